This is an optimization exercise on Yosys and OpenROAD, whose aim is small area and a short achievable clock period, not a production implementation.
At most, simulation tests tie the RTL to the original design; equivalence was not proved.
The runs stand in the order in which they began. Some may have run side by side, so a run need not build on the results above it, and the first need not be the original design.
Some runs may be left out. An edit can pass the tests and still lose a function that they never use.
Only the layout flow was run in runs 2 to 4, 7 to 12 and 20; the RTL was not checked for function there.
No activity file was given, so power comes from the tool's default toggle rates.

File: run.sh
#!/bin/bash
# synth_recipe.tcl (not shown) runs the flow's synth.tcl, then flattens the netlist and writes it again
# the make line also repeats each setting of config.mk as NAME=value (left out here)
make -C /OpenROAD-flow-scripts/flow DESIGN_CONFIG=/design/flow/config.mk WORK_HOME=/design/flow/orfs CLKGATE_MAP_FILE= SYNTH_SCRIPT=/design/flow/synth_recipe.tcl finish
File: config.mk
export PLATFORM = sky130hd
export DESIGN_NAME = free_list
export DESIGN_NICKNAME = free_list
export VERILOG_FILES = /design/flow/design.v
export SDC_FILE = /design/flow/constraint.sdc
export NUM_CORES = 4
export LEC_CHECK = 0
export CAP_MARGIN = 20
export CORE_MARGIN = 2
export CORE_UTILIZATION = 40
export SETUP_SLACK_MARGIN = 0.2
export SLEW_MARGIN = 20
File: constraint.sdc
create_clock -name core_clock -period 7.0 [get_ports {i_clk}]
set_input_delay 1.4000 -clock core_clock [delete_from_list [all_inputs] [get_ports {i_clk}]]
set_output_delay 1.4000 -clock core_clock [all_outputs]
set_load 0.01 [all_outputs]
File: design.v
`default_nettype none
module free_list #(
    parameter LEN = 32 + 16,
    parameter LBITS = $clog2(LEN)
) (
    input wire i_clk,
    input wire i_rst_n,
    input wire [LBITS - 1:0] i_ret_p0,
    input wire [LBITS - 1:0] i_ret_p1,
    input wire [LBITS - 1:0] i_ret_p2,
    input wire [LBITS - 1:0] i_ret_p3,
    input wire [2:0] i_ret_count,
    input wire [2:0] i_req_count,
    output reg [LBITS - 1:0] o_req0,
    output reg [LBITS - 1:0] o_req1,
    output reg [LBITS - 1:0] o_req2,
    output reg [LBITS - 1:0] o_req3,
    output reg [2:0] o_req_count,  
    output reg [LBITS - 1:0] o_avail_count
);
    reg [0:LEN - 1] free;
    wire [0:3] ret_mask = {i_ret_count != 0, i_ret_count > 1, i_ret_count > 2, i_ret_count == 4};
    wire [0:LEN - 1] released0 = ret_mask[0] << i_ret_p0;
    wire [0:LEN - 1] released1 = ret_mask[1] << i_ret_p1;
    wire [0:LEN - 1] released2 = ret_mask[2] << i_ret_p2;
    wire [0:LEN - 1] released3 = ret_mask[3] << i_ret_p3;
    wire [0:LEN - 1] released = free | released0 | released1 | released2 | released3;
    wire [0:LEN - 1] clb0 = released & (released - 1);
    wire [0:LEN - 1] clb1 = clb0 & (clb0 - 1);
    wire [0:LEN - 1] clb2 = clb1 & (clb1 - 1);
    wire [0:LEN - 1] clb3 = clb2 & (clb2 - 1);
    wire [0:LEN - 1] mask0 = released ^ clb0;
    wire [0:LEN - 1] mask1 = clb0 ^ clb1;
    wire [0:LEN - 1] mask2 = clb1 ^ clb2;
    wire [0:LEN - 1] mask3 = clb2 ^ clb3;
    wire [LBITS - 1:0] req0, req1, req2, req3;
    encoder_6bit enc0 (.i_vec(mask0), .o_code(req0));
    encoder_6bit enc1 (.i_vec(mask1), .o_code(req1));
    encoder_6bit enc2 (.i_vec(mask2), .o_code(req2));
    encoder_6bit enc3 (.i_vec(mask3), .o_code(req3));
    always @(posedge i_clk, negedge i_rst_n) begin
        if (!i_rst_n) begin
            free <= {LEN{1'b1}};
            o_avail_count <= LEN;
            o_req0 <= {LBITS{1'b0}};
            o_req1 <= {LBITS{1'b0}};
            o_req2 <= {LBITS{1'b0}};
            o_req3 <= {LBITS{1'b0}};
            o_req_count <= 3'd0;
        end else begin
            o_avail_count <= o_avail_count + i_ret_count - i_req_count;
            case (i_req_count)
                3'd0: free <= released;
                3'd1: free <= clb0;
                3'd2: free <= clb1;
                3'd3: free <= clb2;
                3'd4: free <= clb3;
            endcase
            o_req0 <= req0;
            o_req1 <= req1;
            o_req2 <= req2;
            o_req3 <= req3;
            o_req_count <= i_req_count;
        end
    end
endmodule
module encoder_6bit (
    input wire [63:0] i_vec,
    output reg [5:0] o_code
);
    always @(*) begin
        o_code = 6'h0;
        case (1'b1)
            i_vec[6'h0]: o_code = 6'h0;
            i_vec[6'h1]: o_code = 6'h1;
            i_vec[6'h2]: o_code = 6'h2;
            i_vec[6'h3]: o_code = 6'h3;
            i_vec[6'h4]: o_code = 6'h4;
            i_vec[6'h5]: o_code = 6'h5;
            i_vec[6'h6]: o_code = 6'h6;
            i_vec[6'h7]: o_code = 6'h7;
            i_vec[6'h8]: o_code = 6'h8;
            i_vec[6'h9]: o_code = 6'h9;
            i_vec[6'ha]: o_code = 6'ha;
            i_vec[6'hb]: o_code = 6'hb;
            i_vec[6'hc]: o_code = 6'hc;
            i_vec[6'hd]: o_code = 6'hd;
            i_vec[6'he]: o_code = 6'he;
            i_vec[6'hf]: o_code = 6'hf;
            i_vec[6'h10]: o_code = 6'h10;
            i_vec[6'h11]: o_code = 6'h11;
            i_vec[6'h12]: o_code = 6'h12;
            i_vec[6'h13]: o_code = 6'h13;
            i_vec[6'h14]: o_code = 6'h14;
            i_vec[6'h15]: o_code = 6'h15;
            i_vec[6'h16]: o_code = 6'h16;
            i_vec[6'h17]: o_code = 6'h17;
            i_vec[6'h18]: o_code = 6'h18;
            i_vec[6'h19]: o_code = 6'h19;
            i_vec[6'h1a]: o_code = 6'h1a;
            i_vec[6'h1b]: o_code = 6'h1b;
            i_vec[6'h1c]: o_code = 6'h1c;
            i_vec[6'h1d]: o_code = 6'h1d;
            i_vec[6'h1e]: o_code = 6'h1e;
            i_vec[6'h1f]: o_code = 6'h1f;
            i_vec[6'h20]: o_code = 6'h20;
            i_vec[6'h21]: o_code = 6'h21;
            i_vec[6'h22]: o_code = 6'h22;
            i_vec[6'h23]: o_code = 6'h23;
            i_vec[6'h24]: o_code = 6'h24;
            i_vec[6'h25]: o_code = 6'h25;
            i_vec[6'h26]: o_code = 6'h26;
            i_vec[6'h27]: o_code = 6'h27;
            i_vec[6'h28]: o_code = 6'h28;
            i_vec[6'h29]: o_code = 6'h29;
            i_vec[6'h2a]: o_code = 6'h2a;
            i_vec[6'h2b]: o_code = 6'h2b;
            i_vec[6'h2c]: o_code = 6'h2c;
            i_vec[6'h2d]: o_code = 6'h2d;
            i_vec[6'h2e]: o_code = 6'h2e;
            i_vec[6'h2f]: o_code = 6'h2f;
            i_vec[6'h30]: o_code = 6'h30;
            i_vec[6'h31]: o_code = 6'h31;
            i_vec[6'h32]: o_code = 6'h32;
            i_vec[6'h33]: o_code = 6'h33;
            i_vec[6'h34]: o_code = 6'h34;
            i_vec[6'h35]: o_code = 6'h35;
            i_vec[6'h36]: o_code = 6'h36;
            i_vec[6'h37]: o_code = 6'h37;
            i_vec[6'h38]: o_code = 6'h38;
            i_vec[6'h39]: o_code = 6'h39;
            i_vec[6'h3a]: o_code = 6'h3a;
            i_vec[6'h3b]: o_code = 6'h3b;
            i_vec[6'h3c]: o_code = 6'h3c;
            i_vec[6'h3d]: o_code = 6'h3d;
            i_vec[6'h3e]: o_code = 6'h3e;
            i_vec[6'h3f]: o_code = 6'h3f;
        endcase
    end
endmodule
==> summary.md, run 1 <==
| Metric | Value |
|---|---|
| Post-route setup slack | `0.248 ns` |
| Fin util | `between 60 and 70%` |
| Starting Density | `between 40% and 50%` |
| RePlAce Congestion | `1.11` |
| Peak VDD IR | `0.000293 V` |
| Filler cells | `2751` |
| Critical-path maximum fanout | `13` |
| Chip width | `178 um` |
| CTS root buf | `clkbuf_16` |
| RR Startpoint | `free[43]` |
| CP startpoint | `i_ret_p0[2]` |
| Share of cells above drive strength 1 | `between 30% and 40%` |
| Post-route ant nets | `0` |
| Area delta synth->final | `52.3%` |
| Via density | `6.81` |
| Fmax | `roughly 150 MHz` |
| CTS tree | `yes` |
| Cells after synthesis | `between 1500 and 2000` |
| Sequential area share after synthesis | `17.3%` |
| CP required | `7.32 ns` |
| Die footprint | `31700 um2` |
| FF-to-FF path depth | `19` |
| EDFF count, synth | `0` |
| Max cap viols | `0` |
| Vias post-DR | `18512` |
| WL final | `74900 um` |
| Mean Syn Cell Area | `approximately 6.9 um2` |
| IO Count | `between 60 and 70` |
| Design Area, Final | `18500 um2` |
| Vias in the first global route | `roughly 17000` |
| Synth warn | `6` |
| 1st-pass router iterations | `8` |
| Port Buffers | `64` |
| R2r setup slk | `1.68 ns` |
| Crit Path Class | `in2reg` |
| Relative slew slack | `33.2%` |
| Antenna violations before repair | `5` |
| Worst hold-check path type | `reg2reg` |
| Post-Layout Cell Count | `around 2700` |
| Min-delay src | `free[2]` |
| Post-Place Cells | `2660` |
| Synth unique cells | `105` |
| First-pass GRT wire length | `109000 um` |
| Status | `timing/DRC/antenna clean` |
| Top_reg_cell synth | `dfstp_2` |
| Largest buffer count on any clock path | `2` |
| R2R Path End | `o_req3[0]` |
| RSZ-0062 raised after global routing | `yes` |
| Leakage Power | `7.76 nW` |
| DP Worst Slack | `-0.716 ns` |
| Worst-margin pin slew | `1.00 ns` |
| PwrDens | `224 nW/um2` |
| Grt total ovfl | `0` |
| WHS Endpoint | `free[2]` |
| Core Rows | `63` |
| Arr. time, crit path | `about 7.1 ns` |
| Largest net degree at the start of global routing | `63` |
| DPL Wire Length | `58300 um` |
| H-Tree Depth | `3` |
| Final Max Slew Viols | `0` |
| Final hold vios | `0` |
| Min Tclk post-route | `6.75 ns` |
| Synthesized area | `12100 um2` |
| Hold Crit Depth | `2` |
| Crit end category | `flip-flop` |
| WL per Instance | `27.6 um` |
| Worst Setup Start Kind | `input port` |
| Async set-reset flop share out of synthesis | `100%` |
| Final Setup Violations | `0` |
| Synthesized flop and latch total | `81` |
| Clock transition at path regs | `0.07 ns` |
| Skew final | `0.0145 ns` |
| DRC errors left | `0` |
| Gr usage total | `46.5%` |
| CTS Sinks | `81` |
| 1st-iter DRT viols | `2803` |
| Nets@finish | `2363` |
| Die height | `178 um` |
| Core Box Area | `29700 um2` |
| Hold buffers post-CTS | `0` |
| Mapped Nets | `1797` |
| Clock Latency Late Sink | `between 0.3 and 0.4 ns` |
| Crit share post-route | `96.5%` |
| Dpl cell area | `roughly 17000 um2` |
| Clock buffers created by TritonCTS | `9` |
[logic make-up (layout without fill, tap and decap cells)]
family	Yosys count	count (layout)	synth area share, %
DFF	81	81	17.3
adders and majority gates	18	18	1.86
buffers and inverters	164	734	5.37
AOI/OAI and AO/OA	646	646	36.8
and+or+nand+nor	833	834	37.7
other	0	1	0
xor gates and xnor gates	10	10	0.723
muxes	4	4	0.341
[layout by cell type (no fill, tap or decap), drive strengths merged, types with 20 or more instances in the layout]
| cell type | count |
|---|---|
| dfstp | 50 |
| dfrtp | 31 |
| and3 | 27 |
| a21oi | 140 |
| nor4bb | 20 |
| inv | 35 |
| o21ai | 139 |
| buf | 621 |
| nor2 | 155 |
| o211ai | 20 |
| nand2 | 197 |
| nor4 | 29 |
| clkdlybuf4s50 | 46 |
| nor3 | 44 |
| a31oi | 68 |
| and4 | 33 |
| nand4 | 51 |
| a221oi | 36 |
| nand3 | 151 |
| and2 | 27 |
| a211oi | 20 |
[critical path, cell delays in order]
cell and delay (ns):
clkdlybuf4s50_1 0.45, buf_4 0.21, nor4b_1 0.18, buf_4 0.17, buf_4 0.14, a221o_1 0.34
buf_4 0.18, nor4_4 0.21, buf_4 0.18, buf_4 0.11, nand4_4 0.11, buf_4 0.19
o21ai_0 0.18, buf_4 0.15, and4_4 0.22, nand4_1 0.10, buf_4 0.20, o31ai_4 0.28
nand4_1 0.22, buf_4 0.21, nor3_4 0.14, buf_6 0.16, o2111ai_2 0.11, a311oi_2 0.38
nand3_2 0.21, a2111oi_4 0.45, o32a_1 0.20
[stage by stage]
| step | hold WS (ns) | TNS, ns | power [mW] |
|---|---|---|---|
| CTS | 0.506 | 0 | 3.90 |
| finish | 0.503 | 0 | 4.13 |
| global route | 0.526 | 0 | 4.28 |
| detailed placement | 0.485 | -9.51 | 3.31 |
| floorplan | 0.463 | 0 | 1.91 |
| global placement | 0.479 | -6.13 | 3.28 |
[per-layer routing]
metal  vias to the layer above  GRT usage, %  wire length, um
li1                       8061             -                -
met1                      8805          58.0            29000
met2                      1309          68.4            31300
met3                       331          15.7             9370
met4                         6          29.2             5180
met5                         -             0               40
[synth_stat cells, types with 10 or more instances]
cell,n,area (um2)
clkbuf_1,104,390
inv_1,35,131
nand4_1,49,307
a31o_2,10,87.6
a221o_1,19,190
nor4bb_1,20,200
a41oi_1,15,131
a211oi_1,19,143
o22ai_1,18,113
a221oi_1,31,272
nor2b_1,16,100
o211ai_1,18,135
a31oi_1,68,425
nor4b_1,16,140
or3_1,13,81.3
buf_2,13,65.1
nand2_1,196,736
nor4_1,21,131
a22oi_1,12,90.1
a21oi_1,139,696
o21ai_0,127,636
and2_1,21,131
a21o_1,15,113
nand3_1,148,741
o31ai_1,18,135
a311oi_1,10,87.6
and3_1,27,169
and4_1,33,289
dfrtp_1,31,776
nand2b_1,11,68.8
dfstp_2,50,1310
nor3_1,39,195
nor2_1,154,578
[worst max path at each step]
stage / endpoint / cells past startpoint / slack (ns)
after floorplan: o_req3[0] / 20 / 0.20
after global placement: o_req3[0] / 26 / -0.46
after detailed placement: o_req3[0] / 24 / -0.72
after CTS: o_req3[0] / 21 / 0.13
after global routing: o_req3[0] / 27 / 0.11
final: o_req3[0] / 27 / 0.25
[what timing repair did]
item,CTS,global route
setup buffers,10,28
cloned,1,2
pin swaps,16,43
gates resized for setup,42,118
setup endpoints to repair,22,36
[flip-flops by register name (all words and copies together), names as in the netlist]
name / cells
free: 48
o_req3: 6
o_req0: 6
o_req2: 6
o_req_count: 3
o_req1: 6
o_avail_count: 6
[power breakdown]
part / internal [mW] / total [mW] / switching (mW)
combinational: 1.26 / 2.85 / 1.59
sequential: 0.625 / 0.729 / 0.105
clock: 0.288 / 0.544 / 0.256
total: 2.17 / 4.13 / 1.96
[area by class of cell]
type,count,area (um2),area share (%)
timing repair buffer,683,5440,29.5
clock buffer,12,246,1.34
multi-input combinational,1512,10000,54.2
sequential,81,2090,11.3
antenna,1,2.50,0.0136
tap,390,488,2.64
inverter,35,131,0.712
clock inverter,4,52.6,0.285
==> run 2, diff against run 1 <==
==> design.v (replaced) <==
`default_nettype none
module free_list #(
    parameter LEN = 32 + 16,
    parameter LBITS = $clog2(LEN)
) (
    input wire i_clk,
    input wire i_rst_n,
    input wire [LBITS - 1:0] i_ret_p0,
    input wire [LBITS - 1:0] i_ret_p1,
    input wire [LBITS - 1:0] i_ret_p2,
    input wire [LBITS - 1:0] i_ret_p3,
    input wire [2:0] i_ret_count,
    input wire [2:0] i_req_count,
    output reg [LBITS - 1:0] o_req0,
    output reg [LBITS - 1:0] o_req1,
    output reg [LBITS - 1:0] o_req2,
    output reg [LBITS - 1:0] o_req3,
    output reg [2:0] o_req_count,
    output reg [LBITS - 1:0] o_avail_count
);
    reg [LEN - 1:0] free;
    reg [4:0] rank [0:LEN];
    reg [LEN - 1:0] m0, m1, m2, m3;
    integer i;
    always @(*) begin
        rank[0] = 5'b00001;
        for (i = 0; i < LEN; i = i + 1) begin
            rank[i + 1] = free[i] ? {rank[i][4] | rank[i][3], rank[i][2:0], 1'b0} : rank[i];
            m0[i] = free[i] & rank[i][0];
            m1[i] = free[i] & rank[i][1];
            m2[i] = free[i] & rank[i][2];
            m3[i] = free[i] & rank[i][3];
        end
    end
    reg [LBITS - 1:0] e0, e1, e2, e3;
    always @(*) begin
        e0 = 0; e1 = 0; e2 = 0; e3 = 0;
        for (i = 0; i < LEN; i = i + 1) begin
            e0 = e0 | ({LBITS{m0[i]}} & i[LBITS - 1:0]);
            e1 = e1 | ({LBITS{m1[i]}} & i[LBITS - 1:0]);
            e2 = e2 | ({LBITS{m2[i]}} & i[LBITS - 1:0]);
            e3 = e3 | ({LBITS{m3[i]}} & i[LBITS - 1:0]);
        end
    end
    wire q1 = i_req_count != 3'd0;
    wire q2 = i_req_count[2] | i_req_count[1];
    wire q3 = i_req_count[2] | (i_req_count[1] & i_req_count[0]);
    wire q4 = i_req_count[2];
    wire [LEN - 1:0] taken = (m0 & {LEN{q1}}) | (m1 & {LEN{q2}}) | (m2 & {LEN{q3}}) | (m3 & {LEN{q4}});
    wire r1 = i_ret_count != 3'd0;
    wire r2 = i_ret_count[2] | i_ret_count[1];
    wire r3 = i_ret_count[2] | (i_ret_count[1] & i_ret_count[0]);
    wire r4 = i_ret_count[2];
    reg [LEN - 1:0] ret;
    always @(*) begin
        for (i = 0; i < LEN; i = i + 1)
            ret[i] = (r1 & (i_ret_p0 == i)) | (r2 & (i_ret_p1 == i)) |
                     (r3 & (i_ret_p2 == i)) | (r4 & (i_ret_p3 == i));
    end
    always @(posedge i_clk, negedge i_rst_n) begin
        if (!i_rst_n) begin
            free <= {LEN{1'b1}};
            o_avail_count <= LEN;
            o_req_count <= 3'd0;
        end else begin
            free <= (free & ~taken) | ret;
            o_avail_count <= o_avail_count + i_ret_count - i_req_count;
            o_req_count <= i_req_count;
        end
    end
    always @(posedge i_clk) begin
        o_req0 <= e0;
        o_req1 <= e1;
        o_req2 <= e2;
        o_req3 <= e3;
    end
endmodule
==> run 2 against run 1 <==
Against the previous run:
- critical path depth is 8 lower
- die area is 13% higher
- non-clock buffer count is 565 lower
- sequential power is 77% higher
- clock power is 7.9% lower
- maximum frequency is 3.3% higher
- hold slack better by 0.12 ns
- area after synthesis is 13% higher
- largest power group unchanged
- first-iteration DRC count is 11% higher
- global-route usage is 5.9 points lower
==> summary.md, run 2 <==
| Metric | Value |
|---|---|
| Async set-reset flop share out of synthesis | `a little over two thirds` |
| Leading cell type in the layout, fill and taps excluded | `nand2_1` |
| Synth unique cells | `104` |
| Synthesized area | `13700 um2` |
| Largest net degree at the start of global routing | `58` |
| Commonest cells after routing, fill and taps aside | `nand2_1 (297), nor2_1 (224), a21oi_1 (162), o21ai_0 (162), nand3_1 (79)` |
| Setup tns final | `0 ns` |
| Fmax | `153 MHz` |
| Starting Density | `40.7%` |
| Gr usage total | `just over 40%` |
| CP startpoint | `free[0]` |
| Vias in the first global route | `16659` |
| Design Area, Final | `between 10000 and 15000 um2` |
| Relative slew slack | `27.3%` |
| Vias post-DR | `around 18000` |
| CTS root buf | `clkbuf_16` |
| Sequential area share after synthesis | `14.4%` |
| Top-area cell type share of the netlist area | `9.61%` |
| Port Buffers | `64` |
| Mean Syn Cell Area | `6.43 um2` |
| Final Setup Violations | `0` |
| Hold buffers post-CTS | `0` |
| Peak VDD IR | `0.000326 V` |
| WL per Instance | `29.3 um` |
| Final hold slack | `0.628 ns` |
| Core Box Area | `around 34000 um2` |
| Clock transition at path regs | `0.07 ns` |
| CTS tree | `yes` |
| Post-CTS Resized | `0` |
| Core Rows | `67` |
| 1st-pass router iterations | `8` |
| Top_reg_cell synth | `dfstp_2` |
| Largest buffer count on any clock path | `2` |
| Min Tclk post-route | `6.54 ns` |
| Synth warn | `2` |
| 1st-iter DRT viols | `3115` |
| Post-CTS setup buffer count | `0` |
| Via density | `a little over 7` |
| Chip width | `189 um` |
| RR Startpoint | `free[0]` |
| Most numerous cell in the Yosys netlist | `nand2_1` |
| Antenna violations before repair | `0` |
| Min-delay src | `o_avail_count[4]` |
| Share of cells above drive strength 1 | `9.86%` |
| Largest register FFs | `48` |
| WL final | `~74000 um` |
| Filler cells | `roughly 3600` |
| PnR Total Power | `9.19 mW` |
| Dpl cell area | `14600 um2` |
| Antenna diodes | `0` |
| Worst-margin pin slew | `between 1 and 1.5 ns` |
| Clock Latency Late Sink | `about 0.39 ns` |
| Skew final | `0.0235 ns` |
| Grt total ovfl | `0` |
| PwrDens | `615 nW/um2` |
| DRC errors left | `0` |
| Post-synth top cells | `nand2_1 (297), nor2_1 (227), o21ai_0 (165)` |
| Fin util | `44.5%` |
| Synthesized flop and latch total | `81` |
| DPL Wire Length | `57700 um` |
| Leakage Power | `5.49 nW` |
| Cells after synthesis | `~2100` |
| Post-route ant nets | `0` |
| Status | `timing/DRC/antenna clean` |
| Worst hold-check path type | `reg2reg` |
| Crit Path Class | `reg2reg` |
| Mapped Nets | `approximately 2200` |
| CP required | `7.25 ns` |
| RSZ-0062 raised after global routing | `yes` |
| Synth area leaders | `dfstp_2 (9.6%), nand2_1 (8.2%), nor2_1 (6.2%), o21ai_0 (6.0%), a21oi_1 (6.0%)` |
| Nets@finish | `roughly 2100` |
| Max cap viols | `0` |
| IO Count | `65` |
| Arr. time, crit path | `around 6.8 ns` |
| Die height | `189 um` |
| Clock buffers created by TritonCTS | `9` |
| H-Tree Depth | `3` |
| Die footprint | `roughly 36000 um2` |
| Final Max Slew Viols | `0` |
| Final hold vios | `0` |
| Worst Setup Start Kind | `flip-flop` |
| Crit end category | `flip-flop` |
| Crit share post-route | `93.4%` |
| Post-synth top area cell | `dfstp_2` |
| Critical-path maximum fanout | `13` |
| CTS Sinks | `81` |
| EDFF count, synth | `0` |
| Top reg by flops | `free` |
| First-pass GRT wire length | `between 100000 and 150000 um` |
| R2r setup slk | `0.46 ns` |
| RePlAce Congestion | `just over 1` |
| Area delta synth->final | `9.37%` |
## run 2: changes by cell type after synthesis, moves of 24 or more
| cell | before | now |
|---|---|---|
| dfxtp_1 | 0 | 24 |
| o211ai_1 | 18 | 49 |
| clkbuf_1 | 104 | 136 |
| dfrtp_1 | 31 | 7 |
| nor2_1 | 154 | 227 |
| o22ai_1 | 18 | 46 |
| a21oi_1 | 139 | 163 |
| a31oi_1 | 68 | 34 |
| o21ai_0 | 127 | 165 |
| nand3_1 | 148 | 80 |
| nor3_1 | 39 | 64 |
| o221ai_1 | 8 | 32 |
| and4_1 | 33 | 5 |
| nand2_1 | 196 | 297 |
## run 2: cells by family after synthesis
| family | share of synthesized area (%) |
|---|---|
| compound gates | 40.4 |
| xor+xnor | 1.73 |
| fa+ha+maj | 1.48 |
| buf+inv | 6.75 |
| flops | 14.4 |
| mux | 1.68 |
| simple gates | 33.5 |
## run 2: routing by layer
layer	GRT usage, %	vias to the layer above	wire length (um)
met1	57.4	8763	30700
met2	56.8	1469	30200
met3	9.33	242	9030
met4	20.7	0	4270
met5	0	-	0
li1	-	7995	-
## run 2: layout make-up
cell class | count | area (um2) | area share (%)
multi-input cells | 1812 | 10900 | 72.6
inverters | 63 | 236 | 1.58
clock buffers | 13 | 260 | 1.74
clock inverters | 3 | 23.8 | 0.159
well taps | 448 | 561 | 3.75
repair buffers | 118 | 1040 | 6.97
flip-flops and latches | 81 | 1970 | 13.2
## run 2: final timing paths
| path | to | depth (start not counted) |
|---|---|---|
| max | o_req3[1] | 19 |
| min | o_avail_count[5] | 2 |
| max reg2reg | o_req3[1] | 19 |
| min reg2reg | o_avail_count[5] | 2 |
| max in group asynchronous | o_avail_count[1] | 2 |
| min in group asynchronous | o_req_count[1] | 2 |
## run 2: worst max-delay path, cell delays in order, from the launching register on
cell	delay, ns
dfstp_2	0.55
inv_1	0.06
ha_1	0.40
mux2_4	0.40
nand4_1	0.29
a211oi_1	0.21
or2_1	0.33
nor2_2	0.31
o2111a_1	0.31
nand4_1	0.28
a211oi_1	0.57
or4b_4	0.57
nand3_1	0.14
a31oi_1	0.16
a211oi_2	0.36
o31ai_1	0.22
a21o_1	0.22
a221oi_1	0.44
nand2_1	0.10
or4_1	0.47
## run 2: through the flow
step,setup WS [ns],std cells
after CTS,0.308,2538
final,0.464,2538
after global placement,0.473,2522
after detailed placement,0.305,2522
after floorplan,1.56,2125
after global routing,0.148,2538
## run 2: power by group
part	switching, mW	total, mW	internal [mW]
clock	0.239	0.501	0.262
combinational	4.94	7.40	2.46
sequential	0.544	1.29	0.746
==> run 3, diff against run 2 <==
==> design.v (replaced) <==
`default_nettype none
module free_list #(
    parameter LEN = 32 + 16,
    parameter LBITS = $clog2(LEN)
) (
    input wire i_clk,
    input wire i_rst_n,
    input wire [LBITS - 1:0] i_ret_p0,
    input wire [LBITS - 1:0] i_ret_p1,
    input wire [LBITS - 1:0] i_ret_p2,
    input wire [LBITS - 1:0] i_ret_p3,
    input wire [2:0] i_ret_count,
    input wire [2:0] i_req_count,
    output reg [LBITS - 1:0] o_req0,
    output reg [LBITS - 1:0] o_req1,
    output reg [LBITS - 1:0] o_req2,
    output reg [LBITS - 1:0] o_req3,
    output reg [2:0] o_req_count,
    output reg [LBITS - 1:0] o_avail_count
);
    localparam NN = LEN / 4;
    reg [LEN - 1:0] free;
    function automatic [3:0] tadd(input [3:0] x, input [3:0] y);
        begin
            tadd[0] = x[0] | y[0];
            tadd[1] = x[1] | y[1] | (x[0] & y[0]);
            tadd[2] = x[2] | y[2] | (x[0] & y[1]) | (x[1] & y[0]);
            tadd[3] = x[3] | y[3] | (x[0] & y[2]) | (x[1] & y[1]) | (x[2] & y[0]);
        end
    endfunction
    reg [3:0] ncnt [0:NN - 1];
    reg [3:0] pre [0:NN];
    reg [1:0] lpos [0:NN - 1][0:3];
    integer j, r, u, k;
    reg a, b, c, d;
    always @(*) begin
        for (j = 0; j < NN; j = j + 1) begin
            a = free[4 * j]; b = free[4 * j + 1]; c = free[4 * j + 2]; d = free[4 * j + 3];
            ncnt[j] = tadd(tadd({3'b0, a}, {3'b0, b}), tadd({3'b0, c}, {3'b0, d}));
            lpos[j][0] = a ? 2'd0 : b ? 2'd1 : c ? 2'd2 : 2'd3;
            lpos[j][1] = (a & b) ? 2'd1 : ((a | b) & c) ? 2'd2 : 2'd3;
            lpos[j][2] = (a & b & c) ? 2'd2 : 2'd3;
            lpos[j][3] = 2'd3;
        end
        pre[0] = 4'b0;
        for (j = 0; j < NN; j = j + 1) begin
            if (j % 3 == 0)
                pre[j + 1] = ncnt[j];
            else
                pre[j + 1] = tadd(pre[j], ncnt[j]);
        end
    end
    reg [3:0] gs [0:3];     
    reg [3:0] tb [0:NN];    
    always @(*) begin
        gs[0] = 4'b0;
        gs[1] = pre[3];
        gs[2] = tadd(pre[3], pre[6]);
        gs[3] = tadd(gs[2], pre[9]);
        for (j = 0; j < NN; j = j + 1)
            tb[j] = (j % 3 == 0) ? gs[j / 3] : tadd(gs[j / 3], pre[j]);
        tb[NN] = tadd(gs[3], pre[NN]);
    end
    reg [NN - 1:0] sel [0:3];
    reg [LBITS - 1:0] cand [0:3];
    reg [1:0] lp;
    reg [3:0] eq;   
    always @(*) begin
        for (k = 0; k < 4; k = k + 1) begin
            cand[k] = 0;
            for (j = 0; j < NN; j = j + 1) begin
                sel[k][j] = tb[j + 1][k] & ~tb[j][k];
                eq = {tb[j][2] & ~tb[j][3], tb[j][1] & ~tb[j][2], tb[j][0] & ~tb[j][1], ~tb[j][0]};
                lp = 2'd0;
                for (u = 0; u <= k; u = u + 1)
                    lp = lp | ({2{eq[u]}} & lpos[j][k - u]);
                cand[k] = cand[k] | ({LBITS{sel[k][j]}} & {j[3:0], lp});
            end
        end
    end
    wire [4:0] q = {i_req_count[2], i_req_count[2] | (i_req_count[1] & i_req_count[0]),
                    i_req_count[2] | i_req_count[1], i_req_count != 3'd0, 1'b1};
    reg [3:0] want;
    reg [LEN - 1:0] taken;
    always @(*) begin
        for (j = 0; j < NN; j = j + 1) begin
            eq = {tb[j][2] & ~tb[j][3], tb[j][1] & ~tb[j][2], tb[j][0] & ~tb[j][1], ~tb[j][0]};
            for (r = 0; r < 4; r = r + 1) begin
                want[r] = 1'b0;
                for (u = 0; u < 4; u = u + 1)
                    if (u + r + 1 <= 4)
                        want[r] = want[r] | (eq[u] & q[u + r + 1]);
            end
            a = free[4 * j]; b = free[4 * j + 1]; c = free[4 * j + 2]; d = free[4 * j + 3];
            taken[4 * j]     = a & want[0];
            taken[4 * j + 1] = b & (a ? want[1] : want[0]);
            taken[4 * j + 2] = c & ((a & b) ? want[2] : (a | b) ? want[1] : want[0]);
            taken[4 * j + 3] = d & ((a & b & c) ? want[3] : ((a & b) | (a & c) | (b & c)) ? want[2] :
                                    (a | b | c) ? want[1] : want[0]);
        end
    end
    wire r1 = i_ret_count != 3'd0;
    wire r2 = i_ret_count[2] | i_ret_count[1];
    wire r3 = i_ret_count[2] | (i_ret_count[1] & i_ret_count[0]);
    wire r4 = i_ret_count[2];
    reg [LEN - 1:0] ret;
    integer i;
    always @(*) begin
        for (i = 0; i < LEN; i = i + 1)
            ret[i] = (r1 & (i_ret_p0 == i)) | (r2 & (i_ret_p1 == i)) |
                     (r3 & (i_ret_p2 == i)) | (r4 & (i_ret_p3 == i));
    end
    always @(posedge i_clk, negedge i_rst_n) begin
        if (!i_rst_n) begin
            free <= {LEN{1'b1}};
            o_avail_count <= LEN;
            o_req_count <= 3'd0;
        end else begin
            free <= (free & ~taken) | ret;
            o_avail_count <= o_avail_count + i_ret_count - i_req_count;
            o_req_count <= i_req_count;
        end
    end
    always @(posedge i_clk) begin
        o_req0 <= cand[0];
        o_req1 <= cand[1];
        o_req2 <= cand[2];
        o_req3 <= cand[3];
    end
endmodule
--- a/config.mk
+++ b/config.mk
@@ -6,4 +6,5 @@
 export NUM_CORES = 4
 export LEC_CHECK = 0
+export ABC_AREA = 1
 export CAP_MARGIN = 20
 export CORE_MARGIN = 2
==> run 3 against run 2 <==
Against the previous run:
- synthesized cell count shrank 18%
- wire length shrank 40%
- critical path depth shrank 5
- die area shrank 25%
- sequential power shrank 39%
- clock power shrank 2%
- hold slack lost 0.12 ns
- sequential cell count is the same
- cell count shrank 15%
- non-clock buffer count shrank 44
- power shrank 33%
- global-route usage shrank 7.0 points
- critical path type is now in2reg
==> summary.md, run 3 <==
| Metric | Value |
|---|---|
| DPL Wire Length | `35900 um` |
| Synth unique cells | `57` |
| Crit Path Class | `in2reg` |
| Grt total ovfl | `0` |
| Clock transition at path regs | `around 0.07 ns` |
| EDFF count, synth | `0` |
| Vias post-DR | `12676` |
| Register area | `between 1500 and 2000 um2` |
| Most numerous cell in the Yosys netlist | `nand2_1` |
| Worst Setup Start Kind | `input port` |
| Sequential area share after synthesis | `19.4%` |
| Leakage Power | `around 5.4 nW` |
| PnR Total Power | `6.13 mW` |
| Starting Density | `between 40% and 50%` |
| Core Box Area | `roughly 25000 um2` |
| H-Tree Depth | `3` |
| Vias in the first global route | `11525` |
| Arr. time, crit path | `around 5 ns` |
| Clock buffers created by TritonCTS | `9` |
| Skew final | `0.0161 ns` |
| First-pass GRT wire length | `68000 um` |
| Leading cell type in the layout, fill and taps excluded | `nand2_1` |
| Port Buffers | `between 60 and 70` |
| RePlAce Congestion | `approximately 1.0` |
| Relative slew slack | `22.6%` |
| Multi-input gate area | `6920 um2` |
| Post-route ant nets | `0` |
| Max cap viols | `0` |
| CTS Sinks | `between 80 and 90` |
| Via density | `5.90` |
| Worst-margin pin slew | `1.16 ns` |
| Die height | `163 um` |
| Async set-reset flop share out of synthesis | `70.4%` |
| CP required | `7.29 ns` |
| Mean Syn Cell Area | `roughly 5.8 um2` |
| Post-CTS setup buffer count | `0` |
| Critical-path maximum fanout | `31` |
| Gr usage total | `33.5%` |
| Largest buffer count on any clock path | `2` |
| DRC errors left | `0` |
| CTS tree | `yes` |
| Min Tclk post-route | `4.86 ns` |
| 1st-iter DRT viols | `between 1500 and 2000` |
| Chip width | `163 um` |
| Area delta synth->final | `12.5%` |
| Commonest cells after routing, fill and taps aside | `nand2_1 (420), inv_1 (277), nor2_1 (262)` |
| Post-synth top area cell | `nand2_1` |
| Synthesized area | `10100 um2` |
| IO Count | `65` |
| Dpl cell area | `between 10000 and 15000 um2` |
| Fmax | `just over 200 MHz` |
| Antenna violations before repair | `2` |
| Filler cells | `2788` |
| WL per Instance | `20.7 um` |
| Crit share post-route | `69.4%` |
| Final Max Slew Viols | `0` |
| Design Area, Final | `11400 um2` |
| Synthesized flop and latch total | `between 80 and 90` |
| 1st-pass router iterations | `7` |
| CTS root buf | `clkbuf_16` |
| Antenna diodes | `0` |
| Crit end category | `flip-flop` |
| Post-route setup slack | `between 2 and 2.5 ns` |
| DP Worst Slack | `1.85 ns` |
| Post-CTS Resized | `0` |
| Hold buffers post-CTS | `0` |
| Largest register FFs | `48` |
| Synth warn | `12` |
| Synth area leaders | `nand2_1 (16%), dfstp_2 (13%), inv_1 (10%), nor2_1 (9.7%), nand3_1 (5.2%)` |
| Final Setup Violations | `0` |
| Clock Latency Late Sink | `around 0.37 ns` |
| Post-synth top cells | `nand2_1 (420), inv_1 (277), nor2_1 (262)` |
| Worst hold-check path type | `reg2reg` |
| WL final | `44500 um` |
| Setup tns final | `0 ns` |
| Top reg by flops | `free` |
| Core Rows | `58` |
| Status | `timing/DRC/antenna clean` |
| Top-area cell type share of the netlist area | `15.5%` |
| Cells after synthesis | `1750` |
| Largest net degree at the start of global routing | `58` |
| PwrDens | `537 nW/um2` |
| RSZ-0062 raised after global routing | `no` |
| Top_reg_cell synth | `dfstp_2` |
| Die footprint | `26600 um2` |
| Nets@finish | `between 1500 and 2000` |
| Share of cells above drive strength 1 | `9.89%` |
| Final hold vios | `0` |
| Mapped Nets | `1791` |
| Peak VDD IR | `0.000340 V` |
## run 3: cell count changes after synthesis, sizes merged, moves of 33 or more
| cell | previous run | this run |
|---|---|---|
| inv | 56 | 293 |
| o211ai | 49 | 16 |
| a21oi | 166 | 99 |
| nor2 | 227 | 309 |
| o21ai | 175 | 105 |
| clkbuf | 137 | 7 |
| nand2 | 297 | 447 |
## run 3: worst paths after layout
check | startpoint | endpoint | slack (ns) | cells past startpoint
worst max-delay path | i_req_count[2] | free[15] | 2.14 | 14
worst min-delay path | free[15] | free[15] | 0.51 | 2
worst max register to register | free[2] | o_req3[1] | 2.97 | 19
worst min register to register | free[15] | free[15] | 0.51 | 2
max in group asynchronous | i_rst_n | o_avail_count[0] | 5.31 | 2
min in group asynchronous | i_rst_n | o_avail_count[2] | 1.19 | 2
## run 3: power by group
group | leakage [nW] | switching (mW) | internal, mW
combinational | 4.45 | 3.41 | 1.44
clock | 0.135 | 0.244 | 0.247
sequential | 0.801 | 0.107 | 0.686
## run 3: cell families (layout without fill, tap and decap cells)
kind of cell             after synthesis  count (layout)  synth area share (%)
AO/OA/AOI/OAI                        400             400                  24.7
adder cells (fa/ha/maj)                9               9                  1.33
buffers and inverters                319             389                  12.4
flip-flops                            81              81                  19.4
XOR/XNOR                               5               5                 0.432
AND/OR/NAND/NOR                      936             936                  41.7
## run 3: routing by layer
layer | global-route usage [%] | share of wire, %
met5 | 0 | 0.027
met4 | 11.2 | 3.6
met3 | 8.18 | 11
met2 | 49.6 | 42
met1 | 47.3 | 43
## run 3: worst max-delay path, cell delays in order
cell,delay (ns)
clkdlybuf4s50_1,0.45
buf_4,0.40
clkinv_1,0.12
buf_4,0.24
nand2_1,0.34
nand2_1,0.66
inv_1,0.78
a21oi_1,0.15
nand2_1,0.15
nand2_1,0.08
o21ai_0,0.15
o21bai_1,0.08
nand3_1,0.07
nand2_1,0.05
## run 3: stage by stage
step / util [%] / std cells / hold slack, ns
2_1_floorplan: - / 1750 / 0.474
3_3_place_gp: 44.4 / 2133 / 0.493
3_5_place_dp: 44.4 / 2133 / 0.495
4_1_cts: 45.6 / 2149 / 0.506
5_1_grt: 45.6 / 2150 / 0.529
6_report: 45.6 / 2150 / 0.505
## run 3: layout make-up
cell class,instances,share of cell area (%)
multi-input combinational,1350,60.6
sequential,81,17.3
inverter,299,9.85
timing repair buffer,74,6.23
tap,330,3.62
clock buffer,9,1.97
clock inverter,7,0.504
==> run 4, diff against run 3 <==
--- a/config.mk
+++ b/config.mk
@@ -10,4 +10,4 @@
 export CORE_MARGIN = 2
 export CORE_UTILIZATION = 40
-export SETUP_SLACK_MARGIN = 0.2
+export SETUP_SLACK_MARGIN = 4.2
 export SLEW_MARGIN = 20
==> run 4 against run 3 <==
Against the previous run:
- clock power grew 8.1%
- wire length grew 11%
- critical endpoint is now o_req3[1]
- critical path type is now reg2reg
- via count up 9.6%
- combinational power rose by 37%
==> summary.md, run 4 <==
| Metric | Value |
|---|---|
| Status | `timing/DRC/antenna clean` |
| Final Max Slew Viols | `0` |
| Chip width | `163 um` |
| PnR Total Power | `approximately 8.0 mW` |
| Vias in the first global route | `roughly 12000` |
| CTS root buf | `clkbuf_16` |
| Synth area leaders | `nand2_1 (16%), dfstp_2 (13%), inv_1 (10%), nor2_1 (9.7%), nand3_1 (5.2%)` |
| Crit end category | `flip-flop` |
| 1st-iter DRT viols | `1768` |
| Gr usage total | `35.6%` |
| Area delta synth->final | `44.3%` |
| Dpl cell area | `11100 um2` |
| Largest net degree at the start of global routing | `58` |
| Via density | `5.99` |
| Core Box Area | `25000 um2` |
| Max cap viols | `0` |
| Worst-margin pin slew | `0.846 ns` |
| Post-synth top area cell | `nand2_1` |
| Worst hold-check path type | `reg2reg` |
| R2R Path End | `o_req3[1]` |
| Die footprint | `26600 um2` |
| Commonest cells after routing, fill and taps aside | `nand2_1 (353), inv_1 (233), nor2_1 (217)` |
| WL final | `49300 um` |
| Worst Setup Start Kind | `flip-flop` |
| Clock transition at path regs | `0.08 ns` |
| EDFF count, synth | `0` |
| Antenna violations before repair | `1` |
| Final hold vios | `0` |
| WL per Instance | `about 21 um` |
| CP startpoint | `free[24]` |
| Core Rows | `58` |
| Async set-reset flop share out of synthesis | `between 70 and 80%` |
| Nets@finish | `approximately 2000` |
| Most numerous cell in the Yosys netlist | `nand2_1` |
| Grt total ovfl | `0` |
| Post-synth top cells | `nand2_1 (420), inv_1 (277), nor2_1 (262)` |
| RSZ-0062 raised after global routing | `yes` |
| FF-to-FF path depth | `20` |
| DP Worst Slack | `between 1 and 1.5 ns` |
| Top_reg_cell synth | `dfstp_2` |
| Crit Path Class | `reg2reg` |
| Final Setup Violations | `0` |
| Mean Syn Cell Area | `between 5 and 6 um2` |
| Post-route ant nets | `0` |
| Min Tclk post-route | `roughly 3 ns` |
| Vias post-DR | `13887` |
| First-pass GRT wire length | `72300 um` |
| Largest register FFs | `48` |
| Die height | `163 um` |
| PwrDens | `546 nW/um2` |
| Post-route setup slack | `4.06 ns` |
| CTS Sinks | `81` |
| Share of cells above drive strength 1 | `31.7%` |
| Sequential area share after synthesis | `between 10% and 20%` |
| Synthesized area | `around 10000 um2` |
| Top reg by flops | `free` |
| Design Area, Final | `~15000 um2` |
| Mapped Nets | `1791` |
| Peak VDD IR | `~0.00047 V` |
| Synth warn | `12` |
| H-Tree Depth | `3` |
| DRC errors left | `0` |
| Synthesized flop and latch total | `81` |
| Critical path capture point | `o_req3[1]` |
| Clock Latency Late Sink | `0.36 ns` |
| Crit share post-route | `about two fifths` |
| Top-area cell type share of the netlist area | `15.5%` |
| R2r setup slk | `4.06 ns` |
| Leading cell type in the layout, fill and taps excluded | `nand2_1` |
| Skew final | `0.0177 ns` |
| DPL Wire Length | `approximately 36000 um` |
| Synth unique cells | `57` |
| Fmax | `340 MHz` |
| Clock buffers created by TritonCTS | `9` |
| RePlAce Congestion | `1.00` |
| CP required | `7.31 ns` |
| Relative slew slack | `a little over two fifths` |
| Cells after synthesis | `1750` |
| IO Count | `65` |
| Largest buffer count on any clock path | `2` |
| 1st-pass router iterations | `6` |
| CTS tree | `yes` |
| Critical-path maximum fanout | `10` |
| Setup tns final | `0 ns` |
| RR Startpoint | `free[24]` |
| Arr. time, crit path | `~3.3 ns` |
| Leakage Power | `6.77 nW` |
| Port Buffers | `64` |
| Starting Density | `40.5%` |
## run 4: cell counts after synthesis
No cell type changed its count.
## run 4: timing repair
action | in CTS | in global routing
gates cloned | 2 | 0
hold endpoints to repair | 0 | 0
pin swaps | 54 | 139
hold buffers | 0 | 0
buffers inserted | 79 | 90
resized for setup | 206 | 285
endpoints found under the setup margin | 75 | 59
## run 4: stage by stage
stage / hold slack (ns) / std cells / util, %
4_1_cts: 0.524 / 2228 / 51.6
3_5_place_dp: 0.513 / 2131 / 44.5
6_report: 0.515 / 2319 / 58.5
2_1_floorplan: 0.474 / 1750 / -
5_1_grt: 0.550 / 2318 / 58.5
3_3_place_gp: 0.496 / 2131 / 44.5
## run 4: metal layers
metal  GRT usage [%]  part of all wire, %
met5               0                0.024
met4            15.3                  5.0
met3            7.39                   11
met2            51.9                   42
met1            50.6                   42
## run 4: worst max-delay path, stage by stage (launching register included)
cell and delay [ns]:
dfstp_2 0.40, nor2_4 0.24, nand2_8 0.15, nor2_8 0.15, inv_2 0.11, nor2_4 0.17
buf_4 0.14, nor2_4 0.04, nor2_4 0.19, nand2_8 0.14, buf_6 0.16, clkinv_8 0.04
o21ai_4 0.05, nor2_4 0.21, buf_4 0.16, nand2_4 0.04, nor2_4 0.20, nand2_2 0.09
nand2_4 0.09, inv_2 0.03, nand2_1 0.05
## run 4: worst min path at each step
stage / start / to / cells after the start
6_report: free[11] / free[11] / 2
5_1_grt: free[11] / free[11] / 2
4_1_cts: free[15] / free[15] / 2
3_5_place_dp: free[15] / free[15] / 2
3_3_place_gp: free[15] / free[15] / 2
2_1_floorplan: free[15] / free[15] / 2
## run 4: area by class of cell
cell class	count	area, um2
timing repair buffer	241	2230
clock buffer	9	225
antenna	1	2.50
multi-input combinational	1351	8490
fill	2455	10400
inverter	299	1230
tap	330	413
clock inverter	7	81.3
sequential	81	1970
## run 4: cell families after synthesis
family	Yosys count	share of synthesized area (%)
AND/OR/NAND/NOR	936	41.7
AO/OA/AOI/OAI	400	24.7
buffers and inverters	319	12.4
flip-flops	81	19.4
adder cells (fa/ha/maj)	9	1.33
XOR/XNOR	5	0.432
## run 4: power breakdown
| part | internal (mW) | switching, mW |
|---|---|---|
| Sequential | 0.686 | 0.117 |
| Combinational | 2.44 | 4.22 |
| Clock | 0.284 | 0.246 |
| Total | 3.41 | 4.58 |
==> run 5, diff against run 4 <==
==> design.v (replaced) <==
`default_nettype none
module free_list #(
    parameter LEN = 32 + 16,
    parameter LBITS = $clog2(LEN)
) (
    input wire i_clk,
    input wire i_rst_n,
    input wire [LBITS - 1:0] i_ret_p0,
    input wire [LBITS - 1:0] i_ret_p1,
    input wire [LBITS - 1:0] i_ret_p2,
    input wire [LBITS - 1:0] i_ret_p3,
    input wire [2:0] i_ret_count,
    input wire [2:0] i_req_count,
    output reg [LBITS - 1:0] o_req0,
    output reg [LBITS - 1:0] o_req1,
    output reg [LBITS - 1:0] o_req2,
    output reg [LBITS - 1:0] o_req3,
    output reg [2:0] o_req_count,
    output reg [LBITS - 1:0] o_avail_count
);
    localparam NN = 12;    
    reg [47:0] free;
    function automatic [1:0] sadd(input [1:0] x, input [1:0] y);
        sadd = {x[1] | y[1] | (x[0] & y[0]), x[0] | y[0]};
    endfunction
    wire [1:0] ncnt [0:NN - 1];
    wire [1:0] lo0 [0:NN - 1];
    wire [1:0] lo1 [0:NN - 1];
    wire [1:0] hi0 [0:NN - 1];
    wire [1:0] hi1 [0:NN - 1];
    genvar j;
    generate
        for (j = 0; j < NN; j = j + 1) begin : g_nib
            wire a = free[4 * j], b = free[4 * j + 1], c = free[4 * j + 2], d = free[4 * j + 3];
            assign ncnt[j] = {(a & b) | (a & c) | (a & d) | (b & c) | (b & d) | (c & d), a | b | c | d};
            assign lo0[j] = a ? 2'd0 : b ? 2'd1 : c ? 2'd2 : 2'd3;
            assign lo1[j] = (a & b) ? 2'd1 : ((a | b) & c) ? 2'd2 : 2'd3;
            assign hi0[j] = d ? 2'd3 : c ? 2'd2 : b ? 2'd1 : 2'd0;
            assign hi1[j] = (d & c) ? 2'd2 : ((d | c) & b) ? 2'd1 : 2'd0;
        end
    endgenerate
    wire [1:0] sl [0:4][0:NN - 1];    
    wire [1:0] sh [0:4][0:NN - 1];    
    genvar lv;
    generate
        for (j = 0; j < NN; j = j + 1) begin : g_p0
            assign sl[0][j] = ncnt[j];
            assign sh[0][j] = ncnt[j];
        end
        for (lv = 0; lv < 4; lv = lv + 1) begin : g_lv
            for (j = 0; j < NN; j = j + 1) begin : g_j
                if (j >= (1 << lv)) begin : g_l
                    assign sl[lv + 1][j] = sadd(sl[lv][j - (1 << lv)], sl[lv][j]);
                end else begin : g_lc
                    assign sl[lv + 1][j] = sl[lv][j];
                end
                if (j + (1 << lv) < NN) begin : g_h
                    assign sh[lv + 1][j] = sadd(sh[lv][j], sh[lv][j + (1 << lv)]);
                end else begin : g_hc
                    assign sh[lv + 1][j] = sh[lv][j];
                end
            end
        end
    endgenerate
    wire [4:0] q = {i_req_count[2], i_req_count[2] | (i_req_count[1] & i_req_count[0]),
                    i_req_count[2] | i_req_count[1], i_req_count != 3'd0, 1'b1};
    wire nl1 = q[1], nl2 = q[3], nh1 = q[2], nh2 = q[4];
    wire [LBITS - 1:0] tl0 [0:NN - 1];
    wire [LBITS - 1:0] tl1 [0:NN - 1];
    wire [LBITS - 1:0] th0 [0:NN - 1];
    wire [LBITS - 1:0] th1 [0:NN - 1];
    wire [47:0] taken;
    generate
        for (j = 0; j < NN; j = j + 1) begin : g_sel
            wire [1:0] pl = (j == 0) ? 2'b00 : sl[4][j - 1];
            wire [1:0] ph = (j == NN - 1) ? 2'b00 : sh[4][j + 1];
            wire l0 = ~pl[0], l1 = pl[0] & ~pl[1];    
            wire h0 = ~ph[0], h1 = ph[0] & ~ph[1];
            wire [3:0] nib = j;
            wire sl0 = l0 & ncnt[j][0];
            wire sl1 = (l0 & ncnt[j][1]) | (l1 & ncnt[j][0]);
            wire sh0 = h0 & ncnt[j][0];
            wire sh1 = (h0 & ncnt[j][1]) | (h1 & ncnt[j][0]);
            assign tl0[j] = {LBITS{sl0}} & {nib, lo0[j]};
            assign tl1[j] = {LBITS{sl1}} & {nib, l0 ? lo1[j] : lo0[j]};
            assign th0[j] = {LBITS{sh0}} & {nib, hi0[j]};
            assign th1[j] = {LBITS{sh1}} & {nib, h0 ? hi1[j] : hi0[j]};
            wire wl1 = (l0 & nl1) | (l1 & nl2), wl2 = l0 & nl2;
            wire wh1 = (h0 & nh1) | (h1 & nh2), wh2 = h0 & nh2;
            wire a = free[4 * j], b = free[4 * j + 1], c = free[4 * j + 2], d = free[4 * j + 3];
            wire [1:0] bl1 = {1'b0, a}, bl2 = {a & b, a | b}, bl3 = {(a & b) | (a & c) | (b & c), a | b | c};
            wire [1:0] bh2 = {1'b0, d}, bh1 = {d & c, d | c}, bh0 = {(d & c) | (d & b) | (c & b), d | c | b};
            assign taken[4 * j]     = a & (wl1 | (bh0[0] ? (~bh0[1] & wh2) : wh1));
            assign taken[4 * j + 1] = b & ((bl1[0] ? wl2 : wl1) | (bh1[0] ? (~bh1[1] & wh2) : wh1));
            assign taken[4 * j + 2] = c & ((bl2[0] ? (~bl2[1] & wl2) : wl1) | (bh2[0] ? wh2 : wh1));
            assign taken[4 * j + 3] = d & ((bl3[0] ? (~bl3[1] & wl2) : wl1) | wh1);
        end
    endgenerate
    reg [LBITS - 1:0] cl0, cl1, ch0, ch1;
    integer jj;
    always @(*) begin
        cl0 = 0; cl1 = 0; ch0 = 0; ch1 = 0;
        for (jj = 0; jj < NN; jj = jj + 1) begin
            cl0 = cl0 | tl0[jj];
            cl1 = cl1 | tl1[jj];
            ch0 = ch0 | th0[jj];
            ch1 = ch1 | th1[jj];
        end
    end
    wire [3:0] rv = {i_ret_count[2], i_ret_count[2] | (i_ret_count[1] & i_ret_count[0]),
                     i_ret_count[2] | i_ret_count[1], i_ret_count != 3'd0};
    wire [LBITS - 1:0] rp [0:3];
    assign rp[0] = i_ret_p0;
    assign rp[1] = i_ret_p1;
    assign rp[2] = i_ret_p2;
    assign rp[3] = i_ret_p3;
    wire [5:0] rh [0:3];
    wire [7:0] rl [0:3];
    genvar k, i;
    generate
        for (k = 0; k < 4; k = k + 1) begin : g_pre
            for (i = 0; i < 6; i = i + 1) begin : g_h
                assign rh[k][i] = rv[k] & (rp[k][5:3] == i);
            end
            for (i = 0; i < 8; i = i + 1) begin : g_l
                assign rl[k][i] = rp[k][2:0] == i;
            end
        end
    endgenerate
    wire [47:0] ret;
    generate
        for (i = 0; i < 48; i = i + 1) begin : g_ret
            assign ret[i] = (rh[0][i / 8] & rl[0][i % 8]) | (rh[1][i / 8] & rl[1][i % 8]) |
                            (rh[2][i / 8] & rl[2][i % 8]) | (rh[3][i / 8] & rl[3][i % 8]);
        end
    endgenerate
    wire [4:0] rc1h = {i_ret_count == 3'd4, i_ret_count == 3'd3, i_ret_count == 3'd2,
                       i_ret_count == 3'd1, i_ret_count == 3'd0};
    wire [4:0] qc1h = {i_req_count == 3'd4, i_req_count == 3'd3, i_req_count == 3'd2,
                       i_req_count == 3'd1, i_req_count == 3'd0};
    reg [8:0] dsel;    
    reg [LBITS - 1:0] avail_n;
    integer ri, qi, m;
    always @(*) begin
        dsel = 9'b0;
        for (ri = 0; ri < 5; ri = ri + 1)
            for (qi = 0; qi < 5; qi = qi + 1)
                dsel[ri - qi + 4] = dsel[ri - qi + 4] | (rc1h[ri] & qc1h[qi]);
        avail_n = {LBITS{1'b0}};
        for (m = 0; m < 9; m = m + 1)
            avail_n = avail_n | ({LBITS{dsel[m]}} & (o_avail_count + m - 4));
    end
    always @(posedge i_clk, negedge i_rst_n) begin
        if (!i_rst_n) begin
            free <= {48{1'b1}};
            o_avail_count <= LEN;
            o_req_count <= 3'd0;
        end else begin
            free <= (free & ~taken) | ret;
            o_avail_count <= avail_n;
            o_req_count <= i_req_count;
        end
    end
    always @(posedge i_clk) begin
        o_req0 <= cl0;
        o_req1 <= ch0;
        o_req2 <= cl1;
        o_req3 <= ch1;
    end
endmodule
--- a/config.mk
+++ b/config.mk
@@ -10,4 +10,4 @@
 export CORE_MARGIN = 2
 export CORE_UTILIZATION = 40
-export SETUP_SLACK_MARGIN = 4.2
+export SETUP_SLACK_MARGIN = 0.2
 export SLEW_MARGIN = 20
==> run 5 against run 4 <==
Against the previous run:
- design area decreased by 25%
- maximum frequency decreased by 31%
- sequential power decreased by 8.0%
- critical path depth decreased by 6
==> summary.md, run 5 <==
| Metric | Value |
|---|---|
| Status | `timing/DRC/antenna clean` |
| Vias post-DR | `11961` |
| Synthesized flop and latch total | `just over 80` |
| Worst hold-check path type | `reg2reg` |
| CTS tree | `yes` |
| WL final | `between 40000 and 50000 um` |
| RR Startpoint | `free[0]` |
| Met2 wire length | `19200 um` |
| Min-delay src | `o_avail_count[5]` |
| Met1 Wirelength | `17800 um` |
| PwrDens | `between 300 and 400 nW/um2` |
| Post-synth top area cell | `nand2_1` |
| Post-CTS Resized | `0` |
| Peak VDD IR | `0.000168 V` |
| Clock Power Share | `11.6%` |
| Clock buffers created by TritonCTS | `9` |
| Skew final | `roughly 0.0090 ns` |
| DR top layer | `met5` |
| CTS root buf | `clkbuf_16` |
| Top delay family on crit path | `simple AND/OR/NAND/NOR gates` |
| Final hold slack | `0.534 ns` |
| Grt total ovfl | `0` |
| WL per Instance | `20.9 um` |
| Chip width | `about 160 um` |
| H-Tree Depth | `3` |
| Most numerous cell in the Yosys netlist | `nand2_1` |
| WL met3 | `3670 um` |
| Core Rows | `56` |
| Share of cells above drive strength 1 | `9.96%` |
| Relative slew slack | `between 30 and 40%` |
| Largest buffer count on any clock path | `2` |
| FF-to-FF path depth | `10` |
| Vias in the first global route | `10933` |
| CP required | `7.30 ns` |
| Buf+Inv Stages, Crit Path | `5` |
| Nets@finish | `around 1800` |
| EDFF count, synth | `0` |
| WHS Endpoint | `o_avail_count[5]` |
| DP Worst Slack | `2.53 ns` |
| R2r setup slk | `slightly above 4 ns` |
| Crit share post-route | `approximately 61%` |
| Largest net degree at the start of global routing | `58` |
| Final Max Slew Viols | `0` |
| Core Box Area | `23500 um2` |
| Top-area cell type share of the netlist area | `between 10% and 20%` |
| Synth unique cells | `52` |
| Starting Density | `40.9%` |
| Sw power | `2.51 mW` |
| Internal Dissipation | `about 1.8 mW` |
| Post-route setup slack | `2.76 ns` |
| Worst Setup Start Kind | `input port` |
| Slowest stage delay, CP | `just over 0.6 ns` |
| Clock Latency Late Sink | `about 0.36 ns` |
| Leakage Power | `5.01 nW` |
| Sequential share of power | `17.2%` |
| Crit end category | `flip-flop` |
| Post-Layout Cell Count | `roughly 2000` |
| DRC errors left | `0` |
| Top_reg_cell synth | `dfstp_2` |
| Final hold vios | `0` |
| Post-CTS setup buffer count | `0` |
| Hold Crit Depth | `2` |
| Arr. time, crit path | `4.55 ns` |
| Logic gate share of total power | `a little under three quarters` |
| Fmax | `236 MHz` |
| Critical-path maximum fanout | `23` |
| First-pass GRT wire length | `65000 um` |
| Critical-path cell list | `clkdlybuf4s50_1 -> buf_4 -> nor2_2 -> nand2_1 -> inv_1 -> nor2_1 -> inv_1 -> o21ai_0 -> inv_1 -> nand3_1 -> o21ai_0 -> o21ai_0 -> a21o_1 -> nand2_1` |
| IO Count | `65` |
| R2R Path End | `free[21]` |
| Hold buffers post-CTS | `0` |
| PnR Total Power | `4.29 mW` |
| Crit Path Class | `in2reg` |
| Cells after synthesis | `between 1500 and 2000` |
| 1st-pass router iterations | `6` |
| Slowest stage cell on the critical path | `nor2_2` |
| Largest register FFs | `48` |
| Gr usage total | `33.1%` |
| CTS Sinks | `81` |
| Max cap viols | `0` |
| Worst-margin pin slew | `1.02 ns` |
| Sw Ratio | `between 50% and 60%` |
| Mean Syn Cell Area | `5.83 um2` |
| Die footprint | `25300 um2` |
| Leading cell type in the layout, fill and taps excluded | `nand2_1` |
| Port Buffers | `64` |
| 1st-iter DRT viols | `around 1400` |
| Top reg by flops | `free` |
| Sequential area share after synthesis | `20.5%` |
| Setup tns final | `0 ns` |
| Clock transition at path regs | `0.07 ns` |
| RePlAce Congestion | `1.02` |
| Antenna violations before repair | `2` |
| Via density | `5.84` |
| Mapped Nets | `1694` |
| Post-route ant nets | `0` |
| Die height | `159 um` |
| DPL Wire Length | `35000 um` |
| Post-synth top cells | `nand2_1 (424), nor2_1 (250), inv_1 (213)` |
| Post-Place Cells | `2030` |
| Min Tclk post-route | `4.24 ns` |
| Area delta synth->final | `13.6%` |
| Final Setup Violations | `0` |
| Synthesized area | `9630 um2` |
| Synth warn | `1` |
| Async set-reset flop share out of synthesis | `a little over two thirds` |
| Commonest cells after routing, fill and taps aside | `nand2_1 (424), nor2_1 (250), inv_1 (213)` |
| RSZ-0062 raised after global routing | `no` |
| Synth area leaders | `nand2_1 (17%), dfstp_2 (14%), nor2_1 (9.7%), inv_1 (8.3%), nand3_1 (7.4%)` |
-- run 5: cell types whose count changed after synthesis, moves of 10 or more --
cell | before | now
o221ai_1 | 21 | 7
a21oi_1 | 93 | 63
o21ai_0 | 89 | 76
nor2_1 | 262 | 250
nor3_1 | 40 | 70
nand3_1 | 106 | 142
o22ai_1 | 75 | 61
a221oi_1 | 30 | 15
inv_1 | 277 | 213
nand2_2 | 19 | 9
-- run 5: power by group through the flow --
stage | logic (mW) | registers [mW] | clock network, mW
6_report | 3.05 | 0.739 | 0.496
5_1_grt | 3.30 | 0.755 | 0.512
4_1_cts | 2.96 | 0.737 | 0.498
3_5_place_dp | 2.95 | 0.745 | 0
3_3_place_gp | 2.98 | 0.744 | 0
2_1_floorplan | 1.95 | 0.752 | 0
-- run 5: kinds of logic (layout without fill, tap and decap cells) --
group	count (synthesis)	after routing	synth area share, %
flip-flops	81	81	20.5
XOR/XNOR	12	12	1.09
other	0	1	0
adder cells (fa/ha/maj)	9	9	1.17
buffers and inverters	240	314	9.45
AO/OA/AOI/OAI	313	313	20.1
AND/OR/NAND/NOR	998	998	47.8
-- run 5: how the worst max path moves through the flow --
stage,start,endpoint,cells past startpoint
floorplan,i_ret_count[2],o_avail_count[5],10
global placement,i_req_count[2],free[5],14
detailed placement,i_req_count[2],free[5],14
CTS,i_req_count[2],free[5],14
global route,i_req_count[2],free[5],14
finish,i_req_count[2],free[5],14
-- run 5: through the flow --
step	util, %	instance area, um2
2_1_floorplan	-	9630
3_3_place_gp	45.2	10600
3_5_place_dp	45.2	10600
4_1_cts	46.5	10900
5_1_grt	46.5	10900
6_report	46.5	10900
-- run 5: final cells by class --
type | instances | area, um2
tap | 319 | 399
antenna | 1 | 2.50
timing repair buffer | 67 | 658
sequential | 81 | 1970
multi-input combinational | 1332 | 6750
inverter | 231 | 867
clock inverter | 3 | 22.5
clock buffer | 13 | 270
fill | 2583 | 12600
-- run 5: routing by layer --
metal | global-route usage (%) | vias up
met2 | 53.5 | 665
li1 | - | 5686
met4 | 15.2 | 2
met3 | 5.08 | 133
met5 | 0 | -
met1 | 43.5 | 5475
-- run 5: worst reg2reg max path, stage by stage, from the launching register on --
cell and delay [ns]:
dfstp_2 0.39, nor2_2 0.22, nand2_2 0.28, nor2_8 0.30, nand2_4 0.14, inv_2 0.18
nand2_1 0.25, nor3_1 0.68, a311oi_1 0.13, o211ai_1 0.15, nand2_1 0.07
==> run 6, diff against run 5 <==
--- a/config.mk
+++ b/config.mk
@@ -10,4 +10,4 @@
 export CORE_MARGIN = 2
 export CORE_UTILIZATION = 40
-export SETUP_SLACK_MARGIN = 0.2
+export SETUP_SLACK_MARGIN = 4.5
 export SLEW_MARGIN = 20
==> run 6 against run 5 <==
Against the previous run:
- power grew 9.9%
- critical path type unchanged
- register-to-register slack gained 0.27 ns
- still clean on timing, DRC and antenna
- critical endpoint is now free[18]
- maximum frequency grew 63%
- count of clock-buffer cells in the layout shrank 1
- via count grew 9.0%
- first-iteration DRC count grew 6.6%
- cell count grew 5.5%
- worst setup slack gained 1.6 ns
- largest power group unchanged
- area after synthesis is the same
- non-clock buffer count grew 113
- global-route usage grew 4.0 points
==> summary.md, run 6 <==
| Metric | Value |
|---|---|
| Clock Power Share | `10.1%` |
| Synthesized flop and latch total | `81` |
| WL final | `49100 um` |
| Vias post-DR | `13036` |
| Antenna diodes | `0` |
| Largest family of logic cells by synthesized area | `simple AND/OR/NAND/NOR gates` |
| Final hold vios | `0` |
| Top-area cell type share of the netlist area | `16.5%` |
| Mapped Nets | `about 1700` |
| Mux contribution to synthesized area | `0%` |
| Slowest stage cell on the critical path | `nor2_4` |
| Final Setup Violations | `0` |
| Commonest cells after routing, fill and taps aside | `nand2_1 (396), nor2_1 (220), inv_1 (168)` |
| Status | `timing/DRC/antenna clean` |
| RR Startpoint | `free[29]` |
| Min Tclk post-route | `roughly 2.6 ns` |
| Worst-margin pin slew | `0.867 ns` |
| Worst hold-check path type | `reg2reg` |
| Mean Syn Cell Area | `5.83 um2` |
| Largest buffer count on any clock path | `2` |
| Die footprint | `25300 um2` |
| Critical-path maximum fanout | `4` |
| Top delay family on crit path | `simple AND/OR/NAND/NOR gates` |
| Synthesized area | `9630 um2` |
| Port Buffers | `64` |
| Crit end category | `flip-flop` |
| CP required | `7.28 ns` |
| Sequential share of power | `15.3%` |
| Fmax | `~380 MHz` |
| Skew final | `0.0100 ns` |
| Post-route ant nets | `0` |
| Core Rows | `56` |
| Chip width | `159 um` |
| Post-synth top cells | `nand2_1 (424), nor2_1 (250), inv_1 (213)` |
| IO Count | `65` |
| Nets@finish | `~1900` |
| Area delta synth->final | `40.9%` |
| Slowest stage delay, CP | `about 0.25 ns` |
| Starting Density | `40.9%` |
| Share of cells above drive strength 1 | `a little under a third` |
| Synth Area in Compound Gates | `between 20% and 30%` |
| Crit path top cell by count | `nor2_4` |
| Most numerous cell in the Yosys netlist | `nand2_1` |
| Top reg by flops | `free` |
| CP startpoint | `i_req_count[2]` |
| Internal Dissipation | `1.93 mW` |
| PwrDens | `347 nW/um2` |
| Core Box Area | `between 20000 and 25000 um2` |
| Antenna violations before repair | `2` |
| Vias in the first global route | `around 12000` |
| Design Area, Final | `roughly 14000 um2` |
| Synth warn | `1` |
| Leakage Power | `6.08 nW` |
| Clock buffers created by TritonCTS | `9` |
| DRC errors left | `0` |
| Synth area leaders | `nand2_1 (17%), dfstp_2 (14%), nor2_1 (9.7%), inv_1 (8.3%), nand3_1 (7.4%)` |
| Min-delay src | `free[15]` |
| Sequential area share after synthesis | `~20%` |
| Hold buffers post-CTS | `0` |
| Setup tns final | `0 ns` |
| DPL Wire Length | `37100 um` |
| Sw power | `~2.8 mW` |
| Leading cell type in the layout, fill and taps excluded | `nand2_1` |
| Final Max Slew Viols | `0` |
| 1st-iter DRT viols | `about 1500` |
| Adder-cell share of the synthesized area | `approximately 1.2%` |
| Post-Synth XOR/XNOR Area | `1.09%` |
| Via density | `between 6 and 7` |
| EDFF count, synth | `0` |
| Buf+Inv Stages, Crit Path | `4` |
| Top_reg_cell synth | `dfstp_2` |
| Die height | `159 um` |
| R2r setup slk | `about 4.4 ns` |
| Simple-gate share of the synthesized area | `47.8%` |
| Async set-reset flop share out of synthesis | `70.4%` |
| RePlAce Congestion | `about 1` |
| 1st-pass router iterations | `6` |
| Sw Ratio | `58.9%` |
| Relative slew slack | `42.2%` |
| Post-synth top area cell | `nand2_1` |
| CTS root buf | `clkbuf_16` |
| H-Tree Depth | `3` |
| Arr. time, crit path | `roughly 2.9 ns` |
| Crit Path Class | `in2reg` |
| Largest register FFs | `48` |
| Logic gate share of total power | `74.6%` |
| Grt total ovfl | `0` |
| Synth unique cells | `52` |
| Gr usage total | `a little under two fifths` |
| Crit share post-route | `37.3%` |
| Fin util | `57.6%` |
| CTS Sinks | `81` |
| Critical-path cell list | `buf_8 -> buf_12 -> nor2_4 -> buf_12 -> nor2_4 -> inv_2 -> nor2_4 -> nand2_4 -> nor2_4 -> nand2_2 -> o211ai_1 -> a21oi_1 -> nand2_1 -> o211ai_1` |
| RSZ-0062 raised after global routing | `yes` |
| Clock transition at path regs | `0.07 ns` |
| Worst Setup Start Kind | `input port` |
| Peak VDD IR | `0.000158 V` |
| Clock Latency Late Sink | `roughly 0.37 ns` |
| CTS tree | `yes` |
| Largest net degree at the start of global routing | `58` |
| Cells after synthesis | `1653` |
| Dpl cell area | `between 10000 and 15000 um2` |
| Max cap viols | `0` |
| First-pass GRT wire length | `72200 um` |
| WL per Instance | `22.7 um` |
run 6: cell types whose count changed in the layout (fill, tap and decap cells not counted), moves of 28 or more:
cell             change
nor3_4              +28
inv_1               -45
buf_4               +95
nand3_1             -34
nand2_1             -28
nor3_1              -40
dlygate4sd2_1       +39
inv_2               +30
clkdlybuf4s50_1     -63
nor2_1              -30
run 6: power by group through the flow:
stage / sequential [mW] / combinational, mW / clock, mW
floorplan: 0.752 / 1.96 / 0
global placement: 0.744 / 3.04 / 0
detailed placement: 0.744 / 3.02 / 0
CTS: 0.714 / 3.17 / 0.481
global route: 0.736 / 3.75 / 0.497
finish: 0.720 / 3.52 / 0.474
run 6: worst paths after layout:
path | end | cells after the start
min in group asynchronous | o_req_count[2] | 2
max reg2reg | o_req3[1] | 15
max | free[18] | 14
min reg2reg | free[15] | 2
min | free[15] | 2
max in group asynchronous | o_avail_count[1] | 2
run 6: cell type report:
type | instances | area (um2)
flip-flops and latches | 81 | 1970
inverters | 231 | 920
repair buffers | 180 | 1600
well taps | 319 | 399
multi-input cells | 1333 | 8390
fillers | 2361 | 9980
clock buffers | 12 | 246
clock inverters | 4 | 28.8
run 6: metrics by stage:
stage / worst slack [ns] / total power, mW / cells / hold WS (ns)
floorplan: 4.46 / 2.72 / 1653 / 0.486
global placement: 2.80 / 3.78 / 2030 / 0.532
detailed placement: 2.73 / 3.76 / 2030 / 0.542
CTS: 4.43 / 4.36 / 2115 / 0.562
global route: 4.27 / 4.99 / 2160 / 0.578
finish: 4.39 / 4.71 / 2160 / 0.563
run 6: per-layer routing:
| layer | vias to the layer above | GRT usage (%) | wire length [um] |
|---|---|---|---|
| li1 | 5960 | - | - |
| met4 | 2 | 23.8 | 3440 |
| met5 | - | 0 | 13 |
| met2 | 790 | 60.0 | 22100 |
| met3 | 226 | 6.93 | 4440 |
| met1 | 6058 | 45.6 | 19000 |
run 6: worst min-delay path, cell delays in order, from the launching register on:
cell and delay (ns):
dfstp_2 0.41, o311ai_2 0.09, o21ai_1 0.06
run 6: what timing repair did:
item	4_1_cts	5_1_grt
endpoints found under the hold margin	0	0
pin swaps	54	75
setup buffers	67	44
endpoints found under the setup margin	96	67
cloned	2	1
gates resized for setup	350	170
run 6: logic make-up (layout without fill, tap and decap cells):
logic type,after synthesis,count (layout)
compound gates,313,313
flops,81,81
fa+ha+maj,9,9
xor+xnor,12,12
buf+inv,240,427
simple gates,998,999
==> run 7, diff against run 6 <==
--- a/design.v
+++ b/design.v
@@ -70,5 +70,5 @@
     wire [LBITS - 1:0] th0 [0:NN - 1];
     wire [LBITS - 1:0] th1 [0:NN - 1];
-    wire [47:0] taken;
+    wire [47:0] keep;
     generate
         for (j = 0; j < NN; j = j + 1) begin : g_sel
@@ -86,13 +86,21 @@
             assign th0[j] = {LBITS{sh0}} & {nib, hi0[j]};
             assign th1[j] = {LBITS{sh1}} & {nib, h0 ? hi1[j] : hi0[j]};
-            wire wl1 = (l0 & nl1) | (l1 & nl2), wl2 = l0 & nl2;
-            wire wh1 = (h0 & nh1) | (h1 & nh2), wh2 = h0 & nh2;
             wire a = free[4 * j], b = free[4 * j + 1], c = free[4 * j + 2], d = free[4 * j + 3];
-            wire [1:0] bl1 = {1'b0, a}, bl2 = {a & b, a | b}, bl3 = {(a & b) | (a & c) | (b & c), a | b | c};
-            wire [1:0] bh2 = {1'b0, d}, bh1 = {d & c, d | c}, bh0 = {(d & c) | (d & b) | (c & b), d | c | b};
-            assign taken[4 * j]     = a & (wl1 | (bh0[0] ? (~bh0[1] & wh2) : wh1));
-            assign taken[4 * j + 1] = b & ((bl1[0] ? wl2 : wl1) | (bh1[0] ? (~bh1[1] & wh2) : wh1));
-            assign taken[4 * j + 2] = c & ((bl2[0] ? (~bl2[1] & wl2) : wl1) | (bh2[0] ? wh2 : wh1));
-            assign taken[4 * j + 3] = d & ((bl3[0] ? (~bl3[1] & wl2) : wl1) | wh1);
+            wire [1:0] rl [0:3];
+            wire [1:0] rh [0:3];
+            assign rl[0] = pl;
+            assign rl[1] = sadd(pl, {1'b0, a});
+            assign rl[2] = sadd(pl, {a & b, a | b});
+            assign rl[3] = sadd(pl, {(a & b) | (a & c) | (b & c), a | b | c});
+            assign rh[3] = ph;
+            assign rh[2] = sadd(ph, {1'b0, d});
+            assign rh[1] = sadd(ph, {d & c, d | c});
+            assign rh[0] = sadd(ph, {(d & c) | (d & b) | (c & b), d | c | b});
+            genvar l;
+            for (l = 0; l < 4; l = l + 1) begin : g_b
+                assign keep[4 * j + l] = free[4 * j + l] &
+                                         (~nl1 | rl[l][1] | (rl[l][0] & ~nl2)) &
+                                         (~nh1 | rh[l][1] | (rh[l][0] & ~nh2));
+            end
         end
     endgenerate
@@ -157,5 +165,5 @@
             o_req_count <= 3'd0;
         end else begin
-            free <= (free & ~taken) | ret;
+            free <= keep | ret;
             o_avail_count <= avail_n;
             o_req_count <= i_req_count;
==> run 7 against run 6 <==
Against the previous run:
- worst setup slack got worse by 0.0091 ns
- clock power is 4.4% higher
- register-to-register slack better by 0.14 ns
- core utilization decreased by 3.0 points
- wire length grew 0.89%
- count of clock-buffer cells in the layout unchanged
- cell count down 3.8%
- critical endpoint is now free[25]
==> summary.md, run 7 <==
| Metric | Value |
|---|---|
| Synth area leaders | `nand2_1 (14%), dfstp_2 (14%), nor2_1 (9.0%), inv_1 (7.7%), nand3_1 (6.2%)` |
| CTS root buf | `clkbuf_16` |
| Area delta synth->final | `34.0%` |
| Synthesized area | `9570 um2` |
| Via density | `6.09` |
| Chip width | `159 um` |
| Port Buffers | `64` |
| Vias post-DR | `around 13000` |
| Most numerous cell in the Yosys netlist | `nand2_1` |
| WL final | `49500 um` |
| Starting Density | `approximately two fifths` |
| Skew final | `just over 0.01 ns` |
| Commonest cells after routing, fill and taps aside | `nand2_1 (333), nor2_1 (201), inv_1 (156)` |
| Peak VDD IR | `0.000211 V` |
| Worst hold-check path type | `reg2reg` |
| Largest register FFs | `48` |
| Leakage Power | `just under 6 nW` |
| Worst Setup Start Kind | `input port` |
| Largest net degree at the start of global routing | `58` |
| Die height | `159 um` |
| Synthesized flop and latch total | `81` |
| Hold buffers post-CTS | `0` |
| Post-synth top cells | `nand2_1 (358), nor2_1 (229), inv_1 (197)` |
| IO Count | `65` |
| Largest buffer count on any clock path | `2` |
| Mean Syn Cell Area | `6.00 um2` |
| Status | `timing/DRC/antenna clean` |
| Antenna violations before repair | `2` |
| Crit end category | `flip-flop` |
| Crit share post-route | `between 30 and 40%` |
| Relative slew slack | `42.8%` |
| Post-route ant nets | `0` |
| EDFF count, synth | `0` |
| Critical-path maximum fanout | `14` |
| Max cap viols | `0` |
| R2R Path End | `o_req2[0]` |
| Sequential area share after synthesis | `20.6%` |
| Clock buffers created by TritonCTS | `9` |
| Top-area cell type share of the netlist area | `between 10 and 15%` |
| CTS tree | `yes` |
| Final Max Slew Viols | `0` |
| Mapped Nets | `1635` |
| Min Tclk post-route | `2.62 ns` |
| Final Setup Violations | `0` |
| Post-Place Cells | `1966` |
| Crit Path Class | `in2reg` |
| H-Tree Depth | `3` |
| Fmax | `about 380 MHz` |
| Nets@finish | `1794` |
| R2r setup slk | `4.55 ns` |
| Post-Layout Cell Count | `2078` |
| Post-synth top area cell | `nand2_1` |
| RePlAce Congestion | `approximately 1.1` |
| Design Area, Final | `between 10000 and 15000 um2` |
| DPL Wire Length | `between 30000 and 40000 um` |
| RR Startpoint | `free[2]` |
| Synth unique cells | `51` |
| Dpl cell area | `10600 um2` |
| Setup tns final | `0 ns` |
| Clock Latency Late Sink | `0.37 ns` |
| Core Box Area | `23500 um2` |
| WL per Instance | `about 24 um` |
| FF-to-FF path depth | `14` |
| Die footprint | `25200 um2` |
| 1st-pass router iterations | `5` |
| Grt total ovfl | `0` |
| Clock transition at path regs | `0.07 ns` |
| Gr usage total | `39.7%` |
| Async set-reset flop share out of synthesis | `slightly above 70%` |
| DRC errors left | `0` |
| CP required | `7.27 ns` |
| Worst-margin pin slew | `0.850 ns` |
| Arr. time, crit path | `2.89 ns` |
| CTS Sinks | `81` |
| Leading cell type in the layout, fill and taps excluded | `nand2_1` |
| Synth warn | `1` |
| First-pass GRT wire length | `72800 um` |
| Critical path capture point | `free[25]` |
| Final hold vios | `0` |
| Top_reg_cell synth | `dfstp_2` |
| 1st-iter DRT viols | `around 1400` |
| CP startpoint | `i_req_count[2]` |
| PwrDens | `361 nW/um2` |
| Cells after synthesis | `1594` |
| Core Rows | `56` |
| Vias in the first global route | `~12000` |
| Top reg by flops | `free` |
| Share of cells above drive strength 1 | `29.2%` |
| RSZ-0062 raised after global routing | `yes` |
==> run 7: cell count changes after synthesis, moves of 10 or more <==
cell / delta
o211ai_1: +10
nand2_1: -66
nand3_1: -23
o21ai_0: +19
inv_1: -16
o22ai_1: +13
nor2_1: -21
nor3_1: -18
nand4_1: +10
nand2_2: +10
==> run 7: what timing repair did <==
| action | in CTS | in global routing |
|---|---|---|
| pin swaps | 44 | 52 |
| setup endpoints to repair | 97 | 63 |
| buffers inserted | 56 | 39 |
| gates resized for setup | 304 | 122 |
==> run 7: logic make-up after synthesis <==
| kind of cell | share of synthesized area (%) |
|---|---|
| buffers and inverters | 9.53 |
| adder cells (fa/ha/maj) | 1.28 |
| AO/OA/AOI/OAI | 22.4 |
| AND/OR/NAND/NOR | 45.1 |
| flip-flops | 20.6 |
| XOR/XNOR | 1.10 |
==> run 7: layout make-up <==
class / instances / area (um2)
diodes: 1 / 2.50
fillers: 2379 / 10700
flip-flops and latches: 81 / 1970
inverters: 223 / 910
well taps: 319 / 399
clock inverters: 4 / 47.5
multi-input cells: 1277 / 7870
clock buffers: 12 / 236
repair buffers: 161 / 1380
==> run 7: worst min path at each step <==
| stage | start | endpoint | slack [ns] | depth (start not counted) |
|---|---|---|---|---|
| after floorplan | free[1] | free[1] | 0.47 | 2 |
| final | free[1] | free[1] | 0.51 | 2 |
| after global placement | free[1] | free[1] | 0.49 | 2 |
| after detailed placement | free[1] | free[1] | 0.50 | 2 |
| after CTS | free[1] | free[1] | 0.51 | 2 |
| after global routing | free[1] | free[1] | 0.54 | 2 |
==> run 7: report_power, final <==
group          total, mW  internal (mW)  switching [mW]
logic               3.38           1.03            2.35
clock network      0.495          0.276           0.219
registers          0.753          0.640           0.113
==> run 7: critical path, cell delays in order <==
cell and delay [ns]:
buf_16 0.11, inv_16 0.07, nor2_4 0.13, inv_4 0.07, nor2_4 0.12, nand2_2 0.09
nor2_4 0.27, nand2_2 0.12, o21ai_0 0.10, nand3_1 0.10, o211ai_1 0.14, o211ai_1 0.15
==> run 7: metal layers <==
layer	wire length, um	GRT usage, %	up-vias
met5	0	0	-
met4	3980	26.6	0
met3	4790	7.73	208
met2	21500	61.3	865
met1	19200	50.2	5860
li1	-	-	5730
==> run 7: metrics by stage <==
stage	utilization [%]	worst slack (ns)	hold slack, ns	power [mW]
floorplan	-	4.46	0.474	2.69
global placement	45.1	2.53	0.495	3.73
detailed placement	45.1	2.33	0.501	3.70
CTS	51.8	4.46	0.510	4.26
global route	54.6	4.37	0.537	4.87
finish	54.6	4.38	0.507	4.63
==> run 8, diff against run 7 <==
--- a/config.mk
+++ b/config.mk
@@ -10,4 +10,4 @@
 export CORE_MARGIN = 2
 export CORE_UTILIZATION = 40
-export SETUP_SLACK_MARGIN = 4.5
+export SETUP_SLACK_MARGIN = 4.8
 export SLEW_MARGIN = 20
==> run 8 against run 7 <==
Against the previous run:
- design area increased by 26%
- core utilization increased by 14 points
- cell count increased by 8.5%
- maximum frequency increased by 1.9%
- sequential power increased by 3%
- via count increased by 11%
- count of clock-buffer cells in the layout decreased by 1
- critical path depth decreased by 1
- area after synthesis unchanged
- first-iteration DRC count increased by 18%
- critical endpoint is now free[36]
==> summary.md, run 8 <==
| Metric | Value |
|---|---|
| Core Rows | `56` |
| Top-area cell type share of the netlist area | `14.0%` |
| Crit share post-route | `~37%` |
| Core Box Area | `~23000 um2` |
| Commonest cells after routing, fill and taps aside | `nand2_1 (258), buf_4 (204), nor2_1 (156)` |
| Final Setup Violations | `0` |
| IO Count | `65` |
| Fin util | `68.7%` |
| 1st-iter DRT viols | `roughly 1600` |
| Gr usage total | `about 40%` |
| Vias post-DR | `14000` |
| Skew final | `0.0161 ns` |
| Synthesized area | `9570 um2` |
| CP required | `7.30 ns` |
| Leading cell type in the layout, fill and taps excluded | `nand2_1` |
| Antenna violations before repair | `2` |
| WL final | `55700 um` |
| Post-synth top cells | `nand2_1 (358), nor2_1 (229), inv_1 (197)` |
| RSZ-0062 raised after global routing | `yes` |
| Worst hold-check path type | `reg2reg` |
| Post-route setup slack | `4.43 ns` |
| PnR Total Power | `~6 mW` |
| Slowest stage cell on the critical path | `nor2_4` |
| Largest buffer count on any clock path | `2` |
| Crit Path Class | `in2reg` |
| CTS tree | `yes` |
| Sequential area share after synthesis | `20.6%` |
| Mapped Nets | `1635` |
| Design Area, Final | `around 16000 um2` |
| DP Worst Slack | `2.94 ns` |
| Mean Syn Cell Area | `6.00 um2` |
| Worst Setup Start Kind | `input port` |
| PwrDens | `around 380 nW/um2` |
| Arr. time, crit path | `2.87 ns` |
| Vias in the first global route | `12220` |
| Buf+Inv Stages, Crit Path | `5` |
| Share of cells above drive strength 1 | `51.0%` |
| Dpl cell area | `10700 um2` |
| Synth warn | `1` |
| CTS Sinks | `81` |
| Most numerous cell in the Yosys netlist | `nand2_1` |
| Nets@finish | `between 1500 and 2000` |
| Largest register FFs | `48` |
| Clock buffers created by TritonCTS | `9` |
| Logic gate share of total power | `78.3%` |
| Area delta synth->final | `68.6%` |
| Worst-margin pin slew | `just over 0.9 ns` |
| Final hold vios | `0` |
| Top reg by flops | `free` |
| CTS root buf | `clkbuf_16` |
| Post-route ant nets | `0` |
| Sequential share of power | `12.6%` |
| Sw Ratio | `a little over half` |
| Status | `timing/DRC/antenna clean` |
| Die footprint | `between 20000 and 30000 um2` |
| Sw power | `3.33 mW` |
| Critical-path maximum fanout | `6` |
| Top delay family on crit path | `buffers and inverters` |
| H-Tree Depth | `3` |
| Clock Latency Late Sink | `0.37 ns` |
| Clock Power Share | `9.1%` |
| Async set-reset flop share out of synthesis | `70.4%` |
| First-pass GRT wire length | `~76000 um` |
| EDFF count, synth | `0` |
| Final Max Slew Viols | `0` |
| Final hold slack | `0.510 ns` |
| Synth unique cells | `51` |
| Crit end category | `flip-flop` |
| Via density | `a little over 6` |
| Largest net degree at the start of global routing | `58` |
| Die height | `159 um` |
| 1st-pass router iterations | `6` |
| Starting Density | `40.8%` |
| DRC errors left | `0` |
| Slowest stage delay, CP | `0.20 ns` |
| Relative slew slack | `around 39%` |
| RePlAce Congestion | `1.05` |
| Chip width | `approximately 160 um` |
| Post-Place Cells | `roughly 2000` |
| Setup tns final | `0 ns` |
| Leakage Power | `~7 nW` |
| Max cap viols | `0` |
| Synth area leaders | `nand2_1 (14%), dfstp_2 (14%), nor2_1 (9.0%), inv_1 (7.7%), nand3_1 (6.2%)` |
| Port Buffers | `64` |
| Top_reg_cell synth | `dfstp_2` |
| DPL Wire Length | `around 38000 um` |
| Post-synth top area cell | `nand2_1` |
| Min Tclk post-route | `2.57 ns` |
| Internal Dissipation | `2.81 mW` |
| Synthesized flop and latch total | `81` |
| Peak VDD IR | `0.000328 V` |
| Grt total ovfl | `0` |
| Cells after synthesis | `1594` |
| Post-Layout Cell Count | `approximately 2300` |
| Critical-path cell list | `buf_6 -> buf_12 -> nor2_4 -> buf_6 -> clkinvlp_4 -> buf_12 -> o211ai_1 -> a211oi_2 -> nand2_1 -> nand3_2 -> nand2_1` |
| WL per Instance | `24.7 um` |
| Fmax | `389 MHz` |
| Clock transition at path regs | `0.07 ns` |
[run 8: cell counts after synthesis]
No cell type changed its count.
[run 8: layer usage]
metal	vias to the layer above	share of wire (%)	GRT usage (%)
met5	-	0.059	0
met4	4	10	29.5
met3	352	11	7.87
met2	1046	43	64.4
met1	6509	36	50.5
li1	6089	-	-
[run 8: power groups by stage]
stage	clock (mW)	sequential (mW)	combinational (mW)
4_1_cts	0.563	0.757	3.62
3_5_place_dp	0	0.788	2.91
3_3_place_gp	0	0.789	2.94
5_1_grt	0.578	0.781	5.01
2_1_floorplan	0	0.778	1.92
6_report	0.561	0.772	4.81
[run 8: final timing paths]
kind | depth (start not counted) | to | slack [ns] | start
max | 11 | free[36] | 4.43 | i_req_count[2]
min in group asynchronous | 2 | o_req_count[1] | 1.23 | i_rst_n
min reg2reg | 2 | free[43] | 0.51 | free[43]
max reg2reg | 13 | free[14] | 4.59 | free[20]
min | 2 | free[43] | 0.51 | free[43]
max in group asynchronous | 2 | o_avail_count[2] | 5.20 | i_rst_n
[run 8: layout make-up]
class | count | area (um2)
multi-input cells | 1277 | 9380
well taps | 319 | 399
fillers | 1947 | 7340
clock buffers | 11 | 243
flip-flops and latches | 81 | 1990
repair buffers | 337 | 3040
inverters | 223 | 988
clock inverters | 5 | 87.6
diodes | 1 | 2.50
[run 8: timing repair]
item | in CTS | in global routing
resized for setup | 651 | 357
setup endpoints to repair | 108 | 95
pin swaps | 133 | 177
buffers inserted | 144 | 126
hold buffers | 0 | 0
[run 8: logic make-up (layout without fill, tap and decap cells)]
| kind of cell | after synthesis | after routing | synth area share, % |
|---|---|---|---|
| DFF | 81 | 81 | 20.6 |
| buffers and inverters | 236 | 576 | 9.53 |
| adders and majority gates | 10 | 10 | 1.28 |
| AOI/OAI and AO/OA | 355 | 355 | 22.4 |
| and+or+nand+nor | 900 | 900 | 45.1 |
| xor gates and xnor gates | 12 | 12 | 1.10 |
| other | 0 | 1 | 0 |
[run 8: worst register-to-register path, stage by stage, from the launching register on]
cell and delay [ns]:
dfstp_2 0.42, nor2_4 0.16, nand2_4 0.10, buf_6 0.14
nor2_4 0.17, inv_2 0.10, nand2_1 0.10, nand3_2 0.14
nor2_1 0.16, nand2_1 0.14, nor2_2 0.25, nand2_1 0.08
o211ai_1 0.22, nand2_1 0.13
==> run 9, diff against run 8 <==
--- a/config.mk
+++ b/config.mk
@@ -9,5 +9,5 @@
 export CAP_MARGIN = 20
 export CORE_MARGIN = 2
-export CORE_UTILIZATION = 40
-export SETUP_SLACK_MARGIN = 4.8
+export CORE_UTILIZATION = 65
+export SETUP_SLACK_MARGIN = 4.5
 export SLEW_MARGIN = 20
==> run 9 against run 8 <==
Against the previous run:
- the run now fails in global routing (5_1_grt)
- synthesized cell count stayed put
- area after synthesis did not move
==> summary.md, run 9 <==
| Metric | Value |
|---|---|
| Synthesized flop and latch total | `81` |
| DP Worst Slack | `2.70 ns` |
| Status | `did not finish` |
| Synth Area in Compound Gates | `between 20% and 30%` |
| DPL Wire Length | `31100 um` |
| Mapped Nets | `between 1500 and 2000` |
| Port Buffers | `64` |
| CTS Sinks | `81` |
| Die height | `125 um` |
| Top-area cell type share of the netlist area | `14.0%` |
| Grt total ovfl | `8` |
| Post-Place Cells | `between 1500 and 2000` |
| Dpl cell area | `~10000 um2` |
| RePlAce Congestion | `about 1.3` |
| Worst-path end type | `register input` |
| Adder-cell share of the synthesized area | `1.28%` |
| CTS root buf | `clkbuf_16` |
| Post-synth top area cell | `nand2_1` |
| Largest family of logic cells by synthesized area | `simple AND/OR/NAND/NOR gates` |
| Gr usage total | `72.7%` |
| Largest buffer count on any clock path | `2` |
| Chip width | `125 um` |
| Core Rows | `44` |
| Synth area leaders | `nand2_1 (14%), dfstp_2 (14%), nor2_1 (9.0%), inv_1 (7.7%), nand3_1 (6.2%)` |
| Post-Synth XOR/XNOR Area | `1.10%` |
| Mux contribution to synthesized area | `0%` |
| Top_reg_cell synth | `dfstp_2` |
| Sequential area share after synthesis | `20.6%` |
| Synth unique cells | `51` |
| Error | `[ERROR GRT-0232] Routing congestion too high. Check the congestion heatmap in the GUI.` |
| Synthesized area | `~9600 um2` |
| Synth warn | `1` |
| Async set-reset flop share out of synthesis | `70.4%` |
| Post-synth top cells | `nand2_1 (358), nor2_1 (229), inv_1 (197)` |
| Starting Density | `66.1%` |
| Simple-gate share of the synthesized area | `45.1%` |
| H-Tree Depth | `3` |
| Mean Syn Cell Area | `6.00 um2` |
| Most numerous cell in the Yosys netlist | `nand2_1` |
| Clock buffers created by TritonCTS | `9` |
| GR repair worst EP | `free[24]$_DFF_PN1_/D` |
| Largest net degree at the start of global routing | `58` |
| Hold buffers post-CTS | `0` |
| Last step reached | `global routing (5_1_grt)` |
| IO Count | `between 60 and 70` |
| Cells after synthesis | `roughly 1600` |
| EDFF count, synth | `0` |
-- run 9: cell counts after synthesis --
Identical to the previous run, type by type.
-- run 9: how the worst min path moves through the flow --
stage                     endpoint  slack, ns  cells after the start
after floorplan            free[1]       0.47                      2
after global placement    free[43]       0.49                      2
after detailed placement  free[43]       0.50                      2
after CTS                 free[43]       0.50                      2
-- run 9: kinds of logic after synthesis --
logic type                 after synthesis
and+or+nand+nor                        900
AOI/OAI and AO/OA                      355
buffers and inverters                  236
DFF                                     81
xor gates and xnor gates                12
adders and majority gates               10
-- run 9: through the flow --
step	hold WS (ns)	util [%]
4_1_cts	0.504	78.9
3_5_place_dp	0.495	71.9
3_3_place_gp	0.493	71.9
2_1_floorplan	0.474	-
-- run 9: routing by layer --
metal  GRT overflow  global-route usage [%]
met5              0                    17.3
met4              4                    70.1
met3              0                    56.7
met2              4                    89.5
met1              0                    74.4
-- run 9: timing repair --
| action | 4_1_cts |
|---|---|
| cloned | 0 |
| setup endpoints to repair | 92 |
| gates resized for setup | 215 |
| setup buffers | 31 |
| pin swaps | 20 |
-- run 9: power groups by stage --
stage	registers, mW	logic, mW	clock network [mW]
2_1_floorplan	0.778	1.91	0
3_3_place_gp	0.772	2.71	0
3_5_place_dp	0.778	2.77	0
4_1_cts	0.747	2.83	0.460
==> run 10, diff against run 9 <==
--- a/config.mk
+++ b/config.mk
@@ -9,5 +9,6 @@
 export CAP_MARGIN = 20
 export CORE_MARGIN = 2
-export CORE_UTILIZATION = 65
+export CORE_UTILIZATION = 40
 export SETUP_SLACK_MARGIN = 4.5
 export SLEW_MARGIN = 20
+export TNS_END_PERCENT = 5
==> run 10 against run 9 <==
Against the previous run:
- now clean on timing, DRC and antenna
- synthesized cell count unchanged
- area after synthesis stayed put
==> summary.md, run 10 <==
| Metric | Value |
|---|---|
| Worst Setup Start Kind | `flip-flop` |
| Mapped Nets | `1635` |
| First-pass GRT wire length | `71200 um` |
| WL per Instance | `23.9 um` |
| DPL Wire Length | `just under 40000 um` |
| CTS root buf | `clkbuf_16` |
| Chip width | `159 um` |
| Most numerous cell in the Yosys netlist | `nand2_1` |
| Nets@finish | `between 1500 and 2000` |
| Final Max Slew Viols | `0` |
| EDFF count, synth | `0` |
| Core Box Area | `23500 um2` |
| Grt total ovfl | `0` |
| Hold buffers post-CTS | `0` |
| Largest buffer count on any clock path | `2` |
| Synthesized flop and latch total | `approximately 80` |
| Antenna violations before repair | `3` |
| Top reg by flops | `free` |
| PnR Total Power | `4.51 mW` |
| DP Worst Slack | `2.11 ns` |
| WL final | `between 40000 and 50000 um` |
| Async set-reset flop share out of synthesis | `70.4%` |
| Min Tclk post-route | `approximately 2.7 ns` |
| Clock Latency Late Sink | `0.37 ns` |
| Largest register FFs | `48` |
| CTS Sinks | `81` |
| IO Count | `65` |
| Mean Syn Cell Area | `6.00 um2` |
| Top_reg_cell synth | `dfstp_2` |
| Final hold slack | `0.511 ns` |
| CP required | `7.17 ns` |
| Relative slew slack | `37.7%` |
| DRC errors left | `0` |
| Post-route ant nets | `0` |
| PwrDens | `~370 nW/um2` |
| Critical-path maximum fanout | `9` |
| 1st-iter DRT viols | `1407` |
| Fmax | `368 MHz` |
| Sequential area share after synthesis | `20.6%` |
| Clock buffers created by TritonCTS | `9` |
| Die footprint | `25200 um2` |
| Vias post-DR | `12369` |
| Synth area leaders | `nand2_1 (14%), dfstp_2 (14%), nor2_1 (9.0%), inv_1 (7.7%), nand3_1 (6.2%)` |
| Worst hold-check path type | `reg2reg` |
| H-Tree Depth | `3` |
| Setup tns final | `0 ns` |
| Cells after synthesis | `roughly 1600` |
| Peak VDD IR | `about 0.00020 V` |
| Final hold vios | `0` |
| CTS tree | `yes` |
| Die height | `159 um` |
| Vias in the first global route | `11330` |
| Leading cell type in the layout, fill and taps excluded | `nand2_1` |
| RSZ-0062 raised after global routing | `yes` |
| Core Rows | `56` |
| Top-area cell type share of the netlist area | `14.0%` |
| Leakage Power | `5.62 nW` |
| Arr. time, crit path | `2.88 ns` |
| Gr usage total | `approximately two fifths` |
| Commonest cells after routing, fill and taps aside | `nand2_1 (337), nor2_1 (212), inv_1 (166)` |
| Final Setup Violations | `0` |
| Post-synth top cells | `nand2_1 (358), nor2_1 (229), inv_1 (197)` |
| Post-route setup slack | `4.29 ns` |
| Skew final | `0.0180 ns` |
| Port Buffers | `64` |
| Area delta synth->final | `29.0%` |
| Clock transition at path regs | `0.07 ns` |
| Synth warn | `1` |
| RePlAce Congestion | `1.09` |
| 1st-pass router iterations | `6` |
| Synth unique cells | `51` |
| Starting Density | `40.8%` |
| Crit Path Class | `reg2reg` |
| Synthesized area | `between 9000 and 10000 um2` |
| Share of cells above drive strength 1 | `around 25%` |
| Status | `timing/DRC/antenna clean` |
| Worst-margin pin slew | `0.934 ns` |
| Crit share post-route | `38.8%` |
| Via density | `6.04` |
| Largest net degree at the start of global routing | `between 50 and 60` |
| Max cap viols | `0` |
| Post-synth top area cell | `nand2_1` |
| Crit end category | `flip-flop` |
## run 10: cells by family (layout without fill, tap and decap cells)
group           after synthesis  in the layout  synth area share, %
simple gates                900            900                 45.1
other cells                   0              1                    0
compound gates              355            355                 22.4
buf+inv                     236            369                 9.53
flops                        81             81                 20.6
xor+xnor                     12             12                 1.10
fa+ha+maj                    10             10                 1.28
## run 10: stage by stage
step | std cells | utilization, % | area, um2
after global routing | 2046 | 52.6 | 12300
after detailed placement | 1968 | 45.1 | 10600
after CTS | 2027 | 50.5 | 11900
final | 2047 | 52.6 | 12300
after global placement | 1968 | 45.1 | 10600
after floorplan | 1594 | - | 9590
## run 10: path summary, 6_finish.rpt
path,from,to,depth (start not counted),slack (ns)
worst max-delay path,free[40],o_req1[1],10,4.29
worst min-delay path,free[1],free[1],2,0.51
worst max register to register,free[40],o_req1[1],10,4.29
worst min register to register,free[1],free[1],2,0.51
max in group asynchronous,i_rst_n,o_avail_count[3],2,5.22
min in group asynchronous,i_rst_n,o_req_count[1],2,1.21
## run 10: layout make-up
type / instances / area, um2
fill: 2436 / 11100
multi-input combinational: 1277 / 7530
sequential: 81 / 1970
timing repair buffer: 130 / 1220
inverter: 223 / 883
tap: 319 / 399
clock buffer: 11 / 233
clock inverter: 5 / 104
antenna: 1 / 2.50
## run 10: timing repair
action,CTS,global route
buffers inserted,43,19
hold endpoints to repair,0,0
gates resized for setup,174,100
setup endpoints to repair,100,101
pin swaps,26,17
## run 10: worst max-delay path: stages (launching register included)
cell      delay [ns]
dfstp_2         0.63
nor2_4          0.10
nand2_4         0.18
nor2_4          0.06
buf_4           0.19
nand2_8         0.13
nor2_8          0.06
nand2_4         0.11
nor2_2          0.05
a221oi_1        0.74
nand4_1         0.24
## run 10: metal layers
layer	global-route usage (%)	routed length, um
met5	0	25
met4	26.4	3960
met3	7.46	4410
met2	60.9	21400
met1	48.9	19200
## run 10: where the power goes
group          internal (mW)  switching, mW  leakage [nW]
sequential             0.641          0.118         0.800
combinational          0.947           2.23          4.66
clock                  0.350          0.225         0.164
==> run 11, diff against run 10 <==
--- a/config.mk
+++ b/config.mk
@@ -9,5 +9,5 @@
 export CAP_MARGIN = 20
 export CORE_MARGIN = 2
-export CORE_UTILIZATION = 40
+export CORE_UTILIZATION = 52
 export SETUP_SLACK_MARGIN = 4.5
 export SLEW_MARGIN = 20
==> run 11 against run 10 <==
Against the previous run:
- largest cell class unchanged
- core utilization up 14 points
- count of clock-buffer cells in the layout unchanged
- first-iteration DRC count up 45%
- maximum frequency decreased by 4.8%
- cell count shrank 4.9%
- via count is 4.1% higher
- worst setup slack worse by 0.14 ns
- wire length down 4.6%
- clock power down 8.5%
- critical endpoint is now free[0]
- global-route usage increased by 6.3 points
- die area fell by 23%
- power is 1.2% higher
==> summary.md, run 11 <==
| Metric | Value |
|---|---|
| Status | `timing/DRC/antenna clean` |
| Synthesized area | `9570 um2` |
| Arr. time, crit path | `3.10 ns` |
| Worst-margin pin slew | `approximately 0.86 ns` |
| Chip width | `140 um` |
| Crit end category | `flip-flop` |
| Post-route setup slack | `4.15 ns` |
| Async set-reset flop share out of synthesis | `70.4%` |
| Cells after synthesis | `approximately 1600` |
| Commonest cells after routing, fill and taps aside | `nand2_1 (338), nor2_1 (212), inv_1 (175)` |
| Leakage Power | `5.54 nW` |
| Sw Ratio | `between 50 and 60%` |
| WHS Endpoint | `free[1]` |
| Grt total ovfl | `0` |
| CP required | `7.25 ns` |
| Crit share post-route | `between 40% and 50%` |
| Slowest stage cell on the critical path | `a21oi_1` |
| Nets@finish | `1754` |
| Largest buffer count on any clock path | `2` |
| Max cap viols | `0` |
| RR Startpoint | `free[3]` |
| Logic gate share of total power | `71.9%` |
| WL per Instance | `24.0 um` |
| Antenna violations before repair | `1` |
| First-pass GRT wire length | `67800 um` |
| Critical-path maximum fanout | `6` |
| WL final | `46800 um` |
| IO Count | `65` |
| Die footprint | `19500 um2` |
| Synth area leaders | `nand2_1 (14%), dfstp_2 (14%), nor2_1 (9.0%), inv_1 (7.7%), nand3_1 (6.2%)` |
| 1st-pass router iterations | `9` |
| Gr usage total | `45.4%` |
| Sw power | `2.62 mW` |
| RSZ-0062 raised after global routing | `yes` |
| Post-synth top area cell | `nand2_1` |
| Post-Layout Cell Count | `1947` |
| Critical-path cell list | `clkdlybuf4s15_2 -> inv_2 -> o21ai_4 -> buf_4 -> nand3_2 -> inv_1 -> a21oi_1 -> o221ai_2` |
| Mean Syn Cell Area | `6.00 um2` |
| Leading cell type in the layout, fill and taps excluded | `nand2_1` |
| Sequential area share after synthesis | `20.6%` |
| Top_reg_cell synth | `dfstp_2` |
| CTS tree | `yes` |
| Core Rows | `49` |
| EDFF count, synth | `0` |
| H-Tree Depth | `3` |
| Most numerous cell in the Yosys netlist | `nand2_1` |
| RePlAce Congestion | `1.18` |
| Top-area cell type share of the netlist area | `14.0%` |
| Port Buffers | `64` |
| Largest register FFs | `48` |
| Largest net degree at the start of global routing | `58` |
| Clock Latency Late Sink | `0.36 ns` |
| Post-synth top cells | `nand2_1 (358), nor2_1 (229), inv_1 (197)` |
| Min Tclk post-route | `2.85 ns` |
| Clock Power Share | `11.5%` |
| Skew final | `0.00904 ns` |
| Relative slew slack | `42.6%` |
| Final hold vios | `0` |
| Synth warn | `1` |
| R2R Path End | `o_req2[0]` |
| Hold Crit Depth | `2` |
| R2r setup slk | `4.34 ns` |
| Internal Dissipation | `approximately 1.9 mW` |
| Vias in the first global route | `11424` |
| 1st-iter DRT viols | `about 2000` |
| Post-Place Cells | `between 1500 and 2000` |
| Mapped Nets | `1635` |
| Antenna diodes | `0` |
| Area delta synth->final | `26.0%` |
| Vias post-DR | `12880` |
| Share of cells above drive strength 1 | `24.1%` |
| Final Max Slew Viols | `0` |
| PnR Total Power | `4.56 mW` |
| Crit Path Class | `in2reg` |
| Top reg by flops | `free` |
| FF-to-FF path depth | `13` |
| CTS Sinks | `81` |
| Fin util | `66.9%` |
| Setup tns final | `0 ns` |
| DP Worst Slack | `2.34 ns` |
| Post-route ant nets | `0` |
| Min-delay src | `free[1]` |
| Sequential share of power | `~17%` |
| Slowest stage delay, CP | `0.42 ns` |
| Fmax | `351 MHz` |
| DPL Wire Length | `35100 um` |
| Synthesized flop and latch total | `81` |
| Die height | `140 um` |
| Clock buffers created by TritonCTS | `9` |
| Synth unique cells | `51` |
| Worst Setup Start Kind | `input port` |
| CTS root buf | `clkbuf_16` |
| Worst hold-check path type | `reg2reg` |
| Core Box Area | `18000 um2` |
| PwrDens | `379 nW/um2` |
| Final Setup Violations | `0` |
| Via density | `6.62` |
| Clock transition at path regs | `0.06 ns` |
| Filler cells | `roughly 1700` |
| Starting Density | `between 50% and 60%` |
| Peak VDD IR | `0.000281 V` |
| DRC errors left | `0` |
run 11: power groups by stage:
stage          combinational, mW  clock (mW)  sequential, mW
2_1_floorplan               1.91           0           0.778
3_3_place_gp                2.86           0           0.777
3_5_place_dp                2.86           0           0.781
4_1_cts                     2.96       0.523           0.750
5_1_grt                     3.46       0.542           0.769
6_report                    3.28       0.526           0.758
run 11: kinds of logic after synthesis:
group           after synthesis  share of synthesized area, %
xor+xnor                     12                          1.10
buf+inv                     236                          9.53
flops                        81                          20.6
compound gates              355                          22.4
fa+ha+maj                    10                          1.28
simple gates                900                          45.1
run 11: timing repair:
| item | 4_1_cts | 5_1_grt |
|---|---|---|
| cloned | 0 | 1 |
| gates resized for setup | 126 | 118 |
| hold buffers | 0 | 0 |
| pin swaps | 18 | 28 |
| setup buffers | 26 | 29 |
| setup endpoints to repair | 97 | 99 |
run 11: area by class of cell:
| cell class | count | area, um2 | area share, % |
|---|---|---|---|
| clock buffer | 11 | 233 | 1.93 |
| clock inverter | 5 | 80.1 | 0.664 |
| inverter | 223 | 862 | 7.15 |
| multi-input combinational | 1278 | 7530 | 62.5 |
| sequential | 81 | 1970 | 16.4 |
| tap | 229 | 287 | 2.38 |
| timing repair buffer | 120 | 1080 | 9.00 |
run 11: worst max path at each step:
stage                         from          endpoint  slack (ns)  depth (start not counted)
global route        i_ret_count[2]           free[0]        4.11                          8
global placement    i_req_count[2]           free[9]        2.67                         10
floorplan           i_ret_count[0]  o_avail_count[3]        4.44                         11
finish              i_ret_count[2]           free[0]        4.15                          8
CTS                    i_ret_p3[0]          free[19]        4.31                          7
detailed placement  i_req_count[2]           free[9]        2.34                         10
run 11: layer usage:
layer | wire, um | track usage [%] | vias to the layer above
met5 | 0 | 0 | -
met4 | 4260 | 31.3 | 0
met3 | 6580 | 13.4 | 328
met2 | 19300 | 67.5 | 1148
met1 | 16600 | 56.6 | 5751
li1 | - | - | 5653
run 11: through the flow:
stage / instance area [um2] / hold WS (ns)
after floorplan: 9590 / 0.474
after global placement: 10400 / 0.499
after detailed placement: 10400 / 0.502
after CTS: 11400 / 0.510
after global routing: 12100 / 0.553
final: 12100 / 0.509
run 11: critical path: cells and delay by family:
family	cells	cell delay [ns]
AO/OA/AOI/OAI	3	0.77
AND/OR/NAND/NOR	1	0.12
buffers and inverters	4	0.80
==> run 12, diff against run 11 <==
--- a/config.mk
+++ b/config.mk
@@ -9,6 +9,6 @@
 export CAP_MARGIN = 20
 export CORE_MARGIN = 2
-export CORE_UTILIZATION = 52
-export SETUP_SLACK_MARGIN = 4.5
+export CORE_UTILIZATION = 40
+export SETUP_SLACK_MARGIN = 4.3
 export SLEW_MARGIN = 20
 export TNS_END_PERCENT = 5
==> run 12 against run 11 <==
Against the previous run:
- still clean on timing, DRC and antenna
- sequential share of layout area rose by 0.81 points
- global-route usage fell by 6.9 points
- clock skew rose by 0.0030 ns
- maximum frequency rose by 0.46%
- design area fell by 4.7%
- critical endpoint is now free[34]
- wire length rose by 2.7%
- largest cell class unchanged
- power fell by 2.5%
- via count fell by 5.6%
==> summary.md, run 12 <==
| Metric | Value |
|---|---|
| Status | `timing/DRC/antenna clean` |
| Crit end category | `flip-flop` |
| Setup tns final | `0 ns` |
| Crit Path Class | `reg2reg` |
| Post-route setup slack | `4.16 ns` |
| Port Buffers | `64` |
| Share of cells above drive strength 1 | `18.1%` |
| Synth area leaders | `nand2_1 (14%), dfstp_2 (14%), nor2_1 (9.0%), inv_1 (7.7%), nand3_1 (6.2%)` |
| Crit share post-route | `40.6%` |
| Peak VDD IR | `0.000196 V` |
| Sequential area share after synthesis | `20.6%` |
| DPL Wire Length | `around 39000 um` |
| Cells after synthesis | `1594` |
| Async set-reset flop share out of synthesis | `70.4%` |
| R2r setup slk | `4.16 ns` |
| Commonest cells after routing, fill and taps aside | `nand2_1 (350), nor2_1 (216), inv_1 (189)` |
| Final hold slack | `0.524 ns` |
| WL final | `approximately 48000 um` |
| Min Tclk post-route | `about 2.8 ns` |
| Mean Syn Cell Area | `6.00 um2` |
| CP required | `7.26 ns` |
| Antenna diodes | `0` |
| Post-Layout Cell Count | `between 2000 and 2500` |
| Post-synth top cells | `nand2_1 (358), nor2_1 (229), inv_1 (197)` |
| 1st-iter DRT viols | `1543` |
| Largest net degree at the start of global routing | `58` |
| Vias in the first global route | `10853` |
| Synthesized area | `around 9600 um2` |
| Vias post-DR | `12157` |
| Max cap viols | `0` |
| Slowest stage cell on the critical path | `dfstp_2` |
| Via density | `6.06` |
| EDFF count, synth | `0` |
| CTS tree | `yes` |
| Post-synth top area cell | `nand2_1` |
| Slowest stage delay, CP | `0.40 ns` |
| IO Count | `65` |
| WHS Endpoint | `free[1]` |
| Largest register FFs | `48` |
| Final hold vios | `0` |
| Multi-input gate area | `7120 um2` |
| PwrDens | `387 nW/um2` |
| Relative slew slack | `a little under half` |
| Final Setup Violations | `0` |
| RePlAce Congestion | `1.08` |
| Synth unique cells | `51` |
| RR Startpoint | `free[10]` |
| WL per Instance | `roughly 24 um` |
| Register area | `1970 um2` |
| Hold Crit Depth | `2` |
| Leading cell type in the layout, fill and taps excluded | `nand2_1` |
| Skew final | `0.0121 ns` |
| Clock Latency Late Sink | `approximately 0.36 ns` |
| Critical-path maximum fanout | `9` |
| Worst-margin pin slew | `~0.82 ns` |
| Worst Setup Start Kind | `flip-flop` |
| Critical-path cell list | `nor2_4 -> nand2_4 -> nor2_8 -> nor2_1 -> nor2_1 -> nand2_1 -> nor3b_1 -> nand2_1 -> o21ai_1 -> o211ai_1` |
| 1st-pass router iterations | `5` |
| Starting Density | `approximately 40%` |
| Post-route ant nets | `0` |
| Grt total ovfl | `0` |
| Dpl cell area | `10500 um2` |
| Chip width | `~160 um` |
| Filler cells | `around 2500` |
| Clock transition at path regs | `around 0.07 ns` |
| Synth warn | `1` |
| Core Box Area | `23500 um2` |
| Die footprint | `25200 um2` |
| Critical Path Stages | `10` |
| Nets@finish | `1723` |
| Top_reg_cell synth | `dfstp_2` |
| First-pass GRT wire length | `69900 um` |
| Worst hold-check path type | `reg2reg` |
| CTS Sinks | `between 80 and 90` |
| Arr. time, crit path | `3.10 ns` |
| RSZ-0062 raised after global routing | `yes` |
| Hold buffers post-CTS | `0` |
| DP Worst Slack | `around 2.0 ns` |
| Top-area cell type share of the netlist area | `14.0%` |
| Design Area, Final | `11500 um2` |
| CTS root buf | `clkbuf_16` |
| Largest buffer count on any clock path | `2` |
| Buf+Inv Stages, Crit Path | `0` |
| Top reg by flops | `free` |
| Final Max Slew Viols | `0` |
| Leakage Power | `5.19 nW` |
| H-Tree Depth | `3` |
| FF-to-FF path depth | `10` |
| Synthesized flop and latch total | `81` |
| Antenna violations before repair | `0` |
| Gr usage total | `38.5%` |
| DRC errors left | `0` |
| Fmax | `around 350 MHz` |
| Area delta synth->final | `20.0%` |
| Clock buffers created by TritonCTS | `9` |
| Most numerous cell in the Yosys netlist | `nand2_1` |
| Mapped Nets | `approximately 1600` |
| Top delay family on crit path | `simple AND/OR/NAND/NOR gates` |
| R2R Path End | `free[34]` |
| Min-delay src | `free[1]` |
| Core Rows | `56` |
| Post-Place Cells | `1966` |
| Die height | `159 um` |
[run 12: cell counts after synthesis]
Identical to the previous run, type by type.
[run 12: logic make-up (layout without fill, tap and decap cells)]
logic type | Yosys count | after routing | synth area share (%)
flip-flops | 81 | 81 | 20.6
AND/OR/NAND/NOR | 900 | 900 | 45.1
adder cells (fa/ha/maj) | 10 | 10 | 1.28
XOR/XNOR | 12 | 12 | 1.10
AO/OA/AOI/OAI | 355 | 355 | 22.4
buffers and inverters | 236 | 329 | 9.53
[run 12: metal layers]
layer	up-vias	part of all wire, %	track usage, %
li1	5594	-	-
met1	5568	40	49.7
met2	798	42	57.7
met3	197	9.8	7.95
met4	0	8.2	26.0
met5	-	0	0
[run 12: timing repair]
action                     CTS  global route
pin swaps                   12             7
setup endpoints to repair   64            70
setup buffers               12            12
gates resized for setup     91            38
[run 12: worst max path at each step]
stage / from / end
after CTS: i_req_count[0] / free[35]
after floorplan: i_req_count[2] / o_avail_count[4]
final: free[10] / free[34]
after global routing: i_ret_p0[2] / free[27]
after detailed placement: i_req_count[2] / free[9]
after global placement: i_req_count[2] / o_avail_count[3]
[run 12: area by class of cell]
cell class | count | share of cell area, %
Multi-Input combinational cell | 1277 | 62.0
Sequential cell | 81 | 17.2
Inverter | 223 | 7.41
Timing Repair Buffer | 90 | 7.35
Tap cell | 319 | 3.48
Clock buffer | 10 | 1.99
Clock inverter | 6 | 0.599
[run 12: where the power goes]
| part | switching [mW] | leakage, nW | internal, mW |
|---|---|---|---|
| registers | 0.129 | 0.800 | 0.640 |
| logic | 2.25 | 4.25 | 0.920 |
| clock network | 0.236 | 0.143 | 0.279 |
[run 12: through the flow]
step / utilization (%) / total power [mW]
6_report: 48.9 / 4.45
5_1_grt: 48.9 / 4.68
4_1_cts: 47.9 / 4.26
3_5_place_dp: 44.9 / 3.71
3_3_place_gp: 44.9 / 3.75
2_1_floorplan: - / 2.68
[run 12: tightest hold or removal path: cells and delay by family (launching register included)]
family | cells | cell delay [ns]
DFF | 1 | 0.39
and+or+nand+nor | 2 | 0.14
==> run 13, diff against run 12 <==
--- a/design.v
+++ b/design.v
@@ -148,6 +148,9 @@
                        i_req_count == 3'd1, i_req_count == 3'd0};
     reg [8:0] dsel;    
-    reg [LBITS - 1:0] avail_n;
-    integer ri, qi, m;
+    reg [1:0] lo_n;
+    reg cup, cdn;
+    wire [1:0] alo = o_avail_count[1:0];
+    wire [3:0] ahi = o_avail_count[5:2];
+    integer ri, qi, m, t;
     always @(*) begin
         dsel = 9'b0;
@@ -155,8 +158,18 @@
             for (qi = 0; qi < 5; qi = qi + 1)
                 dsel[ri - qi + 4] = dsel[ri - qi + 4] | (rc1h[ri] & qc1h[qi]);
-        avail_n = {LBITS{1'b0}};
-        for (m = 0; m < 9; m = m + 1)
-            avail_n = avail_n | ({LBITS{dsel[m]}} & (o_avail_count + m - 4));
+        lo_n = 2'b0;
+        cup = 1'b0;
+        cdn = 1'b0;
+        for (m = -4; m <= 4; m = m + 1) begin
+            lo_n = lo_n | ({2{dsel[m + 4]}} & (alo + m[1:0]));
+            t = alo + m;
+            cup = cup | (dsel[m + 4] & (t >= 4));
+            cdn = cdn | (dsel[m + 4] & (t < 0));
+        end
     end
+    wire [3:0] ahi_p = ahi + 4'd1;
+    wire [3:0] ahi_m = ahi - 4'd1;
+    wire [3:0] hi_n = ({4{cup}} & ahi_p) | ({4{cdn}} & ahi_m) | ({4{~cup & ~cdn}} & ahi);
+    wire [LBITS - 1:0] avail_n = {hi_n, lo_n};
     always @(posedge i_clk, negedge i_rst_n) begin
         if (!i_rst_n) begin
--- a/config.mk
+++ b/config.mk
@@ -10,5 +10,5 @@
 export CORE_MARGIN = 2
 export CORE_UTILIZATION = 40
-export SETUP_SLACK_MARGIN = 4.3
+export SETUP_SLACK_MARGIN = 4.4
 export SLEW_MARGIN = 20
 export TNS_END_PERCENT = 5
==> run 13 against run 12 <==
Against the previous run:
- hold slack worse by 0.0078 ns
- sequential cell count is the same
- synthesized cell count shrank 2.1%
- largest cell class unchanged
- highest routed layer is now met5
- largest power group unchanged
- critical endpoint is now free[14]
==> summary.md, run 13 <==
| Metric | Value |
|---|---|
| Status | `timing/DRC/antenna clean` |
| Logic gate share of total power | `69.9%` |
| Commonest cells after routing, fill and taps aside | `nand2_1 (386), nor2_1 (240), inv_1 (170)` |
| Slowest stage cell on the critical path | `clkdlybuf4s50_1` |
| Critical-path maximum fanout | `6` |
| Port Buffers | `64` |
| Nets@finish | `1702` |
| Cells after synthesis | `about 1600` |
| Worst Setup Start Kind | `input port` |
| RR Startpoint | `free[16]` |
| Arr. time, crit path | `3.05 ns` |
| CP required | `7.27 ns` |
| Sequential share of power | `between 10% and 20%` |
| 1st-pass router iterations | `5` |
| WL per Instance | `22.4 um` |
| Most numerous cell in the Yosys netlist | `nand2_1` |
| RSZ-0062 raised after global routing | `yes` |
| Clock buffers created by TritonCTS | `9` |
| Max cap viols | `0` |
| Top delay family on crit path | `buffers and inverters` |
| Top_reg_cell synth | `dfstp_2` |
| First-pass GRT wire length | `65500 um` |
| Crit Path Class | `in2reg` |
| Peak VDD IR | `0.000157 V` |
| Critical-path cell list | `clkdlybuf4s50_1 -> inv_1 -> nand3_1 -> o22ai_1 -> nor3_4 -> nand2_1` |
| Synthesized area | `9150 um2` |
| PwrDens | `370 nW/um2` |
| Area delta synth->final | `23.5%` |
| H-Tree Depth | `3` |
| Async set-reset flop share out of synthesis | `70.4%` |
| Internal Dissipation | `around 1.8 mW` |
| Skew final | `0.0167 ns` |
| Sequential area share after synthesis | `21.5%` |
| Gr usage total | `36.4%` |
| Crit end category | `flip-flop` |
| Grt total ovfl | `0` |
| Min Tclk post-route | `2.78 ns` |
| Starting Density | `about two fifths` |
| Slowest stage delay, CP | `0.58 ns` |
| Buf+Inv Stages, Crit Path | `2` |
| Vias in the first global route | `10614` |
| FF-to-FF path depth | `14` |
| IO Count | `65` |
| Fmax | `~360 MHz` |
| Vias post-DR | `~12000` |
| Critical path capture point | `free[14]` |
| Die height | `155 um` |
| Post-route ant nets | `0` |
| Clock Latency Late Sink | `0.36 ns` |
| Share of cells above drive strength 1 | `19.1%` |
| Largest net degree at the start of global routing | `58` |
| Leakage Power | `5.24 nW` |
| Largest buffer count on any clock path | `2` |
| CTS Sinks | `~80` |
| Sw Ratio | `57.2%` |
| Chip width | `155 um` |
| Setup tns final | `0 ns` |
| Core Box Area | `22600 um2` |
| Worst-margin pin slew | `0.795 ns` |
| Via density | `5.96` |
| Crit share post-route | `between 30% and 40%` |
| Relative slew slack | `47.0%` |
| Filler cells | `2351` |
| Register area | `between 1500 and 2000 um2` |
| Largest register FFs | `48` |
| Final hold vios | `0` |
| Die footprint | `between 20000 and 25000 um2` |
| Mapped Nets | `between 1500 and 2000` |
| R2R Path End | `o_req3[1]` |
| Final Max Slew Viols | `0` |
| Clock Power Share | `around an eighth` |
| Synthesized flop and latch total | `81` |
| Worst hold-check path type | `reg2reg` |
| Synth area leaders | `nand2_1 (16%), dfstp_2 (14%), nor2_1 (11%), inv_1 (7.6%), nand3_1 (6.8%)` |
| DRC errors left | `0` |
| Top reg by flops | `free` |
| CP startpoint | `i_ret_p3[0]` |
| Clock transition at path regs | `approximately 0.08 ns` |
| DPL Wire Length | `~35000 um` |
| Leading cell type in the layout, fill and taps excluded | `nand2_1` |
| Synth warn | `1` |
| Top-area cell type share of the netlist area | `16.3%` |
| Post-synth top area cell | `nand2_1` |
| Post-synth top cells | `nand2_1 (398), nor2_1 (257), inv_1 (185)` |
| EDFF count, synth | `0` |
| Core Rows | `55` |
| 1st-iter DRT viols | `1225` |
| Antenna violations before repair | `2` |
| CTS root buf | `clkbuf_16` |
| Synth unique cells | `50` |
| Final Setup Violations | `0` |
| Critical Path Stages | `6` |
| WL final | `43900 um` |
| R2r setup slk | `4.37 ns` |
| Multi-input gate area | `approximately 6900 um2` |
| Sw power | `approximately 2.4 mW` |
| Final hold slack | `0.517 ns` |
| Mean Syn Cell Area | `5.86 um2` |
| CTS tree | `yes` |
| RePlAce Congestion | `1.05` |
## run 13: kinds of logic (layout without fill, tap and decap cells)
kind of cell	count (synthesis)	in the layout	share of synthesized area, %
other cells	0	2	0
flops	81	81	21.5
compound gates	296	296	19.2
simple gates	964	964	49.3
fa+ha+maj	7	7	0.930
xor+xnor	4	4	0.383
buf+inv	208	317	8.70
## run 13: power by group through the flow
stage | clock network, mW | registers (mW) | logic (mW)
finish | 0.507 | 0.751 | 2.92
global route | 0.531 | 0.771 | 3.13
CTS | 0.513 | 0.748 | 2.78
detailed placement | 0 | 0.761 | 2.72
global placement | 0 | 0.760 | 2.77
floorplan | 0 | 0.772 | 1.75
## run 13: area by class of cell
class / instances / area share, %
Multi-Input combinational cell: 1271 / 61.3
Inverter: 198 / 6.81
Clock buffer: 9 / 1.99
Timing Repair Buffer: 103 / 8.52
Clock inverter: 7 / 0.676
Tap cell: 285 / 3.16
Sequential cell: 81 / 17.5
Antenna cell: 2 / 0.0443
## run 13: worst register-to-register path, cell delays in order (launching register included)
cell and delay (ns):
dfstp_2 0.40, nor2_2 0.30, nand2_4 0.19, nor2_4 0.31
nand2_4 0.17, nor2_4 0.18, nand2_2 0.17, clkinv_2 0.12
nor2_1 0.05, nand3_1 0.09, nand2_1 0.14, nand2_1 0.12
nand2_1 0.06, nor2_1 0.17, nand2_1 0.07
## run 13: routing by layer
metal | vias to the layer above | GRT usage (%) | wire (um)
li1 | 5461 | - | -
met1 | 5287 | 47.8 | 17700
met2 | 750 | 57.2 | 19100
met3 | 158 | 7.35 | 4480
met4 | 2 | 17.6 | 2600
met5 | - | 0 | 13
## run 13: how the worst min path moves through the flow
stage | start | to | slack, ns | cells past startpoint
after detailed placement | free[21] | free[21] | 0.50 | 2
after CTS | free[21] | free[21] | 0.52 | 2
after floorplan | free[9] | free[9] | 0.48 | 2
final | free[21] | free[21] | 0.52 | 2
after global routing | free[21] | free[21] | 0.53 | 2
after global placement | free[21] | free[21] | 0.50 | 2
## run 13: through the flow
| stage | utilization (%) | instance area, um2 | std cells | power [mW] | setup slack [ns] |
|---|---|---|---|---|---|
| global placement | 44.8 | 10100 | 1900 | 3.53 | 2.35 |
| CTS | 48.5 | 10900 | 1944 | 4.04 | 4.17 |
| detailed placement | 44.8 | 10100 | 1900 | 3.48 | 2.18 |
| floorplan | - | 9170 | 1560 | 2.52 | 4.38 |
| global route | 50.0 | 11300 | 1954 | 4.43 | 4.19 |
| finish | 50.0 | 11300 | 1956 | 4.18 | 4.22 |
## run 13: repair_timing
item / 4_1_cts / 5_1_grt
setup endpoints to repair: 84 / 91
hold buffers: 0 / 0
cloned: 0 / 0
pin swaps: 11 / 12
hold endpoints to repair: 0 / 0
setup buffers: 28 / 10
gates resized for setup: 93 / 73
==> run 14, diff against run 13 <==
--- a/config.mk
+++ b/config.mk
@@ -10,4 +10,6 @@
 export CORE_MARGIN = 2
 export CORE_UTILIZATION = 40
+export CTS_BUF_LIST = sky130_fd_sc_hd__clkbuf_8
+export CTS_CLUSTER_SIZE = 40
 export SETUP_SLACK_MARGIN = 4.4
 export SLEW_MARGIN = 20
==> run 14 against run 13 <==
Against the previous run:
- clock power shrank 25%
- die area is the same
- critical path depth is the same
- sequential power shrank 1%
- wire length grew 0.18%
- maximum frequency is essentially flat
- critical endpoint is now free[3]
==> summary.md, run 14 <==
| Metric | Value |
|---|---|
| Filler cells | `2370` |
| DP Worst Slack | `2.18 ns` |
| Crit Path Class | `in2reg` |
| Synth unique cells | `50` |
| DPL Wire Length | `35300 um` |
| H-Tree Depth | `3` |
| Antenna violations before repair | `0` |
| WL met3 | `4020 um` |
| Final Max Slew Viols | `0` |
| Skew final | `0.0284 ns` |
| Via density | `5.94` |
| Min Tclk post-route | `2.78 ns` |
| Top reg by flops | `free` |
| Die footprint | `between 20000 and 25000 um2` |
| Hold buffers post-CTS | `0` |
| Clock Latency Late Sink | `0.40 ns` |
| Arr. time, crit path | `slightly above 3 ns` |
| Cells after synthesis | `between 1500 and 2000` |
| Post-route setup slack | `~4.2 ns` |
| Final hold vios | `0` |
| Post-synth top cells | `nand2_1 (398), nor2_1 (257), inv_1 (185)` |
| Most numerous cell in the Yosys netlist | `nand2_1` |
| Vias in the first global route | `10589` |
| EDFF count, synth | `0` |
| WHS Endpoint | `o_avail_count[5]` |
| Crit end category | `flip-flop` |
| Synth area leaders | `nand2_1 (16%), dfstp_2 (14%), nor2_1 (11%), inv_1 (7.6%), nand3_1 (6.8%)` |
| Share of cells above drive strength 1 | `between 10% and 20%` |
| Internal Dissipation | `1.70 mW` |
| Area delta synth->final | `22.3%` |
| Mapped Nets | `1598` |
| RR Startpoint | `free[6]` |
| Clock Power Share | `about a tenth` |
| RSZ-0062 raised after global routing | `yes` |
| Top-area cell type share of the netlist area | `16.3%` |
| Fmax | `359 MHz` |
| R2r setup slk | `4.41 ns` |
| Sw Ratio | `58.4%` |
| Top_reg_cell synth | `dfstp_2` |
| Max cap viols | `0` |
| 1st-pass router iterations | `6` |
| R2R Path End | `free[33]` |
| Setup tns final | `0 ns` |
| Gr usage total | `36.4%` |
| FF-to-FF path depth | `12` |
| Clock transition at path regs | `approximately 0.1 ns` |
| Logic gate share of total power | `approximately 73%` |
| Final Setup Violations | `0` |
| First-pass GRT wire length | `about 66000 um` |
| Synthesized flop and latch total | `81` |
| Clock buffers created by TritonCTS | `9` |
| PwrDens | `365 nW/um2` |
| Port Buffers | `64` |
| Slowest stage delay, CP | `0.63 ns` |
| 1st-iter DRT viols | `~1400` |
| Die height | `~160 um` |
| Commonest cells after routing, fill and taps aside | `nand2_1 (386), nor2_1 (237), inv_1 (172)` |
| Leading cell type in the layout, fill and taps excluded | `nand2_1` |
| Worst-margin pin slew | `0.789 ns` |
| Relative slew slack | `46.9%` |
| WL per Instance | `approximately 22 um` |
| Starting Density | `40.5%` |
| Synthesized area | `9150 um2` |
| Sequential share of power | `18.1%` |
| CP required | `approximately 7.3 ns` |
| Core Box Area | `about 23000 um2` |
| CTS Sinks | `81` |
| Vias post-DR | `~12000` |
| Peak VDD IR | `between 0.0001 and 0.00015 V` |
| Post-route ant nets | `0` |
| Worst hold-check path type | `reg2reg` |
| Largest buffer count on any clock path | `2` |
| Mean Syn Cell Area | `5.86 um2` |
| Sequential area share after synthesis | `between 20% and 30%` |
| Crit share post-route | `39.8%` |
| CTS root buf | `clkbuf_8` |
| DRC errors left | `0` |
| Grt total ovfl | `0` |
| Min-delay src | `o_avail_count[5]` |
| Chip width | `155 um` |
| DR top layer | `met4` |
| Synth warn | `1` |
| Async set-reset flop share out of synthesis | `70.4%` |
| Critical-path maximum fanout | `6` |
| Core Rows | `55` |
| Slowest stage cell on the critical path | `clkdlybuf4s50_1` |
| Status | `timing/DRC/antenna clean` |
| Post-synth top area cell | `nand2_1` |
| Met2 wire length | `19400 um` |
| Final hold slack | `0.522 ns` |
| Antenna diodes | `0` |
| Largest net degree at the start of global routing | `between 50 and 60` |
| CTS tree | `yes` |
| Worst Setup Start Kind | `input port` |
| Met1 Wirelength | `18200 um` |
| Largest register FFs | `48` |
| Hold Crit Depth | `2` |
| Sw power | `2.39 mW` |
| PnR Total Power | `~4.1 mW` |
| Critical-path cell list | `clkdlybuf4s50_1 -> inv_1 -> nand3_1 -> o22ai_1 -> nor2_1 -> o21ai_0` |
| RePlAce Congestion | `1.05` |
| WL final | `roughly 44000 um` |
| IO Count | `65` |
| Leakage Power | `5.20 nW` |
| Nets@finish | `1708` |
## run 14: cell count changes in the layout (fill, tap and decap cells not counted), moves of 3 or more
cell / delta
buf_4: +7
clkbuf_16: -9
nor2_1: -3
nand3_2: -3
nor2_2: +4
clkbuf_8: +9
## run 14: metrics by stage
step / instance area (um2) / util, % / cells
floorplan: 9170 / - / 1560
global placement: 10100 / 44.8 / 1900
detailed placement: 10100 / 44.8 / 1900
CTS: 10900 / 48.2 / 1947
global route: 11200 / 49.5 / 1960
finish: 11200 / 49.5 / 1960
## run 14: worst max path at each step
stage,end,depth (start not counted),slack (ns),from
4_1_cts,free[29],7,4.26,i_ret_p0[0]
6_report,free[3],6,4.22,i_ret_p2[2]
5_1_grt,free[3],6,4.23,i_ret_p2[2]
3_5_place_dp,o_avail_count[2],8,2.18,i_req_count[2]
3_3_place_gp,o_avail_count[2],8,2.35,i_req_count[2]
2_1_floorplan,o_avail_count[2],10,4.38,i_req_count[2]
## run 14: critical path, delay by kind of cell
family	cells	cell delay, ns
AOI/OAI and AO/OA	2	0.30
and+or+nand+nor	2	0.58
buffers and inverters	2	0.81
## run 14: kinds of logic after synthesis
group           count (synthesis)  share of synthesized area [%]
flops                          81                           21.5
compound gates                296                           19.2
simple gates                  964                           49.3
fa+ha+maj                       7                          0.930
xor+xnor                        4                          0.383
buf+inv                       208                           8.70
## run 14: cell type report
type | instances | area (um2) | share of cell area, %
inverters | 198 | 769 | 6.88
multi-input cells | 1271 | 6890 | 61.6
clock inverters | 7 | 76.3 | 0.683
repair buffers | 109 | 993 | 8.88
well taps | 285 | 357 | 3.19
flip-flops and latches | 81 | 1970 | 17.6
clock buffers | 9 | 124 | 1.11
## run 14: power by group through the flow
stage               clock [mW]  sequential [mW]  combinational (mW)
finish                   0.382            0.741                2.96
global placement             0            0.760                2.77
detailed placement           0            0.761                2.72
floorplan                    0            0.772                1.75
global route             0.402            0.758                3.17
CTS                      0.387            0.738                2.81
## run 14: what timing repair did
| action | CTS | global route |
|---|---|---|
| setup buffers | 31 | 13 |
| pin swaps | 11 | 14 |
| gates cloned | 0 | 0 |
| resized for setup | 97 | 55 |
| endpoints found under the setup margin | 96 | 93 |
## run 14: layer usage
metal | up-vias | global-route usage, %
li1 | 5455 | -
met1 | 5351 | 48.7
met2 | 689 | 57.6
met3 | 146 | 6.21
met4 | 0 | 16.7
met5 | - | 0
==> run 15, diff against run 14 <==
==> flow/run.sh (new file) <==
#!/bin/bash
# The standard layout, with the port buffers made of plain buffers
# (sky130_fd_sc_hd__buf_1) instead of the default delay buffers; the resizer
# may still resize them. Each tool's log is kept under orfs/logs; the make
# output goes to standard.log.
set -euo pipefail
export BUFFER_PORTS_ARGS="-buffer_cell sky130_fd_sc_hd__buf_1"
bash standard.sh finish > standard.log 2>&1
==> standard.sh (new file) <==
#!/bin/bash
# synth_recipe.tcl (not shown) runs the flow's synth.tcl, then flattens the netlist and writes it again
# the make line also repeats each setting of config.mk as NAME=value (left out here)
make -C /OpenROAD-flow-scripts/flow DESIGN_CONFIG=/design/flow/config.mk WORK_HOME=/design/flow/orfs CLKGATE_MAP_FILE= SYNTH_SCRIPT=/design/flow/synth_recipe.tcl "${@:-finish}"
--- a/config.mk
+++ b/config.mk
@@ -10,6 +10,4 @@
 export CORE_MARGIN = 2
 export CORE_UTILIZATION = 40
-export CTS_BUF_LIST = sky130_fd_sc_hd__clkbuf_8
-export CTS_CLUSTER_SIZE = 40
 export SETUP_SLACK_MARGIN = 4.4
 export SLEW_MARGIN = 20
removed: run.sh
==> run 15 against run 14 <==
Against the previous run:
- still clean on timing, DRC and antenna
- synthesized cell count stayed put
- via count is 0.55% higher
- clock skew is 0.014 ns lower
- sequential cell count stayed put
- hold slack better by 0.00066 ns
- worst setup slack better by 0.11 ns
- register-to-register slack worse by 0.08 ns
- die area stayed put
==> summary.md, run 15 <==
| Metric | Value |
|---|---|
| Worst hold-check path type | `reg2reg` |
| Post-route ant nets | `0` |
| Critical-path maximum fanout | `8` |
| RSZ-0062 raised after global routing | `yes` |
| Synthesized area | `approximately 9100 um2` |
| Status | `timing/DRC/antenna clean` |
| Top-area cell type share of the netlist area | `between 15 and 20%` |
| Filler cells | `2503` |
| Sequential share of power | `18.4%` |
| Vias post-DR | `11705` |
| Post-Layout Cell Count | `1960` |
| Die height | `155 um` |
| Synth Area in Compound Gates | `between 10% and 20%` |
| Largest register FFs | `48` |
| Adder-cell share of the synthesized area | `less than 1%` |
| WL per Instance | `roughly 23 um` |
| 1st-pass router iterations | `6` |
| Crit Path Class | `reg2reg` |
| RePlAce Congestion | `1.03` |
| Clock transition at path regs | `0.08 ns` |
| Worst Setup Start Kind | `flip-flop` |
| Share of cells above drive strength 1 | `17.6%` |
| Starting Density | `roughly two fifths` |
| Area delta synth->final | `18.0%` |
| Largest net degree at the start of global routing | `58` |
| First-pass GRT wire length | `between 60000 and 70000 um` |
| Most numerous cell in the Yosys netlist | `nand2_1` |
| Crit end category | `flip-flop` |
| DRC errors left | `0` |
| Clock Latency Late Sink | `0.36 ns` |
| Largest family of logic cells by synthesized area | `simple AND/OR/NAND/NOR gates` |
| DPL Wire Length | `35200 um` |
| PwrDens | `383 nW/um2` |
| Antenna diodes | `0` |
| CTS root buf | `clkbuf_16` |
| WL final | `44500 um` |
| Vias in the first global route | `10637` |
| Top reg by flops | `free` |
| Synth area leaders | `nand2_1 (16%), dfstp_2 (14%), nor2_1 (11%), inv_1 (7.6%), nand3_1 (6.8%)` |
| Sequential area share after synthesis | `21.5%` |
| Post-synth top cells | `nand2_1 (398), nor2_1 (257), inv_1 (185)` |
| Setup tns final | `0 ns` |
| Gr usage total | `around 37%` |
| Min Tclk post-route | `2.67 ns` |
| Chip width | `155 um` |
| Synth unique cells | `50` |
| EDFF count, synth | `0` |
| Crit share post-route | `a little under two fifths` |
| Sw power | `2.46 mW` |
| 1st-iter DRT viols | `roughly 1400` |
| Simple-gate share of the synthesized area | `49.3%` |
| Leading cell type in the layout, fill and taps excluded | `nand2_1` |
| Commonest cells after routing, fill and taps aside | `nand2_1 (385), nor2_1 (239), inv_1 (177)` |
| Worst-margin pin slew | `0.876 ns` |
| Via density | `5.97` |
| Fin util | `around 48%` |
| Mapped Nets | `1598` |
| Antenna violations before repair | `0` |
| Final hold vios | `0` |
| Relative slew slack | `41.0%` |
| Nets@finish | `~1700` |
| Logic gate share of total power | `69.9%` |
| Die footprint | `24100 um2` |
| Final Setup Violations | `0` |
| Port Buffers | `64` |
| Multi-input gate area | `6790 um2` |
| Grt total ovfl | `0` |
| Clock Power Share | `11.7%` |
| Final Max Slew Viols | `0` |
| Internal Dissipation | `around 1.7 mW` |
| H-Tree Depth | `3` |
| Max cap viols | `0` |
| Core Rows | `between 50 and 60` |
| CTS tree | `yes` |
| Register area | `1970 um2` |
| Post-Synth XOR/XNOR Area | `0.383%` |
| Post-Place Cells | `between 1500 and 2000` |
| Cells after synthesis | `around 1600` |
| Synthesized flop and latch total | `81` |
| Synth warn | `1` |
| Core Box Area | `22600 um2` |
| Largest buffer count on any clock path | `2` |
| Clock buffers created by TritonCTS | `9` |
| Async set-reset flop share out of synthesis | `70.4%` |
| Fmax | `374 MHz` |
| CTS Sinks | `81` |
| Leakage Power | `5.01 nW` |
| Sw Ratio | `59.5%` |
| Mean Syn Cell Area | `5.86 um2` |
| Arr. time, crit path | `2.87 ns` |
| Hold buffers post-CTS | `0` |
| IO Count | `65` |
| CP required | `7.20 ns` |
| Top_reg_cell synth | `dfstp_2` |
| Mux contribution to synthesized area | `0%` |
| Skew final | `0.0144 ns` |
| Post-synth top area cell | `nand2_1` |
| Peak VDD IR | `0.000187 V` |
## run 15: cell types whose count changed in the layout (fill, tap and decap cells not counted), moves of 4 or more
cell / change
buf_1: +60
clkdlybuf4s50_1: -53
clkbuf_16: +9
clkbuf_8: -9
nand3_1: +9
nand3_2: -8
inv_2: -7
nor3_4: -6
inv_1: +5
nor2_2: -5
dlygate4sd2_1: -4
## run 15: logic make-up after synthesis
| kind of cell | Yosys count |
|---|---|
| AND/OR/NAND/NOR | 964 |
| AO/OA/AOI/OAI | 296 |
| XOR/XNOR | 4 |
| buffers and inverters | 208 |
| flip-flops | 81 |
| adder cells (fa/ha/maj) | 7 |
## run 15: layout make-up
class / count / share of cell area, %
multi-input cells: 1271 / 62.9
flip-flops and latches: 81 / 18.2
inverters: 198 / 7.30
repair buffers: 109 / 5.67
well taps: 285 / 3.30
clock buffers: 10 / 2.12
clock inverters: 6 / 0.452
## run 15: stage by stage
step                hold slack, ns  power (mW)  setup WS, ns  instance area [um2]
floorplan                    0.481        2.52          4.38                 9170
global placement             0.505        3.41          3.14                 9730
detailed placement           0.509        3.39          3.05                 9730
CTS                          0.519        3.91          4.27                10400
global route                 0.547        4.38          4.29                10800
finish                       0.523        4.14          4.33                10800
## run 15: path summary, 6_finish.rpt
path,cells after the start,slack (ns),start,endpoint
min in group asynchronous,2,1.22,i_rst_n,o_avail_count[1]
worst min register to register,2,0.52,free[43],free[43]
max in group asynchronous,2,5.29,i_rst_n,o_req_count[0]
worst max-delay path,11,4.33,free[30],o_req1[1]
worst min-delay path,2,0.52,free[43],free[43]
worst max register to register,11,4.33,free[30],o_req1[1]
## run 15: repair_timing
| action | 4_1_cts | 5_1_grt |
|---|---|---|
| endpoints found under the setup margin | 63 | 69 |
| setup buffers | 26 | 17 |
| pin swaps | 7 | 13 |
| hold endpoints to repair | 0 | 0 |
| resized for setup | 42 | 69 |
## run 15: routing by layer
| metal | wire length, um | global-route usage, % |
|---|---|---|
| met5 | 0 | 0 |
| met4 | 3020 | 21.1 |
| met3 | 4690 | 6.96 |
| met2 | 18600 | 55.0 |
| met1 | 18200 | 49.2 |
## run 15: power by group through the flow
stage | clock network [mW] | logic (mW) | registers (mW)
2_1_floorplan | 0 | 1.75 | 0.772
3_3_place_gp | 0 | 2.65 | 0.763
3_5_place_dp | 0 | 2.62 | 0.764
4_1_cts | 0.488 | 2.67 | 0.756
5_1_grt | 0.502 | 3.10 | 0.779
6_report | 0.485 | 2.89 | 0.762
## run 15: worst max-delay path: stages, from the launching register on
cell and delay, ns:
dfstp_2 0.67, nor2_4 0.12, nand2_4 0.17, nor2_4 0.08
nand2_2 0.20, nor2_4 0.10, nand2_2 0.17, clkinv_2 0.13
nand2_1 0.16, o211ai_1 0.18, nor3_1 0.34, nand4_1 0.20
==> run 16, diff against run 15 <==
--- a/design.v
+++ b/design.v
@@ -40,24 +40,35 @@
         end
     endgenerate
-    wire [1:0] sl [0:4][0:NN - 1];    
-    wire [1:0] sh [0:4][0:NN - 1];    
-    genvar lv;
-    generate
-        for (j = 0; j < NN; j = j + 1) begin : g_p0
-            assign sl[0][j] = ncnt[j];
-            assign sh[0][j] = ncnt[j];
-        end
-        for (lv = 0; lv < 4; lv = lv + 1) begin : g_lv
-            for (j = 0; j < NN; j = j + 1) begin : g_j
-                if (j >= (1 << lv)) begin : g_l
-                    assign sl[lv + 1][j] = sadd(sl[lv][j - (1 << lv)], sl[lv][j]);
-                end else begin : g_lc
-                    assign sl[lv + 1][j] = sl[lv][j];
-                end
-                if (j + (1 << lv) < NN) begin : g_h
-                    assign sh[lv + 1][j] = sadd(sh[lv][j], sh[lv][j + (1 << lv)]);
-                end else begin : g_hc
-                    assign sh[lv + 1][j] = sh[lv][j];
-                end
+    wire [1:0] sl [0:NN - 1];
+    wire [1:0] sh [0:NN - 1];
+    wire [1:0] xl [0:NN - 1];    
+    wire [1:0] xh [0:NN - 1];    
+    generate
+        for (j = 0; j < NN; j = j + 1) begin : g_x
+            if (j % 4 == 0) begin : g_f
+                assign xl[j] = ncnt[j];
+            end else begin : g_n
+                assign xl[j] = sadd(xl[j - 1], ncnt[j]);
+            end
+            if (j % 4 == 3) begin : g_hf
+                assign xh[j] = ncnt[j];
+            end else begin : g_hn
+                assign xh[j] = sadd(xh[j + 1], ncnt[j]);
+            end
+        end
+    endgenerate
+    wire [1:0] gl1 = xl[3], gl2 = sadd(xl[3], xl[7]);       
+    wire [1:0] gh1 = xh[8], gh0 = sadd(xh[8], xh[4]);       
+    generate
+        for (j = 0; j < NN; j = j + 1) begin : g_s
+            if (j < 4) begin : g_0
+                assign sl[j] = xl[j];
+                assign sh[j] = sadd(gh0, xh[j]);
+            end else if (j < 8) begin : g_1
+                assign sl[j] = sadd(gl1, xl[j]);
+                assign sh[j] = sadd(gh1, xh[j]);
+            end else begin : g_2
+                assign sl[j] = sadd(gl2, xl[j]);
+                assign sh[j] = xh[j];
             end
         end
@@ -73,6 +84,6 @@
     generate
         for (j = 0; j < NN; j = j + 1) begin : g_sel
-            wire [1:0] pl = (j == 0) ? 2'b00 : sl[4][j - 1];
-            wire [1:0] ph = (j == NN - 1) ? 2'b00 : sh[4][j + 1];
+            wire [1:0] pl = (j == 0) ? 2'b00 : sl[j - 1];
+            wire [1:0] ph = (j == NN - 1) ? 2'b00 : sh[j + 1];
             wire l0 = ~pl[0], l1 = pl[0] & ~pl[1];    
             wire h0 = ~ph[0], h1 = ph[0] & ~ph[1];
==> run 16 against run 15 <==
Against the previous run:
- still clean on timing, DRC and antenna
- cell count shrank 7.3%
- hold slack gained 0.0034 ns
- clock power grew 3%
- power shrank 7.1%
- maximum frequency shrank 0.91%
- combinational power shrank 11%
- wire length shrank 14%
- via count shrank 6.3%
- critical path type unchanged
- largest cell class unchanged
- highest routed layer is now met5
==> summary.md, run 16 <==
| Metric | Value |
|---|---|
| Status | `timing/DRC/antenna clean` |
| Internal Dissipation | `around 1.7 mW` |
| Mean Syn Cell Area | `slightly above 6 um2` |
| Vias in the first global route | `10094` |
| CTS root buf | `clkbuf_16` |
| Sequential area share after synthesis | `22.5%` |
| 1st-iter DRT viols | `1376` |
| Arr. time, crit path | `2.95 ns` |
| Share of cells above drive strength 1 | `17.5%` |
| Sequential share of power | `between 15 and 20%` |
| Largest buffer count on any clock path | `2` |
| Crit share post-route | `38.5%` |
| Largest register FFs | `48` |
| Sw Ratio | `~57%` |
| Clock Power Share | `a little over an eighth` |
| Setup tns final | `0 ns` |
| Vias post-DR | `10969` |
| Gr usage total | `32.3%` |
| Synthesized area | `roughly 9000 um2` |
| Leakage Power | `approximately 4.6 nW` |
| Post-Place Cells | `1767` |
| Crit Path Class | `reg2reg` |
| Logic gate share of total power | `67.3%` |
| EDFF count, synth | `0` |
| Largest net degree at the start of global routing | `between 50 and 60` |
| GR Util met3 | `6.30%` |
| Worst-margin pin slew | `0.876 ns` |
| Mapped Nets | `1470` |
| Post-route setup slack | `4.30 ns` |
| Min Tclk post-route | `2.70 ns` |
| Top_reg_cell synth | `dfstp_2` |
| Sw power | `between 2 and 2.5 mW` |
| Die height | `approximately 150 um` |
| Dpl cell area | `9320 um2` |
| Die footprint | `~23000 um2` |
| Most used routing layer | `met2` |
| Synth warn | `1` |
| Core Rows | `54` |
| CP required | `7.26 ns` |
| RePlAce Congestion | `between 1 and 1.5` |
| Post-Layout Cell Count | `approximately 1800` |
| Starting Density | `40.5%` |
| Chip width | `around 150 um` |
| R2R Path End | `free[9]` |
| Antenna diodes | `0` |
| Grt met2 use | `49.0%` |
| IO Count | `65` |
| Peak VDD IR | `0.000163 V` |
| Nets@finish | `1569` |
| Antenna violations before repair | `1` |
| RR Startpoint | `free[46]` |
| Top-area cell type share of the netlist area | `15.0%` |
| Final hold vios | `0` |
| Cells after synthesis | `around 1400` |
| Filler cells | `between 2000 and 2500` |
| Critical-path maximum fanout | `14` |
| Top reg by flops | `free` |
| Relative slew slack | `41.6%` |
| Synth area leaders | `dfstp_2 (15%), nand2_1 (12%), nor2_1 (9.5%), inv_1 (7.9%), nand3_1 (6.4%)` |
| Worst hold-check path type | `reg2reg` |
| DPL Wire Length | `~29000 um` |
| CTS tree | `yes` |
| R2r setup slk | `around 4.3 ns` |
| Fin util | `47.6%` |
| CTS Sinks | `81` |
| Leading cell type in the layout, fill and taps excluded | `nand2_1` |
| WL final | `between 30000 and 40000 um` |
| Grt total ovfl | `0` |
| Commonest cells after routing, fill and taps aside | `nand2_1 (277), nor2_1 (211), inv_1 (178)` |
| Fmax | `371 MHz` |
| Via density | `between 6 and 7` |
| Clock transition at path regs | `0.08 ns` |
| Worst Setup Start Kind | `flip-flop` |
| Crit end category | `flip-flop` |
| Area delta synth->final | `17.6%` |
| PwrDens | `373 nW/um2` |
| Skew final | `0.00965 ns` |
| RSZ-0062 raised after global routing | `yes` |
| 1st-pass router iterations | `7` |
| Post-synth top cells | `nand2_1 (286), nor2_1 (222), inv_1 (185)` |
| Async set-reset flop share out of synthesis | `70.4%` |
| Post-synth top area cell | `dfstp_2` |
| Hold Crit Depth | `2` |
| Synthesized flop and latch total | `81` |
| Max cap viols | `0` |
| Post-route ant nets | `0` |
| Clock buffers created by TritonCTS | `9` |
| Final Max Slew Viols | `0` |
| First-pass GRT wire length | `around 58000 um` |
| H-Tree Depth | `3` |
| Final Setup Violations | `0` |
| Min-delay src | `free[4]` |
| WL per Instance | `21.1 um` |
| Design Area, Final | `10300 um2` |
| DP Worst Slack | `1.67 ns` |
| Hold buffers post-CTS | `0` |
| WHS Endpoint | `free[4]` |
| Core Box Area | `21600 um2` |
| Met1 Use GR | `between 40% and 50%` |
| Most numerous cell in the Yosys netlist | `nand2_1` |
| DRC errors left | `0` |
| FF-to-FF path depth | `12` |
| Port Buffers | `64` |
| Synth unique cells | `56` |
| Clock Latency Late Sink | `around 0.37 ns` |
[run 16: cell count changes after synthesis, sizes merged, moves of 2 or more]
cell / before / now
xor2: 4 / 2
inv: 195 / 199
nor3b: 2 / 0
xnor2: 0 / 3
a21oi: 61 / 67
nor4: 3 / 9
a211oi: 7 / 10
nand3: 125 / 114
o211ai: 19 / 21
a32oi: 0 / 2
nand2: 431 / 309
o22ai: 62 / 80
a31oi: 7 / 9
nor2: 309 / 268
[run 16: what timing repair did]
action / 4_1_cts / 5_1_grt
pin swaps: 6 / 12
gates resized for setup: 49 / 64
setup endpoints to repair: 60 / 66
gates cloned: 1 / 0
setup buffers: 13 / 19
[run 16: metrics by stage]
stage / hold slack, ns / total power [mW]
floorplan: 0.491 / 2.38
global placement: 0.516 / 3.11
detailed placement: 0.512 / 3.09
CTS: 0.527 / 3.64
global route: 0.535 / 4.09
finish: 0.526 / 3.84
[run 16: how the worst max path moves through the flow]
stage | startpoint | endpoint | slack [ns] | depth (start not counted)
after floorplan | i_req_count[2] | o_avail_count[4] | 4.39 | 12
after global placement | i_req_count[2] | free[42] | 1.96 | 15
after detailed placement | i_req_count[2] | free[42] | 1.67 | 15
after CTS | i_ret_count[2] | free[7] | 4.22 | 9
after global routing | i_req_count[1] | o_avail_count[4] | 4.21 | 14
final | free[46] | free[9] | 4.30 | 12
[run 16: logic make-up (layout without fill, tap and decap cells)]
group	after synthesis	after routing	share of synthesized area, %
adder cells (fa/ha/maj)	6	6	0.858
flip-flops	81	81	22.5
AND/OR/NAND/NOR	797	797	43.7
AO/OA/AOI/OAI	331	331	23.0
XOR/XNOR	5	5	0.501
buffers and inverters	212	316	9.40
[run 16: power groups by stage]
stage	clock [mW]	sequential, mW	combinational [mW]
after detailed placement	0	0.762	2.33
after CTS	0.499	0.754	2.39
after global routing	0.520	0.779	2.79
final	0.499	0.757	2.58
after floorplan	0	0.778	1.60
after global placement	0	0.760	2.35
[run 16: worst max-delay path: stages, from the launching register on]
cell      delay [ns]
dfstp_2         0.42
nor2_4          0.21
nand2_4         0.13
nor2_8          0.24
nand2_4         0.22
nor2_8          0.21
nand2_1         0.17
inv_1           0.22
nor2_1          0.12
inv_1           0.08
a31oi_1         0.08
o21ai_2         0.25
o211ai_1        0.21
[run 16: final cells by class]
type                            instances  area, um2  share of cell area (%)
Tap cell                              280        350                    3.41
Multi-Input combinational cell       1139       6320                    61.5
Sequential cell                        81       1970                    19.1
Timing Repair Buffer                   98        566                    5.50
Clock buffer                            9        225                    2.19
Timing Repair inverter                  1       7.51                  0.0730
Inverter                              201        787                    7.65
Clock inverter                          7       60.1                   0.584
[run 16: routing by layer]
layer / up-vias / share of wire (%) / wire length [um]
met5: - / 0.034 / 13
li1: 5119 / - / -
met4: 2 / 6.8 / 2610
met2: 651 / 43 / 16400
met3: 132 / 9.7 / 3710
met1: 5065 / 41 / 15600
==> run 17, diff against run 16 <==
--- a/config.mk
+++ b/config.mk
@@ -10,5 +10,5 @@
 export CORE_MARGIN = 2
 export CORE_UTILIZATION = 40
-export SETUP_SLACK_MARGIN = 4.4
+export SETUP_SLACK_MARGIN = 4.6
 export SLEW_MARGIN = 20
 export TNS_END_PERCENT = 5
==> run 17 against run 16 <==
Against the previous run:
- wire length grew 2.1%
- clock power is essentially flat
- largest power group unchanged
- worst setup slack gained 0.015 ns
- still clean
- sequential share of layout area shrank 0.96 points
- cell count grew 1.9%
- critical path type is now in2reg
- design area grew 5.3%
- combinational power grew 7.8%
==> summary.md, run 17 <==
| Metric | Value |
|---|---|
| Final Setup Violations | `0` |
| Synthesized flop and latch total | `a little over 80` |
| Top-area cell type share of the netlist area | `15.0%` |
| Gr usage total | `32.6%` |
| RePlAce Congestion | `1.02` |
| Worst-margin pin slew | `0.872 ns` |
| CTS root buf | `clkbuf_16` |
| Clock Latency Late Sink | `0.37 ns` |
| Mean Syn Cell Area | `6.11 um2` |
| Post-Synth XOR/XNOR Area | `less than 1%` |
| Antenna diodes | `0` |
| Logic gate share of total power | `68.8%` |
| Starting Density | `roughly two fifths` |
| DP Worst Slack | `between 1.5 and 2 ns` |
| Synth area leaders | `dfstp_2 (15%), nand2_1 (12%), nor2_1 (9.5%), inv_1 (7.9%), nand3_1 (6.4%)` |
| DRC errors left | `0` |
| Synth unique cells | `56` |
| Largest family of logic cells by synthesized area | `simple AND/OR/NAND/NOR gates` |
| Top_reg_cell synth | `dfstp_2` |
| Vias post-DR | `11244` |
| Mux contribution to synthesized area | `0%` |
| Status | `timing/DRC/antenna clean` |
| Via density | `around 6` |
| 1st-pass router iterations | `6` |
| Crit share post-route | `38.3%` |
| Post-synth top cells | `nand2_1 (286), nor2_1 (222), inv_1 (185)` |
| Grt total ovfl | `0` |
| Largest buffer count on any clock path | `2` |
| Leading cell type in the layout, fill and taps excluded | `nand2_1` |
| Slowest stage cell on the critical path | `a2111oi_0` |
| Final hold slack | `0.533 ns` |
| Sw power | `2.27 mW` |
| CTS tree | `yes` |
| Sw Ratio | `56.2%` |
| Crit end category | `flip-flop` |
| Port Buffers | `64` |
| Share of cells above drive strength 1 | `21.8%` |
| CTS Sinks | `81` |
| Sequential share of power | `between 10% and 20%` |
| Clock buffers created by TritonCTS | `9` |
| Area delta synth->final | `23.8%` |
| Internal Dissipation | `between 1.5 and 2 mW` |
| Hold buffers post-CTS | `0` |
| Clock Power Share | `approximately 12%` |
| Final hold vios | `0` |
| Simple-gate share of the synthesized area | `about 44%` |
| Nets@finish | `1604` |
| RSZ-0062 raised after global routing | `yes` |
| Synth Area in Compound Gates | `between 20% and 30%` |
| Min Tclk post-route | `roughly 2.7 ns` |
| PwrDens | `between 300 and 400 nW/um2` |
| 1st-iter DRT viols | `1400` |
| Antenna violations before repair | `1` |
| Most numerous cell in the Yosys netlist | `nand2_1` |
| Post-route setup slack | `4.32 ns` |
| Fmax | `~370 MHz` |
| Largest net degree at the start of global routing | `just under 60` |
| Die height | `152 um` |
| Worst Setup Start Kind | `input port` |
| Top reg by flops | `free` |
| Die footprint | `23100 um2` |
| Worst hold-check path type | `reg2reg` |
| DPL Wire Length | `29400 um` |
| IO Count | `65` |
| Fin util | `between 50% and 60%` |
| Post-Layout Cell Count | `1851` |
| Async set-reset flop share out of synthesis | `70.4%` |
| Adder-cell share of the synthesized area | `0.858%` |
| Leakage Power | `slightly below 5 nW` |
| First-pass GRT wire length | `59000 um` |
| Mapped Nets | `between 1000 and 1500` |
| Core Rows | `54` |
| Largest register FFs | `48` |
| Skew final | `0.0118 ns` |
| Post-synth top area cell | `dfstp_2` |
| Clock transition at path regs | `0.08 ns` |
| Arr. time, crit path | `2.96 ns` |
| Commonest cells after routing, fill and taps aside | `nand2_1 (263), nor2_1 (205), inv_1 (176)` |
| Max cap viols | `0` |
| Relative slew slack | `41.9%` |
| WL final | `39100 um` |
| Cells after synthesis | `1432` |
| Critical-path maximum fanout | `10` |
| Synth warn | `1` |
| EDFF count, synth | `0` |
| Final Max Slew Viols | `0` |
| Synthesized area | `8750 um2` |
| CP required | `7.28 ns` |
| Setup tns final | `0 ns` |
| Critical-path cell list | `buf_8 -> nor2_4 -> buf_4 -> nand2_4 -> inv_6 -> nor2_1 -> nand2_1 -> a2111oi_0 -> o31ai_1` |
| Chip width | `152 um` |
| Slowest stage delay, CP | `0.54 ns` |
| H-Tree Depth | `3` |
| WL per Instance | `21.1 um` |
| Core Box Area | `21600 um2` |
| Crit Path Class | `in2reg` |
| Sequential area share after synthesis | `a little under a quarter` |
| Peak VDD IR | `0.000166 V` |
| Post-route ant nets | `0` |
| Post-Place Cells | `about 1800` |
| Vias in the first global route | `10327` |
## run 17: cell counts after synthesis
Identical to the previous run, type by type.
## run 17: critical path, delay by kind of cell
kind | cells | cell delay, ns
buffers and inverters | 3 | 0.36
AOI/OAI and AO/OA | 2 | 0.67
and+or+nand+nor | 4 | 0.51
## run 17: power groups by stage
stage | clock (mW) | sequential, mW | combinational, mW
final | 0.499 | 0.761 | 2.78
after global routing | 0.520 | 0.781 | 2.98
after CTS | 0.499 | 0.756 | 2.47
after detailed placement | 0 | 0.762 | 2.33
after global placement | 0 | 0.760 | 2.35
after floorplan | 0 | 0.778 | 1.60
## run 17: kinds of logic after synthesis
logic type,after synthesis
buffers and inverters,212
adders and majority gates,6
and+or+nand+nor,797
DFF,81
xor gates and xnor gates,5
AOI/OAI and AO/OA,331
## run 17: path summary, 6_finish.rpt
path	cells after the start	endpoint	slack, ns	from
max	9	free[15]	4.32	i_req_count[1]
min	2	free[33]	0.53	free[33]
max reg2reg	14	free[1]	4.43	free[46]
min reg2reg	2	free[33]	0.53	free[33]
max in group asynchronous	2	o_avail_count[1]	5.20	i_rst_n
min in group asynchronous	2	o_avail_count[2]	1.26	i_rst_n
## run 17: area by class of cell
type / instances / area (um2)
timing repair inverter: 1 / 7.51
inverter: 201 / 802
clock buffer: 9 / 225
clock inverter: 7 / 60.1
tap: 280 / 350
timing repair buffer: 133 / 837
sequential: 81 / 1970
multi-input combinational: 1139 / 6580
fill: 2244 / 10800
## run 17: what timing repair did
action | CTS | global route
pin swaps | 16 | 41
endpoints found under the setup margin | 69 | 77
buffers inserted | 27 | 40
cloned | 1 | 0
resized for setup | 92 | 85
## run 17: metrics by stage
step / power [mW] / area [um2]
after floorplan: 2.38 / 8780
after global placement: 3.11 / 9320
after detailed placement: 3.09 / 9320
after CTS: 3.72 / 10200
after global routing: 4.28 / 10800
final: 4.04 / 10800
## run 17: per-layer routing
layer | vias up | part of all wire [%] | global-route usage [%]
li1 | 5188 | - | -
met1 | 5235 | 40 | 42.4
met2 | 692 | 44 | 50.0
met3 | 129 | 10 | 6.25
met4 | 0 | 6.4 | 20.5
met5 | - | 0 | 0
==> run 18, diff against run 17 <==
--- a/config.mk
+++ b/config.mk
@@ -10,5 +10,6 @@
 export CORE_MARGIN = 2
 export CORE_UTILIZATION = 40
-export SETUP_SLACK_MARGIN = 4.6
+export CTS_BUF_LIST = sky130_fd_sc_hd__clkbuf_8
+export SETUP_SLACK_MARGIN = 4.4
 export SLEW_MARGIN = 20
 export TNS_END_PERCENT = 5
==> run 18 against run 17 <==
Against the previous run:
- first-iteration DRC count decreased by 2.7%
- area after synthesis unchanged
- still clean
- sequential power barely moved
- highest routed layer unchanged
- die area unchanged
==> summary.md, run 18 <==
| Metric | Value |
|---|---|
| Largest buffer count on any clock path | `2` |
| Async set-reset flop share out of synthesis | `70.4%` |
| Leading cell type in the layout, fill and taps excluded | `nand2_1` |
| CTS Sinks | `between 80 and 90` |
| Hold Crit Depth | `2` |
| Final Setup Violations | `0` |
| Crit Path Class | `reg2reg` |
| Vias post-DR | `11020` |
| Critical-path maximum fanout | `9` |
| H-Tree Depth | `3` |
| Relative slew slack | `42.1%` |
| Synthesized area | `8750 um2` |
| Post-synth top area cell | `dfstp_2` |
| Clock buffers created by TritonCTS | `9` |
| Grt total ovfl | `0` |
| Largest register FFs | `48` |
| Commonest cells after routing, fill and taps aside | `nand2_1 (277), nor2_1 (210), inv_1 (176)` |
| Post-route ant nets | `0` |
| Top_reg_cell synth | `dfstp_2` |
| Worst-margin pin slew | `a little under 0.9 ns` |
| Synthesized flop and latch total | `81` |
| Starting Density | `40.5%` |
| Share of cells above drive strength 1 | `17.9%` |
| Post-route setup slack | `roughly 4.4 ns` |
| Final Max Slew Viols | `0` |
| Fmax | `380 MHz` |
| WL final | `38500 um` |
| DPL Wire Length | `roughly 29000 um` |
| First-pass GRT wire length | `58300 um` |
| Gr usage total | `approximately a third` |
| Sequential area share after synthesis | `a little under a quarter` |
| Min Tclk post-route | `2.63 ns` |
| Core Box Area | `21600 um2` |
| Crit share post-route | `a little under two fifths` |
| Area delta synth->final | `17.4%` |
| DP Worst Slack | `1.67 ns` |
| Top reg by flops | `free` |
| RePlAce Congestion | `1.02` |
| 1st-pass router iterations | `6` |
| EDFF count, synth | `0` |
| CP required | `7.30 ns` |
| Max cap viols | `0` |
| Min-delay src | `free[4]` |
| Top-area cell type share of the netlist area | `15.0%` |
| Via density | `6.05` |
| PwrDens | `365 nW/um2` |
| Hold buffers post-CTS | `0` |
| Antenna violations before repair | `2` |
| Core Rows | `54` |
| Port Buffers | `64` |
| Crit end category | `flip-flop` |
| Post-synth top cells | `nand2_1 (286), nor2_1 (222), inv_1 (185)` |
| Skew final | `0.0165 ns` |
| Vias in the first global route | `10075` |
| Mapped Nets | `1470` |
| Arr. time, crit path | `2.94 ns` |
| Synth area leaders | `dfstp_2 (15%), nand2_1 (12%), nor2_1 (9.5%), inv_1 (7.9%), nand3_1 (6.4%)` |
| Clock Latency Late Sink | `0.40 ns` |
| Setup tns final | `0 ns` |
| Final hold vios | `0` |
| Synth unique cells | `56` |
| R2R Path End | `free[9]` |
| Cells after synthesis | `1432` |
| Die height | `152 um` |
| Status | `timing/DRC/antenna clean` |
| WL per Instance | `21.1 um` |
| Synth warn | `1` |
| 1st-iter DRT viols | `about 1400` |
| Die footprint | `23100 um2` |
| DRC errors left | `0` |
| Chip width | `152 um` |
| Mean Syn Cell Area | `6.11 um2` |
| Peak VDD IR | `0.000168 V` |
| RSZ-0062 raised after global routing | `yes` |
| Leakage Power | `~4.6 nW` |
| Largest net degree at the start of global routing | `58` |
| IO Count | `65` |
| CTS tree | `yes` |
| RR Startpoint | `free[46]` |
| R2r setup slk | `approximately 4.4 ns` |
| Worst Setup Start Kind | `flip-flop` |
| CTS root buf | `clkbuf_8` |
| Filler cells | `2316` |
| WHS Endpoint | `free[4]` |
| Most numerous cell in the Yosys netlist | `nand2_1` |
| Worst hold-check path type | `reg2reg` |
| Clock transition at path regs | `0.11 ns` |
| FF-to-FF path depth | `12` |
| Nets@finish | `about 1600` |
==> run 18: final cells by class <==
type | instances | area, um2 | area share (%)
Timing Repair Buffer | 100 | 581 | 5.66
Tap cell | 280 | 350 | 3.41
Clock buffer | 9 | 124 | 1.21
Multi-Input combinational cell | 1140 | 6380 | 62.2
Inverter | 201 | 792 | 7.72
Clock inverter | 7 | 60.1 | 0.585
Antenna cell | 1 | 2.50 | 0.0244
Timing Repair inverter | 1 | 5.00 | 0.0488
Sequential cell | 81 | 1970 | 19.2
==> run 18: worst max path at each step <==
stage                    from                to  slack, ns
2_1_floorplan  i_req_count[2]  o_avail_count[4]       4.39
3_5_place_dp   i_req_count[2]          free[42]       1.67
4_1_cts              free[45]         o_req3[1]       4.22
6_report             free[46]           free[9]       4.37
3_3_place_gp   i_req_count[2]          free[42]       1.96
5_1_grt        i_ret_count[2]  o_avail_count[4]       4.26
==> run 18: through the flow <==
step	cell area [um2]	cells	hold slack (ns)	utilization [%]	power, mW
finish	10300	1820	0.528	47.5	3.75
detailed placement	9320	1767	0.512	43.1	3.09
global placement	9320	1767	0.516	43.1	3.11
floorplan	8780	1432	0.491	-	2.38
CTS	9750	1795	0.532	45.1	3.51
global route	10300	1819	0.541	47.5	3.98
==> run 18: power by group <==
| group | total, mW | internal, mW | switching [mW] |
|---|---|---|---|
| registers | 0.758 | 0.636 | 0.122 |
| clock network | 0.372 | 0.136 | 0.236 |
| logic | 2.62 | 0.782 | 1.83 |
| total | 3.75 | 1.56 | 2.19 |
==> run 18: repair_timing <==
item | 4_1_cts | 5_1_grt
gates cloned | 1 | 1
pin swaps | 5 | 17
hold endpoints to repair | 0 | 0
endpoints found under the setup margin | 61 | 64
buffers inserted | 11 | 23
resized for setup | 44 | 77
==> run 18: cells by family after synthesis <==
| group | share of synthesized area (%) |
|---|---|
| AND/OR/NAND/NOR | 43.7 |
| XOR/XNOR | 0.501 |
| flip-flops | 22.5 |
| AO/OA/AOI/OAI | 23.0 |
| adder cells (fa/ha/maj) | 0.858 |
| buffers and inverters | 9.40 |
==> run 18: critical path: stages (launching register included) <==
cell,delay [ns]
dfstp_2,0.43
nor2_4,0.18
nand2_4,0.15
nor2_8,0.24
inv_2,0.06
nand2_1,0.11
nand3_2,0.13
nor2_4,0.29
nand3_4,0.19
nor3_2,0.20
nand2_1,0.16
o21ai_4,0.21
o211ai_1,0.18
==> run 18: per-layer routing <==
| metal | routed length (um) | GRT usage [%] | vias up |
|---|---|---|---|
| li1 | - | - | 5131 |
| met1 | 15800 | 42.4 | 5112 |
| met2 | 16600 | 49.2 | 649 |
| met3 | 3570 | 6.59 | 128 |
| met4 | 2540 | 18.8 | 0 |
| met5 | 0 | 0 | - |
==> run 19, diff against run 18 <==
--- a/config.mk
+++ b/config.mk
@@ -10,6 +10,5 @@
 export CORE_MARGIN = 2
 export CORE_UTILIZATION = 40
-export CTS_BUF_LIST = sky130_fd_sc_hd__clkbuf_8
-export SETUP_SLACK_MARGIN = 4.4
+export SETUP_SLACK_MARGIN = 4.2
 export SLEW_MARGIN = 20
 export TNS_END_PERCENT = 5
==> run 19 against run 18 <==
Against the previous run:
- sequential power is essentially flat
- die area stayed put
- sequential cell count stayed put
- clock power grew 32%
- global-route usage shrank 0.61 points
- critical path type is now in2reg
- largest power group unchanged
==> summary.md, run 19 <==
| Metric | Value |
|---|---|
| Final hold slack | `0.530 ns` |
| Hold Crit Depth | `2` |
| Top-area cell type share of the netlist area | `between 10% and 20%` |
| Crit end category | `flip-flop` |
| WL per Instance | `approximately 21 um` |
| Largest register FFs | `48` |
| WL met3 | `between 3000 and 4000 um` |
| Leakage Power | `4.50 nW` |
| Die height | `approximately 150 um` |
| Critical-path maximum fanout | `9` |
| Top reg by flops | `free` |
| Relative slew slack | `45.2%` |
| Min Tclk post-route | `~2.9 ns` |
| EDFF count, synth | `0` |
| Synth warn | `1` |
| Port Buffers | `64` |
| Filler cells | `around 2400` |
| CTS tree | `yes` |
| Leading cell type in the layout, fill and taps excluded | `nand2_1` |
| Vias in the first global route | `a little under 10000` |
| DP Worst Slack | `2.48 ns` |
| Clock buffers created by TritonCTS | `9` |
| Via density | `around 6` |
| Status | `timing/DRC/antenna clean` |
| Die footprint | `23100 um2` |
| Worst-margin pin slew | `0.812 ns` |
| Final hold vios | `0` |
| Share of cells above drive strength 1 | `14.8%` |
| Core Box Area | `21600 um2` |
| FF-to-FF path depth | `13` |
| Post-synth top cells | `nand2_1 (286), nor2_1 (222), inv_1 (185)` |
| Starting Density | `40.5%` |
| Final Max Slew Viols | `0` |
| 1st-pass router iterations | `8` |
| Crit share post-route | `about two fifths` |
| Synthesized area | `8750 um2` |
| Max cap viols | `0` |
| R2R Path End | `o_req3[1]` |
| Met2 wire length | `16500 um` |
| Area delta synth->final | `14.0%` |
| Worst Setup Start Kind | `input port` |
| Synth area leaders | `dfstp_2 (15%), nand2_1 (12%), nor2_1 (9.5%), inv_1 (7.9%), nand3_1 (6.4%)` |
| Mean Syn Cell Area | `slightly above 6 um2` |
| PnR Total Power | `between 3 and 4 mW` |
| Post-route setup slack | `4.07 ns` |
| R2r setup slk | `4.17 ns` |
| Crit Path Class | `in2reg` |
| DPL Wire Length | `slightly below 30000 um` |
| Synthesized flop and latch total | `81` |
| Sequential area share after synthesis | `a little under a quarter` |
| CTS Sinks | `81` |
| Grt total ovfl | `0` |
| RePlAce Congestion | `roughly 1` |
| WL final | `37900 um` |
| Async set-reset flop share out of synthesis | `70.4%` |
| IO Count | `between 60 and 70` |
| Met1 Wirelength | `roughly 16000 um` |
| Vias post-DR | `between 10000 and 15000` |
| Setup tns final | `0 ns` |
| First-pass GRT wire length | `57200 um` |
| Chip width | `152 um` |
| Post-route ant nets | `0` |
| Final Setup Violations | `0` |
| CP required | `approximately 7.3 ns` |
| 1st-iter DRT viols | `roughly 1700` |
| Commonest cells after routing, fill and taps aside | `nand2_1 (281), nor2_1 (214), inv_1 (182)` |
| Fmax | `341 MHz` |
| Clock transition at path regs | `approximately 0.07 ns` |
| Gr usage total | `31.7%` |
| Arr. time, crit path | `3.20 ns` |
| Mapped Nets | `1470` |
| RSZ-0062 raised after global routing | `yes` |
| Critical-path cell list | `buf_1 -> buf_6 -> clkinvlp_4 -> buf_6 -> buf_4 -> nor2_2 -> inv_2 -> nor2_2 -> a22oi_1 -> nor3_2 -> o221ai_1` |
| Min-delay src | `free[4]` |
| WHS Endpoint | `free[4]` |
| Post-synth top area cell | `dfstp_2` |
| Largest buffer count on any clock path | `2` |
| RR Startpoint | `free[42]` |
| Skew final | `0.0104 ns` |
| CTS root buf | `clkbuf_16` |
| Cells after synthesis | `about 1400` |
| Slowest stage delay, CP | `around 0.24 ns` |
| PwrDens | `373 nW/um2` |
| Clock Latency Late Sink | `between 0.3 and 0.4 ns` |
| Most numerous cell in the Yosys netlist | `nand2_1` |
| Largest net degree at the start of global routing | `a little under 60` |
| Antenna violations before repair | `1` |
| Peak VDD IR | `about 0.00018 V` |
| H-Tree Depth | `3` |
| DR top layer | `met4` |
| Synth unique cells | `56` |
| Nets@finish | `1559` |
| DRC errors left | `0` |
| Top_reg_cell synth | `dfstp_2` |
| Slowest stage cell on the critical path | `nor3_2` |
| Core Rows | `54` |
| Worst hold-check path type | `reg2reg` |
-- run 19: cell counts after synthesis --
No cell type changed its count.
-- run 19: cells by family (layout without fill, tap and decap cells) --
group / Yosys count / count (layout) / synth area share [%]
other: 0 / 1 / 0
buffers and inverters: 212 / 305 / 9.40
adders and majority gates: 6 / 6 / 0.858
DFF: 81 / 81 / 22.5
and+or+nand+nor: 797 / 798 / 43.7
AOI/OAI and AO/OA: 331 / 331 / 23.0
xor gates and xnor gates: 5 / 5 / 0.501
-- run 19: through the flow --
| step | cells | area [um2] | utilization (%) |
|---|---|---|---|
| global route | 1806 | 9970 | 46.1 |
| floorplan | 1432 | 8750 | - |
| global placement | 1767 | 9290 | 43.0 |
| CTS | 1794 | 9780 | 45.2 |
| detailed placement | 1767 | 9290 | 43.0 |
| finish | 1807 | 9970 | 46.1 |
-- run 19: final cells by class --
| type | count | area [um2] | area share (%) |
|---|---|---|---|
| multi-input cells | 1140 | 6160 | 61.8 |
| flip-flops and latches | 81 | 1970 | 19.7 |
| inverters | 201 | 774 | 7.77 |
| repair buffers | 87 | 424 | 4.25 |
| well taps | 280 | 350 | 3.51 |
| clock buffers | 13 | 260 | 2.61 |
| clock inverters | 3 | 25.0 | 0.251 |
| repair inverters | 1 | 5.00 | 0.0502 |
| diodes | 1 | 2.50 | 0.0251 |
-- run 19: repair_timing --
item	in CTS	in global routing
pin swaps	4	5
setup endpoints to repair	56	49
gates resized for setup	30	27
cloned	1	1
hold buffers	0	0
buffers inserted	10	11
-- run 19: power by group --
part           switching, mW  internal (mW)  total, mW
clock                  0.227          0.262      0.490
sequential             0.124          0.637      0.761
combinational           1.77          0.702       2.47
-- run 19: worst max-delay path by stage --
stage	start	end	slack, ns
4_1_cts	i_req_count[2]	free[46]	4.15
3_5_place_dp	i_req_count[2]	free[46]	2.48
6_report	i_req_count[2]	free[20]	4.07
5_1_grt	i_req_count[2]	free[42]	4.06
3_3_place_gp	i_req_count[2]	free[46]	2.62
2_1_floorplan	i_req_count[1]	o_avail_count[4]	4.24
-- run 19: critical path: cells and delay by family --
family,cells,cell delay [ns]
buffers and inverters,6,0.95
and+or+nand+nor,3,0.57
AOI/OAI and AO/OA,2,0.28
-- run 19: metal layers --
metal / track usage [%] / up-vias
met5: 0 / -
li1: - / 5111
met3: 6.76 / 122
met1: 42.9 / 5124
met4: 13.3 / 0
met2: 48.9 / 707
==> run 20, diff against run 19 <==
--- a/design.v
+++ b/design.v
@@ -25,8 +25,4 @@
     endfunction
     wire [1:0] ncnt [0:NN - 1];
-    wire [1:0] lo0 [0:NN - 1];
-    wire [1:0] lo1 [0:NN - 1];
-    wire [1:0] hi0 [0:NN - 1];
-    wire [1:0] hi1 [0:NN - 1];
     genvar j;
     generate
@@ -34,8 +30,4 @@
             wire a = free[4 * j], b = free[4 * j + 1], c = free[4 * j + 2], d = free[4 * j + 3];
             assign ncnt[j] = {(a & b) | (a & c) | (a & d) | (b & c) | (b & d) | (c & d), a | b | c | d};
-            assign lo0[j] = a ? 2'd0 : b ? 2'd1 : c ? 2'd2 : 2'd3;
-            assign lo1[j] = (a & b) ? 2'd1 : ((a | b) & c) ? 2'd2 : 2'd3;
-            assign hi0[j] = d ? 2'd3 : c ? 2'd2 : b ? 2'd1 : 2'd0;
-            assign hi1[j] = (d & c) ? 2'd2 : ((d | c) & b) ? 2'd1 : 2'd0;
         end
     endgenerate
@@ -77,8 +69,13 @@
                     i_req_count[2] | i_req_count[1], i_req_count != 3'd0, 1'b1};
     wire nl1 = q[1], nl2 = q[3], nh1 = q[2], nh2 = q[4];
-    wire [LBITS - 1:0] tl0 [0:NN - 1];
-    wire [LBITS - 1:0] tl1 [0:NN - 1];
-    wire [LBITS - 1:0] th0 [0:NN - 1];
-    wire [LBITS - 1:0] th1 [0:NN - 1];
+    wire [3:0] tl0 [0:NN - 1];
+    wire [3:0] tl1 [0:NN - 1];
+    wire [3:0] th0 [0:NN - 1];
+    wire [3:0] th1 [0:NN - 1];
+    wire [3:0] nl0 [0:NN - 1];
+    wire [3:0] nl1s [0:NN - 1];
+    wire [3:0] nh0 [0:NN - 1];
+    wire [3:0] nh1s [0:NN - 1];
+    wire [NN - 1:0] zl, zh;
     wire [47:0] keep;
     generate
@@ -93,8 +90,15 @@
             wire sh0 = h0 & ncnt[j][0];
             wire sh1 = (h0 & ncnt[j][1]) | (h1 & ncnt[j][0]);
-            assign tl0[j] = {LBITS{sl0}} & {nib, lo0[j]};
-            assign tl1[j] = {LBITS{sl1}} & {nib, l0 ? lo1[j] : lo0[j]};
-            assign th0[j] = {LBITS{sh0}} & {nib, hi0[j]};
-            assign th1[j] = {LBITS{sh1}} & {nib, h0 ? hi1[j] : hi0[j]};
+            wire [3:0] fn = free[4 * j +: 4];
+            assign tl0[j] = {4{sl0}} & nib;
+            assign tl1[j] = {4{sl1}} & nib;
+            assign th0[j] = {4{sh0}} & nib;
+            assign th1[j] = {4{sh1}} & nib;
+            assign nl0[j] = {4{sl0}} & fn;
+            assign nl1s[j] = {4{sl1}} & fn;
+            assign nh0[j] = {4{sh0}} & fn;
+            assign nh1s[j] = {4{sh1}} & fn;
+            assign zl[j] = sl1 & l0;
+            assign zh[j] = sh1 & h0;
             wire a = free[4 * j], b = free[4 * j + 1], c = free[4 * j + 2], d = free[4 * j + 3];
             wire [1:0] rl [0:3];
@@ -116,15 +120,37 @@
         end
     endgenerate
-    reg [LBITS - 1:0] cl0, cl1, ch0, ch1;
+    reg [3:0] il0, il1, ih0, ih1;    
+    reg [3:0] ql0, ql1, qh0, qh1;    
     integer jj;
     always @(*) begin
-        cl0 = 0; cl1 = 0; ch0 = 0; ch1 = 0;
+        il0 = 0; il1 = 0; ih0 = 0; ih1 = 0;
+        ql0 = 0; ql1 = 0; qh0 = 0; qh1 = 0;
         for (jj = 0; jj < NN; jj = jj + 1) begin
-            cl0 = cl0 | tl0[jj];
-            cl1 = cl1 | tl1[jj];
-            ch0 = ch0 | th0[jj];
-            ch1 = ch1 | th1[jj];
-        end
-    end
+            il0 = il0 | tl0[jj];
+            il1 = il1 | tl1[jj];
+            ih0 = ih0 | th0[jj];
+            ih1 = ih1 | th1[jj];
+            ql0 = ql0 | nl0[jj];
+            ql1 = ql1 | nl1s[jj];
+            qh0 = qh0 | nh0[jj];
+            qh1 = qh1 | nh1s[jj];
+        end
+    end
+    function automatic [1:0] first(input [3:0] n);
+        first = n[0] ? 2'd0 : n[1] ? 2'd1 : n[2] ? 2'd2 : 2'd3;
+    endfunction
+    function automatic [1:0] second(input [3:0] n);
+        second = (n[0] & n[1]) ? 2'd1 : ((n[0] | n[1]) & n[2]) ? 2'd2 : 2'd3;
+    endfunction
+    function automatic [1:0] last(input [3:0] n);
+        last = n[3] ? 2'd3 : n[2] ? 2'd2 : n[1] ? 2'd1 : 2'd0;
+    endfunction
+    function automatic [1:0] slast(input [3:0] n);
+        slast = (n[3] & n[2]) ? 2'd2 : ((n[3] | n[2]) & n[1]) ? 2'd1 : 2'd0;
+    endfunction
+    wire [LBITS - 1:0] cl0 = {il0, first(ql0)};
+    wire [LBITS - 1:0] cl1 = {il1, (|zl) ? second(ql1) : first(ql1)};
+    wire [LBITS - 1:0] ch0 = {ih0, last(qh0)};
+    wire [LBITS - 1:0] ch1 = {ih1, (|zh) ? slast(qh1) : last(qh1)};
     wire [3:0] rv = {i_ret_count[2], i_ret_count[2] | (i_ret_count[1] & i_ret_count[0]),
                      i_ret_count[2] | i_ret_count[1], i_ret_count != 3'd0};
--- a/config.mk
+++ b/config.mk
@@ -10,5 +10,6 @@
 export CORE_MARGIN = 2
 export CORE_UTILIZATION = 40
-export SETUP_SLACK_MARGIN = 4.2
+export CTS_BUF_LIST = sky130_fd_sc_hd__clkbuf_8
+export SETUP_SLACK_MARGIN = 4.4
 export SLEW_MARGIN = 20
 export TNS_END_PERCENT = 5
==> run 20 against run 19 <==
Against the previous run:
- sequential power increased by 2.9%
- still clean on timing, DRC and antenna
- non-clock buffer count increased by 103
- critical endpoint is now free[18]
- clock power decreased by about 20%
- combinational power increased by 9.7%
- worst setup slack improved by 0.27 ns
- critical path type unchanged
- maximum frequency increased by 10%
- highest routed layer unchanged
- wire length increased by 8.5%
- cell count increased by 1.9%
- synthesized cell count decreased by 3.6%
==> summary.md, run 20 <==
| Metric | Value |
|---|---|
| Status | `timing/DRC/antenna clean` |
| Vias in the first global route | `around 9600` |
| 1st-iter DRT viols | `1221` |
| FF-to-FF path depth | `14` |
| Starting Density | `40.9%` |
| Skew final | `roughly 0.022 ns` |
| Worst hold-check path type | `reg2reg` |
| Grt total ovfl | `0` |
| Relative slew slack | `48.5%` |
| DRC errors left | `0` |
| Final hold slack | `0.565 ns` |
| CTS Sinks | `81` |
| Clock transition at path regs | `0.10 ns` |
| Worst Setup Start Kind | `input port` |
| R2R Path End | `free[3]` |
| Die height | `about 150 um` |
| RePlAce Congestion | `1.01` |
| Post-route ant nets | `0` |
| EDFF count, synth | `0` |
| Mapped Nets | `1418` |
| Post-Synth XOR/XNOR Area | `0.506%` |
| Peak VDD IR | `~0.00016 V` |
| RSZ-0062 raised after global routing | `yes` |
| Most numerous cell in the Yosys netlist | `nand2_1` |
| Simple-gate share of the synthesized area | `40.9%` |
| Gr usage total | `a little over a third` |
| Antenna diodes | `0` |
| Adder-cell share of the synthesized area | `0.983%` |
| IO Count | `65` |
| PwrDens | `351 nW/um2` |
| Design Area, Final | `11100 um2` |
| Top_reg_cell synth | `dfstp_2` |
| CTS tree | `yes` |
| Hold buffers post-CTS | `0` |
| Via density | `5.90` |
| Clock Latency Late Sink | `0.39 ns` |
| Fmax | `between 300 and 400 MHz` |
| Port Buffers | `64` |
| Final hold vios | `0` |
| Synth unique cells | `60` |
| WHS Endpoint | `o_avail_count[5]` |
| Synth warn | `1` |
| Min-delay src | `o_avail_count[5]` |
| WL final | `roughly 41000 um` |
| Share of cells above drive strength 1 | `a little over a quarter` |
| Crit share post-route | `about two fifths` |
| Critical-path maximum fanout | `13` |
| First-pass GRT wire length | `a little under 60000 um` |
| Vias post-DR | `10865` |
| Largest net degree at the start of global routing | `between 50 and 60` |
| Filler cells | `2205` |
| Mean Syn Cell Area | `6.28 um2` |
| Mux contribution to synthesized area | `0%` |
| Synth Area in Compound Gates | `23.9%` |
| CTS root buf | `clkbuf_8` |
| Antenna violations before repair | `0` |
| Final Max Slew Viols | `0` |
| Clock buffers created by TritonCTS | `9` |
| WL per Instance | `about 22 um` |
| Dpl cell area | `9140 um2` |
| Chip width | `151 um` |
| Min Tclk post-route | `2.66 ns` |
| DPL Wire Length | `31800 um` |
| Crit end category | `flip-flop` |
| Post-synth top cells | `nand2_1 (282), nor2_1 (207), inv_1 (183)` |
| Post-synth top area cell | `dfstp_2` |
| Area delta synth->final | `27.7%` |
| Synthesized area | `approximately 8700 um2` |
| Die footprint | `approximately 23000 um2` |
| Top reg by flops | `free` |
| Async set-reset flop share out of synthesis | `70.4%` |
| Largest family of logic cells by synthesized area | `simple AND/OR/NAND/NOR gates` |
| Leading cell type in the layout, fill and taps excluded | `nand2_1` |
| Sequential area share after synthesis | `22.7%` |
| Worst-margin pin slew | `0.773 ns` |
| Arr. time, crit path | `2.96 ns` |
| Cells after synthesis | `1380` |
| Synth area leaders | `dfstp_2 (15%), nand2_1 (12%), nor2_1 (9.0%), inv_1 (7.9%), dfxtp_1 (5.5%)` |
| Largest register FFs | `48` |
| H-Tree Depth | `3` |
| Core Rows | `53` |
| Leakage Power | `4.97 nW` |
| Final Setup Violations | `0` |
| Hold Crit Depth | `2` |
| Synthesized flop and latch total | `between 80 and 90` |
| Largest buffer count on any clock path | `2` |
| R2r setup slk | `4.35 ns` |
| CP required | `7.30 ns` |
| 1st-pass router iterations | `8` |
| Core Box Area | `21200 um2` |
| Nets@finish | `1600` |
| RR Startpoint | `free[24]` |
| Crit Path Class | `in2reg` |
| Top-area cell type share of the netlist area | `15.2%` |
| Setup tns final | `0 ns` |
| Commonest cells after routing, fill and taps aside | `nand2_1 (254), nor2_1 (184), inv_1 (175)` |
| Max cap viols | `0` |
-- run 20: timing repair --
item,CTS,global route
pin swaps,13,62
endpoints found under the setup margin,63,62
resized for setup,56,142
endpoints found under the hold margin,0,0
buffers inserted,37,87
gates cloned,0,2
-- run 20: cell families after synthesis --
| group | count (synthesis) |
|---|---|
| AOI/OAI and AO/OA | 309 |
| buffers and inverters | 238 |
| adders and majority gates | 7 |
| and+or+nand+nor | 740 |
| xor gates and xnor gates | 5 |
| DFF | 81 |
-- run 20: power breakdown --
group	internal, mW	total, mW	switching [mW]
clock	0.169	0.390	0.222
sequential	0.636	0.783	0.147
combinational	0.943	2.71	1.77
total	1.75	3.89	2.14
-- run 20: area by class of cell --
type                    instances  area (um2)  share of cell area, %
clock buffers                   9         124                   1.12
clock inverters                 7        76.3                  0.690
inverters                     217         873                   7.90
multi-input cells            1063        6370                   57.6
flip-flops and latches         81        1970                   17.8
well taps                     275         344                   3.11
repair buffers                190        1310                   11.8
-- run 20: critical path, stage by stage --
cell and delay [ns]:
buf_16 0.12, nor2_4 0.06, buf_4 0.15, nand2_8 0.13
clkinvlp_4 0.13, buf_4 0.19, nor3_1 0.40, a21oi_1 0.12
o221ai_1 0.12, o211ai_1 0.13
-- run 20: per-layer routing --
metal	up-vias	GRT usage (%)	wire length, um
li1	5118	-	-
met1	4984	50.0	17400
met2	660	52.3	17400
met3	103	7.02	4470
met4	0	13.7	1830
met5	-	0	0
-- run 20: worst max path at each step --
| stage | from | to | slack [ns] | cells past startpoint |
|---|---|---|---|---|
| final | i_req_count[2] | free[18] | 4.34 | 10 |
| after global routing | i_req_count[2] | o_avail_count[4] | 4.23 | 13 |
| after CTS | i_req_count[1] | free[43] | 4.26 | 16 |
| after detailed placement | i_req_count[2] | o_avail_count[5] | 2.57 | 12 |
| after global placement | i_req_count[2] | o_avail_count[4] | 2.70 | 12 |
| after floorplan | i_req_count[0] | free[43] | 4.09 | 14 |
-- run 20: metrics by stage --
stage               cells  util [%]  power, mW  setup WS [ns]
CTS                  1753      46.4       3.36           4.26
finish               1842      52.3       3.89           4.34
global placement     1700      43.2       2.89           2.70
detailed placement   1700      43.2       2.87           2.57
floorplan            1380         -       2.27           4.09
global route         1842      52.3       4.12           4.23
==> run 21, diff against run 20 <==
==> design.v: back to that of run 16 <==
--- a/config.mk
+++ b/config.mk
@@ -11,4 +11,5 @@
 export CORE_UTILIZATION = 40
 export CTS_BUF_LIST = sky130_fd_sc_hd__clkbuf_8
+export CTS_CLUSTER_SIZE = 40
 export SETUP_SLACK_MARGIN = 4.4
 export SLEW_MARGIN = 20
==> run 21 against run 20 <==
Against the previous run:
- power is 3.5% lower
- still clean
- die area is 0.98% higher
- core utilization is 4.8 points lower
- non-clock buffer count is 90 lower
==> summary.md, run 21 <==
| Metric | Value |
|---|---|
| Post-Place Cells | `~1800` |
| Post-route ant nets | `0` |
| Synthesized flop and latch total | `81` |
| Top delay family on crit path | `simple AND/OR/NAND/NOR gates` |
| Skew final | `around 0.017 ns` |
| Peak VDD IR | `0.000168 V` |
| Mapped Nets | `1470` |
| Core Rows | `54` |
| Worst hold-check path type | `reg2reg` |
| Critical Path Stages | `12` |
| Status | `timing/DRC/antenna clean` |
| Post-synth top cells | `nand2_1 (286), nor2_1 (222), inv_1 (185)` |
| Clock Latency Late Sink | `0.40 ns` |
| Slowest stage delay, CP | `0.43 ns` |
| DRC errors left | `0` |
| 1st-pass router iterations | `6` |
| Cells after synthesis | `approximately 1400` |
| Buf+Inv Stages, Crit Path | `1` |
| CTS Sinks | `81` |
| Top reg by flops | `free` |
| Most numerous cell in the Yosys netlist | `nand2_1` |
| Top_reg_cell synth | `dfstp_2` |
| Crit share post-route | `37.6%` |
| Gr usage total | `between 30% and 40%` |
| H-Tree Depth | `3` |
| Relative slew slack | `between 40% and 50%` |
| Grt total ovfl | `0` |
| Max cap viols | `0` |
| Largest net degree at the start of global routing | `58` |
| RSZ-0062 raised after global routing | `yes` |
| Clock Power Share | `9.9%` |
| CTS tree | `yes` |
| Area delta synth->final | `17.4%` |
| CTS root buf | `clkbuf_8` |
| Leakage Power | `4.57 nW` |
| Arr. time, crit path | `2.94 ns` |
| DPL Wire Length | `between 20000 and 30000 um` |
| WL final | `38500 um` |
| PwrDens | `approximately 370 nW/um2` |
| Antenna violations before repair | `2` |
| Internal Dissipation | `around 1.6 mW` |
| Share of cells above drive strength 1 | `17.9%` |
| Post-synth top area cell | `dfstp_2` |
| Chip width | `152 um` |
| Final Setup Violations | `0` |
| Hold buffers post-CTS | `0` |
| RePlAce Congestion | `1.02` |
| Fmax | `380 MHz` |
| Final Max Slew Viols | `0` |
| Synth unique cells | `56` |
| Nets@finish | `1572` |
| Filler cells | `2316` |
| Sw power | `between 2 and 2.5 mW` |
| Logic gate share of total power | `between 60% and 70%` |
| Via density | `around 6.1` |
| Vias in the first global route | `10075` |
| Port Buffers | `64` |
| Synthesized area | `8750 um2` |
| Synth warn | `1` |
| Leading cell type in the layout, fill and taps excluded | `nand2_1` |
| Crit Path Class | `reg2reg` |
| Sequential share of power | `20.2%` |
| Post-Layout Cell Count | `1820` |
| Worst Setup Start Kind | `flip-flop` |
| Core Box Area | `21600 um2` |
| Sequential area share after synthesis | `22.5%` |
| Worst-margin pin slew | `just under 0.9 ns` |
| Crit end category | `flip-flop` |
| 1st-iter DRT viols | `~1400` |
| Critical-path cell list | `nor2_4 -> nand2_4 -> nor2_8 -> inv_2 -> nand2_1 -> nand3_2 -> nor2_4 -> nand3_4 -> nor3_2 -> nand2_1 -> o21ai_4 -> o211ai_1` |
| Min Tclk post-route | `between 2 and 3 ns` |
| Setup tns final | `0 ns` |
| Largest register FFs | `48` |
| Critical-path maximum fanout | `9` |
| IO Count | `65` |
| Die footprint | `between 20000 and 25000 um2` |
| Clock buffers created by TritonCTS | `9` |
| Die height | `152 um` |
| First-pass GRT wire length | `58300 um` |
| Starting Density | `40.5%` |
| Sw Ratio | `58.5%` |
| Slowest stage cell on the critical path | `dfstp_2` |
| FF-to-FF path depth | `12` |
| Mean Syn Cell Area | `6.11 um2` |
| Vias post-DR | `11020` |
| EDFF count, synth | `0` |
| Final hold vios | `0` |
| Largest buffer count on any clock path | `2` |
| Clock transition at path regs | `between 0.1 and 0.15 ns` |
| Hold Crit Depth | `2` |
| WL per Instance | `21.1 um` |
| Synth area leaders | `dfstp_2 (15%), nand2_1 (12%), nor2_1 (9.5%), inv_1 (7.9%), nand3_1 (6.4%)` |
| Top-area cell type share of the netlist area | `between 10% and 20%` |
| Async set-reset flop share out of synthesis | `between 70% and 80%` |
| Commonest cells after routing, fill and taps aside | `nand2_1 (277), nor2_1 (210), inv_1 (176)` |
| CP required | `7.30 ns` |
[run 21: cell types whose count changed in the layout (fill, tap and decap cells not counted), sizes merged, moves of 18 or more]
cell    before  now
o21ai       58  103
buf        187   97
o211ai      41   21
inv        219  199
o22ai       62   80
nand3       90  114
[run 21: power groups by stage]
| stage | Clock, mW | Combinational (mW) | Sequential (mW) |
|---|---|---|---|
| floorplan | 0 | 1.60 | 0.778 |
| finish | 0.372 | 2.62 | 0.758 |
| global route | 0.392 | 2.81 | 0.778 |
| detailed placement | 0 | 2.33 | 0.762 |
| CTS | 0.372 | 2.38 | 0.754 |
| global placement | 0 | 2.35 | 0.760 |
[run 21: cell families after synthesis]
kind of cell,count (synthesis),share of synthesized area [%]
XOR/XNOR,5,0.501
adder cells (fa/ha/maj),6,0.858
flip-flops,81,22.5
AO/OA/AOI/OAI,331,23.0
buffers and inverters,212,9.40
AND/OR/NAND/NOR,797,43.7
[run 21: path summary, 6_finish.rpt]
check	from	to	slack, ns
max	free[46]	free[9]	4.37
min	free[4]	free[4]	0.53
max reg2reg	free[46]	free[9]	4.37
min reg2reg	free[4]	free[4]	0.53
max in group asynchronous	i_rst_n	o_req_count[0]	5.25
min in group asynchronous	i_rst_n	o_avail_count[2]	1.19
[run 21: cell type report]
cell class	instances	area (um2)	area share, %
Multi-Input combinational cell	1140	6380	62.2
Sequential cell	81	1970	19.2
Clock buffer	9	124	1.21
Inverter	201	792	7.72
Clock inverter	7	60.1	0.585
Antenna cell	1	2.50	0.0244
Timing Repair inverter	1	5.00	0.0488
Timing Repair Buffer	100	581	5.66
Tap cell	280	350	3.41
[run 21: routing by layer]
layer / up-vias / wire, um / GRT usage, %
met5: - / 0 / 0
met4: 0 / 2540 / 18.8
met3: 128 / 3570 / 6.59
met2: 649 / 16600 / 49.2
met1: 5112 / 15800 / 42.4
li1: 5131 / - / -
[run 21: metrics by stage]
stage | worst slack, ns | util, % | power, mW | area (um2) | hold slack (ns)
global route | 4.26 | 47.5 | 3.98 | 10300 | 0.541
detailed placement | 1.67 | 43.1 | 3.09 | 9320 | 0.512
global placement | 1.96 | 43.1 | 3.11 | 9320 | 0.516
floorplan | 4.39 | - | 2.38 | 8780 | 0.491
finish | 4.37 | 47.5 | 3.75 | 10300 | 0.528
CTS | 4.22 | 45.1 | 3.51 | 9750 | 0.532
[run 21: what timing repair did]
action / CTS / global route
setup buffers: 11 / 23
setup endpoints to repair: 61 / 64
resized for setup: 44 / 77
pin swaps: 5 / 17
gates cloned: 1 / 1
[run 21: worst min-delay path, stage by stage, from the launching register on]
cell and delay [ns]:
dfstp_2 0.41, nand2_1 0.07, o21ai_1 0.06
==> run 22, diff against run 21 <==
==> flow/run.sh (replaced) <==
#!/bin/bash
# The standard layout, with the port buffers made of plain buffers
# (sky130_fd_sc_hd__buf_2) instead of the default delay buffers; the resizer
# may still resize them. Each tool's log is kept under orfs/logs; the make
# output goes to standard.log.
set -euo pipefail
export BUFFER_PORTS_ARGS="-buffer_cell sky130_fd_sc_hd__buf_2"
bash standard.sh finish > standard.log 2>&1
--- a/config.mk
+++ b/config.mk
@@ -11,5 +11,4 @@
 export CORE_UTILIZATION = 40
 export CTS_BUF_LIST = sky130_fd_sc_hd__clkbuf_8
-export CTS_CLUSTER_SIZE = 40
 export SETUP_SLACK_MARGIN = 4.4
 export SLEW_MARGIN = 20
==> run 22 against run 21 <==
Against the previous run:
- clock power is 2% lower
- critical path depth stayed put
- hold slack better by 0.0092 ns
- largest power group unchanged
- highest routed layer is now met5
- worst setup slack worse by 0.070 ns
==> summary.md, run 22 <==
| Metric | Value |
|---|---|
| Status | `timing/DRC/antenna clean` |
| Critical-path maximum fanout | `9` |
| Fmax | `370 MHz` |
| Hold buffers post-CTS | `0` |
| Leakage Power | `4.83 nW` |
| Largest net degree at the start of global routing | `58` |
| CP required | `~7.3 ns` |
| Largest register FFs | `48` |
| 1st-pass router iterations | `8` |
| WL final | `just under 40000 um` |
| Chip width | `152 um` |
| Area delta synth->final | `20.7%` |
| Cells after synthesis | `between 1000 and 1500` |
| Final hold vios | `0` |
| WL per Instance | `21.1 um` |
| Synth unique cells | `56` |
| Clock transition at path regs | `0.10 ns` |
| Hold Crit Depth | `2` |
| Die footprint | `about 23000 um2` |
| Worst-margin pin slew | `~0.84 ns` |
| Synthesized flop and latch total | `81` |
| Via density | `6.07` |
| Die height | `152 um` |
| RSZ-0062 raised after global routing | `yes` |
| Worst Setup Start Kind | `flip-flop` |
| Core Rows | `54` |
| Min Tclk post-route | `2.70 ns` |
| Post-route ant nets | `0` |
| Async set-reset flop share out of synthesis | `70.4%` |
| Final Max Slew Viols | `0` |
| Relative slew slack | `43.7%` |
| PwrDens | `366 nW/um2` |
| EDFF count, synth | `0` |
| Synth warn | `1` |
| H-Tree Depth | `3` |
| CTS Sinks | `about 80` |
| Most numerous cell in the Yosys netlist | `nand2_1` |
| Crit Path Class | `reg2reg` |
| RePlAce Congestion | `0.997` |
| Commonest cells after routing, fill and taps aside | `nand2_1 (271), nor2_1 (206), inv_1 (177)` |
| Post-synth top area cell | `dfstp_2` |
| Vias post-DR | `11129` |
| Share of cells above drive strength 1 | `23.5%` |
| Clock buffers created by TritonCTS | `9` |
| Grt total ovfl | `0` |
| First-pass GRT wire length | `roughly 57000 um` |
| Peak VDD IR | `between 0.00015 and 0.0002 V` |
| 1st-iter DRT viols | `1316` |
| Filler cells | `about 2300` |
| Arr. time, crit path | `approximately 3 ns` |
| Mean Syn Cell Area | `6.11 um2` |
| Port Buffers | `64` |
| Leading cell type in the layout, fill and taps excluded | `nand2_1` |
| Gr usage total | `a little under a third` |
| Largest buffer count on any clock path | `2` |
| FF-to-FF path depth | `12` |
| Nets@finish | `around 1600` |
| Antenna diodes | `0` |
| Top_reg_cell synth | `dfstp_2` |
| Clock Latency Late Sink | `0.41 ns` |
| CTS tree | `yes` |
| Core Box Area | `21600 um2` |
| Synth area leaders | `dfstp_2 (15%), nand2_1 (12%), nor2_1 (9.5%), inv_1 (7.9%), nand3_1 (6.4%)` |
| Setup tns final | `0 ns` |
| Max cap viols | `0` |
| Skew final | `around 0.015 ns` |
| Crit share post-route | `38.6%` |
| Post-route setup slack | `about 4.3 ns` |
| Worst hold-check path type | `reg2reg` |
| Top-area cell type share of the netlist area | `about 15%` |
| Post-synth top cells | `nand2_1 (286), nor2_1 (222), inv_1 (185)` |
| Top reg by flops | `free` |
| Antenna violations before repair | `2` |
| DRC errors left | `0` |
| DPL Wire Length | `29600 um` |
| Mapped Nets | `1470` |
| CTS root buf | `clkbuf_8` |
| Vias in the first global route | `about 10000` |
| IO Count | `65` |
| Final Setup Violations | `0` |
| Crit end category | `flip-flop` |
| DP Worst Slack | `2.86 ns` |
| Fin util | `48.8%` |
| Starting Density | `40.5%` |
| Sequential area share after synthesis | `a little under a quarter` |
| Synthesized area | `8750 um2` |
-- run 22: changes by cell type in the layout (fill, tap and decap cells not counted), moves of 3 or more --
cell / before / now
nand2_4: 16 / 13
buf_4: 34 / 45
nor2_1: 210 / 206
a21oi_2: 1 / 4
nor3_2: 13 / 16
buf_1: 58 / 0
nand2_1: 277 / 271
a21oi_1: 64 / 61
clkbuf_2: 3 / 0
nor3_1: 46 / 43
buf_2: 0 / 61
clkinv_4: 0 / 3
nand2_2: 13 / 20
-- run 22: what timing repair did --
action,4_1_cts,5_1_grt
pin swaps,5,32
setup buffers,6,40
gates cloned,0,2
setup endpoints to repair,57,65
gates resized for setup,35,99
-- run 22: worst paths after layout --
check / startpoint / end / slack, ns
worst max-delay path: free[41] / free[5] / 4.30
worst min-delay path: free[4] / free[4] / 0.54
worst max register to register: free[41] / free[5] / 4.30
worst min register to register: free[4] / free[4] / 0.54
max in group asynchronous: i_rst_n / o_req_count[0] / 5.28
min in group asynchronous: i_rst_n / o_avail_count[2] / 1.19
-- run 22: through the flow --
stage	hold slack [ns]	cells	cell area (um2)	power, mW
finish	0.538	1832	10600	3.86
global route	0.560	1832	10600	4.11
CTS	0.535	1790	9780	3.53
detailed placement	0.520	1768	9410	3.13
global placement	0.518	1768	9410	3.14
floorplan	0.491	1432	8780	2.38
-- run 22: area by class of cell --
cell class | instances | area (um2) | area share, %
clock buffer | 9 | 124 | 1.17
clock inverter | 7 | 66.3 | 0.628
inverter | 201 | 791 | 7.49
multi-input combinational | 1140 | 6460 | 61.2
sequential | 81 | 1970 | 18.7
tap | 280 | 350 | 3.32
timing repair buffer | 114 | 793 | 7.52
-- run 22: cells by family after synthesis --
logic type / count (synthesis) / share of synthesized area [%]
XOR/XNOR: 5 / 0.501
AO/OA/AOI/OAI: 331 / 23.0
buffers and inverters: 212 / 9.40
adder cells (fa/ha/maj): 6 / 0.858
AND/OR/NAND/NOR: 797 / 43.7
flip-flops: 81 / 22.5
-- run 22: where the power goes --
part | internal, mW | switching, mW | leakage, nW
registers | 0.636 | 0.120 | 0.803
logic | 0.872 | 1.87 | 3.94
clock network | 0.135 | 0.230 | 0.0888
-- run 22: per-layer routing --
| layer | part of all wire (%) | GRT usage, % |
|---|---|---|
| met4 | 4.8 | 13.9 |
| met5 | 0.021 | 0 |
| met1 | 40 | 42.1 |
| met3 | 10 | 5.11 |
| met2 | 45 | 51.2 |
-- run 22: worst max-delay path: stages, from the launching register on --
cell and delay (ns):
dfstp_2 0.43, nor2_4 0.22, nand2_8 0.13, nor2_8 0.19, inv_2 0.05, nand2_1 0.10, nand3_2 0.13, nor2_4 0.31
nand3_4 0.15, inv_4 0.11, nand2_4 0.08, o31ai_4 0.35, o211ai_1 0.28
==> run 23, diff against run 22 <==
==> flow/run.sh (replaced) <==
#!/bin/bash
# The standard layout, with the port buffers made of plain buffers
# (sky130_fd_sc_hd__buf_1) instead of the default delay buffers; the resizer
# may still resize them. Each tool's log is kept under orfs/logs; the make
# output goes to standard.log.
set -euo pipefail
export BUFFER_PORTS_ARGS="-buffer_cell sky130_fd_sc_hd__buf_1"
bash standard.sh finish > standard.log 2>&1
--- a/config.mk
+++ b/config.mk
@@ -11,4 +11,5 @@
 export CORE_UTILIZATION = 40
 export CTS_BUF_LIST = sky130_fd_sc_hd__clkbuf_8
+export PLACE_DENSITY = 0.75
 export SETUP_SLACK_MARGIN = 4.4
 export SLEW_MARGIN = 20
==> run 23 against run 22 <==
Against the previous run:
- count of clock-buffer cells in the layout stayed put
- synthesized cell count is the same
- worst setup slack got worse by 0.10 ns
- power down 6.4%
- non-clock buffer count is 20 lower
- register-to-register slack about the same
- design area down 4.6%
- first-iteration DRC count up 18%
- wire length down 2.6%
==> summary.md, run 23 <==
| Metric | Value |
|---|---|
| Internal Dissipation | `between 1.5 and 2 mW` |
| 1st-iter DRT viols | `1549` |
| Post-route ant nets | `0` |
| Core Rows | `54` |
| 1st-pass router iterations | `6` |
| RSZ-0062 raised after global routing | `yes` |
| Crit share post-route | `40.0%` |
| PnR Total Power | `3.62 mW` |
| Worst Setup Start Kind | `input port` |
| Setup tns final | `0 ns` |
| Peak VDD IR | `between 0.00015 and 0.0002 V` |
| Synth unique cells | `56` |
| Critical-path maximum fanout | `8` |
| Sw power | `2.09 mW` |
| Top_reg_cell synth | `dfstp_2` |
| Area delta synth->final | `15.2%` |
| CTS tree | `yes` |
| DPL Wire Length | `28400 um` |
| Die height | `152 um` |
| Most numerous cell in the Yosys netlist | `nand2_1` |
| WL final | `37600 um` |
| Largest net degree at the start of global routing | `58` |
| Chip width | `152 um` |
| WL per Instance | `20.8 um` |
| Core Box Area | `roughly 22000 um2` |
| Share of cells above drive strength 1 | `16.4%` |
| CP startpoint | `i_req_count[2]` |
| Die footprint | `23100 um2` |
| Post-Layout Cell Count | `1811` |
| Grt total ovfl | `0` |
| Max cap viols | `0` |
| Min Tclk post-route | `between 2 and 3 ns` |
| Worst hold-check path type | `reg2reg` |
| Synth warn | `1` |
| Cells after synthesis | `1432` |
| Top reg by flops | `free` |
| Status | `timing/DRC/antenna clean` |
| Synth area leaders | `dfstp_2 (15%), nand2_1 (12%), nor2_1 (9.5%), inv_1 (7.9%), nand3_1 (6.4%)` |
| Post-Place Cells | `1768` |
| CP required | `7.34 ns` |
| RePlAce Congestion | `1.05` |
| Sequential share of power | `21.1%` |
| EDFF count, synth | `0` |
| Port Buffers | `64` |
| First-pass GRT wire length | `57100 um` |
| Post-synth top area cell | `dfstp_2` |
| Post-synth top cells | `nand2_1 (286), nor2_1 (222), inv_1 (185)` |
| Clock Power Share | `10.0%` |
| Logic gate share of total power | `68.9%` |
| DRC errors left | `0` |
| Leakage Power | `4.53 nW` |
| Crit end category | `flip-flop` |
| Relative slew slack | `between 40 and 50%` |
| Clock transition at path regs | `0.10 ns` |
| Vias in the first global route | `10129` |
| Gr usage total | `31.2%` |
| Final Setup Violations | `0` |
| DP Worst Slack | `2.89 ns` |
| Post-route setup slack | `4.20 ns` |
| Fmax | `357 MHz` |
| Clock Latency Late Sink | `0.41 ns` |
| Sequential area share after synthesis | `a little under a quarter` |
| Leading cell type in the layout, fill and taps excluded | `nand2_1` |
| Clock buffers created by TritonCTS | `9` |
| Final Max Slew Viols | `0` |
| IO Count | `65` |
| Mean Syn Cell Area | `6.11 um2` |
| RR Startpoint | `free[38]` |
| Antenna violations before repair | `1` |
| Skew final | `0.0221 ns` |
| Final hold vios | `0` |
| Antenna diodes | `0` |
| PwrDens | `359 nW/um2` |
| Commonest cells after routing, fill and taps aside | `nand2_1 (278), nor2_1 (212), inv_1 (180)` |
| Arr. time, crit path | `~3.1 ns` |
| Vias post-DR | `11096` |
| Nets@finish | `~1600` |
| Synthesized area | `8750 um2` |
| H-Tree Depth | `3` |
| CTS Sinks | `just over 80` |
| Top-area cell type share of the netlist area | `between 10% and 20%` |
| Synthesized flop and latch total | `81` |
| Hold buffers post-CTS | `0` |
| Mapped Nets | `~1500` |
| Largest buffer count on any clock path | `2` |
| Via density | `6.13` |
| Largest register FFs | `48` |
| Min-delay src | `free[39]` |
| CTS root buf | `clkbuf_8` |
| Filler cells | `2324` |
| Async set-reset flop share out of synthesis | `slightly above 70%` |
| Crit Path Class | `in2reg` |
| Sw Ratio | `57.9%` |
| Worst-margin pin slew | `0.833 ns` |
| Starting Density | `between 40% and 50%` |
run 23: cell type report:
type                    instances  area [um2]  share of cell area, %
flip-flops and latches         81        1970                   19.5
clock inverters                 7        63.8                  0.633
inverters                     201         779                   7.74
repair buffers                 94         537                   5.33
well taps                     280         350                   3.48
multi-input cells            1139        6250                   62.0
clock buffers                   9         124                   1.23
run 23: layer usage:
layer / GRT usage, % / vias to the layer above / routed length (um)
li1: - / 5113 / -
met1: 42.0 / 5076 / 14800
met2: 47.1 / 745 / 15900
met3: 6.53 / 160 / 4490
met4: 16.5 / 2 / 2460
met5: 0 / - / 13
run 23: power groups by stage:
| stage | clock, mW | combinational [mW] | sequential (mW) |
|---|---|---|---|
| after floorplan | 0 | 1.60 | 0.778 |
| after global placement | 0 | 2.31 | 0.764 |
| after detailed placement | 0 | 2.30 | 0.766 |
| after CTS | 0.365 | 2.35 | 0.759 |
| after global routing | 0.379 | 2.68 | 0.782 |
| final | 0.361 | 2.49 | 0.763 |
run 23: logic make-up (layout without fill, tap and decap cells):
family,after synthesis,after routing,synth area share (%)
and+or+nand+nor,797,797,43.7
AOI/OAI and AO/OA,331,331,23.0
buffers and inverters,212,311,9.40
DFF,81,81,22.5
adders and majority gates,6,6,0.858
xor gates and xnor gates,5,5,0.501
run 23: path summary, 6_finish.rpt:
| kind | cells after the start | end | slack [ns] |
|---|---|---|---|
| setup reg to reg | 12 | free[5] | 4.30 |
| max in group asynchronous | 2 | o_req_count[1] | 5.27 |
| setup / recovery | 12 | free[11] | 4.20 |
| hold / removal | 2 | free[39] | 0.53 |
| hold reg to reg | 2 | free[39] | 0.53 |
| min in group asynchronous | 2 | o_req_count[0] | 1.22 |
run 23: through the flow:
stage	util [%]	hold WS [ns]	instance area (um2)
floorplan	-	0.491	8780
global placement	43.1	0.516	9330
detailed placement	43.1	0.514	9330
CTS	45.2	0.531	9770
global route	46.6	0.555	10100
finish	46.6	0.527	10100
run 23: critical path, cell delays in order:
cell	delay (ns)
buf_1	0.09
buf_6	0.14
clkinvlp_4	0.14
nand2_4	0.15
clkinvlp_4	0.17
buf_12	0.20
buf_6	0.16
buf_4	0.14
nor2_2	0.14
a21oi_1	0.06
o31ai_1	0.25
o21ai_1	0.10
run 23: repair_timing:
action	in CTS	in global routing
setup buffers	12	14
hold endpoints to repair	0	0
setup endpoints to repair	59	64
cloned	0	1
resized for setup	37	48
pin swaps	5	15
==> run 24, diff against run 23 <==
--- a/config.mk
+++ b/config.mk
@@ -6,10 +6,9 @@
 export NUM_CORES = 4
 export LEC_CHECK = 0
-export ABC_AREA = 1
+export ABC_AREA = 0
 export CAP_MARGIN = 20
 export CORE_MARGIN = 2
 export CORE_UTILIZATION = 40
 export CTS_BUF_LIST = sky130_fd_sc_hd__clkbuf_8
-export PLACE_DENSITY = 0.75
 export SETUP_SLACK_MARGIN = 4.4
 export SLEW_MARGIN = 20
==> run 24 against run 23 <==
Against the previous run:
- hold slack worse by 0.027 ns
- via count up 16%
- clock skew rose by 0.0084 ns
- design area grew 21%
- sequential cell count is the same
- wire length is 25% higher
- combinational power rose by 22%
- count of clock-buffer cells in the layout is 1 higher
- global-route usage up 4.4 points
==> summary.md, run 24 <==
| Metric | Value |
|---|---|
| Peak VDD IR | `0.000146 V` |
| Die footprint | `25100 um2` |
| Mapped Nets | `1426` |
| EDFF count, synth | `0` |
| Filler cells | `2264` |
| CTS Sinks | `81` |
| Synth warn | `1` |
| Crit share post-route | `between 40% and 50%` |
| Crit end category | `flip-flop` |
| Arr. time, crit path | `3.48 ns` |
| Leakage Power | `4.51 nW` |
| RePlAce Congestion | `1.07` |
| IO Count | `65` |
| Vias post-DR | `between 10000 and 15000` |
| Multi-input gate area | `~7700 um2` |
| CTS root buf | `clkbuf_8` |
| Clock buffers created by TritonCTS | `9` |
| Largest buffer count on any clock path | `2` |
| Post-route ant nets | `0` |
| DPL Wire Length | `31300 um` |
| PwrDens | `343 nW/um2` |
| 1st-pass router iterations | `12` |
| Max cap viols | `0` |
| Vias in the first global route | `roughly 11000` |
| Most numerous cell in the Yosys netlist | `nor2_1` |
| R2r setup slk | `3.82 ns` |
| DRC errors left | `0` |
| Fin util | `51.9%` |
| Fmax | `315 MHz` |
| Synth area leaders | `dfstp_2 (14%), a21oi_1 (6.2%), nor2_1 (6.1%), nand2_1 (5.6%), o21ai_0 (5.1%)` |
| Largest net degree at the start of global routing | `58` |
| Worst Setup Start Kind | `flip-flop` |
| Worst-margin pin slew | `0.977 ns` |
| Min Tclk post-route | `3.18 ns` |
| Clock transition at path regs | `0.11 ns` |
| RSZ-0062 raised after global routing | `yes` |
| Synth unique cells | `87` |
| WL per Instance | `25.3 um` |
| Die height | `158 um` |
| Post-synth top area cell | `dfstp_2` |
| Skew final | `0.0304 ns` |
| Top_reg_cell synth | `dfstp_2` |
| Setup tns final | `0 ns` |
| Port Buffers | `64` |
| Starting Density | `approximately two fifths` |
| Cells after synthesis | `1388` |
| Top-area cell type share of the netlist area | `13.8%` |
| Via density | `6.93` |
| Share of cells above drive strength 1 | `26.4%` |
| Core Rows | `56` |
| CTS tree | `yes` |
| Nets@finish | `around 1600` |
| Hold buffers post-CTS | `0` |
| Chip width | `roughly 160 um` |
| Final Max Slew Viols | `0` |
| Leading cell type in the layout, fill and taps excluded | `buf_4` |
| First-pass GRT wire length | `68000 um` |
| H-Tree Depth | `3` |
| Worst hold-check path type | `reg2reg` |
| Clock Latency Late Sink | `0.40 ns` |
| Core Box Area | `about 23000 um2` |
| Area delta synth->final | `27.8%` |
| Gr usage total | `35.6%` |
| Sequential area share after synthesis | `roughly a fifth` |
| PnR Total Power | `4.18 mW` |
| Synthesized area | `9540 um2` |
| Final Setup Violations | `0` |
| Critical-path maximum fanout | `7` |
| CP required | `between 7 and 8 ns` |
| Post-synth top cells | `nor2_1 (156), nand2_1 (143), a21oi_1 (119)` |
| Async set-reset flop share out of synthesis | `70.4%` |
| Commonest cells after routing, fill and taps aside | `buf_4 (170), nor2_1 (147), nand2_1 (133)` |
| Register area | `2020 um2` |
| 1st-iter DRT viols | `2140` |
| Relative slew slack | `between 30% and 40%` |
| Mean Syn Cell Area | `between 6 and 7 um2` |
| Final hold vios | `0` |
| Crit Path Class | `reg2reg` |
| Synthesized flop and latch total | `slightly above 80` |
| Grt total ovfl | `0` |
| WL final | `46800 um` |
| Largest register FFs | `48` |
| Antenna violations before repair | `0` |
| Status | `timing/DRC/antenna clean` |
| Top reg by flops | `free` |
-- run 24: cell types whose count changed after synthesis, moves of 17 or more --
| cell | previous run | this run |
|---|---|---|
| clkbuf_1 | 5 | 98 |
| nand3_1 | 111 | 46 |
| o22ai_1 | 79 | 45 |
| nand2_1 | 286 | 143 |
| or3_1 | 0 | 25 |
| a21oi_1 | 66 | 119 |
| nor2b_1 | 0 | 20 |
| inv_1 | 185 | 27 |
| nor2_1 | 222 | 156 |
| nor2_4 | 25 | 1 |
| or4_1 | 1 | 18 |
| o211ai_1 | 21 | 38 |
| maj3_1 | 0 | 27 |
-- run 24: logic make-up after synthesis --
family                     share of synthesized area, %
AOI/OAI and AO/OA                                  35.0
xor gates and xnor gates                           1.47
adders and majority gates                          3.74
buffers and inverters                              6.35
DFF                                                20.6
muxes                                             0.223
and+or+nand+nor                                    32.5
-- run 24: layout make-up --
| class | count | share of cell area, % |
|---|---|---|
| Antenna cell | 1 | 0.0205 |
| Clock buffer | 10 | 1.13 |
| Clock inverter | 6 | 0.595 |
| Inverter | 28 | 0.965 |
| Multi-Input combinational cell | 1153 | 62.8 |
| Sequential cell | 81 | 16.6 |
| Tap cell | 319 | 3.27 |
| Timing Repair Buffer | 255 | 14.7 |
-- run 24: metrics by stage --
stage                     hold slack, ns  instance area [um2]  setup slack, ns  std cells
after floorplan                    0.495                 9720             3.99       1388
after global placement             0.477                 9950             2.96       1667
after detailed placement           0.482                 9950             3.02       1667
after CTS                          0.498                11400             3.92       1794
after global routing               0.525                12200             3.77       1852
final                              0.500                12200             3.82       1853
-- run 24: final timing paths --
| kind | from | cells past startpoint | to |
|---|---|---|---|
| max in group asynchronous | i_rst_n | 2 | free[24] |
| min | o_avail_count[5] | 1 | o_avail_count[5] |
| max reg2reg | free[46] | 10 | free[36] |
| min in group asynchronous | i_rst_n | 2 | o_avail_count[3] |
| max | free[46] | 10 | free[36] |
| min reg2reg | o_avail_count[5] | 1 | o_avail_count[5] |
-- run 24: repair_timing --
action / 4_1_cts / 5_1_grt
buffers inserted: 110 / 56
pin swaps: 37 / 40
resized for setup: 98 / 71
endpoints found under the setup margin: 73 / 69
cloned: 1 / 1
-- run 24: worst max-delay path, stage by stage (launching register included) --
cell and delay, ns:
dfstp_4 0.51, or4_4 0.54, buf_4 0.19, buf_4 0.15, nor2_1 0.58, nand2_1 0.24, maj3_1 0.42, nor2_1 0.09
nor2_1 0.05, o221ai_1 0.22, nand3_1 0.11
-- run 24: metal layers --
| metal | global-route usage [%] | part of all wire [%] | wire, um |
|---|---|---|---|
| met4 | 20.3 | 7.4 | 3480 |
| met3 | 9.09 | 13 | 6260 |
| met5 | 0 | 0 | 0 |
| met1 | 47.8 | 39 | 18300 |
| met2 | 51.7 | 40 | 18800 |
-- run 24: where the power goes --
part / leakage, nW / switching (mW) / internal (mW)
Combinational: 3.59 / 1.84 / 1.21
Clock: 0.104 / 0.216 / 0.179
Sequential: 0.813 / 0.130 / 0.613
Total: 4.51 / 2.18 / 2.00
==> run 25, diff against run 24 <==
==> flow/run.sh (replaced) <==
#!/bin/bash
# The standard layout, with the port buffers made of plain buffers
# (sky130_fd_sc_hd__buf_1) instead of the default delay buffers, and with the
# resizer's power recovery after global routing (downsizing gates off the
# critical paths). Each tool's log is kept under orfs/logs; the make output
# goes to standard.log.
set -euo pipefail
export BUFFER_PORTS_ARGS="-buffer_cell sky130_fd_sc_hd__buf_1"
export RECOVER_POWER=100
bash standard.sh finish > standard.log 2>&1
--- a/config.mk
+++ b/config.mk
@@ -6,9 +6,10 @@
 export NUM_CORES = 4
 export LEC_CHECK = 0
-export ABC_AREA = 0
+export ABC_AREA = 1
 export CAP_MARGIN = 20
 export CORE_MARGIN = 2
 export CORE_UTILIZATION = 40
 export CTS_BUF_LIST = sky130_fd_sc_hd__clkbuf_8
+export CTS_CLUSTER_SIZE = 40
 export SETUP_SLACK_MARGIN = 4.4
 export SLEW_MARGIN = 20
==> run 25 against run 24 <==
Against the previous run:
- die area decreased by 8.1%
- worst setup slack got worse by 1.3 ns
- still clean on timing, DRC and antenna
- core utilization is 5.7 points lower
- register-to-register slack got worse by 1.3 ns
- critical endpoint is now o_req2[3]
==> summary.md, run 25 <==
| Metric | Value |
|---|---|
| WL final | `38400 um` |
| Synthesized area | `8750 um2` |
| Die height | `152 um` |
| Starting Density | `a little over 40%` |
| Crit end category | `flip-flop` |
| Chip width | `152 um` |
| Vias in the first global route | `slightly above 10000` |
| Min Tclk post-route | `4.48 ns` |
| PwrDens | `360 nW/um2` |
| IO Count | `65` |
| Largest register FFs | `between 40 and 50` |
| Post-synth top area cell | `dfstp_2` |
| Vias post-DR | `approximately 11000` |
| H-Tree Depth | `3` |
| Final Setup Violations | `0` |
| DPL Wire Length | `29400 um` |
| CTS Sinks | `81` |
| WL per Instance | `about 21 um` |
| Port Buffers | `64` |
| Arr. time, crit path | `4.76 ns` |
| Final hold vios | `0` |
| 1st-iter DRT viols | `1320` |
| Worst-margin pin slew | `0.882 ns` |
| Grt total ovfl | `0` |
| Mean Syn Cell Area | `6.11 um2` |
| Critical-path maximum fanout | `11` |
| Largest buffer count on any clock path | `2` |
| Hold Crit Depth | `2` |
| Top reg by flops | `free` |
| Synth area leaders | `dfstp_2 (15%), nand2_1 (12%), nor2_1 (9.5%), inv_1 (7.9%), nand3_1 (6.4%)` |
| Largest net degree at the start of global routing | `58` |
| Top-area cell type share of the netlist area | `between 10% and 20%` |
| Status | `timing/DRC/antenna clean` |
| RR Startpoint | `free[5]` |
| Via density | `approximately 6.0` |
| Worst hold-check path type | `reg2reg` |
| Final Max Slew Viols | `0` |
| CP required | `around 7.3 ns` |
| Core Box Area | `21600 um2` |
| PnR Total Power | `3.60 mW` |
| Skew final | `0.0150 ns` |
| Post-Place Cells | `1767` |
| Post-Layout Cell Count | `1820` |
| Post-route ant nets | `0` |
| Relative slew slack | `41.2%` |
| Worst Setup Start Kind | `flip-flop` |
| FF-to-FF path depth | `12` |
| Async set-reset flop share out of synthesis | `70.4%` |
| First-pass GRT wire length | `about 58000 um` |
| CP startpoint | `free[5]` |
| Commonest cells after routing, fill and taps aside | `nand2_1 (283), nor2_1 (224), inv_1 (179)` |
| Setup tns final | `0 ns` |
| Min-delay src | `free[4]` |
| Sequential area share after synthesis | `22.5%` |
| Area delta synth->final | `14.4%` |
| Clock buffers created by TritonCTS | `9` |
| Antenna violations before repair | `2` |
| Cells after synthesis | `around 1400` |
| CTS tree | `yes` |
| Synthesized flop and latch total | `between 80 and 90` |
| Fmax | `223 MHz` |
| DRC errors left | `0` |
| Clock Latency Late Sink | `roughly 0.4 ns` |
| Leading cell type in the layout, fill and taps excluded | `nand2_1` |
| Core Rows | `54` |
| Share of cells above drive strength 1 | `between 10% and 20%` |
| Die footprint | `about 23000 um2` |
| RePlAce Congestion | `~1.0` |
| Post-synth top cells | `nand2_1 (286), nor2_1 (222), inv_1 (185)` |
| RSZ-0062 raised after global routing | `yes` |
| Hold buffers post-CTS | `0` |
| CTS root buf | `clkbuf_8` |
| Synth warn | `1` |
| Clock transition at path regs | `0.11 ns` |
| Most numerous cell in the Yosys netlist | `nand2_1` |
| 1st-pass router iterations | `7` |
| Top_reg_cell synth | `dfstp_2` |
| Crit share post-route | `64.0%` |
| Synth unique cells | `56` |
| Gr usage total | `32.3%` |
| Peak VDD IR | `0.000148 V` |
| Nets@finish | `~1600` |
| Crit Path Class | `reg2reg` |
| Max cap viols | `0` |
| Mapped Nets | `1470` |
| Leakage Power | `4.46 nW` |
| EDFF count, synth | `0` |
-- run 25: cell types whose count changed after synthesis, sizes merged, moves of 35 or more --
cell | previous run | this run
clkbuf | 98 | 5
nand2 | 144 | 309
inv | 28 | 199
o22ai | 45 | 80
a21oi | 119 | 67
nor2 | 157 | 268
nand3 | 48 | 114
-- run 25: power by group --
| part | switching (mW) | internal, mW | total [mW] | leakage [nW] |
|---|---|---|---|---|
| Clock | 0.233 | 0.136 | 0.369 | 0.0901 |
| Sequential | 0.121 | 0.635 | 0.755 | 0.802 |
| Combinational | 1.75 | 0.734 | 2.48 | 3.57 |
| Total | 2.10 | 1.50 | 3.60 | 4.46 |
-- run 25: area by class of cell --
class	instances	area (um2)
Fill cell	2347	11600
Timing Repair inverter	1	5.00
Timing Repair Buffer	100	558
Clock inverter	7	60.1
Antenna cell	1	2.50
Multi-Input combinational cell	1140	6150
Sequential cell	81	1970
Inverter	201	790
Tap cell	280	350
Clock buffer	9	124
-- run 25: per-stage QoR --
step	cell area [um2]	worst slack (ns)	util (%)	hold slack, ns
finish	10000	2.52	46.3	0.526
global placement	9320	1.96	43.1	0.516
floorplan	8780	4.39	-	0.491
global route	10000	2.19	46.3	0.542
CTS	9750	4.22	45.1	0.532
detailed placement	9320	1.67	43.1	0.512
-- run 25: what timing repair did --
action / in CTS / in global routing
setup endpoints to repair: 61 / 64
gates resized for setup: 44 / 77
cloned: 1 / 1
pin swaps: 5 / 17
setup buffers: 11 / 23
endpoints found under the hold margin: 0 / 0
-- run 25: final timing paths --
kind | slack, ns | endpoint
max | 2.52 | o_req2[3]
min | 0.53 | free[4]
max reg2reg | 2.52 | o_req2[3]
min reg2reg | 0.53 | free[4]
max in group asynchronous | 5.23 | o_req_count[2]
min in group asynchronous | 1.19 | o_avail_count[2]
-- run 25: worst max-delay path: stages (launching register included) --
cell and delay, ns:
dfstp_2 0.42, nor2_1 0.29, nand2_1 0.36, nor2_1 0.72, nand2_1 0.59, nor2_1 0.70
nand2_4 0.19, nor2_1 0.44, nor2_1 0.08, nand3_1 0.12, nand2_1 0.10, nor2_2 0.20
nand3_1 0.14
-- run 25: cells by family after synthesis --
family                     Yosys count  synth area share, %
AOI/OAI and AO/OA                  331                 23.0
xor gates and xnor gates             5                0.501
adders and majority gates            6                0.858
buffers and inverters              212                 9.40
DFF                                 81                 22.5
and+or+nand+nor                    797                 43.7
-- run 25: per-layer routing --
layer  part of all wire (%)  routed length [um]  global-route usage, %
met4                    6.6                2540                   18.8
met5                      0                   0                      0
met1                     40               15500                   42.4
met3                    9.9                3820                   6.59
met2                     43               16600                   49.2
==> run 26, diff against run 25 <==
==> flow/run.sh (replaced) <==
#!/bin/bash
# The standard layout, with the port buffers made of plain buffers
# (sky130_fd_sc_hd__buf_1) instead of the default delay buffers; the resizer
# may still resize them. Each tool's log is kept under orfs/logs; the make
# output goes to standard.log.
set -euo pipefail
export BUFFER_PORTS_ARGS="-buffer_cell sky130_fd_sc_hd__buf_1"
bash standard.sh finish > standard.log 2>&1
--- a/config.mk
+++ b/config.mk
@@ -11,6 +11,5 @@
 export CORE_UTILIZATION = 40
 export CTS_BUF_LIST = sky130_fd_sc_hd__clkbuf_8
-export CTS_CLUSTER_SIZE = 40
-export SETUP_SLACK_MARGIN = 4.4
+export SETUP_SLACK_MARGIN = 4.5
 export SLEW_MARGIN = 20
 export TNS_END_PERCENT = 5
==> run 26 against run 25 <==
Against the previous run:
- count of clock-buffer cells in the layout unchanged
- synthesized cell count unchanged
- critical path depth decreased by 2
- first-iteration DRC count decreased by 2.2%
- critical endpoint is now free[9]
- non-clock buffer count increased by 25
- sequential share of layout area decreased by 1.0 points
- wire length increased by 1.4%
==> summary.md, run 26 <==
| Metric | Value |
|---|---|
| Post-synth top area cell | `dfstp_2` |
| WL per Instance | `21.1 um` |
| Fmax | `around 380 MHz` |
| Synthesized flop and latch total | `81` |
| Antenna violations before repair | `2` |
| Synth warn | `1` |
| Leakage Power | `approximately 4.7 nW` |
| Synth unique cells | `56` |
| Mapped Nets | `1470` |
| Sequential area share after synthesis | `22.5%` |
| Largest register FFs | `48` |
| CTS tree | `yes` |
| Top_reg_cell synth | `dfstp_2` |
| Async set-reset flop share out of synthesis | `70.4%` |
| Post-route ant nets | `0` |
| EDFF count, synth | `0` |
| Status | `timing/DRC/antenna clean` |
| Min Tclk post-route | `~2.6 ns` |
| First-pass GRT wire length | `58600 um` |
| Leading cell type in the layout, fill and taps excluded | `nand2_1` |
| Crit end category | `flip-flop` |
| Port Buffers | `64` |
| Max cap viols | `0` |
| Synthesized area | `8750 um2` |
| Core Rows | `between 50 and 60` |
| Vias in the first global route | `~10000` |
| PwrDens | `364 nW/um2` |
| RSZ-0062 raised after global routing | `yes` |
| Filler cells | `between 2000 and 2500` |
| Nets@finish | `1596` |
| Die footprint | `between 20000 and 25000 um2` |
| Relative slew slack | `a little over two fifths` |
| Top-area cell type share of the netlist area | `15.0%` |
| Cells after synthesis | `about 1400` |
| Largest net degree at the start of global routing | `58` |
| Post-route setup slack | `4.37 ns` |
| Peak VDD IR | `0.000162 V` |
| CTS root buf | `clkbuf_8` |
| Clock buffers created by TritonCTS | `9` |
| Final hold slack | `0.528 ns` |
| Commonest cells after routing, fill and taps aside | `nand2_1 (273), nor2_1 (208), inv_1 (176)` |
| Worst Setup Start Kind | `input port` |
| Area delta synth->final | `20.6%` |
| Vias post-DR | `roughly 11000` |
| DP Worst Slack | `1.67 ns` |
| Via density | `6.03` |
| Clock Latency Late Sink | `0.40 ns` |
| Skew final | `0.0133 ns` |
| Arr. time, crit path | `2.93 ns` |
| Die height | `152 um` |
| Critical-path maximum fanout | `10` |
| Crit Path Class | `in2reg` |
| Mean Syn Cell Area | `just over 6 um2` |
| Core Box Area | `21600 um2` |
| RePlAce Congestion | `1.02` |
| Largest buffer count on any clock path | `2` |
| 1st-iter DRT viols | `1291` |
| Final hold vios | `0` |
| 1st-pass router iterations | `7` |
| Clock transition at path regs | `about 0.11 ns` |
| CP required | `7.30 ns` |
| Setup tns final | `0 ns` |
| Share of cells above drive strength 1 | `20.2%` |
| WL final | `38900 um` |
| Gr usage total | `32.4%` |
| IO Count | `between 60 and 70` |
| Chip width | `152 um` |
| Crit share post-route | `37.6%` |
| H-Tree Depth | `3` |
| Worst-margin pin slew | `0.868 ns` |
| Worst hold-check path type | `reg2reg` |
| DPL Wire Length | `between 20000 and 30000 um` |
| Grt total ovfl | `0` |
| Final Setup Violations | `0` |
| Starting Density | `about two fifths` |
| Most numerous cell in the Yosys netlist | `nand2_1` |
| Top reg by flops | `free` |
| Synth area leaders | `dfstp_2 (15%), nand2_1 (12%), nor2_1 (9.5%), inv_1 (7.9%), nand3_1 (6.4%)` |
| Post-synth top cells | `nand2_1 (286), nor2_1 (222), inv_1 (185)` |
| Final Max Slew Viols | `0` |
| CTS Sinks | `81` |
| DRC errors left | `0` |
## run 26: through the flow
step	area, um2	utilization [%]	power, mW	cells
2_1_floorplan	8780	-	2.38	1432
3_3_place_gp	9320	43.1	3.11	1767
3_5_place_dp	9320	43.1	3.09	1767
4_1_cts	9940	46.0	3.56	1804
5_1_grt	10500	48.8	4.07	1843
6_report	10500	48.8	3.83	1845
## run 26: kinds of logic (layout without fill, tap and decap cells)
family | Yosys count | after routing | share of synthesized area [%]
AND/OR/NAND/NOR | 797 | 797 | 43.7
AO/OA/AOI/OAI | 331 | 331 | 23.0
buffers and inverters | 212 | 343 | 9.40
flip-flops | 81 | 81 | 22.5
adder cells (fa/ha/maj) | 6 | 6 | 0.858
XOR/XNOR | 5 | 5 | 0.501
other | 0 | 2 | 0
## run 26: worst paths after layout
path                       depth (start not counted)      startpoint               end  slack [ns]
setup / recovery                                  10  i_req_count[0]           free[9]        4.37
hold / removal                                     2         free[4]           free[4]        0.53
setup reg to reg                                  12        free[30]           free[9]        4.40
hold reg to reg                                    2         free[4]           free[4]        0.53
max in group asynchronous                          2         i_rst_n  o_avail_count[1]        5.26
min in group asynchronous                          2         i_rst_n  o_avail_count[2]        1.21
## run 26: power breakdown
part / switching (mW) / total, mW / internal (mW)
registers: 0.122 / 0.758 / 0.636
clock network: 0.235 / 0.371 / 0.136
logic: 1.86 / 2.70 / 0.842
total: 2.22 / 3.83 / 1.62
## run 26: cell type report
type / instances / area [um2] / area share (%)
Antenna cell: 2 / 5.00 / 0.0475
Tap cell: 280 / 350 / 3.32
Clock inverter: 7 / 60.1 / 0.570
Inverter: 201 / 802 / 7.61
Multi-Input combinational cell: 1139 / 6460 / 61.3
Clock buffer: 9 / 124 / 1.17
Timing Repair Buffer: 125 / 764 / 7.25
Sequential cell: 81 / 1970 / 18.7
Timing Repair inverter: 1 / 7.51 / 0.0712
## run 26: critical path, cell delays in order
cell	delay, ns
buf_4	0.15
inv_1	0.18
nand2_4	0.14
inv_6	0.20
nor2_1	0.10
o21ai_2	0.12
inv_1	0.09
o22ai_1	0.23
o21ai_4	0.13
o211ai_1	0.17
## run 26: metal layers
metal | up-vias | routed length, um | global-route usage [%] | share of wire, %
met4 | 0 | 2490 | 19.0 | 6.4
li1 | 5174 | - | - | -
met1 | 5157 | 15700 | 42.4 | 40
met3 | 122 | 3730 | 6.65 | 9.6
met5 | - | 0 | 0 | 0
met2 | 664 | 17000 | 49.7 | 44
## run 26: timing repair
item / CTS / global route
cloned: 1 / 0
resized for setup: 71 / 75
hold buffers: 0 / 0
endpoints found under the setup margin: 64 / 71
pin swaps: 10 / 35
buffers inserted: 20 / 39
==> run 27, diff against run 26 <==
--- a/config.mk
+++ b/config.mk
@@ -11,5 +11,5 @@
 export CORE_UTILIZATION = 40
 export CTS_BUF_LIST = sky130_fd_sc_hd__clkbuf_8
-export SETUP_SLACK_MARGIN = 4.5
+export SETUP_SLACK_MARGIN = 4.3
 export SLEW_MARGIN = 20
 export TNS_END_PERCENT = 5
==> run 27 against run 26 <==
Against the previous run:
- still clean on timing, DRC and antenna
- sequential cell count did not move
- non-clock buffer count is 25 lower
- wire length decreased by 0.60%
- design area fell by 3.3%
- worst setup slack got worse by 0.10 ns
- critical path depth is 1 lower
- clock power is 4% higher
- register-to-register slack got worse by 0.07 ns
- area after synthesis is the same
- highest routed layer unchanged
==> summary.md, run 27 <==
| Metric | Value |
|---|---|
| Most numerous cell in the Yosys netlist | `nand2_1` |
| Share of cells above drive strength 1 | `17.2%` |
| Crit path top cell by count | `buf_4` |
| Hold Crit Depth | `2` |
| Clock transition at path regs | `0.10 ns` |
| WL per Instance | `about 21 um` |
| 1st-iter DRT viols | `1611` |
| Leakage Power | `between 4 and 5 nW` |
| Crit share post-route | `39.1%` |
| EDFF count, synth | `0` |
| CP required | `7.26 ns` |
| Grt total ovfl | `0` |
| Status | `timing/DRC/antenna clean` |
| FF-to-FF path depth | `13` |
| Synth warn | `1` |
| Cells after synthesis | `1432` |
| Antenna violations before repair | `0` |
| Met2 wire length | `~16000 um` |
| Mapped Nets | `1470` |
| 1st-pass router iterations | `6` |
| Largest buffer count on any clock path | `2` |
| Largest register FFs | `48` |
| Slowest stage delay, CP | `between 0.5 and 0.6 ns` |
| WHS Endpoint | `free[4]` |
| Slowest stage cell on the critical path | `or4_1` |
| Final hold vios | `0` |
| Gr usage total | `between 30% and 40%` |
| Leading cell type in the layout, fill and taps excluded | `nand2_1` |
| DRC errors left | `0` |
| RR Startpoint | `free[16]` |
| RSZ-0062 raised after global routing | `yes` |
| Synth area leaders | `dfstp_2 (15%), nand2_1 (12%), nor2_1 (9.5%), inv_1 (7.9%), nand3_1 (6.4%)` |
| Synth unique cells | `56` |
| Antenna diodes | `0` |
| Critical-path cell list | `buf_2 -> nor2_4 -> buf_4 -> nand2_4 -> buf_4 -> a21oi_1 -> or4_1 -> o21ai_0 -> o211ai_1` |
| Worst hold-check path type | `reg2reg` |
| Area delta synth->final | `16.6%` |
| Clock buffers created by TritonCTS | `9` |
| Final Max Slew Viols | `0` |
| Via density | `6.04` |
| Die height | `152 um` |
| Top reg by flops | `free` |
| Sequential area share after synthesis | `22.5%` |
| Starting Density | `between 40 and 50%` |
| Arr. time, crit path | `3.00 ns` |
| Post-synth top cells | `nand2_1 (286), nor2_1 (222), inv_1 (185)` |
| Top_reg_cell synth | `dfstp_2` |
| Final hold slack | `0.533 ns` |
| Relative slew slack | `44.4%` |
| Core Box Area | `between 20000 and 25000 um2` |
| Worst-margin pin slew | `0.834 ns` |
| Mean Syn Cell Area | `6.11 um2` |
| Async set-reset flop share out of synthesis | `70.4%` |
| DPL Wire Length | `30100 um` |
| Crit Path Class | `in2reg` |
| Die footprint | `around 23000 um2` |
| Largest net degree at the start of global routing | `58` |
| H-Tree Depth | `3` |
| Commonest cells after routing, fill and taps aside | `nand2_1 (276), nor2_1 (210), inv_1 (179)` |
| Clock Latency Late Sink | `0.39 ns` |
| Nets@finish | `about 1600` |
| Multi-input gate area | `approximately 6300 um2` |
| Final Setup Violations | `0` |
| R2r setup slk | `4.33 ns` |
| Peak VDD IR | `0.000203 V` |
| Min-delay src | `free[4]` |
| Vias post-DR | `10974` |
| Skew final | `0.0151 ns` |
| RePlAce Congestion | `1.02` |
| Post-synth top area cell | `dfstp_2` |
| R2R Path End | `o_req3[0]` |
| Fmax | `~370 MHz` |
| WL final | `38700 um` |
| Port Buffers | `64` |
| First-pass GRT wire length | `58400 um` |
| IO Count | `65` |
| Worst Setup Start Kind | `input port` |
| Synthesized area | `8750 um2` |
| Register area | `between 1500 and 2000 um2` |
| Top-area cell type share of the netlist area | `15.0%` |
| Post-route ant nets | `0` |
| Core Rows | `54` |
| Chip width | `152 um` |
| DR top layer | `met4` |
| Filler cells | `around 2300` |
| CTS root buf | `clkbuf_8` |
| Synthesized flop and latch total | `between 80 and 90` |
| Critical-path maximum fanout | `7` |
| Crit end category | `flip-flop` |
| Setup tns final | `0 ns` |
| Vias in the first global route | `9841` |
| CTS Sinks | `81` |
| Min Tclk post-route | `between 2 and 3 ns` |
| PwrDens | `366 nW/um2` |
| Max cap viols | `0` |
| Met1 Wirelength | `15800 um` |
| WL met3 | `4320 um` |
| CTS tree | `yes` |
run 27: cell counts after synthesis:
Identical to the previous run, type by type.
run 27: area by class of cell:
cell class | count | share of cell area, %
Clock buffer | 10 | 1.35
Clock inverter | 6 | 0.638
Inverter | 201 | 7.69
Multi-Input combinational cell | 1139 | 62.0
Sequential cell | 81 | 19.3
Tap cell | 280 | 3.43
Timing Repair Buffer | 100 | 5.54
run 27: repair_timing:
action | CTS | global route
setup buffers | 12 | 20
hold buffers | 0 | 0
cloned | 1 | 0
endpoints found under the hold margin | 0 | 0
setup endpoints to repair | 61 | 62
gates resized for setup | 33 | 75
pin swaps | 5 | 20
run 27: routing by layer:
metal | vias to the layer above | GRT usage [%]
met3 | 134 | 8.07
met1 | 5011 | 43.6
met4 | 0 | 16.1
met5 | - | 0
met2 | 694 | 48.8
li1 | 5135 | -
run 27: where the power goes:
group          internal (mW)  leakage, nW  switching (mW)  total (mW)
Clock                  0.176        0.108           0.207       0.384
Combinational          0.763         3.67            1.82        2.59
Sequential             0.637        0.803           0.126       0.763
Total                   1.58         4.59            2.16        3.73
run 27: through the flow:
stage / total power [mW] / utilization (%) / setup slack (ns) / instances / area (um2)
finish: 3.73 / 47.2 / 4.26 / 1817 / 10200
global placement: 3.13 / 43.0 / 2.78 / 1768 / 9300
global route: 3.98 / 47.2 / 4.21 / 1817 / 10200
detailed placement: 3.10 / 43.0 / 2.67 / 1768 / 9300
floorplan: 2.38 / - / 4.28 / 1432 / 8750
CTS: 3.54 / 45.1 / 4.10 / 1797 / 9750
run 27: logic make-up (layout without fill, tap and decap cells):
family                   Yosys count  count (layout)  synth area share, %
AND/OR/NAND/NOR                  797             797                 43.7
flip-flops                        81              81                 22.5
adder cells (fa/ha/maj)            6               6                0.858
buffers and inverters            212             317                 9.40
AO/OA/AOI/OAI                    331             331                 23.0
XOR/XNOR                           5               5                0.501
run 27: worst max-delay path by stage:
stage,startpoint,end,slack (ns),cells past startpoint
5_1_grt,free[42],o_req3[0],4.21,13
2_1_floorplan,i_req_count[1],o_avail_count[4],4.28,12
4_1_cts,i_ret_count[2],free[30],4.10,7
3_5_place_dp,i_req_count[2],free[46],2.67,16
3_3_place_gp,i_req_count[2],free[46],2.78,16
6_report,i_req_count[1],o_avail_count[1],4.26,9
run 27: critical path, delay by kind of cell:
kind	cells	cell delay (ns)
simple gates	3	0.75
buf+inv	3	0.50
compound gates	3	0.35
==> run 28, diff against run 27 <==
--- a/config.mk
+++ b/config.mk
@@ -11,5 +11,5 @@
 export CORE_UTILIZATION = 40
 export CTS_BUF_LIST = sky130_fd_sc_hd__clkbuf_8
-export SETUP_SLACK_MARGIN = 4.3
+export SETUP_SLACK_MARGIN = 4.4
 export SLEW_MARGIN = 20
-export TNS_END_PERCENT = 5
+export TNS_END_PERCENT = 20
==> run 28 against run 27 <==
Against the previous run:
- core utilization grew 1.3 points
- global-route usage is 0.24 points lower
- sequential share of layout area is 0.53 points lower
- clock power down 3%
- critical path type unchanged
- highest routed layer unchanged
==> summary.md, run 28 <==
| Metric | Value |
|---|---|
| Clock buffers created by TritonCTS | `9` |
| Synthesized flop and latch total | `81` |
| CTS tree | `yes` |
| Critical-path maximum fanout | `4` |
| DRC errors left | `0` |
| CTS root buf | `clkbuf_8` |
| Filler cells | `about 2300` |
| Fmax | `384 MHz` |
| WL final | `38800 um` |
| Gr usage total | `between 30% and 40%` |
| Die height | `approximately 150 um` |
| Crit share post-route | `37.2%` |
| Most used routing layer | `met2` |
| Sequential area share after synthesis | `22.5%` |
| Crit Path Class | `in2reg` |
| Min Tclk post-route | `2.61 ns` |
| Via density | `6.04` |
| PwrDens | `362 nW/um2` |
| WL per Instance | `21.1 um` |
| DPL Wire Length | `29400 um` |
| Post-route ant nets | `0` |
| Grt total ovfl | `0` |
| Skew final | `0.0191 ns` |
| Most numerous cell in the Yosys netlist | `nand2_1` |
| Crit end category | `flip-flop` |
| Vias post-DR | `11076` |
| GR Util met3 | `6.56%` |
| Vias in the first global route | `10082` |
| Worst-margin pin slew | `0.880 ns` |
| Top_reg_cell synth | `dfstp_2` |
| Worst hold-check path type | `reg2reg` |
| Worst Setup Start Kind | `input port` |
| Status | `timing/DRC/antenna clean` |
| Post-route setup slack | `approximately 4.4 ns` |
| First-pass GRT wire length | `58300 um` |
| CP required | `7.33 ns` |
| Clock transition at path regs | `between 0.1 and 0.15 ns` |
| IO Count | `between 60 and 70` |
| Port Buffers | `64` |
| Async set-reset flop share out of synthesis | `70.4%` |
| PnR Total Power | `3.80 mW` |
| Synth area leaders | `dfstp_2 (15%), nand2_1 (12%), nor2_1 (9.5%), inv_1 (7.9%), nand3_1 (6.4%)` |
| DP Worst Slack | `1.67 ns` |
| Nets@finish | `around 1600` |
| Area delta synth->final | `19.9%` |
| Final hold vios | `0` |
| Core Rows | `54` |
| CTS Sinks | `between 80 and 90` |
| Relative slew slack | `41.3%` |
| Commonest cells after routing, fill and taps aside | `nand2_1 (272), nor2_1 (208), inv_1 (172)` |
| Mapped Nets | `1470` |
| Chip width | `about 150 um` |
| Clock Latency Late Sink | `0.41 ns` |
| Leading cell type in the layout, fill and taps excluded | `nand2_1` |
| Post-synth top area cell | `dfstp_2` |
| Final Max Slew Viols | `0` |
| RePlAce Congestion | `between 1 and 1.5` |
| 1st-iter DRT viols | `1376` |
| Top-area cell type share of the netlist area | `between 15 and 20%` |
| Top reg by flops | `free` |
| Die footprint | `23100 um2` |
| Antenna violations before repair | `2` |
| Post-synth top cells | `nand2_1 (286), nor2_1 (222), inv_1 (185)` |
| Grt met2 use | `49.4%` |
| Cells after synthesis | `1432` |
| Largest net degree at the start of global routing | `slightly below 60` |
| Share of cells above drive strength 1 | `19.7%` |
| Final Setup Violations | `0` |
| Register area | `between 1500 and 2000 um2` |
| Synth warn | `1` |
| RSZ-0062 raised after global routing | `yes` |
| Met1 Use GR | `42.4%` |
| Largest register FFs | `between 40 and 50` |
| Arr. time, crit path | `2.94 ns` |
| Leakage Power | `about 4.7 nW` |
| H-Tree Depth | `3` |
| Setup tns final | `0 ns` |
| Starting Density | `40.5%` |
| 1st-pass router iterations | `5` |
| Multi-input gate area | `6470 um2` |
| Mean Syn Cell Area | `6.11 um2` |
| Max cap viols | `0` |
| Largest buffer count on any clock path | `2` |
| Synth unique cells | `56` |
| Peak VDD IR | `about 0.00017 V` |
| Synthesized area | `between 8000 and 9000 um2` |
| EDFF count, synth | `0` |
| Core Box Area | `21600 um2` |
==> run 28: layout make-up <==
type / count / share of cell area (%)
multi-input combinational: 1140 / 61.7
sequential: 81 / 18.8
inverter: 201 / 7.71
timing repair buffer: 114 / 6.63
tap: 280 / 3.34
clock buffer: 9 / 1.18
clock inverter: 7 / 0.573
timing repair inverter: 1 / 0.0716
antenna: 1 / 0.0239
==> run 28: critical path, stage by stage <==
cell        delay [ns]
buf_16            0.09
clkinvlp_4        0.11
nand2_4           0.11
clkinvlp_4        0.12
buf_8             0.14
nor2_2            0.10
inv_2             0.07
nor2_4            0.13
inv_4             0.07
nor2_4            0.12
nand3_4           0.11
o22ai_1           0.14
nand3_1           0.10
nand2_1           0.07
nand2_1           0.04
==> run 28: metal layers <==
metal	part of all wire (%)	up-vias
met5	0	-
met1	40	5145
met2	44	674
met3	10	112
met4	6.0	0
li1	-	5145
==> run 28: per-stage QoR <==
| step | hold slack (ns) | util, % | area (um2) | instances |
|---|---|---|---|---|
| finish | 0.529 | 48.5 | 10500 | 1834 |
| global route | 0.541 | 48.5 | 10500 | 1833 |
| CTS | 0.532 | 45.1 | 9760 | 1795 |
| detailed placement | 0.512 | 43.1 | 9320 | 1767 |
| global placement | 0.516 | 43.1 | 9320 | 1767 |
| floorplan | 0.491 | - | 8780 | 1432 |
==> run 28: what timing repair did <==
action,in CTS,in global routing
gates resized for setup,46,106
setup endpoints to repair,61,64
pin swaps,6,30
hold buffers,0,0
gates cloned,1,1
setup buffers,11,37
==> run 28: cells by family after synthesis <==
logic type	share of synthesized area, %
flops	22.5
fa+ha+maj	0.858
compound gates	23.0
simple gates	43.7
buf+inv	9.40
xor+xnor	0.501
==> run 28: worst paths after layout <==
kind                                start          endpoint  slack (ns)  cells after the start
min in group asynchronous         i_rst_n  o_avail_count[2]        1.20                      2
setup / recovery           i_req_count[2]          free[46]        4.39                     15
hold reg to reg                   free[4]           free[4]        0.53                      2
setup reg to reg                 free[42]         o_req3[1]        4.44                     14
max in group asynchronous         i_rst_n  o_avail_count[1]        5.24                      2
hold / removal                    free[4]           free[4]        0.53                      2
==> run 28: report_power, final <==
part	switching [mW]	internal [mW]
clock	0.235	0.136
combinational	1.85	0.811
sequential	0.123	0.636
==> run 29, diff against run 28 <==
--- a/config.mk
+++ b/config.mk
@@ -13,3 +13,3 @@
 export SETUP_SLACK_MARGIN = 4.4
 export SLEW_MARGIN = 20
-export TNS_END_PERCENT = 20
+export TNS_END_PERCENT = 0
==> run 29 against run 28 <==
Against the previous run:
- still clean on timing, DRC and antenna
- die area stayed put
- core utilization is 1.1 points lower
- register-to-register slack worse by 0.09 ns
- synthesized cell count stayed put
- worst setup slack worse by 0.081 ns
- count of clock-buffer cells in the layout stayed put
- critical path type unchanged
- critical endpoint is now free[9]
- largest power group unchanged
==> summary.md, run 29 <==
| Metric | Value |
|---|---|
| CP startpoint | `i_req_count[2]` |
| Status | `timing/DRC/antenna clean` |
| Min-delay src | `free[4]` |
| Largest buffer count on any clock path | `2` |
| Top_reg_cell synth | `dfstp_2` |
| Min Tclk post-route | `2.69 ns` |
| Crit end category | `flip-flop` |
| RR Startpoint | `free[46]` |
| Mean Syn Cell Area | `6.11 um2` |
| Internal Dissipation | `1.55 mW` |
| Synth warn | `1` |
| Skew final | `~0.012 ns` |
| Setup tns final | `0 ns` |
| DP Worst Slack | `1.67 ns` |
| Dpl cell area | `9320 um2` |
| Sw power | `2.17 mW` |
| Cells after synthesis | `1432` |
| Synthesized area | `8750 um2` |
| Clock Latency Late Sink | `0.40 ns` |
| PnR Total Power | `3.72 mW` |
| Vias in the first global route | `roughly 10000` |
| Post-route setup slack | `4.31 ns` |
| Synthesized flop and latch total | `81` |
| Relative slew slack | `40.3%` |
| Core Rows | `54` |
| Clock Power Share | `under 10%` |
| Final hold slack | `about 0.53 ns` |
| Mapped Nets | `1470` |
| Port Buffers | `64` |
| IO Count | `65` |
| Largest net degree at the start of global routing | `58` |
| Vias post-DR | `11063` |
| Leakage Power | `4.56 nW` |
| Crit Path Class | `in2reg` |
| Sw Ratio | `58.3%` |
| Post-Layout Cell Count | `~1800` |
| Worst Setup Start Kind | `input port` |
| Top-area cell type share of the netlist area | `15.0%` |
| DRC errors left | `0` |
| CP required | `~7.3 ns` |
| Logic gate share of total power | `69.7%` |
| WL per Instance | `21.1 um` |
| RePlAce Congestion | `1.02` |
| Slowest stage cell on the critical path | `o22ai_1` |
| EDFF count, synth | `0` |
| 1st-pass router iterations | `6` |
| First-pass GRT wire length | `about 58000 um` |
| Die height | `152 um` |
| Final Setup Violations | `0` |
| Buf+Inv Stages, Crit Path | `3` |
| CTS Sinks | `81` |
| Design Area, Final | `about 10000 um2` |
| Synth unique cells | `56` |
| Nets@finish | `1570` |
| Final Max Slew Viols | `0` |
| Top reg by flops | `free` |
| Max cap viols | `0` |
| Chip width | `152 um` |
| Leading cell type in the layout, fill and taps excluded | `nand2_1` |
| Arr. time, crit path | `2.99 ns` |
| Antenna violations before repair | `2` |
| Fmax | `372 MHz` |
| 1st-iter DRT viols | `1344` |
| Top delay family on crit path | `compound AO/OA/AOI/OAI gates` |
| H-Tree Depth | `3` |
| Clock transition at path regs | `~0.11 ns` |
| Post-synth top area cell | `dfstp_2` |
| Area delta synth->final | `17.1%` |
| Critical-path maximum fanout | `15` |
| Starting Density | `40.5%` |
| Gr usage total | `32.1%` |
| Post-synth top cells | `nand2_1 (286), nor2_1 (222), inv_1 (185)` |
| WL final | `38300 um` |
| Die footprint | `roughly 23000 um2` |
| Worst hold-check path type | `reg2reg` |
| Crit share post-route | `38.4%` |
| Synth area leaders | `dfstp_2 (15%), nand2_1 (12%), nor2_1 (9.5%), inv_1 (7.9%), nand3_1 (6.4%)` |
| Final hold vios | `0` |
| Clock buffers created by TritonCTS | `9` |
| Most numerous cell in the Yosys netlist | `nand2_1` |
| Commonest cells after routing, fill and taps aside | `nand2_1 (277), nor2_1 (211), inv_1 (177)` |
| CTS tree | `yes` |
| Sequential area share after synthesis | `22.5%` |
| RSZ-0062 raised after global routing | `yes` |
| Fin util | `47.4%` |
| Post-Place Cells | `1767` |
| Peak VDD IR | `0.000162 V` |
| Async set-reset flop share out of synthesis | `70.4%` |
| Core Box Area | `approximately 22000 um2` |
| Slowest stage delay, CP | `0.23 ns` |
| Grt total ovfl | `0` |
| Sequential share of power | `20.3%` |
| Critical-path cell list | `buf_16 -> nor2_4 -> nand2_8 -> inv_6 -> nor2_1 -> o21ai_1 -> inv_1 -> o22ai_1 -> o21ai_4 -> o211ai_1` |
| Largest register FFs | `48` |
| Worst-margin pin slew | `0.895 ns` |
| DPL Wire Length | `29400 um` |
| Share of cells above drive strength 1 | `17.4%` |
| CTS root buf | `clkbuf_8` |
| Post-route ant nets | `0` |
| PwrDens | `363 nW/um2` |
| Via density | `6.09` |
[run 29: kinds of logic (layout without fill, tap and decap cells)]
| kind of cell | Yosys count | in the layout | synth area share (%) |
|---|---|---|---|
| buf+inv | 212 | 316 | 9.40 |
| compound gates | 331 | 331 | 23.0 |
| other cells | 0 | 1 | 0 |
| flops | 81 | 81 | 22.5 |
| xor+xnor | 5 | 5 | 0.501 |
| fa+ha+maj | 6 | 6 | 0.858 |
| simple gates | 797 | 798 | 43.7 |
[run 29: what timing repair did]
action                                  in CTS  in global routing
hold buffers                                 0                  0
gates resized for setup                     32                 81
cloned                                       1                  2
endpoints found under the setup margin      61                 65
buffers inserted                             4                 27
pin swaps                                    2                 15
[run 29: worst reg2reg max path, stage by stage, from the launching register on]
cell      delay [ns]
dfstp_2         0.43
nor2_4          0.21
nand2_4         0.15
nor2_8          0.21
buf_12          0.14
nand2_8         0.12
nor2_8          0.20
nand2_1         0.16
inv_1           0.21
nor2_1          0.11
inv_1           0.08
a31oi_1         0.12
o21ai_4         0.23
o211ai_1        0.18
[run 29: worst paths after layout]
| kind | end | slack, ns | cells past startpoint |
|---|---|---|---|
| min in group asynchronous | o_avail_count[3] | 1.21 | 2 |
| setup reg to reg | free[9] | 4.35 | 13 |
| max in group asynchronous | o_avail_count[1] | 5.22 | 2 |
| setup / recovery | free[9] | 4.31 | 10 |
| hold reg to reg | free[4] | 0.53 | 2 |
| hold / removal | free[4] | 0.53 | 2 |
[run 29: cell type report]
type,instances,area [um2]
multi-input cells,1140,6360
repair buffers,98,587
fillers,2329,11400
diodes,1,2.50
clock inverters,7,60.1
clock buffers,9,124
inverters,201,788
well taps,280,350
repair inverters,1,7.51
flip-flops and latches,81,1970
[run 29: power groups by stage]
stage	Clock (mW)	Combinational, mW	Sequential (mW)
after floorplan	0	1.60	0.778
after global placement	0	2.35	0.760
after detailed placement	0	2.33	0.762
after CTS	0.372	2.36	0.754
after global routing	0.393	2.80	0.778
final	0.369	2.60	0.758
[run 29: layer usage]
| layer | up-vias | part of all wire [%] | global-route usage (%) |
|---|---|---|---|
| met4 | 0 | 6.6 | 18.1 |
| met2 | 687 | 43 | 49.1 |
| met1 | 5118 | 40 | 42.5 |
| met5 | - | 0 | 0 |
| li1 | 5126 | - | - |
| met3 | 132 | 9.9 | 6.19 |
==> run 30, diff against run 29 <==
==> flow/run.sh (replaced) <==
#!/bin/bash
# The standard layout with two changes: the port buffers are plain buffers
# (sky130_fd_sc_hd__buf_1) instead of the default delay buffers, and Yosys's ABC
# maps the logic for area with "strash; dch; map -a" (no buffering or
# sizing inside ABC; the resizer does that after placement). The flow scripts
# are copied unchanged apart from that ABC script. Each tool's log is kept under
# orfs/logs; the make output goes to standard.log.
set -euo pipefail
rm -rf scripts
cp -r "$FLOW_HOME/scripts" scripts
printf 'strash\ndch\nmap -a\ntopo\nstime -c\n' > scripts/abc_area.script
export SCRIPTS_DIR="$PWD/scripts"
export BUFFER_PORTS_ARGS="-buffer_cell sky130_fd_sc_hd__buf_1"
bash standard.sh finish > standard.log 2>&1
--- a/config.mk
+++ b/config.mk
@@ -11,5 +11,6 @@
 export CORE_UTILIZATION = 40
 export CTS_BUF_LIST = sky130_fd_sc_hd__clkbuf_8
+export CTS_CLUSTER_SIZE = 40
 export SETUP_SLACK_MARGIN = 4.4
 export SLEW_MARGIN = 20
-export TNS_END_PERCENT = 0
+export TNS_END_PERCENT = 5
==> run 30 against run 29 <==
Against the previous run:
- non-clock buffer count up 93
- clock skew down 0.0039 ns
- die area down 9.8%
- sequential cell count unchanged
- combinational power up 34%
- critical path depth up 10
- area after synthesis down 10%
- critical endpoint is now free[2]
==> summary.md, run 30 <==
| Metric | Value |
|---|---|
| Status | `timing/DRC/antenna clean` |
| Leading cell type in the layout, fill and taps excluded | `nor2_1` |
| Chip width | `approximately 140 um` |
| Clock transition at path regs | `approximately 0.09 ns` |
| Antenna violations before repair | `1` |
| First-pass GRT wire length | `~60000 um` |
| DRC errors left | `0` |
| Final hold vios | `0` |
| Arr. time, crit path | `3.75 ns` |
| Top reg by flops | `free` |
| Vias in the first global route | `10014` |
| RSZ-0062 raised after global routing | `yes` |
| Vias post-DR | `11092` |
| Mapped Nets | `between 1000 and 1500` |
| Largest net degree at the start of global routing | `58` |
| Skew final | `0.00800 ns` |
| Clock buffers created by TritonCTS | `9` |
| Largest buffer count on any clock path | `2` |
| Via density | `approximately 6.3` |
| Critical-path maximum fanout | `5` |
| H-Tree Depth | `3` |
| Final Max Slew Viols | `0` |
| WL final | `41100 um` |
| Die footprint | `20800 um2` |
| Mean Syn Cell Area | `approximately 6 um2` |
| R2r setup slk | `3.57 ns` |
| Worst-margin pin slew | `0.890 ns` |
| Antenna diodes | `0` |
| Port Buffers | `64` |
| Worst hold-check path type | `reg2reg` |
| Top-area cell type share of the netlist area | `between 10% and 20%` |
| CTS root buf | `clkbuf_8` |
| Dpl cell area | `8940 um2` |
| 1st-pass router iterations | `8` |
| Starting Density | `40.6%` |
| Synthesized area | `7870 um2` |
| Cells after synthesis | `around 1300` |
| DPL Wire Length | `30900 um` |
| Post-Layout Cell Count | `1755` |
| Most numerous cell in the Yosys netlist | `nor2_1` |
| Final Setup Violations | `0` |
| Post-route ant nets | `0` |
| Nets@finish | `1523` |
| CTS tree | `yes` |
| Peak VDD IR | `0.000222 V` |
| Share of cells above drive strength 1 | `between 20 and 30%` |
| Synth unique cells | `36` |
| Async set-reset flop share out of synthesis | `70.4%` |
| CP required | `7.32 ns` |
| Synth area leaders | `dfstp_2 (17%), nor2_1 (14%), clkinv_1 (12%), dfxtp_1 (6.1%), o22ai_1 (5.9%)` |
| Setup tns final | `0 ns` |
| Post-Place Cells | `1614` |
| 1st-iter DRT viols | `1382` |
| EDFF count, synth | `0` |
| Worst Setup Start Kind | `flip-flop` |
| CTS Sinks | `81` |
| PwrDens | `about 420 nW/um2` |
| Clock Latency Late Sink | `0.39 ns` |
| Leakage Power | `3.77 nW` |
| Fmax | `291 MHz` |
| Commonest cells after routing, fill and taps aside | `nor2_1 (214), clkinv_1 (167), buf_4 (124)` |
| Core Rows | `51` |
| Crit Path Class | `reg2reg` |
| Gr usage total | `about two fifths` |
| Top_reg_cell synth | `dfstp_2` |
| Grt total ovfl | `0` |
| Design Area, Final | `10900 um2` |
| Relative slew slack | `40.7%` |
| Sequential area share after synthesis | `25.0%` |
| Synthesized flop and latch total | `81` |
| Post-synth top area cell | `dfstp_2` |
| Crit share post-route | `49.0%` |
| Area delta synth->final | `38.5%` |
| WL per Instance | `roughly 23 um` |
| Largest register FFs | `48` |
| Synth warn | `1` |
| Min Tclk post-route | `3.43 ns` |
| Core Box Area | `19400 um2` |
| Max cap viols | `0` |
| Post-synth top cells | `nor2_1 (299), clkinv_1 (251), nand2_1 (102)` |
| Crit end category | `flip-flop` |
| Die height | `approximately 140 um` |
| IO Count | `65` |
| RePlAce Congestion | `1.04` |
run 30: area by class of cell:
class	instances	area, um2
multi-input combinational	951	6010
sequential	81	1970
clock buffer	9	124
fill	1937	8500
inverter	251	1180
tap	265	332
clock inverter	7	52.6
timing repair buffer	191	1240
run 30: per-layer routing:
metal | vias to the layer above | track usage (%) | routed length [um] | part of all wire (%)
li1 | 4968 | - | - | -
met1 | 5138 | 54.9 | 16700 | 41
met2 | 818 | 59.8 | 17500 | 43
met3 | 166 | 6.89 | 4720 | 11
met4 | 2 | 17.4 | 2120 | 5.2
met5 | - | 0 | 13 | 0.032
run 30: report_power, final:
part           internal [mW]  switching (mW)
combinational           1.27            2.21
sequential             0.654           0.135
clock                  0.132           0.215
total                   2.06            2.56
run 30: cells by family after synthesis:
kind of cell | after synthesis | share of synthesized area (%)
buf+inv | 251 | 12.0
xor+xnor | 5 | 0.556
simple gates | 545 | 28.8
compound gates | 394 | 32.6
flops | 81 | 25.0
fa+ha+maj | 6 | 0.954
mux | 1 | 0.127
run 30: stage by stage:
step           setup slack [ns]  power (mW)  utilization (%)  hold slack, ns
2_1_floorplan              3.90        2.40                -           0.482
3_3_place_gp               2.52        3.21             46.1           0.485
3_5_place_dp               2.42        3.16             46.1           0.490
4_1_cts                    3.83        4.32             54.8           0.504
5_1_grt                    3.47        4.87             56.2           0.522
6_report                   3.57        4.62             56.2           0.496
run 30: final timing paths:
kind,from,endpoint,cells past startpoint
min in group asynchronous,i_rst_n,o_req_count[2],2
hold reg to reg,o_avail_count[5],o_avail_count[5],2
hold / removal,o_avail_count[5],o_avail_count[5],2
max in group asynchronous,i_rst_n,o_avail_count[3],2
setup / recovery,free[45],free[2],20
setup reg to reg,free[45],free[2],20
run 30: critical path, stage by stage (launching register included):
cell       delay, ns
dfstp_2         0.41
nor2_4          0.15
nand2_2         0.10
nor2_4          0.18
clkinv_4        0.09
nor2_4          0.15
clkinv_4        0.12
nor2_4          0.17
clkinv_4        0.11
nor2_4          0.15
clkinv_4        0.09
a2111oi_4       0.34
nand2_4         0.14
nor3_4          0.30
clkinv_2        0.12
nor3_4          0.27
nand2_1         0.10
nor2_2          0.16
o21ai_1         0.09
nand3_1         0.08
nand2_1         0.05
run 30: what timing repair did:
action                     4_1_cts  5_1_grt
buffers inserted                98       27
hold buffers                     0        0
gates cloned                     0        0
setup endpoints to repair       74       71
resized for setup              204       19
pin swaps                       61       37
==> run 31, diff against run 30 <==
==> flow/run.sh (replaced) <==
#!/bin/bash
# The standard layout with two changes: the port buffers are plain buffers
# (sky130_fd_sc_hd__buf_1) instead of the default delay buffers, and Yosys's ABC
# maps the logic for area with "&get -n; &st; &dch; &nf; &put" (no buffering or
# sizing inside ABC; the resizer does that after placement). The flow scripts
# are copied unchanged apart from that ABC script. Each tool's log is kept under
# orfs/logs; the make output goes to standard.log.
set -euo pipefail
rm -rf scripts
cp -r "$FLOW_HOME/scripts" scripts
printf '&get -n\n&st\n&dch\n&nf\n&put\ntopo\n' > scripts/abc_area.script
export SCRIPTS_DIR="$PWD/scripts"
export BUFFER_PORTS_ARGS="-buffer_cell sky130_fd_sc_hd__buf_1"
bash standard.sh finish > standard.log 2>&1
==> run 31 against run 30 <==
Against the previous run:
- wire length decreased by 10%
- critical path depth shrank 5
- non-clock buffer count fell by 45
- area after synthesis is 0.33% lower
- still clean on timing, DRC and antenna
- cell count down 8.9%
- design area decreased by 7.0%
- die area is 0.33% lower
- sequential power is 2% lower
- clock skew increased by 0.0085 ns
- synthesized cell count decreased by 8.9%
- power down 14%
- hold slack better by 0.049 ns
==> summary.md, run 31 <==
| Metric | Value |
|---|---|
| Status | `timing/DRC/antenna clean` |
| WL final | `36900 um` |
| Mapped Nets | `1207` |
| Commonest cells after routing, fill and taps aside | `nor2_1 (196), nand2_1 (147), o21ai_0 (81)` |
| Skew final | `0.0165 ns` |
| Post-route ant nets | `0` |
| Nets@finish | `1365` |
| Area delta synth->final | `29.3%` |
| Cells after synthesis | `1169` |
| CTS Sinks | `81` |
| Sw Ratio | `52.8%` |
| PwrDens | `slightly below 400 nW/um2` |
| Vias post-DR | `10777` |
| Worst-margin pin slew | `around 1.1 ns` |
| Async set-reset flop share out of synthesis | `between 70 and 80%` |
| Synthesized area | `slightly below 8000 um2` |
| Critical-path maximum fanout | `5` |
| Clock transition at path regs | `0.09 ns` |
| Final hold vios | `0` |
| Sw power | `2.10 mW` |
| Min Tclk post-route | `3.38 ns` |
| R2r setup slk | `between 3 and 4 ns` |
| Top reg by flops | `free` |
| Share of cells above drive strength 1 | `20.3%` |
| Internal Dissipation | `1.88 mW` |
| Slowest stage cell on the critical path | `or4_4` |
| Die footprint | `20700 um2` |
| Post-synth top cells | `nor2_1 (219), nand2_1 (160), o21ai_0 (87)` |
| Final Setup Violations | `0` |
| Mean Syn Cell Area | `6.71 um2` |
| Clock buffers created by TritonCTS | `9` |
| Sequential share of power | `19.5%` |
| Peak VDD IR | `~0.00018 V` |
| Critical-path cell list | `or4_4 -> buf_12 -> nor3_4 -> nor2_2 -> nor4_4 -> buf_4 -> buf_4 -> nand3_4 -> nor2_4 -> nand4_1 -> buf_4 -> o31ai_4 -> buf_6 -> nor2_4 -> nand4_1` |
| Crit Path Class | `reg2reg` |
| Clock Latency Late Sink | `0.39 ns` |
| IO Count | `65` |
| CP required | `approximately 7.3 ns` |
| Final hold slack | `0.545 ns` |
| Grt total ovfl | `0` |
| WL per Instance | `23.1 um` |
| Worst Setup Start Kind | `flip-flop` |
| Fmax | `~300 MHz` |
| Sequential area share after synthesis | `25.1%` |
| Largest buffer count on any clock path | `2` |
| H-Tree Depth | `3` |
| Largest net degree at the start of global routing | `58` |
| Largest register FFs | `48` |
| Slowest stage delay, CP | `0.59 ns` |
| Most numerous cell in the Yosys netlist | `nor2_1` |
| 1st-iter DRT viols | `1596` |
| Synth area leaders | `dfstp_2 (17%), nor2_1 (10%), nand2_1 (7.7%), dfxtp_1 (6.1%), o22ai_1 (5.6%)` |
| DRC errors left | `0` |
| RSZ-0062 raised after global routing | `yes` |
| CTS tree | `yes` |
| Leakage Power | `3.49 nW` |
| DPL Wire Length | `25900 um` |
| Chip width | `144 um` |
| Synthesized flop and latch total | `81` |
| Top_reg_cell synth | `dfstp_2` |
| Die height | `roughly 140 um` |
| Crit path top cell by count | `buf_4` |
| Logic gate share of total power | `about 70%` |
| Core Box Area | `19300 um2` |
| RePlAce Congestion | `around 1.0` |
| Clock Power Share | `9.0%` |
| Crit end category | `flip-flop` |
| Relative slew slack | `28.3%` |
| 1st-pass router iterations | `8` |
| Filler cells | `roughly 1900` |
| Core Rows | `51` |
| Synth warn | `1` |
| Synth unique cells | `57` |
| Max cap viols | `0` |
| Setup tns final | `0 ns` |
| EDFF count, synth | `0` |
| Final Max Slew Viols | `0` |
| Starting Density | `40.6%` |
| Antenna violations before repair | `2` |
| Leading cell type in the layout, fill and taps excluded | `nor2_1` |
| Port Buffers | `between 60 and 70` |
| Hold buffers post-CTS | `0` |
| Crit share post-route | `48.3%` |
| First-pass GRT wire length | `55500 um` |
| Arr. time, crit path | `3.71 ns` |
| Via density | `6.74` |
| Post-synth top area cell | `dfstp_2` |
| Vias in the first global route | `9380` |
| Worst hold-check path type | `reg2reg` |
| Top-area cell type share of the netlist area | `16.7%` |
| PnR Total Power | `3.98 mW` |
| Gr usage total | `35.3%` |
| CTS root buf | `clkbuf_8` |
run 31: repair_timing:
| action | CTS | global route |
|---|---|---|
| endpoints found under the setup margin | 72 | 71 |
| buffers inserted | 59 | 17 |
| gates cloned | 2 | 0 |
| pin swaps | 39 | 22 |
| resized for setup | 119 | 24 |
run 31: cells by family after synthesis:
group | after synthesis | synth area share (%)
simple gates | 642 | 38.7
compound gates | 400 | 32.8
flops | 81 | 25.1
buf+inv | 33 | 1.58
fa+ha+maj | 8 | 1.21
xor+xnor | 5 | 0.558
run 31: worst paths after layout:
check / start / to / depth (start not counted)
max: free[31] / o_req2[3] / 15
min: free[28] / free[28] / 2
max reg2reg: free[31] / o_req2[3] / 15
min reg2reg: free[28] / free[28] / 2
max in group asynchronous: i_rst_n / o_req_count[1] / 2
min in group asynchronous: i_rst_n / o_avail_count[3] / 2
run 31: worst max-delay path, delay by kind of cell (launching register included):
family,cells,cell delay [ns]
compound gates,1,0.29
buf+inv,5,0.84
flops,1,0.40
simple gates,9,1.79
run 31: area by class of cell:
class / instances / area, um2 / area share, %
multi-input cells: 1056 / 6580 / 64.9
flip-flops and latches: 81 / 1970 / 19.4
repair buffers: 146 / 927 / 9.14
well taps: 265 / 332 / 3.27
inverters: 33 / 134 / 1.32
clock buffers: 9 / 124 / 1.22
clock inverters: 7 / 71.3 / 0.703
diodes: 1 / 2.50 / 0.0247
run 31: metrics by stage:
step | setup WS, ns | instance area [um2] | utilization (%) | cells
2_1_floorplan | 3.97 | 8040 | - | 1169
3_3_place_gp | 2.69 | 8650 | 44.7 | 1503
3_5_place_dp | 2.66 | 8650 | 44.7 | 1503
4_1_cts | 3.90 | 9880 | 51.1 | 1580
5_1_grt | 3.53 | 10100 | 52.4 | 1597
6_report | 3.62 | 10100 | 52.5 | 1598
run 31: power by group through the flow:
stage                     Combinational, mW  Clock [mW]  Sequential, mW
after floorplan                        1.31           0           0.788
after global placement                 2.00           0           0.775
after detailed placement               1.98           0           0.778
after CTS                              2.53       0.363           0.773
after global routing                   3.00       0.384           0.796
final                                  2.85       0.359           0.777
run 31: metal layers:
layer  up-vias  global-route usage (%)  part of all wire [%]  routed length [um]
li1       4829                       -                     -                   -
met1      4982                    48.9                    41               15000
met2       794                    50.5                    41               15100
met3       172                    7.95                    12                4400
met4         0                    19.7                   6.5                2400
met5         -                       0                     0                   0

[re-timing with driven ports]
The results above use ideal ports. As a check the final layouts listed here were re-extracted and re-timed, cells and wires unchanged. Step 1 sets driving cells, clkbuf_16 on the clock port and buf_2 on the other inputs (assumed; they add their load-dependent delay and slew). Step 2 moves the port delays by t, midway between the first and last clock arrival at a register: inputs arrive t later, outputs are due t later. That takes back most of the time a late clock gives input paths. Three values: no drivers, after step 1, after step 2; two values: the first two.
run | t, ns | slack for setup (ns) | worst setup path at the end | worst data-port slew with drivers (ns) | pins driven straight from the clock port
run 1 | 0.443 | 0.248 / 0.268 / -0.175 | input to register | 0.04 | 1
run 2 | 0.427 | 0.464 / 0.464 / 0.464 | register to register | 0.05 | 1
run 3 | 0.405 | 2.140 / 2.163 / 1.758 | input to register | 0.04 | 1
run 4 | 0.399 | 4.061 / 4.061 / 3.694 | input to register | 0.07 | 1
run 5 | 0.403 | 2.755 / 2.782 / 2.378 | input to register | 0.03 | 1
run 6 | 0.409 | 4.391 / 4.392 / 3.983 | input to register | 0.05 | 1
run 7 | 0.410 | 4.382 / 4.348 / 3.938 | input to register | 0.08 | 1
run 8 | 0.410 | 4.431 / 4.451 / 4.041 | input to register | 0.06 | 1
run 10 | 0.410 | 4.285 / 4.251 / 3.890 | input to register | 0.09 | 1
run 11 | 0.402 | 4.148 / 4.176 / 3.773 | input to register | 0.06 | 1
run 12 | 0.403 | 4.161 / 4.142 / 3.786 | input to register | 0.06 | 1
run 13 | 0.399 | 4.218 / 4.233 / 3.834 | input to register | 0.05 | 1
run 14 | 0.428 | 4.217 / 4.223 / 3.794 | input to register | 0.06 | 1
run 15 | 0.398 | 4.329 / 4.329 / 4.006 | input to register | 0.03 | 1
run 16 | 0.411 | 4.304 / 4.304 / 3.895 | input to register | 0.08 | 1
run 17 | 0.412 | 4.319 / 4.318 / 3.906 | input to register | 0.08 | 1
run 18 | 0.439 | 4.369 / 4.358 / 3.919 | input to register | 0.08 | 1
run 19 | 0.406 | 4.068 / 4.092 / 3.685 | input to register | 0.03 | 1
run 20 | 0.424 | 4.339 / 4.294 / 3.870 | input to register | 0.08 | 1
run 21 | 0.439 | 4.369 / 4.358 / 3.919 | input to register | 0.08 | 1
run 22 | 0.442 | 4.298 / 4.298 / 3.894 | input to register | 0.08 | 1
run 23 | 0.438 | 4.198 / 4.219 / 3.781 | input to register | 0.04 | 1
run 24 | 0.430 | 3.823 / 3.823 / 3.513 | input to register | 0.04 | 1
run 25 | 0.439 | 2.518 / 2.518 / 2.518 | register to register | 0.08 | 1
run 26 | 0.441 | 4.367 / 4.356 / 3.915 | input to register | 0.08 | 1
run 27 | 0.426 | 4.264 / 4.287 / 3.861 | input to register | 0.04 | 1
run 28 | 0.444 | 4.393 / 4.349 / 3.906 | input to register | 0.08 | 1
run 29 | 0.439 | 4.312 / 4.268 / 3.829 | input to register | 0.13 | 1
run 30 | 0.433 | 3.569 / 3.569 / 3.367 | input to register | 0.04 | 1
run 31 | 0.431 | 3.620 / 3.620 / 3.434 | input to register | 0.03 | 1
Met with ideal ports but missed after step 2: setup timing in run 1. The setup slack of run 28, which loses most, moves by -0.044 ns with the drivers and by -0.487 ns with both steps.
